Source: an optimization exercise on an open RTL-to-GDS flow (aim: a short achievable clock period and few clock cycles). Production flows keep margins and buffers that such runs may drop. Where RTL was checked, it was by simulation tests only, not by an equivalence proof against the original. Order is by start time. A run may have started before the one above it ended, and the first run may already hold edits. Not every run is shown, and edits may drop behaviour that the tests do not exercise. Function not checked in runs 4 and 5: the RTL went through the layout flow alone. Power figures rest on the tool's default switching activity, not on a simulated workload.

==> design/flow/run.sh <==
#!/bin/bash
# synth_recipe.tcl (not shown) runs the flow's synth.tcl, then flattens the netlist and writes it again
# the make line also repeats each setting of config.mk as NAME=value (left out here)
make -C /OpenROAD-flow-scripts/flow DESIGN_CONFIG=/design/flow/config.mk WORK_HOME=/design/flow/orfs CLKGATE_MAP_FILE= SYNTH_SCRIPT=/design/flow/synth_recipe.tcl finish
==> design/flow/config.mk <==
export PLATFORM = sky130hd
export DESIGN_NAME = computer
export DESIGN_NICKNAME = computer
export VERILOG_FILES = /design/flow/design.v
export SDC_FILE = /design/flow/constraint.sdc
export NUM_CORES = 4
export LEC_CHECK = 0
export CAP_MARGIN = 20
export CORE_MARGIN = 2
export CORE_UTILIZATION = 40
export SLEW_MARGIN = 20
==> design/flow/constraint.sdc <==
create_clock -name core_clock -period 8.0 [get_ports {clk}]
set_input_delay 1.6000 -clock core_clock [delete_from_list [all_inputs] [get_ports {clk}]]
set_output_delay 1.6000 -clock core_clock [all_outputs]
set_load 0.01 [all_outputs]
==> design/flow/design.v <==
`timescale 1ns/1ps
module alu(
    output reg [7:0] Result,
	output reg [3:0] NZVC,
	input wire [7:0] A, B,
	input wire [2:0] ALU_Sel
    );
	always @ (A, B, ALU_Sel)
		begin
			case (ALU_Sel)
                3'b000: begin
							{NZVC[0], Result} = A + B;
							NZVC[3] = Result[7];
							if (Result==0)
								NZVC[2] = 1;
							else
								NZVC[2] = 0;
							if (A[7]==0 && B[7]==0 && Result[7]==1) 
								NZVC[1] = 1;
							else if (A[7]==1 && B[7]==1 && Result[7]==0)
								NZVC[1] = 1;
							else
								NZVC[1] = 0;
						end
                3'b001: begin
							{NZVC[0], Result} = A + 1;
							NZVC[3] = Result[7];
							if (Result==0)
								NZVC[2] = 1;
							else
								NZVC[2] = 0;
							if (A[7]==0 && Result[7]==1) 
								NZVC[1] = 1;
							else
								NZVC[1] = 0;
						end	
                3'b010: begin
							{NZVC[0], Result} = A - B;
							NZVC[3] = Result[7];
							if (Result==0)
								NZVC[2] = 1;
							else
								NZVC[2] = 0;
							if (A[7]==0 && B[7]==1 && Result[7]==1) 
								NZVC[1] = 1;
							else if (A[7]==1 && B[7]==0 && Result[7]==0)
								NZVC[1] = 1;
							else 
								NZVC[1] = 0;
						end
                3'b011: begin
							{NZVC[0], Result} = A - 1;
							NZVC[3] = Result[7];
							if (Result==0)
								NZVC[2] = 1;
							else
								NZVC[2] = 0;
							if (A[7]==1 && Result[7]==0) 
								NZVC[1] = 1;
							else 
								NZVC[1] = 0;          
						end	
                3'b100: begin
							Result = A & B;
							NZVC[3] = Result[7];
							if (Result==0)
								NZVC[2] = 1;
							else
								NZVC[2] = 0;
							NZVC[1] = 0;
							NZVC[0] = 0;
						end
                3'b101: begin
							Result = A | B;
							NZVC[3] = Result[7];
							if (Result==0)
								NZVC[2] = 1;
							else
								NZVC[2] = 0;
							NZVC[1] = 0;
							NZVC[0] = 0;
						end
                3'b110: begin
							Result = A ^ B;
							NZVC[3] = Result[7];
							if (Result==0)
								NZVC[2] = 1;
							else
								NZVC[2] = 0;
							NZVC[1] = 0;
							NZVC[0] = 0;
						end
                3'b111: begin
							Result = ~A;
							NZVC[3] = Result[7];
							if (Result==0)
								NZVC[2] = 1;
							else
								NZVC[2] = 0;
							NZVC[1] = 0;
							NZVC[0] = 0;
						end	
                default: begin
							Result = 8'hXX;
							NZVC = 4'hX; 
						end
				endcase	
		end	
endmodule
`timescale 1ns/1ps
module register(
    output reg [7:0] Reg_Out, 
    input wire clk, load, reset,
    input wire [7:0] Reg_In
    );
  always @ (posedge clk)
    begin: REGISTER	  	
        if (!reset)
            Reg_Out <= 8'b0;
        else
            if (load)
                Reg_Out <= Reg_In;
  	end
endmodule
`timescale 1ns/1ps
module counter(
    output reg [7:0] CNT, 
    input wire clk, load, inc, reset,
    input wire [7:0] CNT_In
    );
  always @ (posedge clk)
    begin: COUNTER	  	
        if (!reset)
            CNT <= 8'b0;
        else
            if (load)
                CNT <= CNT_In;	
            else if (inc)
                CNT <= CNT + 1; 		
    end
endmodule
module data_path(
	output reg [7:0] address,
	output reg [7:0] to_memory,
	output wire [7:0] IR_out,
	output wire [3:0] CCR_Result, 
	input wire [7:0] from_memory,
	input wire [2:0] ALU_Sel,
	input wire [1:0] Bus1_Sel, Bus2_Sel,
	input wire IR_Load, MAR_Load, PC_Load, PC_Inc, A_Load, B_Load, CCR_Load,  
	input wire clk, reset
	);
	reg [7:0] Bus1, Bus2;
	wire [7:0] PC, MAR, A, B, ALU_Result;
	wire [3:0] NZVC;
	always @ (Bus1_Sel, PC, A, B) 
	begin: MUX_BUS1
		case (Bus1_Sel)
			2'b00 : Bus1 = PC;
			2'b01 : Bus1 = A;
			2'b10 : Bus1 = B; 
			default : Bus1 = 8'hXX;
		endcase 
	end
	always @ (Bus2_Sel, ALU_Result, Bus1, from_memory) 
	begin: MUX_BUS2
		case (Bus2_Sel)
			2'b00 : Bus2 = ALU_Result;
			2'b01 : Bus2 = Bus1;
			2'b10 : Bus2 = from_memory; 
			default : Bus2 = 8'hXX;
		endcase 
	end	
	always @ (Bus1, MAR) 
	begin
		to_memory = Bus1;
		address = MAR; 
	end
	counter PC0(
		.CNT(PC),
		.clk(clk),
		.load(PC_Load),
		.inc(PC_Inc),
		.reset(reset),
		.CNT_In(Bus2)
	);
	register MAR0(
		.Reg_Out(MAR),
		.clk(clk),
		.load(MAR_Load),
		.reset(reset),
		.Reg_In(Bus2)
	);
	register IR0(
		.Reg_Out(IR_out),
		.clk(clk),
		.load(IR_Load),
		.reset(reset),
		.Reg_In(Bus2)
	);
	register A_Register(
		.Reg_Out(A),
		.clk(clk),
		.load(A_Load),
		.reset(reset),
		.Reg_In(Bus2)
	);
	register B_Register(
		.Reg_Out(B),
		.clk(clk),
		.load(B_Load),
		.reset(reset),
		.Reg_In(Bus2)
	);
	alu ALU0(
		.A(B),
		.B(Bus1),
		.ALU_Sel(ALU_Sel),
		.Result(ALU_Result),
		.NZVC(NZVC)
	);
	register CCR0(
		.Reg_Out(CCR_Result),
		.clk(clk),
		.load(CCR_Load),
		.reset(reset),
		.Reg_In(NZVC)
	);
endmodule
module control_unit(
	output reg IR_Load, 
	output reg MAR_Load, 
	output reg PC_Load, PC_Inc, 
	output reg A_Load, B_Load,
	output reg CCR_Load,
	output reg [2:0] ALU_Sel,
	output reg [1:0] Bus1_Sel, Bus2_Sel,
	output reg write, 
	input wire [7:0] IR, 
	input wire [3:0] CCR_Result,
	input wire clk, reset
	);
  	reg [7:0] current_state, next_state;
	parameter LDA_IMM = 8'h86;  
	parameter LDA_DIR = 8'h87;  
	parameter LDB_IMM = 8'h88;  
	parameter LDB_DIR = 8'h89;  
	parameter STA_DIR = 8'h96;  
	parameter STB_DIR = 8'h97;  
	parameter ADD_AB  = 8'h42;  
	parameter SUB_AB  = 8'h43;  
	parameter AND_AB  = 8'h44;  
	parameter OR_AB   = 8'h45;  
	parameter INCA    = 8'h46;  
	parameter INCB    = 8'h47;  
	parameter DECA	  = 8'h48;  
	parameter DECB    = 8'h49;  
	parameter XOR_AB  = 8'h4A;  
	parameter NOTA	  = 8'h4B;  
	parameter NOTB    = 8'h4C;  
	parameter BRA     = 8'h20;  
	parameter BMI     = 8'h21;  
	parameter BPL     = 8'h22;  
	parameter BEQ     = 8'h23;  
	parameter BNE	  = 8'h24;  
	parameter BVS	  = 8'h25;  
	parameter BVC     = 8'h26;  
	parameter BCS     = 8'h27;  
	parameter BCC     = 8'h28;  
	parameter S0_FETCH =    0,   
              S1_FETCH =    1,
              S2_FETCH =    2,
              S3_DECODE =   3,  
              S4_LDA_IMM =  4,  
              S5_LDA_IMM =  5,
              S6_LDA_IMM =  6,
              S4_LDA_DIR =  7,  
              S5_LDA_DIR =  8,
              S6_LDA_DIR =  9,
			  S7_LDA_DIR = 10,
			  S8_LDA_DIR = 11,
			  S4_LDB_IMM = 12,  
			  S5_LDB_IMM = 13,
			  S6_LDB_IMM = 14,
			  S4_LDB_DIR = 15,  
			  S5_LDB_DIR = 16,
			  S6_LDB_DIR = 17,
			  S7_LDB_DIR = 18,
			  S8_LDB_DIR = 19,
			  S4_STA_DIR = 20,  
			  S5_STA_DIR = 21,
			  S6_STA_DIR = 22,
			  S7_STA_DIR = 23,
			  S4_STB_DIR = 24,  
			  S5_STB_DIR = 25,
			  S6_STB_DIR = 26,
			  S7_STB_DIR = 27,
			  S4_ADD_AB = 28,  
			  S4_SUB_AB = 29,  
			  S5_SUB_AB = 30,
			  S6_SUB_AB = 31,
			  S4_AND_AB = 32,  
			  S4_OR_AB  = 33,  
			  S4_INCA   = 34,  
			  S5_INCA   = 35,
			  S4_INCB   = 36,  
			  S4_DECA   = 37,  
			  S5_DECA   = 38,
			  S4_DECB   = 39,  
			  S4_XOR_AB = 40,  
			  S4_NOTA   = 41,  
			  S5_NOTA   = 42,
			  S4_NOTB   = 43,  
			  S4_BRA    = 44,  
			  S5_BRA    = 45,
			  S6_BRA    = 46,
			  S4_BMI    = 47,  
			  S5_BMI    = 48,
			  S6_BMI    = 49,
			  S7_BMI    = 50,
			  S4_BPL    = 51,  
			  S5_BPL    = 52,
			  S6_BPL    = 53,
			  S7_BPL    = 54,
			  S4_BEQ    = 55,  
			  S5_BEQ    = 56,
			  S6_BEQ    = 57,
			  S7_BEQ    = 58,
			  S4_BNE    = 59,  
			  S5_BNE    = 60,
			  S6_BNE    = 61,
			  S7_BNE    = 62,
			  S4_BVS    = 63,  
			  S5_BVS    = 64,
			  S6_BVS    = 65,
			  S7_BVS    = 66,
			  S4_BVC    = 67,  
			  S5_BVC    = 68,
			  S6_BVC    = 69,
			  S7_BVC    = 70,
			  S4_BCS    = 71,  
			  S5_BCS    = 72,
			  S6_BCS    = 73,
			  S7_BCS    = 74,
			  S4_BCC    = 75,  
			  S5_BCC    = 76,
			  S6_BCC    = 77,
			  S7_BCC    = 78;
  	always @ (posedge clk or negedge reset)
  		begin: STATE_MEMORY
  			if (!reset)
  				current_state <= S0_FETCH;
  			else
  				current_state <= next_state;
  		end
  	always @ (*)
  		begin: NEXT_STATE_LOGIC
			case (current_state)
				S0_FETCH : next_state = S1_FETCH;
  				S1_FETCH : next_state = S2_FETCH;
  				S2_FETCH : next_state = S3_DECODE;
  				S3_DECODE :  if (IR == LDA_IMM) next_state = S4_LDA_IMM;
  						else if (IR == LDA_DIR) next_state = S4_LDA_DIR;
						else if (IR == LDB_IMM) next_state = S4_LDB_IMM;
  						else if (IR == LDB_DIR) next_state = S4_LDB_DIR;
  						else if (IR == STA_DIR) next_state = S4_STA_DIR;
  						else if (IR == STB_DIR) next_state = S4_STB_DIR;
  						else if (IR ==  ADD_AB) next_state = S4_ADD_AB;
  						else if (IR ==  SUB_AB) next_state = S4_SUB_AB;
  						else if (IR ==  AND_AB) next_state = S4_AND_AB;
  						else if (IR ==   OR_AB) next_state = S4_OR_AB;
  						else if (IR ==    INCA) next_state = S4_INCA;
  						else if (IR ==    INCB) next_state = S4_INCB;
  						else if (IR ==    DECA) next_state = S4_DECA;
  						else if (IR ==    DECB) next_state = S4_DECB;
  						else if (IR ==  XOR_AB) next_state = S4_XOR_AB;
  						else if (IR ==    NOTA) next_state = S4_NOTA;
  						else if (IR ==    NOTB) next_state = S4_NOTB;
  						else if (IR ==     BRA) next_state = S4_BRA;
						else if (IR == BMI) begin
							if (CCR_Result[3] == 1)
								next_state = S4_BMI;
							else
								next_state = S7_BMI;
						end
						else if (IR == BPL) begin
							if (CCR_Result[3] == 0)
								next_state = S4_BPL;
							else
								next_state = S7_BPL;
						end
						else if (IR == BEQ) begin
							if (CCR_Result[2] == 1)
								next_state = S4_BEQ;
							else
								next_state = S7_BEQ;
						end
						else if (IR == BNE) begin
							if (CCR_Result[2] == 0)
								next_state = S4_BNE;
							else
								next_state = S7_BNE;
						end
						else if (IR == BVS) begin
							if (CCR_Result[1] == 1)
								next_state = S4_BVS;
							else
								next_state = S7_BVS;
						end
						else if (IR == BVC) begin
							if (CCR_Result[1] == 0)
								next_state = S4_BVC;
							else
								next_state = S7_BVC;
						end
						else if (IR == BCS) begin
							if (CCR_Result[0] == 1)
								next_state = S4_BCS;
							else
								next_state = S7_BCS;
						end
						else if (IR == BCC) begin
							if (CCR_Result[0] == 0)
								next_state = S4_BCC;
							else
								next_state = S7_BCC;
						end
						else next_state = S0_FETCH;
  				S4_LDA_IMM : next_state = S5_LDA_IMM;  
  				S5_LDA_IMM : next_state = S6_LDA_IMM;
				S6_LDA_IMM : next_state = S0_FETCH;
				S4_LDA_DIR : next_state = S5_LDA_DIR;  
				S5_LDA_DIR : next_state = S6_LDA_DIR;
				S6_LDA_DIR : next_state = S7_LDA_DIR;
				S7_LDA_DIR : next_state = S8_LDA_DIR;
				S8_LDA_DIR : next_state = S0_FETCH;
				S4_LDB_IMM : next_state = S5_LDB_IMM;  
				S5_LDB_IMM : next_state = S6_LDB_IMM;
				S6_LDB_IMM : next_state = S0_FETCH;
				S4_LDB_DIR : next_state = S5_LDB_DIR;  
				S5_LDB_DIR : next_state = S6_LDB_DIR;
				S6_LDB_DIR : next_state = S7_LDB_DIR;
				S7_LDB_DIR : next_state = S8_LDB_DIR;
				S8_LDB_DIR : next_state = S0_FETCH;
				S4_STA_DIR : next_state = S5_STA_DIR;  
				S5_STA_DIR : next_state = S6_STA_DIR;
				S6_STA_DIR : next_state = S7_STA_DIR;
				S7_STA_DIR : next_state = S0_FETCH;
				S4_STB_DIR : next_state = S5_STB_DIR;  
				S5_STB_DIR : next_state = S6_STB_DIR;
				S6_STB_DIR : next_state = S7_STB_DIR;
				S7_STB_DIR : next_state = S0_FETCH;
				S4_ADD_AB : next_state = S0_FETCH;  
				S4_SUB_AB : next_state = S5_SUB_AB;  
				S5_SUB_AB : next_state = S6_SUB_AB;
				S6_SUB_AB : next_state = S0_FETCH;
				S4_AND_AB : next_state = S0_FETCH;  
				S4_OR_AB  : next_state = S0_FETCH;  
				S4_INCA   : next_state = S5_INCA;
				S5_INCA   : next_state = S0_FETCH;  
				S4_INCB   : next_state = S0_FETCH;  
				S4_DECA   : next_state = S5_DECA;
				S5_DECA   : next_state = S0_FETCH;  
				S4_DECB   : next_state = S0_FETCH;  
				S4_XOR_AB : next_state = S0_FETCH;  
				S4_NOTA   : next_state = S5_NOTA;
				S5_NOTA   : next_state = S0_FETCH;  
				S4_NOTB   : next_state = S0_FETCH;  
				S4_BRA : next_state = S5_BRA;  
				S5_BRA : next_state = S6_BRA;
				S6_BRA : next_state = S0_FETCH;
				S4_BMI : next_state = S5_BMI;  
				S5_BMI : next_state = S6_BMI;
				S6_BMI : next_state = S0_FETCH;
				S7_BMI : next_state = S0_FETCH;
				S4_BPL : next_state = S5_BPL;  
				S5_BPL : next_state = S6_BPL;
				S6_BPL : next_state = S0_FETCH;
				S7_BPL : next_state = S0_FETCH;
				S4_BEQ : next_state = S5_BEQ;  
				S5_BEQ : next_state = S6_BEQ;
				S6_BEQ : next_state = S0_FETCH;
				S7_BEQ : next_state = S0_FETCH;
				S4_BNE : next_state = S5_BNE;  
				S5_BNE : next_state = S6_BNE;
				S6_BNE : next_state = S0_FETCH;
				S7_BNE : next_state = S0_FETCH;
				S4_BVS : next_state = S5_BVS;  
				S5_BVS : next_state = S6_BVS;
				S6_BVS : next_state = S0_FETCH;
				S7_BVS : next_state = S0_FETCH;
				S4_BVC : next_state = S5_BVC;  
				S5_BVC : next_state = S6_BVC;
				S6_BVC : next_state = S0_FETCH;
				S7_BVC : next_state = S0_FETCH;
				S4_BCS : next_state = S5_BCS;  
				S5_BCS : next_state = S6_BCS;
				S6_BCS : next_state = S0_FETCH;
				S7_BCS : next_state = S0_FETCH;
				S4_BCC : next_state = S5_BCC;  
				S5_BCC : next_state = S6_BCC;
				S6_BCC : next_state = S0_FETCH;
				S7_BCC : next_state = S0_FETCH;
  				default  : next_state = S0_FETCH;
			endcase
  		end
  		always @ (*)
  			begin: OUTPUT_LOGIC
  				case (current_state)
  					S0_FETCH : 
  						begin  
  							IR_Load = 0;
							MAR_Load = 1;
							PC_Load = 0;
							PC_Inc = 0;
 							A_Load = 0;
							B_Load = 0;
 							ALU_Sel = 3'b000;
 							CCR_Load = 0;
 							Bus1_Sel = 2'b00;  
  							Bus2_Sel = 2'b01;  
 							write = 0;
						end
					S1_FETCH : 
  						begin  
  							IR_Load = 0;
							MAR_Load = 1;
							PC_Load = 0;
							PC_Inc = 1;
 							A_Load = 0;
							B_Load = 0;
 							ALU_Sel = 3'b000;
 							CCR_Load = 0;
 							Bus1_Sel = 2'b00;  
  							Bus2_Sel = 2'b01;  
 							write = 0;
						end
					S2_FETCH : 
  						begin  
  							IR_Load = 1;
							MAR_Load = 0;
							PC_Load = 0;
							PC_Inc = 0;
 							A_Load = 0;
							B_Load = 0;
 							ALU_Sel = 3'b000;
 							CCR_Load = 0;
 							Bus1_Sel = 2'b00;  
  							Bus2_Sel = 2'b10;  
 							write = 0;
						end
					S3_DECODE : 
  						begin  
  							IR_Load = 0;
							MAR_Load = 0;
							PC_Load = 0;
							PC_Inc = 0;
 							A_Load = 0;
							B_Load = 0;
 							ALU_Sel = 3'b000;
 							CCR_Load = 0;
 							Bus1_Sel = 2'b00;  
  							Bus2_Sel = 2'b01;  
 							write = 0;
						end
					S4_LDA_IMM : 
  						begin  
  							IR_Load = 0;
							MAR_Load = 1;
							PC_Load = 0;
							PC_Inc = 0;
 							A_Load = 0;
							B_Load = 0;
 							ALU_Sel = 3'b000;
 							CCR_Load = 0;
 							Bus1_Sel = 2'b00;  
  							Bus2_Sel = 2'b01;  
 							write = 0;
						end
					S5_LDA_IMM : 
  						begin  
  							IR_Load = 0;
							MAR_Load = 0;
							PC_Load = 0;
							PC_Inc = 1;
 							A_Load = 0;
							B_Load = 0;
 							ALU_Sel = 3'b000;
 							CCR_Load = 0;
 							Bus1_Sel = 2'b00;  
  							Bus2_Sel = 2'b10;  
 							write = 0;
						end
					S6_LDA_IMM : 
  						begin  
  							IR_Load = 0;
							MAR_Load = 0;
							PC_Load = 0;
							PC_Inc = 0;
 							A_Load = 1;
							B_Load = 0;
 							ALU_Sel = 3'b000;
 							CCR_Load = 0;
 							Bus1_Sel = 2'b00;  
  							Bus2_Sel = 2'b10;  
 							write = 0;
						end
					S4_LDA_DIR : 
  						begin  
  							IR_Load = 0;
							MAR_Load = 1;
							PC_Load = 0;
							PC_Inc = 0;
 							A_Load = 0;
							B_Load = 0;
 							ALU_Sel = 3'b000;
 							CCR_Load = 0;
 							Bus1_Sel = 2'b00;  
  							Bus2_Sel = 2'b01;  
 							write = 0;
						end
					S5_LDA_DIR : 
  						begin  
  							IR_Load = 0;
							MAR_Load = 0;
							PC_Load = 0;
							PC_Inc = 1;
 							A_Load = 0;
							B_Load = 0;
 							ALU_Sel = 3'b000;
 							CCR_Load = 0;
 							Bus1_Sel = 2'b00;  
  							Bus2_Sel = 2'b10;  
 							write = 0;
						end
					S6_LDA_DIR : 
  						begin  
  							IR_Load = 0;
							MAR_Load = 1;
							PC_Load = 0;
							PC_Inc = 0;
 							A_Load = 0;
							B_Load = 0;
 							ALU_Sel = 3'b000;
 							CCR_Load = 0;
 							Bus1_Sel = 2'b00;  
  							Bus2_Sel = 2'b10;  
 							write = 0;
						end
					S7_LDA_DIR :
						begin  
  							IR_Load = 0;
							MAR_Load = 0;
							PC_Load = 0;
							PC_Inc = 0;
 							A_Load = 0;
							B_Load = 0;
 							ALU_Sel = 3'b000;
 							CCR_Load = 0;
 							Bus1_Sel = 2'b00;  
  							Bus2_Sel = 2'b10;  
 							write = 0;
						end
					S8_LDA_DIR :
						begin  
  							IR_Load = 0;
							MAR_Load = 0;
							PC_Load = 0;
							PC_Inc = 0;
 							A_Load = 1;
							B_Load = 0;
 							ALU_Sel = 3'b000;
 							CCR_Load = 0;
 							Bus1_Sel = 2'b00;  
  							Bus2_Sel = 2'b10;  
 							write = 0;
						end
					S4_LDB_IMM : 
  						begin  
  							IR_Load = 0;
							MAR_Load = 1;
							PC_Load = 0;
							PC_Inc = 0;
 							A_Load = 0;
							B_Load = 0;
 							ALU_Sel = 3'b000;
 							CCR_Load = 0;
 							Bus1_Sel = 2'b00;  
  							Bus2_Sel = 2'b01;  
 							write = 0;
						end
					S5_LDB_IMM : 
  						begin  
  							IR_Load = 0;
							MAR_Load = 0;
							PC_Load = 0;
							PC_Inc = 1;
 							A_Load = 0;
							B_Load = 0;
 							ALU_Sel = 3'b000;
 							CCR_Load = 0;
 							Bus1_Sel = 2'b00;  
  							Bus2_Sel = 2'b10;  
 							write = 0;
						end
					S6_LDB_IMM : 
  						begin  
  							IR_Load = 0;
							MAR_Load = 0;
							PC_Load = 0;
							PC_Inc = 0;
 							A_Load = 0;
							B_Load = 1;
 							ALU_Sel = 3'b000;
 							CCR_Load = 0;
 							Bus1_Sel = 2'b00;  
  							Bus2_Sel = 2'b10;  
 							write = 0;
						end
					S4_LDB_DIR : 
  						begin  
  							IR_Load = 0;
							MAR_Load = 1;
							PC_Load = 0;
							PC_Inc = 0;
 							A_Load = 0;
							B_Load = 0;
 							ALU_Sel = 3'b000;
 							CCR_Load = 0;
 							Bus1_Sel = 2'b00;  
  							Bus2_Sel = 2'b01;  
 							write = 0;
						end
					S5_LDB_DIR : 
  						begin  
  							IR_Load = 0;
							MAR_Load = 0;
							PC_Load = 0;
							PC_Inc = 1;
 							A_Load = 0;
							B_Load = 0;
 							ALU_Sel = 3'b000;
 							CCR_Load = 0;
 							Bus1_Sel = 2'b00;  
  							Bus2_Sel = 2'b10;  
 							write = 0;
						end
					S6_LDB_DIR : 
  						begin  
  							IR_Load = 0;
							MAR_Load = 1;
							PC_Load = 0;
							PC_Inc = 0;
 							A_Load = 0;
							B_Load = 0;
 							ALU_Sel = 3'b000;
 							CCR_Load = 0;
 							Bus1_Sel = 2'b00;  
  							Bus2_Sel = 2'b10;  
 							write = 0;
						end
					S7_LDB_DIR : 
  						begin  
  							IR_Load = 0;
							MAR_Load = 0;
							PC_Load = 0;
							PC_Inc = 0;
 							A_Load = 0;
							B_Load = 0;
 							ALU_Sel = 3'b000;
 							CCR_Load = 0;
 							Bus1_Sel = 2'b00;  
  							Bus2_Sel = 2'b10;  
 							write = 0;
						end
					S8_LDB_DIR :
						begin  
  							IR_Load = 0;
							MAR_Load = 0;
							PC_Load = 0;
							PC_Inc = 0;
 							A_Load = 0;
							B_Load = 1;
 							ALU_Sel = 3'b000;
 							CCR_Load = 0;
 							Bus1_Sel = 2'b00;  
  							Bus2_Sel = 2'b10;  
 							write = 0;
						end
					S4_STA_DIR : 
  						begin  
  							IR_Load = 0;
							MAR_Load = 1;
							PC_Load = 0;
							PC_Inc = 0;
 							A_Load = 0;
							B_Load = 0;
 							ALU_Sel = 3'b000;
 							CCR_Load = 0;
 							Bus1_Sel = 2'b00;  
  							Bus2_Sel = 2'b01;  
 							write = 0;
						end
					S5_STA_DIR : 
  						begin  
  							IR_Load = 0;
							MAR_Load = 0;
							PC_Load = 0;
							PC_Inc = 1;
 							A_Load = 0;
							B_Load = 0;
 							ALU_Sel = 3'b000;
 							CCR_Load = 0;
 							Bus1_Sel = 2'b00;  
  							Bus2_Sel = 2'b10;  
 							write = 0;
						end
					S6_STA_DIR : 
  						begin  
  							IR_Load = 0;
							MAR_Load = 1;
							PC_Load = 0;
							PC_Inc = 0;
 							A_Load = 0;
							B_Load = 0;
 							ALU_Sel = 3'b000;
 							CCR_Load = 0;
 							Bus1_Sel = 2'b00;  
  							Bus2_Sel = 2'b10;  
 							write = 0;
						end
					S7_STA_DIR : 
  						begin  
  							IR_Load = 0;
							MAR_Load = 0;
							PC_Load = 0;
							PC_Inc = 0;
 							A_Load = 0;
							B_Load = 0;
 							ALU_Sel = 3'b000;
 							CCR_Load = 0;
 							Bus1_Sel = 2'b01;  
  							Bus2_Sel = 2'b00;  
 							write = 1;
						end
					S4_STB_DIR : 
  						begin  
  							IR_Load = 0;
							MAR_Load = 1;
							PC_Load = 0;
							PC_Inc = 0;
 							A_Load = 0;
							B_Load = 0;
 							ALU_Sel = 3'b000;
 							CCR_Load = 0;
 							Bus1_Sel = 2'b00;  
  							Bus2_Sel = 2'b01;  
 							write = 0;
						end
					S5_STB_DIR : 
  						begin  
  							IR_Load = 0;
							MAR_Load = 0;
							PC_Load = 0;
							PC_Inc = 1;
 							A_Load = 0;
							B_Load = 0;
 							ALU_Sel = 3'b000;
 							CCR_Load = 0;
 							Bus1_Sel = 2'b00;  
  							Bus2_Sel = 2'b10;  
 							write = 0;
						end
					S6_STB_DIR : 
  						begin  
  							IR_Load = 0;
							MAR_Load = 1;
							PC_Load = 0;
							PC_Inc = 0;
 							A_Load = 0;
							B_Load = 0;
 							ALU_Sel = 3'b000;
 							CCR_Load = 0;
 							Bus1_Sel = 2'b00;  
  							Bus2_Sel = 2'b10;  
 							write = 0;
						end
					S7_STB_DIR : 
  						begin  
  							IR_Load = 0;
							MAR_Load = 0;
							PC_Load = 0;
							PC_Inc = 0;
 							A_Load = 0;
							B_Load = 0;
 							ALU_Sel = 3'b000;
 							CCR_Load = 0;
 							Bus1_Sel = 2'b10;  
  							Bus2_Sel = 2'b00;  
 							write = 1;
						end
					S4_ADD_AB : 
  						begin  
  							IR_Load = 0;
							MAR_Load = 0;
							PC_Load = 0;
							PC_Inc = 0;
 							A_Load = 1;
							B_Load = 0;
 							ALU_Sel = 3'b000;
 							CCR_Load = 1;
 							Bus1_Sel = 2'b01;  
  							Bus2_Sel = 2'b00;  
 							write = 0;
						end
					S4_SUB_AB :
						begin  
							IR_Load = 0;
							MAR_Load = 0;
							PC_Load = 0;
							PC_Inc = 0;
							A_Load = 0;
							B_Load = 1;
							ALU_Sel = 3'b111;
							CCR_Load = 0;
							Bus1_Sel = 2'b10;  
							Bus2_Sel = 2'b00;  
							write = 0;
						end
					S5_SUB_AB :
						begin  
							IR_Load = 0;
							MAR_Load = 0;
							PC_Load = 0;
							PC_Inc = 0;
							A_Load = 0;
							B_Load = 1;
							ALU_Sel = 3'b001;
							CCR_Load = 0;
							Bus1_Sel = 2'b10;  
							Bus2_Sel = 2'b00;  
							write = 0;
						end
					S6_SUB_AB :
						begin  
							IR_Load = 0;
							MAR_Load = 0;
							PC_Load = 0;
							PC_Inc = 0;
							A_Load = 1;
							B_Load = 0;
							ALU_Sel = 3'b000;
							CCR_Load = 1;
							Bus1_Sel = 2'b01;  
							Bus2_Sel = 2'b00;  
							write = 0;
						end
					S4_AND_AB :
						begin  
							IR_Load = 0;
							MAR_Load = 0;
							PC_Load = 0;
							PC_Inc = 0;
							A_Load = 1;
							B_Load = 0;
							ALU_Sel = 3'b100;
							CCR_Load = 1;
							Bus1_Sel = 2'b01;  
							Bus2_Sel = 2'b00;  
							write = 0;
						end
					S4_OR_AB :
						begin  
							IR_Load = 0;
							MAR_Load = 0;
							PC_Load = 0;
							PC_Inc = 0;
							A_Load = 1;
							B_Load = 0;
							ALU_Sel = 3'b101;
							CCR_Load = 1;
							Bus1_Sel = 2'b01;  
							Bus2_Sel = 2'b00;  
							write = 0;
						end
					S4_INCA :
						begin  
							IR_Load = 0;
							MAR_Load = 0;
							PC_Load = 0;
							PC_Inc = 0;
							A_Load = 0;
							B_Load = 1;
							ALU_Sel = 3'b000;
							CCR_Load = 0;
							Bus1_Sel = 2'b01;  
							Bus2_Sel = 2'b01;  
							write = 0;
						end
					S5_INCA :
						begin  
							IR_Load = 0;
							MAR_Load = 0;
							PC_Load = 0;
							PC_Inc = 0;
							A_Load = 1;
							B_Load = 0;
							ALU_Sel = 3'b001;
							CCR_Load = 0;
							Bus1_Sel = 2'b01;  
							Bus2_Sel = 2'b00;  
							write = 0;
						end
					S4_INCB :
						begin  
							IR_Load = 0;
							MAR_Load = 0;
							PC_Load = 0;
							PC_Inc = 0;
							A_Load = 0;
							B_Load = 1;
							ALU_Sel = 3'b001;
							CCR_Load = 1;
							Bus1_Sel = 2'b10;  
							Bus2_Sel = 2'b00;  
							write = 0;
						end	
					S4_DECA :
						begin  
							IR_Load = 0;
							MAR_Load = 0;
							PC_Load = 0;
							PC_Inc = 0;
							A_Load = 0;
							B_Load = 1;
							ALU_Sel = 3'b000;
							CCR_Load = 0;
							Bus1_Sel = 2'b01;  
							Bus2_Sel = 2'b01;  
							write = 0;
						end
					S5_DECA :
						begin  
							IR_Load = 0;
							MAR_Load = 0;
							PC_Load = 0;
							PC_Inc = 0;
							A_Load = 1;
							B_Load = 0;
							ALU_Sel = 3'b011;
							CCR_Load = 0;
							Bus1_Sel = 2'b01;  
							Bus2_Sel = 2'b00;  
							write = 0;
						end
					S4_DECB :
						begin  
							IR_Load = 0;
							MAR_Load = 0;
							PC_Load = 0;
							PC_Inc = 0;
							A_Load = 0;
							B_Load = 1;
							ALU_Sel = 3'b011;
							CCR_Load = 1;
							Bus1_Sel = 2'b10;  
							Bus2_Sel = 2'b00;  
							write = 0;
						end
					S4_XOR_AB :
						begin  
							IR_Load = 0;
							MAR_Load = 0;
							PC_Load = 0;
							PC_Inc = 0;
							A_Load = 1;
							B_Load = 0;
							ALU_Sel = 3'b110;
							CCR_Load = 1;
							Bus1_Sel = 2'b01;  
							Bus2_Sel = 2'b00;  
							write = 0;
						end
					S4_NOTA :
						begin  
							IR_Load = 0;
							MAR_Load = 0;
							PC_Load = 0;
							PC_Inc = 0;
							A_Load = 0;
							B_Load = 1;
							ALU_Sel = 3'b000;
							CCR_Load = 0;
							Bus1_Sel = 2'b01;  
							Bus2_Sel = 2'b01;  
							write = 0;
						end
					S5_NOTA :
						begin  
							IR_Load = 0;
							MAR_Load = 0;
							PC_Load = 0;
							PC_Inc = 0;
							A_Load = 1;
							B_Load = 0;
							ALU_Sel = 3'b111;
							CCR_Load = 1;
							Bus1_Sel = 2'b01;  
							Bus2_Sel = 2'b00;  
							write = 0;
						end
					S4_NOTB :
						begin  
							IR_Load = 0;
							MAR_Load = 0;
							PC_Load = 0;
							PC_Inc = 0;
							A_Load = 0;
							B_Load = 1;
							ALU_Sel = 3'b111;
							CCR_Load = 1;
							Bus1_Sel = 2'b10;  
							Bus2_Sel = 2'b00;  
							write = 0;
						end
					S4_BRA :
						begin  
							IR_Load = 0;
							MAR_Load = 1;
							PC_Load = 0;
							PC_Inc = 0;
							A_Load = 0;
							B_Load = 0;
							ALU_Sel = 3'b000;
							CCR_Load = 0;
							Bus1_Sel = 2'b00;  
							Bus2_Sel = 2'b01;  
							write = 0;
						end
					S5_BRA :
						begin  
							IR_Load = 0;
							MAR_Load = 0;
							PC_Load = 0;
							PC_Inc = 0;
							A_Load = 0;
							B_Load = 0;
							ALU_Sel = 3'b000;
							CCR_Load = 0;
							Bus1_Sel = 2'b00;  
							Bus2_Sel = 2'b10;  
							write = 0;
						end
					S6_BRA :
						begin  
							IR_Load = 0;
							MAR_Load = 0;
							PC_Load = 1;
							PC_Inc = 0;
							A_Load = 0;
							B_Load = 0;
							ALU_Sel = 3'b000;
							CCR_Load = 0;
							Bus1_Sel = 2'b00;  
							Bus2_Sel = 2'b10;  
							write = 0;
						end
					S4_BMI :
						begin  
							IR_Load = 0;
							MAR_Load = 1;
							PC_Load = 0;
							PC_Inc = 0;
							A_Load = 0;
							B_Load = 0;
							ALU_Sel = 3'b000;
							CCR_Load = 0;
							Bus1_Sel = 2'b00;  
							Bus2_Sel = 2'b01;  
							write = 0;
						end
					S5_BMI :
						begin  
							IR_Load = 0;
							MAR_Load = 0;
							PC_Load = 0;
							PC_Inc = 0;
							A_Load = 0;
							B_Load = 0;
							ALU_Sel = 3'b000;
							CCR_Load = 0;
							Bus1_Sel = 2'b00;  
							Bus2_Sel = 2'b10;  
							write = 0;
						end
					S6_BMI :
						begin  
							IR_Load = 0;
							MAR_Load = 0;
							PC_Load = 1;
							PC_Inc = 0;
							A_Load = 0;
							B_Load = 0;
							ALU_Sel = 3'b000;
							CCR_Load = 0;
							Bus1_Sel = 2'b00;  
							Bus2_Sel = 2'b10;  
							write = 0;
						end
					S7_BMI :
						begin  
							IR_Load = 0;
							MAR_Load = 0;
							PC_Load = 0;
							PC_Inc = 1;
							A_Load = 0;
							B_Load = 0;
							ALU_Sel = 3'b000;
							CCR_Load = 0;
							Bus1_Sel = 2'b00;  
							Bus2_Sel = 2'b10;  
							write = 0;
						end
					S4_BPL :
						begin  
							IR_Load = 0;
							MAR_Load = 1;
							PC_Load = 0;
							PC_Inc = 0;
							A_Load = 0;
							B_Load = 0;
							ALU_Sel = 3'b000;
							CCR_Load = 0;
							Bus1_Sel = 2'b00;  
							Bus2_Sel = 2'b01;  
							write = 0;
						end
					S5_BPL :
						begin  
							IR_Load = 0;
							MAR_Load = 0;
							PC_Load = 0;
							PC_Inc = 0;
							A_Load = 0;
							B_Load = 0;
							ALU_Sel = 3'b000;
							CCR_Load = 0;
							Bus1_Sel = 2'b00;  
							Bus2_Sel = 2'b10;  
							write = 0;
						end
					S6_BPL :
						begin  
							IR_Load = 0;
							MAR_Load = 0;
							PC_Load = 1;
							PC_Inc = 0;
							A_Load = 0;
							B_Load = 0;
							ALU_Sel = 3'b000;
							CCR_Load = 0;
							Bus1_Sel = 2'b00;  
							Bus2_Sel = 2'b10;  
							write = 0;
						end
					S7_BPL :
						begin  
							IR_Load = 0;
							MAR_Load = 0;
							PC_Load = 0;
							PC_Inc = 1;
							A_Load = 0;
							B_Load = 0;
							ALU_Sel = 3'b000;
							CCR_Load = 0;
							Bus1_Sel = 2'b00;  
							Bus2_Sel = 2'b10;  
							write = 0;
						end
					S4_BEQ :
						begin  
							IR_Load = 0;
							MAR_Load = 1;
							PC_Load = 0;
							PC_Inc = 0;
							A_Load = 0;
							B_Load = 0;
							ALU_Sel = 3'b000;
							CCR_Load = 0;
							Bus1_Sel = 2'b00;  
							Bus2_Sel = 2'b01;  
							write = 0;
						end
					S5_BEQ :
						begin  
							IR_Load = 0;
							MAR_Load = 0;
							PC_Load = 0;
							PC_Inc = 0;
							A_Load = 0;
							B_Load = 0;
							ALU_Sel = 3'b000;
							CCR_Load = 0;
							Bus1_Sel = 2'b00;  
							Bus2_Sel = 2'b10;  
							write = 0;
						end
					S6_BEQ :
						begin  
							IR_Load = 0;
							MAR_Load = 0;
							PC_Load = 1;
							PC_Inc = 0;
							A_Load = 0;
							B_Load = 0;
							ALU_Sel = 3'b000;
							CCR_Load = 0;
							Bus1_Sel = 2'b00;  
							Bus2_Sel = 2'b10;  
							write = 0;
						end
					S7_BEQ :
						begin  
							IR_Load = 0;
							MAR_Load = 0;
							PC_Load = 0;
							PC_Inc = 1;
							A_Load = 0;
							B_Load = 0;
							ALU_Sel = 3'b000;
							CCR_Load = 0;
							Bus1_Sel = 2'b00;  
							Bus2_Sel = 2'b10;  
							write = 0;
						end
					S4_BNE :
						begin  
							IR_Load = 0;
							MAR_Load = 1;
							PC_Load = 0;
							PC_Inc = 0;
							A_Load = 0;
							B_Load = 0;
							ALU_Sel = 3'b000;
							CCR_Load = 0;
							Bus1_Sel = 2'b00;  
							Bus2_Sel = 2'b01;  
							write = 0;
						end
					S5_BNE :
						begin  
							IR_Load = 0;
							MAR_Load = 0;
							PC_Load = 0;
							PC_Inc = 0;
							A_Load = 0;
							B_Load = 0;
							ALU_Sel = 3'b000;
							CCR_Load = 0;
							Bus1_Sel = 2'b00;  
							Bus2_Sel = 2'b10;  
							write = 0;
						end
					S6_BNE :
						begin  
							IR_Load = 0;
							MAR_Load = 0;
							PC_Load = 1;
							PC_Inc = 0;
							A_Load = 0;
							B_Load = 0;
							ALU_Sel = 3'b000;
							CCR_Load = 0;
							Bus1_Sel = 2'b00;  
							Bus2_Sel = 2'b10;  
							write = 0;
						end
					S7_BNE :
						begin  
							IR_Load = 0;
							MAR_Load = 0;
							PC_Load = 0;
							PC_Inc = 1;
							A_Load = 0;
							B_Load = 0;
							ALU_Sel = 3'b000;
							CCR_Load = 0;
							Bus1_Sel = 2'b00;  
							Bus2_Sel = 2'b10;  
							write = 0;
						end
					S4_BVS :
						begin  
							IR_Load = 0;
							MAR_Load = 1;
							PC_Load = 0;
							PC_Inc = 0;
							A_Load = 0;
							B_Load = 0;
							ALU_Sel = 3'b000;
							CCR_Load = 0;
							Bus1_Sel = 2'b00;  
							Bus2_Sel = 2'b01;  
							write = 0;
						end
					S5_BVS :
						begin  
							IR_Load = 0;
							MAR_Load = 0;
							PC_Load = 0;
							PC_Inc = 0;
							A_Load = 0;
							B_Load = 0;
							ALU_Sel = 3'b000;
							CCR_Load = 0;
							Bus1_Sel = 2'b00;  
							Bus2_Sel = 2'b10;  
							write = 0;
						end
					S6_BVS :
						begin  
							IR_Load = 0;
							MAR_Load = 0;
							PC_Load = 1;
							PC_Inc = 0;
							A_Load = 0;
							B_Load = 0;
							ALU_Sel = 3'b000;
							CCR_Load = 0;
							Bus1_Sel = 2'b00;  
							Bus2_Sel = 2'b10;  
							write = 0;
						end
					S7_BVS :
						begin  
							IR_Load = 0;
							MAR_Load = 0;
							PC_Load = 0;
							PC_Inc = 1;
							A_Load = 0;
							B_Load = 0;
							ALU_Sel = 3'b000;
							CCR_Load = 0;
							Bus1_Sel = 2'b00;  
							Bus2_Sel = 2'b10;  
							write = 0;
						end
					S4_BVC :
						begin  
							IR_Load = 0;
							MAR_Load = 1;
							PC_Load = 0;
							PC_Inc = 0;
							A_Load = 0;
							B_Load = 0;
							ALU_Sel = 3'b000;
							CCR_Load = 0;
							Bus1_Sel = 2'b00;  
							Bus2_Sel = 2'b01;  
							write = 0;
						end
					S5_BVC :
						begin  
							IR_Load = 0;
							MAR_Load = 0;
							PC_Load = 0;
							PC_Inc = 0;
							A_Load = 0;
							B_Load = 0;
							ALU_Sel = 3'b000;
							CCR_Load = 0;
							Bus1_Sel = 2'b00;  
							Bus2_Sel = 2'b10;  
							write = 0;
						end
					S6_BVC :
						begin  
							IR_Load = 0;
							MAR_Load = 0;
							PC_Load = 1;
							PC_Inc = 0;
							A_Load = 0;
							B_Load = 0;
							ALU_Sel = 3'b000;
							CCR_Load = 0;
							Bus1_Sel = 2'b00;  
							Bus2_Sel = 2'b10;  
							write = 0;
						end
					S7_BVC :
						begin  
							IR_Load = 0;
							MAR_Load = 0;
							PC_Load = 0;
							PC_Inc = 1;
							A_Load = 0;
							B_Load = 0;
							ALU_Sel = 3'b000;
							CCR_Load = 0;
							Bus1_Sel = 2'b00;  
							Bus2_Sel = 2'b10;  
							write = 0;
						end
					S4_BCS :
						begin  
							IR_Load = 0;
							MAR_Load = 1;
							PC_Load = 0;
							PC_Inc = 0;
							A_Load = 0;
							B_Load = 0;
							ALU_Sel = 3'b000;
							CCR_Load = 0;
							Bus1_Sel = 2'b00;  
							Bus2_Sel = 2'b01;  
							write = 0;
						end
					S5_BCS :
						begin  
							IR_Load = 0;
							MAR_Load = 0;
							PC_Load = 0;
							PC_Inc = 0;
							A_Load = 0;
							B_Load = 0;
							ALU_Sel = 3'b000;
							CCR_Load = 0;
							Bus1_Sel = 2'b00;  
							Bus2_Sel = 2'b10;  
							write = 0;
						end
					S6_BCS :
						begin  
							IR_Load = 0;
							MAR_Load = 0;
							PC_Load = 1;
							PC_Inc = 0;
							A_Load = 0;
							B_Load = 0;
							ALU_Sel = 3'b000;
							CCR_Load = 0;
							Bus1_Sel = 2'b00;  
							Bus2_Sel = 2'b10;  
							write = 0;
						end
					S7_BCS :
						begin  
							IR_Load = 0;
							MAR_Load = 0;
							PC_Load = 0;
							PC_Inc = 1;
							A_Load = 0;
							B_Load = 0;
							ALU_Sel = 3'b000;
							CCR_Load = 0;
							Bus1_Sel = 2'b00;  
							Bus2_Sel = 2'b10;  
							write = 0;
						end
					S4_BCC :
						begin  
							IR_Load = 0;
							MAR_Load = 1;
							PC_Load = 0;
							PC_Inc = 0;
							A_Load = 0;
							B_Load = 0;
							ALU_Sel = 3'b000;
							CCR_Load = 0;
							Bus1_Sel = 2'b00;  
							Bus2_Sel = 2'b01;  
							write = 0;
						end
					S5_BCC :
						begin  
							IR_Load = 0;
							MAR_Load = 0;
							PC_Load = 0;
							PC_Inc = 0;
							A_Load = 0;
							B_Load = 0;
							ALU_Sel = 3'b000;
							CCR_Load = 0;
							Bus1_Sel = 2'b00;  
							Bus2_Sel = 2'b10;  
							write = 0;
						end
					S6_BCC :
						begin  
							IR_Load = 0;
							MAR_Load = 0;
							PC_Load = 1;
							PC_Inc = 0;
							A_Load = 0;
							B_Load = 0;
							ALU_Sel = 3'b000;
							CCR_Load = 0;
							Bus1_Sel = 2'b00;  
							Bus2_Sel = 2'b10;  
							write = 0;
						end
					S7_BCC :
						begin  
							IR_Load = 0;
							MAR_Load = 0;
							PC_Load = 0;
							PC_Inc = 1;
							A_Load = 0;
							B_Load = 0;
							ALU_Sel = 3'b000;
							CCR_Load = 0;
							Bus1_Sel = 2'b00;  
							Bus2_Sel = 2'b10;  
							write = 0;
						end
					default : 
						begin
							IR_Load = 0;
							MAR_Load = 0;
							PC_Load = 0;
							PC_Inc = 0;
							A_Load = 0;
							B_Load = 0;
							ALU_Sel = 3'b000;
							CCR_Load = 0;
							Bus1_Sel = 2'b00;  
							Bus2_Sel = 2'b00;  
							write = 0;
						end
				endcase
  			end
endmodule
module cpu(
    output wire [7:0] address,
    output wire [7:0] to_memory,
    output wire write,
    input wire [7:0] from_memory,
    input wire clk, reset
    );
    wire IR_Load;
    wire MAR_Load;
    wire PC_Load;
    wire PC_Inc;
    wire A_Load;
    wire B_Load;
    wire CCR_Load;
    wire [2:0] ALU_Sel;
    wire [1:0] Bus1_Sel;
    wire [1:0] Bus2_Sel;
    wire [7:0] IR;
    wire [3:0] CCR_Result;
    control_unit c_unit(
        .IR_Load(IR_Load),
        .MAR_Load(MAR_Load),
        .PC_Load(PC_Load),
        .PC_Inc(PC_Inc),
        .A_Load(A_Load),
        .B_Load(B_Load),
        .CCR_Load(CCR_Load),
        .ALU_Sel(ALU_Sel),
        .Bus1_Sel(Bus1_Sel),
        .Bus2_Sel(Bus2_Sel),
        .write(write),
        .IR(IR),
        .CCR_Result(CCR_Result),
        .clk(clk),
        .reset(reset)
    );
    data_path d_path(
        .address(address),
        .to_memory(to_memory),
        .IR_out(IR),
        .CCR_Result(CCR_Result),
        .from_memory(from_memory),
        .ALU_Sel(ALU_Sel),
        .Bus1_Sel(Bus1_Sel),
        .Bus2_Sel(Bus2_Sel),
        .IR_Load(IR_Load),
        .MAR_Load(MAR_Load),
        .PC_Load(PC_Load),
        .PC_Inc(PC_Inc),
        .A_Load(A_Load),
        .B_Load(B_Load),
        .CCR_Load(CCR_Load),
        .clk(clk),
        .reset(reset)
    );
endmodule
module port_out8_sync
	(output reg [7:0] port_out_00,
	 output reg [7:0] port_out_01,
	 output reg [7:0] port_out_02,
	 output reg [7:0] port_out_03,
	 output reg [7:0] port_out_04,
	 output reg [7:0] port_out_05,
	 output reg [7:0] port_out_06,
	 output reg [7:0] port_out_07,
	 output reg [7:0] port_out_08,
	 output reg [7:0] port_out_09,
	 output reg [7:0] port_out_10,
	 output reg [7:0] port_out_11,
	 output reg [7:0] port_out_12,
	 output reg [7:0] port_out_13,
	 output reg [7:0] port_out_14,
	 output reg [7:0] port_out_15,
	 input wire [7:0] address,
	 input wire [7:0] data_in,
	 input wire write, clk, reset);
	 always @ (posedge clk or negedge reset)
		begin
			if (!reset)
				port_out_00 <= 8'h00; 
			else if (address == 8'hE0 && write)
				port_out_00 <= data_in;
		end
	 always @ (posedge clk or negedge reset)
		begin
			if (!reset)
				port_out_01 <= 8'h00; 
			else if (address == 8'hE1 && write) 
				port_out_01 <= data_in;
		end
	 always @ (posedge clk or negedge reset)
		begin
			if (!reset)
				port_out_02 <= 8'h00; 
			else if (address == 8'hE2 && write)
				port_out_02 <= data_in;
		end	
	 always @ (posedge clk or negedge reset)
		begin
			if (!reset)
				port_out_03 <= 8'h00; 
			else if (address == 8'hE3 && write)
				port_out_03 <= data_in;
		end	
	 always @ (posedge clk or negedge reset)
		begin
			if (!reset)
				port_out_04 <= 8'h00; 
			else if (address == 8'hE4 && write) 
				port_out_04 <= data_in;
		end	
	 always @ (posedge clk or negedge reset)
		begin
			if (!reset)
				port_out_05 <= 8'h00; 
			else if (address == 8'hE5 && write) 
				port_out_05 <= data_in;
		end
	 always @ (posedge clk or negedge reset)
		begin
			if (!reset)
				port_out_06 <= 8'h00; 
			else if (address == 8'hE6 && write)
				port_out_06 <= data_in;
		end	
	 always @ (posedge clk or negedge reset)
		begin
			if (!reset)
				port_out_07 <= 8'h00; 
			else if (address == 8'hE7 && write) 
				port_out_07 <= data_in;
		end	
	 always @ (posedge clk or negedge reset)
		begin
			if (!reset)
				port_out_08 <= 8'h00; 
			else if (address == 8'hE8 && write) 
				port_out_08 <= data_in;
		end	
	 always @ (posedge clk or negedge reset)
		begin
			if (!reset)
				port_out_09 <= 8'h00; 
			else if (address == 8'hE9 && write) 
				port_out_09 <= data_in;
		end	
	 always @ (posedge clk or negedge reset)
		begin
			if (!reset)
				port_out_10 <= 8'h00; 
			else if (address == 8'hEA && write)
				port_out_10 <= data_in;
		end	
	 always @ (posedge clk or negedge reset)
		begin
			if (!reset)
				port_out_11 <= 8'h00; 
			else if (address == 8'hEB && write) 
				port_out_11 <= data_in;
		end	
	 always @ (posedge clk or negedge reset)
		begin
			if (!reset)
				port_out_12 <= 8'h00; 
			else if (address == 8'hEC && write) 
				port_out_12 <= data_in;
		end	
	 always @ (posedge clk or negedge reset)
		begin
			if (!reset)
				port_out_13 <= 8'h00; 
			else if (address == 8'hED && write) 
				port_out_13 <= data_in;
		end
	 always @ (posedge clk or negedge reset)
		begin
			if (!reset)
				port_out_14 <= 8'h00; 
			else if (address == 8'hEE && write) 
				port_out_14 <= data_in;
		end	
	 always @ (posedge clk or negedge reset)
		begin
			if (!reset)
				port_out_15 <= 8'h00; 
			else if (address == 8'hEF && write) 
				port_out_15 <= data_in;
		end					
endmodule
module rw_96x8_sync(
	output reg [7:0] data_out,
	input wire [7:0] address,
	input wire       WE,
	input wire [7:0] data_in,
	input wire       clk
	);
	reg[7:0] RW[0:95];
	reg EN;
	always @ (address) 
	begin
	if ( (address >= 128) && (address <= 223) ) 
		EN = 1'b1;
	else
		EN = 1'b0;
	end
	always @ (posedge clk)
	begin
		if (WE && EN)
			RW[address[6:0]] = data_in;
		else if (!WE && EN)
			data_out = RW[address[6:0]];
	end
endmodule
module memory(
	output wire [7:0] port_out_00,
	output wire [7:0] port_out_01,
	output wire [7:0] port_out_02,
	output wire [7:0] port_out_03,
	output wire [7:0] port_out_04,
	output wire [7:0] port_out_05,
	output wire [7:0] port_out_06,
	output wire [7:0] port_out_07,
	output wire [7:0] port_out_08,
	output wire [7:0] port_out_09,
	output wire [7:0] port_out_10,
	output wire [7:0] port_out_11,
	output wire [7:0] port_out_12,
	output wire [7:0] port_out_13,
	output wire [7:0] port_out_14,
	output wire [7:0] port_out_15,
	output reg [7:0] data_out,
	output wire [6:0] rom_addr,
	input wire [7:0] rom_data,
	input wire [7:0] address,
	input wire [7:0] data_in,
	input wire [7:0] port_in_00,
	input wire [7:0] port_in_01,
	input wire [7:0] port_in_02,
	input wire [7:0] port_in_03,
	input wire [7:0] port_in_04,
	input wire [7:0] port_in_05,
	input wire [7:0] port_in_06,
	input wire [7:0] port_in_07,
	input wire [7:0] port_in_08,
	input wire [7:0] port_in_09,
	input wire [7:0] port_in_10,
	input wire [7:0] port_in_11,
	input wire [7:0] port_in_12,
	input wire [7:0] port_in_13,
	input wire [7:0] port_in_14,
	input wire [7:0] port_in_15,
	input wire write, clk, reset
	);
	wire [7:0] rom_data_out, rw_data_out;
	assign rom_addr = address[6:0];
	assign rom_data_out = rom_data;
	always @ (	address, rom_data_out, rw_data_out, 
				port_in_00, port_in_01, port_in_02, port_in_03,
				port_in_04, port_in_05, port_in_06, port_in_07,
				port_in_08, port_in_09, port_in_10, port_in_11,
				port_in_12, port_in_13, port_in_14, port_in_15	)
	begin: Multiplexing_to_Memory_Data_Bus
		if ( (address >= 0) && (address <= 127) ) 
			data_out = rom_data_out;
		else if ( (address >= 128) && (address <= 223) ) 
			data_out = rw_data_out;
		else if (address == 8'hF0) 
			data_out = port_in_00; 
		else if (address == 8'hF1) 
			data_out = port_in_01; 
		else if (address == 8'hF2) 
			data_out = port_in_02; 
		else if (address == 8'hF3) 
			data_out = port_in_03; 
		else if (address == 8'hF4) 
			data_out = port_in_04; 
		else if (address == 8'hF5) 
			data_out = port_in_05; 
		else if (address == 8'hF6) 
			data_out = port_in_06; 
		else if (address == 8'hF7) 
			data_out = port_in_07; 
		else if (address == 8'hF8) 
			data_out = port_in_08; 
		else if (address == 8'hF9) 
			data_out = port_in_09; 
		else if (address == 8'hFA) 
			data_out = port_in_10; 
		else if (address == 8'hFB) 
			data_out = port_in_11; 
		else if (address == 8'hFC) 
			data_out = port_in_12; 
		else if (address == 8'hFD) 
			data_out = port_in_13; 
		else if (address == 8'hFE) 
			data_out = port_in_14; 
		else if (address == 8'hFF) 
			data_out = port_in_15;
		else
			data_out = 8'h00;
	end
	port_out8_sync port_out_sync(
		.port_out_00(port_out_00),
		.port_out_01(port_out_01),
		.port_out_02(port_out_02),
		.port_out_03(port_out_03),
		.port_out_04(port_out_04),
		.port_out_05(port_out_05),
		.port_out_06(port_out_06),
		.port_out_07(port_out_07),
		.port_out_08(port_out_08),
		.port_out_09(port_out_09),
		.port_out_10(port_out_10),
		.port_out_11(port_out_11),
		.port_out_12(port_out_12),
		.port_out_13(port_out_13),
		.port_out_14(port_out_14),
		.port_out_15(port_out_15),
		.address(address),
		.data_in(data_in),
		.write(write),
		.clk(clk),
		.reset(reset)
	);
	rw_96x8_sync rw_sync(
		.data_out(rw_data_out),
		.address(address),
		.data_in(data_in),
		.WE(write),
		.clk(clk)
	);
endmodule
module computer(
	output wire [7:0] port_out_00,
	output wire [7:0] port_out_01,
	output wire [7:0] port_out_02,
	output wire [7:0] port_out_03,
	output wire [7:0] port_out_04,
	output wire [7:0] port_out_05,
	output wire [7:0] port_out_06,
	output wire [7:0] port_out_07,
	output wire [7:0] port_out_08,
	output wire [7:0] port_out_09,
	output wire [7:0] port_out_10,
	output wire [7:0] port_out_11,
	output wire [7:0] port_out_12,
	output wire [7:0] port_out_13,
	output wire [7:0] port_out_14,
	output wire [7:0] port_out_15,
	input wire [7:0] port_in_00,
	input wire [7:0] port_in_01,
	input wire [7:0] port_in_02,
	input wire [7:0] port_in_03,
	input wire [7:0] port_in_04,
	input wire [7:0] port_in_05,
	input wire [7:0] port_in_06,
	input wire [7:0] port_in_07,
	input wire [7:0] port_in_08,
	input wire [7:0] port_in_09,
	input wire [7:0] port_in_10,
	input wire [7:0] port_in_11,
	input wire [7:0] port_in_12,
	input wire [7:0] port_in_13,
	input wire [7:0] port_in_14,
	input wire [7:0] port_in_15,
	output wire [6:0] rom_addr,
	input wire [7:0] rom_data,
	input wire clk, reset
	);
	wire [7:0] address; 
	wire [7:0] to_memory;
	wire [7:0] from_memory;
	wire write;
	cpu cpu_1(
		.address(address),
		.to_memory(to_memory),
		.from_memory(from_memory),
		.write(write),
		.clk(clk),
		.reset(reset)
	);
	memory memory_1(
		.rom_addr(rom_addr),
		.rom_data(rom_data),
		.port_out_00(port_out_00),
		.port_out_01(port_out_01),
		.port_out_02(port_out_02),
		.port_out_03(port_out_03),
		.port_out_04(port_out_04),
		.port_out_05(port_out_05),
		.port_out_06(port_out_06),
		.port_out_07(port_out_07),
		.port_out_08(port_out_08),
		.port_out_09(port_out_09),
		.port_out_10(port_out_10),
		.port_out_11(port_out_11),
		.port_out_12(port_out_12),
		.port_out_13(port_out_13),
		.port_out_14(port_out_14),
		.port_out_15(port_out_15),
		.data_out(from_memory),
		.port_in_00(port_in_00),
		.port_in_01(port_in_01),
		.port_in_02(port_in_02),
		.port_in_03(port_in_03),
		.port_in_04(port_in_04),
		.port_in_05(port_in_05),
		.port_in_06(port_in_06),
		.port_in_07(port_in_07),
		.port_in_08(port_in_08),
		.port_in_09(port_in_09),
		.port_in_10(port_in_10),
		.port_in_11(port_in_11),
		.port_in_12(port_in_12),
		.port_in_13(port_in_13),
		.port_in_14(port_in_14),
		.port_in_15(port_in_15),
		.data_in(to_memory),
		.write(write),
		.clk(clk),
		.reset(reset),
		.address(address)
	);
endmodule
==> run_results.csv, run 1 <==
group,metric,value,unit
power_and_ir_drop,p_leak,15.38,nW
detailed_routing,vias,33170,
critical_path,critPathMaxFanout,29,
place,dp_cells,4881,
sta,slew_headroom,0.1618,
clock_network,cts_setup_buffers,0,
power_and_ir_drop,ir_drop,0.0001969,V
clock_network,cts_resized,0,
yosys,ys_ff_latch,955,
final_layout,final_core_util,0.4800,
sta,finalSetupTns,0,ps
detailed_routing,drc_errors,0,
place,pre_cts_ws,1945,ps
clock_network,root_buffer,"clkbuf_16",
clock_network,htreeDepth,3,
global_route,track_usage,0.3107,
yosys,yosysUniqueCellTypes,104,
critical_path,cp.arrival,6700,ps
floorplan,die_h,328.2,um
detailed_routing,drtIter0Drc,5078,
floorplan,io_pins,273,
detailed_routing,ant_nets,0,
global_route,grt_pass1_vias,30800,
worst_hold_path,min_path_cells,2,
sta,period_share,0.7711,
place,post-dp-hpwl,111500,um
sta,drv_slew,0,
global_route,grt_first_pass_wirelength,238600,um
critical_path,reg2reg_depth,18,
run_status,status,"timing/DRC/antenna clean",
worst_hold_path,hp-start,"cpu_1.d_path.A_Register.Reg_Out[5]$_SDFFE_PN0P_",
place,portBuffers,272,
yosys,async_flop_share,0.1414,
clock_network,cts_tree,"yes",
yosys,yosys_warnings,11,
yosys,synth_area,42040,sq um
worst_hold_path,hold_path_class,"flop to flop",
critical_path,crit_type,"flop to flop",
yosys,yosys_most_used_dff,"edfxtp_1",
sta,fin_ws,1831,ps
sta,finClkSkew,59.62,ps
detailed_routing,finalWirelength,171300,um
final_layout,syn_to_final_growth,18.66,%
sta,fmax,162.1,MHz
detailed_routing,wl_per_cell,33.81,um
worst_hold_path,min_to,"cpu_1.d_path.A_Register.Reg_Out[5]$_SDFFE_PN0P_",
sta,hold_slack,473.4,ps
clock_network,clock_sinks,955,
critical_path,r2r_slack,1830,ps
yosys,syn_nets,3548,
detailed_routing,via_per_inst,6.549,
clock_network,clock_latency,710,ps
final_layout,largest_reg_flops,768,
global_route,grt-ovfl-total,0,
final_layout,fillers,9274,
yosys,seq_area_frac_synth,0.6555,
critical_path,crit_path_end_kind,"flop",
critical_path,start_kind,"flop",
sta,hold_viol_final,0,
clock_network,path_clk_slew,70,ps
global_route,antenna_found_initial,9,
final_layout,fin_cells,5065,
critical_path,reg2reg_from,"cpu_1.c_unit.current_state[1]$_DFF_PN0_",
yosys,syn_inst,3362,
critical_path,critPathRequiredTime,8530,ps
job,maxCapViolations,0,
floorplan,rows,118,
floorplan,start_util,0.4045,
sta,rsz0062_at_grt,"false",
yosys,avgSynthCellArea,12.51,sq um
clock_network,cts_buffers,97,
yosys,synth_edf_count,776,
final_layout,fin_nets,3789,
final_layout,regArea,27580,sq um
sta,period_needed,6169,ps
floorplan,core-area,103900,sq um
floorplan,die_w,328.2,um
global_route,grt_max_degree,121,
final_layout,multi_input_area,13240,sq um
floorplan,fp.dieArea,107700,sq um
place,finalWeightedCongestion,0.9655,
clock_network,cts_buffer_depth,3,
sta,worst_pin_slew,1256,ps
clock_network,ctsHoldBuffers,0,
detailed_routing,dr.pass1.iters,6,
sta,finalSetupViolCount,0,
critical_path,rr_endpoint,"cpu_1.d_path.IR0.Reg_Out[4]$_SDFFE_PN0P_",
power_and_ir_drop,p_per_area,283.0,nW/um^2
final_layout,drive_gt1_frac,0.1079,
## worst max path at each step
stage	startpoint	slack, ps	endpoint	cells after the start
floorplan	cpu_1.c_unit.current_state[1]$_DFF_PN0_	540	cpu_1.d_path.PC0.CNT[4]$_SDFFE_PN0P_	21
global placement	cpu_1.c_unit.current_state[1]$_DFF_PN0_	2080	cpu_1.d_path.PC0.CNT[4]$_SDFFE_PN0P_	18
detailed placement	cpu_1.c_unit.current_state[1]$_DFF_PN0_	1940	cpu_1.d_path.PC0.CNT[4]$_SDFFE_PN0P_	18
CTS	cpu_1.c_unit.current_state[1]$_DFF_PN0_	1930	cpu_1.d_path.PC0.CNT[4]$_SDFFE_PN0P_	18
global route	cpu_1.c_unit.current_state[1]$_DFF_PN0_	1440	cpu_1.d_path.PC0.CNT[4]$_SDFFE_PN0P_	18
finish	cpu_1.c_unit.current_state[1]$_DFF_PN0_	1830	cpu_1.d_path.IR0.Reg_Out[4]$_SDFFE_PN0P_	18
## logic make-up after synthesis
kind of cell,Yosys count,synth area share
DFF,955,0.6555
and+or+nand+nor,957,0.1175
AOI/OAI and AO/OA,975,0.1556
muxes,55,0.01440
xor gates and xnor gates,30,0.006249
adders and majority gates,48,0.01464
buffers and inverters,342,0.03607
## through the flow
stage | cell area (sq um) | power [W]
after floorplan | 42040 | 0.007884
after global routing | 49880 | 0.01447
after global placement | 46600 | 0.009421
after detailed placement | 46620 | 0.009407
after CTS | 49850 | 0.01400
final | 49890 | 0.01412
## layout by cell type, fill, tap and decap left out, types with 25 or more instances in the layout
| master | synthesis | routed |
|---|---|---|
| dfxtp_1 | 44 | 40 |
| o22ai_1 | 62 | 62 |
| a32oi_1 | 40 | 40 |
| o21ai_0 | 245 | 238 |
| nand3_1 | 197 | 197 |
| a31oi_1 | 40 | 40 |
| clkdlybuf4s50_1 | 0 | 271 |
| nand4_1 | 66 | 66 |
| ha_1 | 46 | 46 |
| a22oi_1 | 189 | 189 |
| inv_1 | 56 | 54 |
| edfxtp_1 | 776 | 776 |
| a222oi_1 | 39 | 39 |
| mux2i_1 | 29 | 29 |
| clkbuf_16 | 0 | 98 |
| nor4_1 | 26 | 26 |
| a21oi_1 | 148 | 146 |
| buf_4 | 14 | 152 |
| dfrtp_1 | 135 | 135 |
| nand2_1 | 266 | 266 |
| nor2_1 | 168 | 145 |
| clkbuf_1 | 164 | 27 |
| nand2b_1 | 25 | 25 |
| nor3_1 | 41 | 36 |
| and3_1 | 25 | 25 |
## where the power goes
part           leakage, nW  switching (W)  internal (W)  total [W]
Combinational         5.68        0.00265       0.00110    0.00375
Sequential            8.15       0.000183       0.00553    0.00571
Clock                 1.55        0.00198       0.00267    0.00465
Total                 15.4        0.00482       0.00930     0.0141
## layout make-up
class                           count  share of cell area
Antenna cell                        5           0.0002508
Clock buffer                      127             0.05174
Timing Repair Buffer              427             0.07807
Inverter                           57            0.004339
Sequential cell                   955              0.5527
Tap cell                         1380             0.03461
Multi-Input combinational cell   2065              0.2653
Clock inverter                     49             0.01297
## worst max-delay path: stages (launching register included)
cell and delay, ps:
dfrtp_1 570, inv_1 170, ha_1 480, nor2_1 120, o22a_1 210, nor2_1 100
a31oi_1 50, nor2_1 240, ha_1 600, o21ai_4 920, ha_1 350, fa_1 310
o21bai_1 90, a21oi_1 410, a31o_2 220, a211oi_1 80, or4b_1 550, a22oi_1 430
a21oi_1 130
## cell usage after synthesis, drive strengths merged (8+ instances only)
cell type | count | area share
nor3 | 43 | 0.0054
xor2 | 11 | 0.0023
nor4 | 28 | 0.0045
a22o | 23 | 0.0048
dfxtp | 44 | 0.021
nand3 | 197 | 0.023
nor4bb | 8 | 0.0023
a32oi | 40 | 0.0083
o211ai | 19 | 0.0034
a211oi | 17 | 0.0030
a31oi | 40 | 0.0060
inv | 56 | 0.0050
edfxtp | 776 | 0.55
nor3b | 19 | 0.0035
a222oi | 39 | 0.0093
clkbuf | 164 | 0.015
or4 | 16 | 0.0029
ha | 46 | 0.014
xnor2 | 19 | 0.0040
a221oi | 24 | 0.0051
dfrtp | 135 | 0.080
nor2 | 168 | 0.015
a21oi | 148 | 0.018
nor2b | 19 | 0.0028
buf | 121 | 0.016
mux2i | 29 | 0.0069
a21boi | 8 | 0.0014
nand3b | 16 | 0.0029
or3 | 11 | 0.0016
o22ai | 62 | 0.0092
nor4b | 11 | 0.0037
a2111oi | 10 | 0.0022
o21ai | 252 | 0.030
nand4 | 66 | 0.0098
a211o | 9 | 0.0019
nand2 | 266 | 0.024
o21a | 8 | 0.0014
a22oi | 189 | 0.034
and3 | 25 | 0.0037
nand2b | 25 | 0.0037
mux2 | 24 | 0.0064
o221ai | 11 | 0.0023
## per-layer routing
metal	track usage	wire (um)	vias to the layer above
li1	-	-	13650
met1	0.4172	64200	16390
met2	0.4610	73690	2571
met3	0.08333	22140	548
met4	0.1643	11170	8
met5	0	49	-
Testbench counts, summed over its fixed seeds: cycles 228,308.
==> inputs of run 2 (changes only) <==
==> design/flow/design.v (replaced) <==
module cpu(
	output wire [6:0] rom_addr,
	input  wire [7:0] rom_data,
	output wire [7:0] mem_addr,
	output wire [7:0] mem_wdata,
	output wire       mem_we,
	input  wire [7:0] mem_rdata,
	input  wire       clk, reset
	);
	localparam [7:0] LDA_IMM = 8'h86, LDA_DIR = 8'h87, LDB_IMM = 8'h88, LDB_DIR = 8'h89,
	                 STA_DIR = 8'h96, STB_DIR = 8'h97,
	                 ADD_AB = 8'h42, SUB_AB = 8'h43, AND_AB = 8'h44, OR_AB = 8'h45,
	                 INCA = 8'h46, INCB = 8'h47, DECA = 8'h48, DECB = 8'h49,
	                 XOR_AB = 8'h4A, NOTA = 8'h4B, NOTB = 8'h4C, BRA = 8'h20;
	localparam [2:0] K_LDI = 3'd0, K_LDD = 3'd1, K_ST = 3'd2, K_BR = 3'd3;
	reg [6:0] fa;         
	reg [6:0] fa_save;    
	reg       rv;         
	reg       lw;         
	reg       rl;         
	reg       rlb;        
	reg       opnd;       
	reg [2:0] pk;         
	reg       pb;         
	reg [3:0] pc;         
	reg [7:0] A, B;
	reg       N, Z, V, C;
	reg [7:0] ib;
	reg       ev;
	reg       e_add, e_sub, e_and, e_or, e_xor, e_inca, e_deca, e_nota,
	          e_incb, e_decb, e_notb;
	reg       e_ldi, e_ldm, e_st, e_b;
	assign rom_addr = fa;
	wire [7:0] b = rom_data;
	reg taken;
	always @(*) begin
		case (pc)
			4'h0: taken = 1'b1;
			4'h1: taken = N;
			4'h2: taken = !N;
			4'h3: taken = Z;
			4'h4: taken = !Z;
			4'h5: taken = V;
			4'h6: taken = !V;
			4'h7: taken = C;
			4'h8: taken = !C;
			default: taken = 1'b0;
		endcase
	end
	wire is_opc   = rv && !opnd;
	wire is_opd   = rv && opnd;
	wire br_take  = is_opd && pk == K_BR && taken;
	wire rom_load = is_opd && pk == K_LDD && !b[7];
	wire o_ldi = b == LDA_IMM || b == LDB_IMM;
	wire o_ldd = b == LDA_DIR || b == LDB_DIR;
	wire o_st  = b == STA_DIR || b == STB_DIR;
	wire o_br  = b[7:4] == 4'h2 && b[3:0] <= 4'h8;
	wire o_two = o_ldi || o_ldd || o_st || o_br;
	always @(posedge clk or negedge reset) begin
		if (!reset) begin
			fa <= 7'd0; fa_save <= 7'd0;
			rv <= 1'b0; lw <= 1'b0; rl <= 1'b0; rlb <= 1'b0;
			opnd <= 1'b0; pk <= 3'd0; pb <= 1'b0; pc <= 4'd0;
		end else begin
			if (br_take || rom_load)
				fa <= b[6:0];
			else if (lw)
				fa <= fa_save;
			else
				fa <= fa + 7'd1;
			if (rom_load)
				fa_save <= fa + 7'd1;
			rv <= !br_take && !lw;
			lw <= rom_load;
			rl <= lw;
			if (rom_load) rlb <= pb;
			if (is_opc) begin
				opnd <= o_two;
				pk   <= o_ldi ? K_LDI : o_ldd ? K_LDD : o_st ? K_ST : K_BR;
				pb   <= o_st ? b[0] : b[3];
				pc   <= b[3:0];
			end else if (is_opd) begin
				opnd <= 1'b0;
			end
		end
	end
	always @(posedge clk or negedge reset) begin
		if (!reset) begin
			ib <= 8'd0; ev <= 1'b0;
			{e_add, e_sub, e_and, e_or, e_xor, e_inca, e_deca, e_nota,
			 e_incb, e_decb, e_notb} <= 11'd0;
			{e_ldi, e_ldm, e_st, e_b} <= 4'd0;
		end else if (rv) begin
			ib <= b;
			ev <= 1'b1;
			e_add  <= is_opc && b == ADD_AB;
			e_sub  <= is_opc && b == SUB_AB;
			e_and  <= is_opc && b == AND_AB;
			e_or   <= is_opc && b == OR_AB;
			e_xor  <= is_opc && b == XOR_AB;
			e_inca <= is_opc && b == INCA;
			e_deca <= is_opc && b == DECA;
			e_nota <= is_opc && b == NOTA;
			e_incb <= is_opc && b == INCB;
			e_decb <= is_opc && b == DECB;
			e_notb <= is_opc && b == NOTB;
			e_ldi  <= is_opd && pk == K_LDI;
			e_ldm  <= is_opd && pk == K_LDD && b[7];
			e_st   <= is_opd && pk == K_ST;
			e_b    <= pb;
		end else if (!rl) begin
			ev <= 1'b0;
		end
	end
	wire x = ev && !rl;    
	assign mem_addr  = ib;
	assign mem_wdata = e_b ? B : A;
	assign mem_we    = x && e_st;
	wire [8:0] add_s  = {1'b0, B} + {1'b0, A};
	wire [7:0] sub_r  = A - B;
	wire       b_nz   = |B;
	wire [7:0] negb   = 8'd0 - B;
	wire       sub_c  = (A >= B) && b_nz;
	wire       sub_v  = (negb[7] == A[7]) && (sub_r[7] != A[7]);
	wire       add_v  = (B[7] == A[7]) && (add_s[7] != A[7]);
	wire [7:0] incb_r = B + 8'd1;
	wire [7:0] decb_r = B - 8'd1;
	reg [7:0] a_n, b_n;
	reg       a_w, b_w, f_w;
	reg [7:0] f_r;      
	reg       v_n, c_n;
	always @(*) begin
		a_n = A; b_n = B; a_w = 1'b0; b_w = 1'b0; f_w = 1'b0;
		f_r = 8'd0; v_n = 1'b0; c_n = 1'b0;
		if (rl) begin
			if (rlb) begin b_n = b; b_w = 1'b1; end
			else     begin a_n = b; a_w = 1'b1; end
		end else if (ev) begin
			if (e_add) begin
				a_n = add_s[7:0]; a_w = 1'b1; f_w = 1'b1; f_r = add_s[7:0];
				v_n = add_v; c_n = add_s[8];
			end
			if (e_sub) begin
				a_n = sub_r; a_w = 1'b1; b_n = negb; b_w = 1'b1; f_w = 1'b1; f_r = sub_r;
				v_n = sub_v; c_n = sub_c;
			end
			if (e_and) begin
				a_n = A & B; a_w = 1'b1; f_w = 1'b1; f_r = A & B;
			end
			if (e_or) begin
				a_n = A | B; a_w = 1'b1; f_w = 1'b1; f_r = A | B;
			end
			if (e_xor) begin
				a_n = A ^ B; a_w = 1'b1; f_w = 1'b1; f_r = A ^ B;
			end
			if (e_inca) begin
				a_n = A + 8'd1; a_w = 1'b1; b_n = A; b_w = 1'b1;
			end
			if (e_deca) begin
				a_n = A - 8'd1; a_w = 1'b1; b_n = A; b_w = 1'b1;
			end
			if (e_nota) begin
				a_n = ~A; a_w = 1'b1; b_n = A; b_w = 1'b1; f_w = 1'b1; f_r = ~A;
			end
			if (e_incb) begin
				b_n = incb_r; b_w = 1'b1; f_w = 1'b1; f_r = incb_r;
				v_n = !B[7] && incb_r[7]; c_n = B == 8'hFF;
			end
			if (e_decb) begin
				b_n = decb_r; b_w = 1'b1; f_w = 1'b1; f_r = decb_r;
				v_n = B[7] && !decb_r[7]; c_n = B == 8'h00;
			end
			if (e_notb) begin
				b_n = ~B; b_w = 1'b1; f_w = 1'b1; f_r = ~B;
			end
			if (e_ldi) begin
				if (e_b) begin b_n = ib; b_w = 1'b1; end
				else     begin a_n = ib; a_w = 1'b1; end
			end
			if (e_ldm) begin
				if (e_b) begin b_n = mem_rdata; b_w = 1'b1; end
				else     begin a_n = mem_rdata; a_w = 1'b1; end
			end
		end
	end
	always @(posedge clk or negedge reset) begin
		if (!reset) begin
			A <= 8'd0; B <= 8'd0;
			N <= 1'b0; Z <= 1'b0; V <= 1'b0; C <= 1'b0;
		end else begin
			if (a_w) A <= a_n;
			if (b_w) B <= b_n;
			if (f_w) begin
				N <= f_r[7]; Z <= f_r == 8'd0; V <= v_n; C <= c_n;
			end
		end
	end
endmodule
module port_out8_sync(
	output reg [127:0] port_out,
	input  wire [7:0]  address,
	input  wire [7:0]  data_in,
	input  wire        write, clk, reset
	);
	integer i;
	always @(posedge clk or negedge reset) begin
		if (!reset)
			port_out <= 128'd0;
		else if (write && address[7:4] == 4'hE)
			for (i = 0; i < 16; i = i + 1)
				if (address[3:0] == i)
					port_out[8*i +: 8] <= data_in;
	end
endmodule
module rw_96x8_sync(
	output wire [7:0] data_out,
	input  wire [7:0] address,
	input  wire       WE,
	input  wire [7:0] data_in,
	input  wire       clk
	);
	reg [7:0] RW [0:95];
	always @(posedge clk)
		if (WE && address[7] && address[6:0] < 7'd96)
			RW[address[6:0]] <= data_in;
	assign data_out = RW[address[6:0]];
endmodule
module memory(
	output wire [127:0] port_out,
	output reg  [7:0]   data_out,
	input  wire [127:0] port_in,
	input  wire [7:0]   address,
	input  wire [7:0]   data_in,
	input  wire         write, clk, reset
	);
	wire [7:0] rw_data_out;
	always @(*) begin
		if (address[7:4] == 4'hF)
			data_out = port_in[8*address[3:0] +: 8];
		else
			data_out = rw_data_out;
	end
	port_out8_sync port_out_sync(
		.port_out(port_out),
		.address(address),
		.data_in(data_in),
		.write(write),
		.clk(clk),
		.reset(reset)
	);
	rw_96x8_sync rw_sync(
		.data_out(rw_data_out),
		.address(address),
		.WE(write),
		.data_in(data_in),
		.clk(clk)
	);
endmodule
module computer(
	output wire [7:0] port_out_00,
	output wire [7:0] port_out_01,
	output wire [7:0] port_out_02,
	output wire [7:0] port_out_03,
	output wire [7:0] port_out_04,
	output wire [7:0] port_out_05,
	output wire [7:0] port_out_06,
	output wire [7:0] port_out_07,
	output wire [7:0] port_out_08,
	output wire [7:0] port_out_09,
	output wire [7:0] port_out_10,
	output wire [7:0] port_out_11,
	output wire [7:0] port_out_12,
	output wire [7:0] port_out_13,
	output wire [7:0] port_out_14,
	output wire [7:0] port_out_15,
	input wire [7:0] port_in_00,
	input wire [7:0] port_in_01,
	input wire [7:0] port_in_02,
	input wire [7:0] port_in_03,
	input wire [7:0] port_in_04,
	input wire [7:0] port_in_05,
	input wire [7:0] port_in_06,
	input wire [7:0] port_in_07,
	input wire [7:0] port_in_08,
	input wire [7:0] port_in_09,
	input wire [7:0] port_in_10,
	input wire [7:0] port_in_11,
	input wire [7:0] port_in_12,
	input wire [7:0] port_in_13,
	input wire [7:0] port_in_14,
	input wire [7:0] port_in_15,
	output wire [6:0] rom_addr,
	input wire [7:0] rom_data,
	input wire clk, reset
	);
	wire [7:0] address, to_memory, from_memory;
	wire write;
	wire [127:0] port_out, port_in;
	assign port_out_00 = port_out[7:0];
	assign port_out_01 = port_out[15:8];
	assign port_out_02 = port_out[23:16];
	assign port_out_03 = port_out[31:24];
	assign port_out_04 = port_out[39:32];
	assign port_out_05 = port_out[47:40];
	assign port_out_06 = port_out[55:48];
	assign port_out_07 = port_out[63:56];
	assign port_out_08 = port_out[71:64];
	assign port_out_09 = port_out[79:72];
	assign port_out_10 = port_out[87:80];
	assign port_out_11 = port_out[95:88];
	assign port_out_12 = port_out[103:96];
	assign port_out_13 = port_out[111:104];
	assign port_out_14 = port_out[119:112];
	assign port_out_15 = port_out[127:120];
	assign port_in = {port_in_15, port_in_14, port_in_13, port_in_12, port_in_11, port_in_10, port_in_09, port_in_08, port_in_07, port_in_06, port_in_05, port_in_04, port_in_03, port_in_02, port_in_01, port_in_00};
	cpu cpu_1(
		.rom_addr(rom_addr),
		.rom_data(rom_data),
		.mem_addr(address),
		.mem_wdata(to_memory),
		.mem_we(write),
		.mem_rdata(from_memory),
		.clk(clk),
		.reset(reset)
	);
	memory memory_1(
		.port_out(port_out),
		.data_out(from_memory),
		.port_in(port_in),
		.address(address),
		.data_in(to_memory),
		.write(write),
		.clk(clk),
		.reset(reset)
	);
endmodule
==> run 2 against run 1 <==
Register-to-register slack improved by 1900 ps. Largest power group unchanged. Highest routed layer is now met4. Count of clock-buffer cells in the layout fell by 1. Utilization fell by 0.72 points. Non-clock buffer count fell by 106. Worst setup slack improved by 1900 ps. Clock skew fell by 20 ps. Total power fell by 6.0%. Via count fell by 24%. Sequential share of layout area rose by 1.9 points. Largest cell class unchanged. Cell count fell by 14%. Cell area fell by 1.8%.
==> run_results.csv, run 2 <==
group,metric,value,unit
detailed_routing,finalWirelength,115000,um
clock_network,cts_buffer_depth,3,
final_layout,fin_nets,3080,
global_route,grt_first_pass_wirelength,170600,um
yosys,synth_edf_count,768,
global_route,track_usage,0.2131,
place,pre_cts_ws,3754,ps
place,finalWeightedCongestion,0.9372,
clock_network,cts_resized,0,
yosys,syn_nets,2835,
final_layout,final_core_util,0.4728,
global_route,globalRouteMet1Util,0.2871,
sta,fin_ws,3684,ps
global_route,grt_pass1_vias,25630,
sta,hold_viol_final,0,
critical_path,r2r_slack,3680,ps
final_layout,drive_gt1_frac,0.1688,
yosys,ys_ff_latch,966,
global_route,antenna_found_initial,1,
floorplan,die_w,327.3,um
detailed_routing,wl_per_cell,26.34,um
floorplan,rows,118,
critical_path,crit_type,"flop to flop",
worst_hold_path,hp-start,"cpu_1.ev$_DFFE_PN0P_",
clock_network,cts_tree,"yes",
worst_hold_path,hold_path_class,"flop to flop",
sta,period_needed,4316,ps
global_route,grt-ovfl-total,0,
clock_network,path_clk_slew,60,ps
worst_hold_path,min_path_cells,1,
place,portBuffers,272,
global_route,gr-max-usage-layer,"met2",
detailed_routing,via_per_inst,5.792,
sta,slew_headroom,0.2377,
detailed_routing,ant_nets,0,
place,post-dp-hpwl,74230,um
power_and_ir_drop,p_leak,16.40,nW
yosys,synth_area,41820,sq um
yosys,synth.area.top_cells,"edfxtp_1 (55%), mux4_2 (14%), dfrtp_1 (12%), nor2_1 (2.8%), a21oi_1 (2.5%)",
sta,drv_slew,0,
critical_path,cp.arrival,4880,ps
yosys,yosys_most_used_dff,"edfxtp_1",
clock_network,root_buffer,"clkbuf_16",
yosys,syn_inst,2664,
final_layout,mostFrequentLayoutCell,"edfxtp_1",
critical_path,critPathLaunch,"cpu_1.B[4]$_DFFE_PN0P_",
clock_network,clock_sinks,966,
yosys,yosys.cell_count.top_type,"edfxtp_1",
critical_path,critPathRequiredTime,8570,ps
yosys,yosys.area.top_type,"edfxtp_1",
floorplan,core-area,103600,sq um
global_route,use_met2,0.3540,
detailed_routing,dr.pass1.iters,5,
clock_network,clock_latency,690,ps
final_layout,fin_area,49000,sq um
final_layout,layout_common_cells,"edfxtp_1 (768), nor2_1 (310), clkdlybuf4s50_1 (271), mux4_2 (254), a21oi_1 (211)",
detailed_routing,vias,25290,
sta,period_share,0.5396,
sta,fmax,231.7,MHz
yosys,seq_area_frac_synth,0.6699,
floorplan,fp.dieArea,107200,sq um
final_layout,fillers,8834,
global_route,use_met3,0.03385,
clock_network,htreeDepth,3,
sta,finalSetupTns,0,ps
critical_path,reg2reg_depth,9,
clock_network,ctsHoldBuffers,0,
floorplan,io_pins,273,
yosys,async_flop_share,0.2050,
power_and_ir_drop,ir_drop,0.0001699,V
clock_network,cts_setup_buffers,0,
yosys,yosys_warnings,4,
sta,worst_pin_slew,1141,ps
final_layout,syn_to_final_growth,17.16,%
critical_path,rr_endpoint,"cpu_1.A[5]$_DFFE_PN0P_",
clock_network,cts_buffers,98,
power_and_ir_drop,p_per_area,270.8,nW/um^2
critical_path,critPathMaxFanout,13,
detailed_routing,drtIter0Drc,2825,
yosys,yosysUniqueCellTypes,77,
sta,finalSetupViolCount,0,
floorplan,start_util,0.4035,
critical_path,reg2reg_from,"cpu_1.B[4]$_DFFE_PN0P_",
yosys,synth_top_area_share,0.5514,
critical_path,crit_path_end_kind,"flop",
worst_hold_path,min_to,"cpu_1.ev$_DFFE_PN0P_",
critical_path,start_kind,"flop",
floorplan,die_h,327.3,um
sta,finClkSkew,40.08,ps
job,maxCapViolations,0,
sta,rsz0062_at_grt,"false",
run_status,status,"timing/DRC/antenna clean",
detailed_routing,drc_errors,0,
yosys,avgSynthCellArea,15.70,sq um
place,place_area,45820,sq um
yosys,yosys-top-cells-count,"edfxtp_1 (768), nor2_1 (313), mux4_2 (254)",
final_layout,largest_reg_flops,768,
global_route,grt_max_degree,144,
==> run 2: cell count changes after synthesis, moves of 63 or more <==
cell,change
a21oi_1,+63
a22oi_1,-155
clkbuf_1,-68
dfrtp_1,+63
mux4_2,+252
nand2_1,-148
nand3_1,-151
nor2_1,+145
o21ai_0,-184
==> run 2: layer usage <==
layer / wire length, um / share of wire
met3: 7929 / 0.069
met2: 56580 / 0.49
met1: 46940 / 0.41
met5: 0 / 0
met4: 3573 / 0.031
==> run 2: per-stage QoR <==
step / std cells / hold WS, ps / power, W
detailed placement: 4188 / 461.8 / 0.008844
global route: 4366 / 498.3 / 0.01376
finish: 4367 / 474.5 / 0.01327
floorplan: 2664 / 437.1 / 0.007769
CTS: 4365 / 476.3 / 0.01334
global placement: 4188 / 455.5 / 0.008770
==> run 2: layout make-up <==
| type | instances | area (sq um) | share of cell area |
|---|---|---|---|
| Sequential cell | 966 | 28030 | 0.5721 |
| Multi-Input combinational cell | 1463 | 12730 | 0.2598 |
| Timing Repair Buffer | 321 | 3119 | 0.06366 |
| Clock buffer | 126 | 2640 | 0.05388 |
| Tap cell | 1380 | 1727 | 0.03524 |
| Clock inverter | 51 | 528.0 | 0.01078 |
| Inverter | 59 | 221.5 | 0.004520 |
| Antenna cell | 1 | 2.502 | 0.00005107 |
==> run 2: cell families after synthesis <==
logic type | Yosys count | share of synthesized area
flops | 966 | 0.6699
fa+ha+maj | 33 | 0.01005
buf+inv | 235 | 0.02696
simple gates | 610 | 0.06375
compound gates | 487 | 0.07375
xor+xnor | 25 | 0.005236
mux | 308 | 0.1503
==> run 2: worst max-delay path, stage by stage, from the launching register on <==
cell,delay (ps)
dfrtp_1,650
inv_1,290
ha_1,630
inv_1,140
a221oi_1,770
a21oi_1,220
o41ai_1,690
a31oi_1,280
a31o_2,300
a31o_2,210
==> run 2: power by group <==
group	internal, W	leakage (nW)	switching (W)
logic	0.000797	5.41	0.00173
registers	0.00604	9.45	0.000184
clock network	0.00257	1.54	0.00195
total	0.00941	16.4	0.00386
==> run 2: how the worst max path moves through the flow <==
stage	end
3_5_place_dp	cpu_1.A[1]$_DFFE_PN0P_
6_report	cpu_1.A[5]$_DFFE_PN0P_
5_1_grt	cpu_1.A[3]$_DFFE_PN0P_
2_1_floorplan	cpu_1.A[2]$_DFFE_PN0P_
3_3_place_gp	cpu_1.A[3]$_DFFE_PN0P_
4_1_cts	cpu_1.A[1]$_DFFE_PN0P_
Testbench counts for the RTL of run 2, summed over its fixed seeds: cycles 60,028.
==> inputs of run 3 (changes only) <==
--- a/design/flow/config.mk
+++ b/design/flow/config.mk
@@ -7,2 +7,3 @@
 export LEC_CHECK = 0
+export ABC_CLOCK_PERIOD_IN_PS = 2500
 export CAP_MARGIN = 20
@@ -10,2 +11,3 @@
 export CORE_UTILIZATION = 40
+export SETUP_SLACK_MARGIN = 5
 export SLEW_MARGIN = 20
==> run 3 against run 2 <==
Worst setup slack better by 1100 ps. Still clean on timing, DRC and antenna. Critical path type unchanged. First-iteration DRC count increased by 0.28%. Maximum frequency increased by 35%. Combinational power grew 32%. Largest power group unchanged. Cell area up 7.3%. Clock skew decreased by 8.8 ps. Utilization is 3.5 points higher. Routed wire length is 11% higher. Cell count rose by 3.3%. Count of clock-buffer cells in the layout is 5 lower. Register-to-register slack better by 1100 ps. Die area unchanged.
==> run_results.csv, run 3 <==
group,metric,value,unit
run_status,status,"timing/DRC/antenna clean",
yosys,synth.area.top_cells,"edfxtp_1 (55%), mux4_2 (14%), dfrtp_1 (12%), nor2_1 (2.8%), a21oi_1 (2.5%)",
floorplan,die_w,327.3,um
yosys,yosys_most_used_dff,"edfxtp_1",
final_layout,syn_to_final_growth,25.76,%
worst_hold_path,hold_path_class,"flop to flop",
sta,fmax,312.1,MHz
detailed_routing,drtIter0Drc,2833,
clock_network,root_buffer,"clkbuf_16",
detailed_routing,highest_layer,"met4",
detailed_routing,wl_per_cell,28.19,um
yosys,syn_nets,2835,
detailed_routing,via_per_inst,5.960,
critical_path,critPathMaxFanout,6,
yosys,seq_area_frac_synth,0.6699,
critical_path,cp.arrival,3740,ps
global_route,grt_pass1_vias,26860,
clock_network,clock_sinks,966,
yosys,synth_area,41820,sq um
detailed_routing,wl_met3,9844,um
place,post-dp-hpwl,77040,um
floorplan,io_pins,273,
place,pre_cts_ws,3772,ps
job,maxCapViolations,0,
yosys,async_flop_share,0.2050,
final_layout,multi_input_area,14410,sq um
detailed_routing,drc_errors,0,
global_route,antenna_found_initial,0,
sta,worst_pin_slew,1133,ps
place,portBuffers,272,
yosys,synth_top_area_share,0.5514,
yosys,yosys_warnings,4,
sta,drv_slew,0,
critical_path,crit_type,"flop to flop",
global_route,grt_first_pass_wirelength,185500,um
critical_path,crit_path_end_kind,"flop",
yosys,yosys.area.top_type,"edfxtp_1",
final_layout,final_core_util,0.5074,
sta,finalSetupTns,0,ps
critical_path,critPathRequiredTime,8540,ps
final_layout,fillers,8462,
final_layout,mostFrequentLayoutCell,"edfxtp_1",
sta,period_share,0.4006,
detailed_routing,vias,26890,
power_and_ir_drop,ir_drop,0.0002800,V
clock_network,cts_buffers,99,
place,finalWeightedCongestion,0.9489,
detailed_routing,finalWirelength,127100,um
floorplan,core-area,103600,sq um
final_layout,diodes,0,
yosys,avgSynthCellArea,15.70,sq um
sta,period_needed,3205,ps
detailed_routing,dr.pass1.iters,8,
clock_network,cts_tree,"yes",
critical_path,start_kind,"flop",
final_layout,layout_common_cells,"edfxtp_1 (768), mux4_2 (254), nor2_1 (201), a21oi_1 (200), dfrtp_1 (177)",
sta,finClkSkew,31.24,ps
floorplan,fp.dieArea,107200,sq um
clock_network,htreeDepth,3,
final_layout,drive_gt1_frac,0.2890,
sta,rsz0062_at_grt,"true",
sta,slew_headroom,0.2422,
global_route,track_usage,0.2336,
detailed_routing,wl_met2,63930,um
global_route,grt_max_degree,128,
clock_network,clock_latency,690,ps
power_and_ir_drop,p_per_area,267.5,nW/um^2
yosys,syn_inst,2664,
final_layout,largest_reg_flops,768,
clock_network,path_clk_slew,60,ps
yosys,yosys.cell_count.top_type,"edfxtp_1",
power_and_ir_drop,finalPower,0.01407,W
global_route,grt-ovfl-total,0,
sta,hold_viol_final,0,
clock_network,ctsHoldBuffers,0,
detailed_routing,ant_nets,0,
sta,fin_ws,4795,ps
final_layout,fin_nets,3225,
floorplan,rows,118,
detailed_routing,wl_met1,49810,um
yosys,ys_ff_latch,966,
yosys,yosysUniqueCellTypes,77,
final_layout,regArea,28050,sq um
power_and_ir_drop,p_leak,18.37,nW
floorplan,die_h,327.3,um
yosys,yosys-top-cells-count,"edfxtp_1 (768), nor2_1 (313), mux4_2 (254)",
clock_network,cts_buffer_depth,3,
floorplan,start_util,0.4035,
sta,finalSetupViolCount,0,
yosys,synth_edf_count,768,
[run 3: cell types whose count changed in the layout (fill, tap and decap cells not counted), moves of 17 or more]
| cell | before | now |
|---|---|---|
| buf_12 | 2 | 29 |
| clkdlybuf4s50_1 | 271 | 80 |
| buf_4 | 47 | 121 |
| clkdlybuf4s15_1 | 0 | 39 |
| dfrtp_2 | 0 | 17 |
| dlygate4sd2_1 | 0 | 131 |
| buf_16 | 0 | 19 |
| dfrtp_1 | 194 | 177 |
| nor2_4 | 0 | 101 |
| nor2_1 | 310 | 201 |
| dlymetal6s2s_1 | 0 | 17 |
[run 3: worst paths after layout]
check / start / endpoint / slack [ps] / cells past startpoint
min in group asynchronous: reset / memory_1.port_out_sync.port_out[56]$_DFFE_PN0P_ / 1080 / 1
hold reg to reg: cpu_1.pc[3]$_DFFE_PN0P_ / cpu_1.pc[3]$_DFFE_PN0P_ / 490 / 2
hold / removal: cpu_1.pc[3]$_DFFE_PN0P_ / cpu_1.pc[3]$_DFFE_PN0P_ / 490 / 2
setup / recovery: cpu_1.ib[0]$_DFFE_PN0P_ / cpu_1.A[3]$_DFFE_PN0P_ / 4800 / 12
setup reg to reg: cpu_1.ib[0]$_DFFE_PN0P_ / cpu_1.A[3]$_DFFE_PN0P_ / 4800 / 12
max in group asynchronous: reset / cpu_1.ib[0]$_DFFE_PN0P_ / 5540 / 2
[run 3: repair_timing]
item	in CTS	in global routing
setup endpoints to repair	1240	721
pin swaps	38	41
resized for setup	562	154
cloned	14	2
setup buffers	65	63
[run 3: where the power goes]
part           total (W)  leakage (nW)  internal, W  switching, W
Combinational    0.00333          7.37      0.00121       0.00212
Sequential       0.00617          9.44      0.00605      0.000123
Clock            0.00457          1.56      0.00263       0.00194
[run 3: per-stage QoR]
stage	hold slack [ps]	cell area (sq um)	cells
floorplan	437.1	41840	2664
detailed placement	471.2	45860	4189
CTS	484.2	51280	4446
finish	485.4	52590	4511
global placement	466.2	45850	4189
global route	516.8	52590	4511
[run 3: cells by family (layout without fill, tap and decap cells)]
family / Yosys count / in the layout / synth area share
buffers and inverters: 235 / 702 / 0.02696
AOI/OAI and AO/OA: 487 / 487 / 0.07375
muxes: 308 / 308 / 0.1503
DFF: 966 / 966 / 0.6699
xor gates and xnor gates: 25 / 25 / 0.005236
adders and majority gates: 33 / 33 / 0.01005
and+or+nand+nor: 610 / 610 / 0.06375
[run 3: per-layer routing]
layer,track usage,up-vias
met5,0,-
met4,0.06512,0
met3,0.03815,241
met2,0.3954,1311
met1,0.3131,14070
li1,-,11260
[run 3: critical path, stage by stage, from the launching register on]
cell and delay (ps):
dfrtp_4 480, buf_12 170, buf_12 150, buf_16 140, buf_8 130, mux4_2 490
mux4_2 540, nor3_4 270, a2111oi_4 100, a211oi_2 170, buf_4 190, nand2b_1 120
a21oi_1 90
[run 3: cell type report]
class | instances | share of cell area
well taps | 1380 | 0.03283
repair buffers | 465 | 0.09452
clock buffers | 121 | 0.05003
inverters | 59 | 0.004853
clock inverters | 57 | 0.01032
multi-input cells | 1463 | 0.2740
flip-flops and latches | 966 | 0.5334
==> inputs of run 4 (changes only) <==
==> design/flow/design.v (replaced) <==
module cpu(
	output wire [6:0] rom_addr,
	input  wire [7:0] rom_data,
	output wire [7:0] mem_addr,
	output wire [127:0] mem_sel,
	output wire [7:0] mem_wdata,
	output wire       mem_we,
	input  wire [7:0] mem_rdata,
	input  wire       clk, reset
	);
	localparam [7:0] LDA_IMM = 8'h86, LDA_DIR = 8'h87, LDB_IMM = 8'h88, LDB_DIR = 8'h89,
	                 STA_DIR = 8'h96, STB_DIR = 8'h97,
	                 ADD_AB = 8'h42, SUB_AB = 8'h43, AND_AB = 8'h44, OR_AB = 8'h45,
	                 INCA = 8'h46, INCB = 8'h47, DECA = 8'h48, DECB = 8'h49,
	                 XOR_AB = 8'h4A, NOTA = 8'h4B, NOTB = 8'h4C;
	reg [7:0]   ic [0:127];
	reg [127:0] iv;
	reg [6:0] fp;        
	reg [6:0] fd;        
	reg       fdv;       
	reg [6:0] fret;      
	reg       fres;      
	assign rom_addr = fp;
	always @(posedge clk)
		if (fdv) ic[fd] <= rom_data;
	reg [6:0] PC;
	reg [7:0] A, B;
	reg       N, Z, V, C;
	reg         ev;
	reg [7:0]   eo;         
	reg [127:0] eoh;        
	reg       e_add, e_sub, e_and, e_or, e_xor, e_inca, e_deca, e_nota,
	          e_incb, e_decb, e_notb;
	reg       e_ldi, e_ld, e_st, e_b, e_fs;
	reg  [127:0] pco;    
	wire [127:0] oh0 = pco;
	wire [127:0] oh1 = {pco[126:0], pco[127]};
	wire [127:0] oh2 = {pco[125:0], pco[127:126]};
	reg [7:0] op, opr;
	reg       opv, oprv;
	integer i;
	always @(*) begin
		op = 8'd0; opr = 8'd0;
		for (i = 0; i < 128; i = i + 1) begin
			op  = op  | ({8{oh0[i]}} & ic[i]);
			opr = opr | ({8{oh1[i]}} & ic[i]);
		end
		opv  = |(oh0 & iv);
		oprv = |(oh1 & iv);
	end
	wire o_ldi = op == LDA_IMM || op == LDB_IMM;
	wire o_ld  = op == LDA_DIR || op == LDB_DIR;
	wire o_st  = op == STA_DIR || op == STB_DIR;
	wire o_br  = op[7:4] == 4'h2 && op[3:0] <= 4'h8;
	wire o_two = o_ldi || o_ld || o_st || o_br;
	wire o_fs  = op == ADD_AB || op == SUB_AB || op == AND_AB || op == OR_AB ||
	             op == XOR_AB || op == NOTA || op == INCB || op == DECB || op == NOTB;
	reg cond;
	always @(*) begin
		case (op[3:0])
			4'h0: cond = 1'b1;
			4'h1: cond = N;
			4'h2: cond = !N;
			4'h3: cond = Z;
			4'h4: cond = !Z;
			4'h5: cond = V;
			4'h6: cond = !V;
			4'h7: cond = C;
			default: cond = !C;
		endcase
	end
	wire       x_rom   = !eo[7];
	wire       x_hit   = |(eoh & iv);
	wire       x_byp   = fdv && fd == eo[6:0];
	wire       ex_ldr  = ev && e_ld && x_rom;
	wire       ex_stall = ex_ldr && !x_hit && !x_byp;
	wire flag_wait = o_br && op[3:0] != 4'h0 && ev && e_fs;
	wire go   = !ex_stall && opv && (!o_two || oprv) && !flag_wait;
	wire take = o_br && cond;
	wire [6:0] pc1 = PC + 7'd1;
	wire [6:0] pc2 = PC + 7'd2;
	wire [6:0] npc = take ? opr[6:0] : (o_two ? pc2 : pc1);
	wire [127:0] opr_oh = 128'd1 << opr[6:0];
	wire [127:0] npco = take ? opr_oh : (o_two ? oh2 : oh1);
	always @(posedge clk or negedge reset) begin
		if (!reset) begin
			PC <= 7'd0; pco <= 128'd1;
			ev <= 1'b0; eo <= 8'd0; eoh <= 128'd0;
			{e_add, e_sub, e_and, e_or, e_xor, e_inca, e_deca, e_nota,
			 e_incb, e_decb, e_notb} <= 11'd0;
			{e_ldi, e_ld, e_st, e_b, e_fs} <= 5'd0;
		end else if (!ex_stall) begin
			if (go) begin PC <= npc; pco <= npco; end
			ev     <= go;
			eo     <= opr;
			eoh    <= opr_oh;
			e_add  <= op == ADD_AB;
			e_sub  <= op == SUB_AB;
			e_and  <= op == AND_AB;
			e_or   <= op == OR_AB;
			e_xor  <= op == XOR_AB;
			e_inca <= op == INCA;
			e_deca <= op == DECA;
			e_nota <= op == NOTA;
			e_incb <= op == INCB;
			e_decb <= op == DECB;
			e_notb <= op == NOTB;
			e_ldi  <= o_ldi;
			e_ld   <= o_ld;
			e_st   <= o_st;
			e_b    <= o_st ? op[0] : op[3];
			e_fs   <= o_fs;
		end
	end
	wire [6:0] miss_a = !opv ? PC : pc1;
	wire       miss   = !opv || (o_two && !oprv);
	wire       soon   = (fdv && fd == miss_a) || fp == miss_a || fp + 7'd1 == miss_a;
	wire       x_soon = x_byp || fp == eo[6:0];
	wire       x_req  = ex_stall && !x_soon;
	wire       i_req  = !ex_stall && miss && !soon;
	always @(posedge clk or negedge reset) begin
		if (!reset) begin
			fp <= 7'd0; fd <= 7'd0; fdv <= 1'b1; fret <= 7'd0; fres <= 1'b0;
			iv <= 128'd0;
		end else begin
			if (fdv) iv[fd] <= 1'b1;
			fd  <= fp;
			fdv <= 1'b1;
			fres <= x_req;
			if (x_req) begin
				fp   <= eo[6:0];
				fret <= fp + 7'd1;
			end else if (fres)
				fp <= fret;
			else if (i_req)
				fp <= miss_a;
			else
				fp <= fp + 7'd1;
		end
	end
	reg [7:0] icx;
	always @(*) begin
		icx = 8'd0;
		for (i = 0; i < 128; i = i + 1)
			icx = icx | ({8{eoh[i]}} & ic[i]);
	end
	wire [7:0] ldv = x_rom ? (x_hit ? icx : rom_data) : mem_rdata;
	wire       x   = ev && !ex_stall;
	assign mem_addr  = eo;
	assign mem_sel   = eoh;
	assign mem_wdata = e_b ? B : A;
	assign mem_we    = x && e_st;
	wire [8:0] add_s  = {1'b0, B} + {1'b0, A};
	wire [7:0] sub_r  = A - B;
	wire [7:0] negb   = 8'd0 - B;
	wire       sub_c  = (A >= B) && (|B);
	wire       sub_v  = (negb[7] == A[7]) && (sub_r[7] != A[7]);
	wire       add_v  = (B[7] == A[7]) && (add_s[7] != A[7]);
	wire [7:0] incb_r = B + 8'd1;
	wire [7:0] decb_r = B - 8'd1;
	reg [7:0] a_n, b_n, f_r;
	reg       a_w, b_w, f_w, v_n, c_n;
	always @(*) begin
		a_n = A; b_n = B; a_w = 1'b0; b_w = 1'b0; f_w = 1'b0;
		f_r = 8'd0; v_n = 1'b0; c_n = 1'b0;
		if (x) begin
			if (e_add) begin
				a_n = add_s[7:0]; a_w = 1'b1; f_w = 1'b1; f_r = add_s[7:0];
				v_n = add_v; c_n = add_s[8];
			end
			if (e_sub) begin
				a_n = sub_r; a_w = 1'b1; b_n = negb; b_w = 1'b1; f_w = 1'b1; f_r = sub_r;
				v_n = sub_v; c_n = sub_c;
			end
			if (e_and) begin a_n = A & B; a_w = 1'b1; f_w = 1'b1; f_r = A & B; end
			if (e_or)  begin a_n = A | B; a_w = 1'b1; f_w = 1'b1; f_r = A | B; end
			if (e_xor) begin a_n = A ^ B; a_w = 1'b1; f_w = 1'b1; f_r = A ^ B; end
			if (e_inca) begin a_n = A + 8'd1; a_w = 1'b1; b_n = A; b_w = 1'b1; end
			if (e_deca) begin a_n = A - 8'd1; a_w = 1'b1; b_n = A; b_w = 1'b1; end
			if (e_nota) begin
				a_n = ~A; a_w = 1'b1; b_n = A; b_w = 1'b1; f_w = 1'b1; f_r = ~A;
			end
			if (e_incb) begin
				b_n = incb_r; b_w = 1'b1; f_w = 1'b1; f_r = incb_r;
				v_n = !B[7] && incb_r[7]; c_n = B == 8'hFF;
			end
			if (e_decb) begin
				b_n = decb_r; b_w = 1'b1; f_w = 1'b1; f_r = decb_r;
				v_n = B[7] && !decb_r[7]; c_n = B == 8'h00;
			end
			if (e_notb) begin b_n = ~B; b_w = 1'b1; f_w = 1'b1; f_r = ~B; end
			if (e_ldi) begin
				if (e_b) begin b_n = eo; b_w = 1'b1; end
				else     begin a_n = eo; a_w = 1'b1; end
			end
			if (e_ld) begin
				if (e_b) begin b_n = ldv; b_w = 1'b1; end
				else     begin a_n = ldv; a_w = 1'b1; end
			end
		end
	end
	always @(posedge clk or negedge reset) begin
		if (!reset) begin
			A <= 8'd0; B <= 8'd0;
			N <= 1'b0; Z <= 1'b0; V <= 1'b0; C <= 1'b0;
		end else begin
			if (a_w) A <= a_n;
			if (b_w) B <= b_n;
			if (f_w) begin
				N <= f_r[7]; Z <= f_r == 8'd0; V <= v_n; C <= c_n;
			end
		end
	end
endmodule
module port_out8_sync(
	output reg [127:0] port_out,
	input  wire [15:0] sel,
	input  wire [7:0]  data_in,
	input  wire        write, clk, reset
	);
	integer i;
	always @(posedge clk)
		for (i = 0; i < 16; i = i + 1)
			if (!reset)
				port_out[8*i +: 8] <= 8'h00;
			else if (write && sel[i])
				port_out[8*i +: 8] <= data_in;
endmodule
module rw_96x8_sync(
	output wire [767:0] words,
	input  wire [95:0]  sel,
	input  wire         WE,
	input  wire [7:0]   data_in,
	input  wire         clk
	);
	reg [7:0] RW [0:95];
	genvar g;
	generate
		for (g = 0; g < 96; g = g + 1) begin : w
			always @(posedge clk)
				if (WE && sel[g])
					RW[g] <= data_in;
			assign words[8*g +: 8] = RW[g];
		end
	endgenerate
endmodule
module memory(
	output wire [127:0] port_out,
	output reg  [7:0]   data_out,
	input  wire [127:0] port_in,
	input  wire [7:0]   address,
	input  wire [127:0] sel,
	input  wire [7:0]   data_in,
	input  wire         write, clk, reset
	);
	wire [767:0] ram_words;
	integer i;
	always @(*) begin
		data_out = 8'd0;
		for (i = 0; i < 96; i = i + 1)
			data_out = data_out | ({8{sel[i]}} & ram_words[8*i +: 8]);
		for (i = 0; i < 16; i = i + 1)
			data_out = data_out | ({8{sel[112 + i]}} & port_in[8*i +: 8]);
	end
	port_out8_sync port_out_sync(
		.port_out(port_out),
		.sel(sel[111:96]),
		.data_in(data_in),
		.write(write && address[7]),
		.clk(clk),
		.reset(reset)
	);
	rw_96x8_sync rw_sync(
		.words(ram_words),
		.sel(sel[95:0]),
		.WE(write && address[7]),
		.data_in(data_in),
		.clk(clk)
	);
endmodule
module computer(
	output wire [7:0] port_out_00,
	output wire [7:0] port_out_01,
	output wire [7:0] port_out_02,
	output wire [7:0] port_out_03,
	output wire [7:0] port_out_04,
	output wire [7:0] port_out_05,
	output wire [7:0] port_out_06,
	output wire [7:0] port_out_07,
	output wire [7:0] port_out_08,
	output wire [7:0] port_out_09,
	output wire [7:0] port_out_10,
	output wire [7:0] port_out_11,
	output wire [7:0] port_out_12,
	output wire [7:0] port_out_13,
	output wire [7:0] port_out_14,
	output wire [7:0] port_out_15,
	input wire [7:0] port_in_00,
	input wire [7:0] port_in_01,
	input wire [7:0] port_in_02,
	input wire [7:0] port_in_03,
	input wire [7:0] port_in_04,
	input wire [7:0] port_in_05,
	input wire [7:0] port_in_06,
	input wire [7:0] port_in_07,
	input wire [7:0] port_in_08,
	input wire [7:0] port_in_09,
	input wire [7:0] port_in_10,
	input wire [7:0] port_in_11,
	input wire [7:0] port_in_12,
	input wire [7:0] port_in_13,
	input wire [7:0] port_in_14,
	input wire [7:0] port_in_15,
	output wire [6:0] rom_addr,
	input wire [7:0] rom_data,
	input wire clk, reset
	);
	wire [7:0] address, to_memory, from_memory;
	wire write;
	wire [127:0] port_out, port_in, sel;
	assign port_out_00 = port_out[7:0];
	assign port_out_01 = port_out[15:8];
	assign port_out_02 = port_out[23:16];
	assign port_out_03 = port_out[31:24];
	assign port_out_04 = port_out[39:32];
	assign port_out_05 = port_out[47:40];
	assign port_out_06 = port_out[55:48];
	assign port_out_07 = port_out[63:56];
	assign port_out_08 = port_out[71:64];
	assign port_out_09 = port_out[79:72];
	assign port_out_10 = port_out[87:80];
	assign port_out_11 = port_out[95:88];
	assign port_out_12 = port_out[103:96];
	assign port_out_13 = port_out[111:104];
	assign port_out_14 = port_out[119:112];
	assign port_out_15 = port_out[127:120];
	assign port_in = {port_in_15, port_in_14, port_in_13, port_in_12, port_in_11, port_in_10, port_in_09, port_in_08, port_in_07, port_in_06, port_in_05, port_in_04, port_in_03, port_in_02, port_in_01, port_in_00};
	cpu cpu_1(
		.rom_addr(rom_addr),
		.rom_data(rom_data),
		.mem_addr(address),
		.mem_sel(sel),
		.mem_wdata(to_memory),
		.mem_we(write),
		.mem_rdata(from_memory),
		.clk(clk),
		.reset(reset)
	);
	memory memory_1(
		.port_out(port_out),
		.data_out(from_memory),
		.port_in(port_in),
		.address(address),
		.sel(sel),
		.data_in(to_memory),
		.write(write),
		.clk(clk),
		.reset(reset)
	);
endmodule
==> run 4 against run 3 <==
Area after synthesis increased to 2.6 times the previous value. Synthesized cell count increased to 3.1 times the previous value. The flow now stops in global routing.
==> run_results.csv, run 4 <==
group,metric,value,unit
run_status,status,"aborted with a tool error",
run_status,failed_stage,"global routing",
run_status,tool.error,"[ERROR GRT-0116] Global routing finished with congestion. Check the congestion regions in the DRC Viewer.",
floorplan,rows,190,
clock_network,root_buffer,"clkbuf_16",
yosys,yosys_most_used_dff,"edfxtp_1",
yosys,yosys.area.top_type,"edfxtp_1",
yosys,yosys-top-cells-count,"edfxtp_1 (1792), a22o_1 (742), a22oi_1 (734)",
yosys,synth_edf_count,1792,
place,place_area,119100,sq um
floorplan,io_pins,273,
place,post-dp-hpwl,707700,um
global_route,track_usage,0.8814,
yosys,synth.area.top_cells,"edfxtp_1 (50%), dfrtp_1 (11%), a22o_1 (6.0%), a221oi_1 (5.9%), a22oi_1 (5.1%)",
yosys,yosys_warnings,5,
yosys,synth_top_area_share,0.4982,
place,portBuffers,272,
yosys,avgSynthCellArea,12.94,sq um
yosys,synth_area,108000,sq um
floorplan,die_w,523.6,um
yosys,syn_nets,8523,
global_route,grt_max_degree,141,
global_route,grt-ovfl-total,1490,
clock_network,ctsHoldBuffers,0,
yosys,yosysUniqueCellTypes,94,
clock_network,htreeDepth,5,
place,finalWeightedCongestion,1.302,
floorplan,start_util,0.4028,
yosys,yosys.cell_count.top_type,"edfxtp_1",
clock_network,cts_buffers,272,
yosys,seq_area_frac_synth,0.6281,
yosys,async_flop_share,0.1926,
clock_network,cts_buffer_depth,4,
floorplan,die_h,523.6,um
clock_network,clock_sinks,2378,
global_route,grt_first_pass_wirelength,1614000,um
global_route,grt_pass1_vias,136800,
yosys,ys_ff_latch,2378,
yosys,syn_inst,8347,
==> run 4: changes by cell type after synthesis, sizes merged, moves of 333 or more <==
| cell | change |
|---|---|
| clkbuf | +543 |
| edfxtp | +1024 |
| a22oi | +700 |
| nand2 | +395 |
| a221oi | +719 |
| a22o | +740 |
| nand4 | +333 |
==> run 4: what timing repair did <==
| action | CTS |
|---|---|
| buffers inserted | 555 |
| gates cloned | 90 |
| setup endpoints to repair | 1912 |
| pin swaps | 255 |
| resized for setup | 2247 |
==> run 4: per-layer routing <==
metal	GRT overflow	GRT usage
met5	14	0.6743
met4	447	0.8430
met3	184	0.8285
met2	646	0.9511
met1	199	0.8895
==> run 4: per-stage QoR <==
stage / total power, W / cells / hold slack (ps) / worst slack, ps
after CTS: 0.02668 / 13210 / 481.5 / 3881
after global placement: 0.01373 / 12050 / 466.7 / 60.03
after detailed placement: 0.01373 / 12070 / 469.5 / 1847
after floorplan: 0.01348 / 8347 / 433.0 / 4600
==> run 4: worst min-delay path by stage <==
stage / from / endpoint / slack (ps) / cells after the start
floorplan: cpu_1.fp[2]$_DFF_PN0_ / cpu_1.fd[2]$_DFF_PN0_ / 430 / 0
global placement: cpu_1.fret[1]$_DFFE_PN0P_ / cpu_1.fret[1]$_DFFE_PN0P_ / 470 / 2
detailed placement: cpu_1.fret[1]$_DFFE_PN0P_ / cpu_1.fret[1]$_DFFE_PN0P_ / 470 / 2
CTS: cpu_1.fret[1]$_DFFE_PN0P_ / cpu_1.fret[1]$_DFFE_PN0P_ / 480 / 2
==> run 4: cell families after synthesis <==
family / after synthesis / synth area share
and+or+nand+nor: 1702 / 0.07721
adders and majority gates: 38 / 0.004541
muxes: 293 / 0.02889
xor gates and xnor gates: 73 / 0.006302
AOI/OAI and AO/OA: 3004 / 0.2237
buffers and inverters: 859 / 0.03126
DFF: 2378 / 0.6281
==> run 4: power groups by stage <==
stage,Combinational [W],Sequential [W],Clock (W)
floorplan,0.00000983,0.0135,0
global placement,0.000251,0.0135,0
detailed placement,0.000255,0.0135,0
CTS,0.000258,0.0132,0.0132
==> inputs of run 5 (changes only) <==
--- a/design/flow/design.v
+++ b/design/flow/design.v
@@ -14,138 +14,108 @@
 	                 INCA = 8'h46, INCB = 8'h47, DECA = 8'h48, DECB = 8'h49,
-	                 XOR_AB = 8'h4A, NOTA = 8'h4B, NOTB = 8'h4C;
-	reg [7:0]   ic [0:127];
-	reg [127:0] iv;
-	reg [6:0] fp;        
-	reg [6:0] fd;        
-	reg       fdv;       
-	reg [6:0] fret;      
-	reg       fres;      
-	assign rom_addr = fp;
-	always @(posedge clk)
-		if (fdv) ic[fd] <= rom_data;
-	reg [6:0] PC;
+	                 XOR_AB = 8'h4A, NOTA = 8'h4B, NOTB = 8'h4C, BRA = 8'h20;
+	localparam [2:0] K_LDI = 3'd0, K_LDD = 3'd1, K_ST = 3'd2, K_BR = 3'd3;
+	reg [6:0] fa;         
+	reg [6:0] fa_save;    
+	reg       rv;         
+	reg       lw;         
+	reg       rl;         
+	reg       rlb;        
+	reg       opnd;       
+	reg [2:0] pk;         
+	reg       pb;         
+	reg [3:0] pc;         
 	reg [7:0] A, B;
 	reg       N, Z, V, C;
+	reg [7:0]   ib;
+	reg [127:0] ibh;      
 	reg         ev;
-	reg [7:0]   eo;         
-	reg [127:0] eoh;        
 	reg       e_add, e_sub, e_and, e_or, e_xor, e_inca, e_deca, e_nota,
 	          e_incb, e_decb, e_notb;
-	reg       e_ldi, e_ld, e_st, e_b, e_fs;
-	reg  [127:0] pco;    
-	wire [127:0] oh0 = pco;
-	wire [127:0] oh1 = {pco[126:0], pco[127]};
-	wire [127:0] oh2 = {pco[125:0], pco[127:126]};
-	reg [7:0] op, opr;
-	reg       opv, oprv;
-	integer i;
+	reg       e_ldi, e_ldm, e_st, e_b;
+	assign rom_addr = fa;
+	wire [7:0] b = rom_data;
+	reg taken;
 	always @(*) begin
-		op = 8'd0; opr = 8'd0;
-		for (i = 0; i < 128; i = i + 1) begin
-			op  = op  | ({8{oh0[i]}} & ic[i]);
-			opr = opr | ({8{oh1[i]}} & ic[i]);
-		end
-		opv  = |(oh0 & iv);
-		oprv = |(oh1 & iv);
-	end
-	wire o_ldi = op == LDA_IMM || op == LDB_IMM;
-	wire o_ld  = op == LDA_DIR || op == LDB_DIR;
-	wire o_st  = op == STA_DIR || op == STB_DIR;
-	wire o_br  = op[7:4] == 4'h2 && op[3:0] <= 4'h8;
-	wire o_two = o_ldi || o_ld || o_st || o_br;
-	wire o_fs  = op == ADD_AB || op == SUB_AB || op == AND_AB || op == OR_AB ||
-	             op == XOR_AB || op == NOTA || op == INCB || op == DECB || op == NOTB;
-	reg cond;
-	always @(*) begin
-		case (op[3:0])
-			4'h0: cond = 1'b1;
-			4'h1: cond = N;
-			4'h2: cond = !N;
-			4'h3: cond = Z;
-			4'h4: cond = !Z;
-			4'h5: cond = V;
-			4'h6: cond = !V;
-			4'h7: cond = C;
-			default: cond = !C;
+		case (pc)
+			4'h0: taken = 1'b1;
+			4'h1: taken = N;
+			4'h2: taken = !N;
+			4'h3: taken = Z;
+			4'h4: taken = !Z;
+			4'h5: taken = V;
+			4'h6: taken = !V;
+			4'h7: taken = C;
+			4'h8: taken = !C;
+			default: taken = 1'b0;
 		endcase
 	end
-	wire       x_rom   = !eo[7];
-	wire       x_hit   = |(eoh & iv);
-	wire       x_byp   = fdv && fd == eo[6:0];
-	wire       ex_ldr  = ev && e_ld && x_rom;
-	wire       ex_stall = ex_ldr && !x_hit && !x_byp;
-	wire flag_wait = o_br && op[3:0] != 4'h0 && ev && e_fs;
-	wire go   = !ex_stall && opv && (!o_two || oprv) && !flag_wait;
-	wire take = o_br && cond;
-	wire [6:0] pc1 = PC + 7'd1;
-	wire [6:0] pc2 = PC + 7'd2;
-	wire [6:0] npc = take ? opr[6:0] : (o_two ? pc2 : pc1);
-	wire [127:0] opr_oh = 128'd1 << opr[6:0];
-	wire [127:0] npco = take ? opr_oh : (o_two ? oh2 : oh1);
+	wire is_opc   = rv && !opnd;
+	wire is_opd   = rv && opnd;
+	wire br_take  = is_opd && pk == K_BR && taken;
+	wire rom_load = is_opd && pk == K_LDD && !b[7];
+	wire o_ldi = b == LDA_IMM || b == LDB_IMM;
+	wire o_ldd = b == LDA_DIR || b == LDB_DIR;
+	wire o_st  = b == STA_DIR || b == STB_DIR;
+	wire o_br  = b[7:4] == 4'h2 && b[3:0] <= 4'h8;
+	wire o_two = o_ldi || o_ldd || o_st || o_br;
 	always @(posedge clk or negedge reset) begin
 		if (!reset) begin
-			PC <= 7'd0; pco <= 128'd1;
-			ev <= 1'b0; eo <= 8'd0; eoh <= 128'd0;
-			{e_add, e_sub, e_and, e_or, e_xor, e_inca, e_deca, e_nota,
-			 e_incb, e_decb, e_notb} <= 11'd0;
-			{e_ldi, e_ld, e_st, e_b, e_fs} <= 5'd0;
-		end else if (!ex_stall) begin
-			if (go) begin PC <= npc; pco <= npco; end
-			ev     <= go;
-			eo     <= opr;
-			eoh    <= opr_oh;
-			e_add  <= op == ADD_AB;
-			e_sub  <= op == SUB_AB;
-			e_and  <= op == AND_AB;
-			e_or   <= op == OR_AB;
-			e_xor  <= op == XOR_AB;
-			e_inca <= op == INCA;
-			e_deca <= op == DECA;
-			e_nota <= op == NOTA;
-			e_incb <= op == INCB;
-			e_decb <= op == DECB;
-			e_notb <= op == NOTB;
-			e_ldi  <= o_ldi;
-			e_ld   <= o_ld;
-			e_st   <= o_st;
-			e_b    <= o_st ? op[0] : op[3];
-			e_fs   <= o_fs;
+			fa <= 7'd0; fa_save <= 7'd0;
+			rv <= 1'b0; lw <= 1'b0; rl <= 1'b0; rlb <= 1'b0;
+			opnd <= 1'b0; pk <= 3'd0; pb <= 1'b0; pc <= 4'd0;
+		end else begin
+			if (br_take || rom_load)
+				fa <= b[6:0];
+			else if (lw)
+				fa <= fa_save;
+			else
+				fa <= fa + 7'd1;
+			if (rom_load)
+				fa_save <= fa + 7'd1;
+			rv <= !br_take && !lw;
+			lw <= rom_load;
+			rl <= lw;
+			if (rom_load) rlb <= pb;
+			if (is_opc) begin
+				opnd <= o_two;
+				pk   <= o_ldi ? K_LDI : o_ldd ? K_LDD : o_st ? K_ST : K_BR;
+				pb   <= o_st ? b[0] : b[3];
+				pc   <= b[3:0];
+			end else if (is_opd) begin
+				opnd <= 1'b0;
+			end
 		end
 	end
-	wire [6:0] miss_a = !opv ? PC : pc1;
-	wire       miss   = !opv || (o_two && !oprv);
-	wire       soon   = (fdv && fd == miss_a) || fp == miss_a || fp + 7'd1 == miss_a;
-	wire       x_soon = x_byp || fp == eo[6:0];
-	wire       x_req  = ex_stall && !x_soon;
-	wire       i_req  = !ex_stall && miss && !soon;
 	always @(posedge clk or negedge reset) begin
 		if (!reset) begin
-			fp <= 7'd0; fd <= 7'd0; fdv <= 1'b1; fret <= 7'd0; fres <= 1'b0;
-			iv <= 128'd0;
-		end else begin
-			if (fdv) iv[fd] <= 1'b1;
-			fd  <= fp;
-			fdv <= 1'b1;
-			fres <= x_req;
-			if (x_req) begin
-				fp   <= eo[6:0];
-				fret <= fp + 7'd1;
-			end else if (fres)
-				fp <= fret;
-			else if (i_req)
-				fp <= miss_a;
-			else
-				fp <= fp + 7'd1;
+			ib <= 8'd0; ibh <= 128'd0; ev <= 1'b0;
+			{e_add, e_sub, e_and, e_or, e_xor, e_inca, e_deca, e_nota,
+			 e_incb, e_decb, e_notb} <= 11'd0;
+			{e_ldi, e_ldm, e_st, e_b} <= 4'd0;
+		end else if (rv) begin
+			ib <= b;
+			ibh <= 128'd1 << b[6:0];
+			ev <= 1'b1;
+			e_add  <= is_opc && b == ADD_AB;
+			e_sub  <= is_opc && b == SUB_AB;
+			e_and  <= is_opc && b == AND_AB;
+			e_or   <= is_opc && b == OR_AB;
+			e_xor  <= is_opc && b == XOR_AB;
+			e_inca <= is_opc && b == INCA;
+			e_deca <= is_opc && b == DECA;
+			e_nota <= is_opc && b == NOTA;
+			e_incb <= is_opc && b == INCB;
+			e_decb <= is_opc && b == DECB;
+			e_notb <= is_opc && b == NOTB;
+			e_ldi  <= is_opd && pk == K_LDI;
+			e_ldm  <= is_opd && pk == K_LDD && b[7];
+			e_st   <= is_opd && pk == K_ST;
+			e_b    <= pb;
+		end else if (!rl) begin
+			ev <= 1'b0;
 		end
 	end
-	reg [7:0] icx;
-	always @(*) begin
-		icx = 8'd0;
-		for (i = 0; i < 128; i = i + 1)
-			icx = icx | ({8{eoh[i]}} & ic[i]);
-	end
-	wire [7:0] ldv = x_rom ? (x_hit ? icx : rom_data) : mem_rdata;
-	wire       x   = ev && !ex_stall;
-	assign mem_addr  = eo;
-	assign mem_sel   = eoh;
+	wire x = ev && !rl;    
+	assign mem_addr  = ib;
+	assign mem_sel   = ibh;
 	assign mem_wdata = e_b ? B : A;
@@ -154,4 +124,5 @@
 	wire [7:0] sub_r  = A - B;
+	wire       b_nz   = |B;
 	wire [7:0] negb   = 8'd0 - B;
-	wire       sub_c  = (A >= B) && (|B);
+	wire       sub_c  = (A >= B) && b_nz;
 	wire       sub_v  = (negb[7] == A[7]) && (sub_r[7] != A[7]);
@@ -160,4 +131,6 @@
 	wire [7:0] decb_r = B - 8'd1;
-	reg [7:0] a_n, b_n, f_r;
-	reg       a_w, b_w, f_w, v_n, c_n;
+	reg [7:0] a_n, b_n;
+	reg       a_w, b_w, f_w;
+	reg [7:0] f_r;      
+	reg       v_n, c_n;
 	always @(*) begin
@@ -165,3 +138,6 @@
 		f_r = 8'd0; v_n = 1'b0; c_n = 1'b0;
-		if (x) begin
+		if (rl) begin
+			if (rlb) begin b_n = b; b_w = 1'b1; end
+			else     begin a_n = b; a_w = 1'b1; end
+		end else if (ev) begin
 			if (e_add) begin
@@ -174,7 +150,17 @@
 			end
-			if (e_and) begin a_n = A & B; a_w = 1'b1; f_w = 1'b1; f_r = A & B; end
-			if (e_or)  begin a_n = A | B; a_w = 1'b1; f_w = 1'b1; f_r = A | B; end
-			if (e_xor) begin a_n = A ^ B; a_w = 1'b1; f_w = 1'b1; f_r = A ^ B; end
-			if (e_inca) begin a_n = A + 8'd1; a_w = 1'b1; b_n = A; b_w = 1'b1; end
-			if (e_deca) begin a_n = A - 8'd1; a_w = 1'b1; b_n = A; b_w = 1'b1; end
+			if (e_and) begin
+				a_n = A & B; a_w = 1'b1; f_w = 1'b1; f_r = A & B;
+			end
+			if (e_or) begin
+				a_n = A | B; a_w = 1'b1; f_w = 1'b1; f_r = A | B;
+			end
+			if (e_xor) begin
+				a_n = A ^ B; a_w = 1'b1; f_w = 1'b1; f_r = A ^ B;
+			end
+			if (e_inca) begin
+				a_n = A + 8'd1; a_w = 1'b1; b_n = A; b_w = 1'b1;
+			end
+			if (e_deca) begin
+				a_n = A - 8'd1; a_w = 1'b1; b_n = A; b_w = 1'b1;
+			end
 			if (e_nota) begin
@@ -190,10 +176,12 @@
 			end
-			if (e_notb) begin b_n = ~B; b_w = 1'b1; f_w = 1'b1; f_r = ~B; end
+			if (e_notb) begin
+				b_n = ~B; b_w = 1'b1; f_w = 1'b1; f_r = ~B;
+			end
 			if (e_ldi) begin
-				if (e_b) begin b_n = eo; b_w = 1'b1; end
-				else     begin a_n = eo; a_w = 1'b1; end
+				if (e_b) begin b_n = ib; b_w = 1'b1; end
+				else     begin a_n = ib; a_w = 1'b1; end
 			end
-			if (e_ld) begin
-				if (e_b) begin b_n = ldv; b_w = 1'b1; end
-				else     begin a_n = ldv; a_w = 1'b1; end
+			if (e_ldm) begin
+				if (e_b) begin b_n = mem_rdata; b_w = 1'b1; end
+				else     begin a_n = mem_rdata; a_w = 1'b1; end
 			end
==> run 5 against run 4 <==
The run now finishes clean. Area after synthesis is 59% lower. Synthesized cell count is 61% lower.
==> run_results.csv, run 5 <==
group,metric,value,unit
clock_network,clock_sinks,1094,
floorplan,io_pins,273,
detailed_routing,finalWirelength,190400,um
clock_network,cts_tree,"yes",
sta,drv_slew,0,
detailed_routing,ant_nets,0,
sta,period_needed,3258,ps
yosys,syn_nets,3420,
yosys,yosys_warnings,5,
run_status,status,"timing/DRC/antenna clean",
clock_network,cts_buffer_depth,3,
yosys,muxShareOfSynthArea,0.009858,
yosys,synth_top_area_share,0.5206,
clock_network,clock_latency,760,ps
worst_hold_path,hold_path_class,"flop to flop",
sta,hold_viol_final,0,
final_layout,largest_reg_flops,768,
yosys,yosys.cell_count.top_type,"edfxtp_1",
yosys,synth_top_family_by_area,"compound AO/OA/AOI/OAI gates",
sta,finalSetupViolCount,0,
global_route,antenna_found_initial,6,
power_and_ir_drop,p_leak,20.42,nW
detailed_routing,drc_errors,0,
final_layout,fin_cells,5070,
place,place_area,48510,sq um
yosys,syn_inst,3249,
yosys,yosysUniqueCellTypes,83,
yosys,synth.area.top_cells,"edfxtp_1 (52%), dfrtp_1 (11%), dfxtp_1 (5.8%), a22oi_1 (3.4%), o211a_1 (3.0%)",
detailed_routing,drtIter0Drc,5644,
detailed_routing,dr.pass1.iters,6,
final_layout,fin_area,53410,sq um
global_route,grt_max_degree,113,
yosys,ys_ff_latch,1094,
power_and_ir_drop,clockPowerShare,0.364,
place,portBuffers,272,
yosys,synthSimpleGateAreaFrac,0.07559,
clock_network,path_clk_slew,60,ps
yosys,avgSynthCellArea,13.63,sq um
final_layout,fillers,9787,
global_route,grt-ovfl-total,0,
floorplan,rows,122,
job,maxCapViolations,0,
sta,worst_pin_slew,1216,ps
place,finalWeightedCongestion,0.9885,
power_and_ir_drop,switching_share,0.2871,
power_and_ir_drop,ir_drop,0.0002474,V
yosys,yosys-top-cells-count,"edfxtp_1 (768), clkbuf_1 (233), a22oi_1 (203)",
sta,fin_ws,4742,ps
yosys,synth_xor_area_frac,0.003954,
clock_network,cts_buffers,112,
sta,slew_headroom,0.1892,
critical_path,critPathMaxFanout,10,
clock_network,root_buffer,"clkbuf_16",
sta,rsz0062_at_grt,"true",
critical_path,crit_type,"flop to flop",
global_route,track_usage,0.3304,
power_and_ir_drop,p_sw,0.004125,W
critical_path,critPathRequiredTime,8520,ps
power_and_ir_drop,finalPower,0.01437,W
final_layout,syn_to_final_growth,20.58,%
floorplan,core-area,110200,sq um
power_and_ir_drop,p_per_area,269.0,nW/um^2
yosys,yosys_most_used_dff,"edfxtp_1",
sta,fmax,307.0,MHz
floorplan,die_h,336.8,um
clock_network,htreeDepth,3,
detailed_routing,via_per_inst,6.544,
final_layout,drive_gt1_frac,0.1558,
yosys,synth_edf_count,768,
critical_path,crit_path_end_kind,"flop",
sta,finalSetupTns,0,ps
floorplan,fp.dieArea,113400,sq um
power_and_ir_drop,combPwrFrac,0.165,
global_route,grt_pass1_vias,30300,
detailed_routing,vias,33180,
place,pre_cts_ws,3249,ps
yosys,seq_area_frac_synth,0.6903,
critical_path,cp.arrival,3780,ps
floorplan,start_util,0.4019,
final_layout,mostFrequentLayoutCell,"edfxtp_1",
critical_path,start_kind,"flop",
final_layout,layout_common_cells,"edfxtp_1 (768), nand2_1 (195), a22oi_1 (190), dfrtp_1 (172), inv_1 (163)",
sta,period_share,0.4072,
place,post-dp-hpwl,122500,um
detailed_routing,wl_per_cell,37.55,um
yosys,synth_area,44300,sq um
clock_network,ctsHoldBuffers,0,
yosys,synthAdderAreaFrac,0.009660,
final_layout,fin_nets,3647,
yosys,async_flop_share,0.1810,
power_and_ir_drop,p_seq_frac,0.471,
yosys,yosys.area.top_type,"edfxtp_1",
sta,finClkSkew,100.5,ps
place,dp_cells,4817,
yosys,synth_compound_area_frac,0.1712,
global_route,grt_first_pass_wirelength,255000,um
power_and_ir_drop,internal_power,0.01024,W
floorplan,die_w,336.8,um
==> run 5: cell types whose count changed after synthesis, sizes merged, moves of 292 or more <==
cell    delta
nor2     -292
clkbuf   -407
edfxtp  -1024
a22o     -617
a22oi    -531
a221oi   -608
nand2    -313
==> run 5: power groups by stage <==
| stage | Combinational (W) | Sequential [W] | Clock [W] |
|---|---|---|---|
| after detailed placement | 0.00202 | 0.00695 | 0 |
| final | 0.00236 | 0.00677 | 0.00523 |
| after global routing | 0.00247 | 0.00677 | 0.00543 |
| after CTS | 0.00221 | 0.00678 | 0.00523 |
| after floorplan | 0.00114 | 0.00686 | 0 |
| after global placement | 0.00199 | 0.00695 | 0 |
==> run 5: layout make-up <==
cell class	instances	area [sq um]	area share
timing repair buffer	384	3437	0.06435
tap	1488	1862	0.03486
sequential	1094	30610	0.5732
multi-input combinational	1706	13170	0.2465
antenna	8	20.02	0.0003748
clock buffer	142	2987	0.05592
clock inverter	70	648.1	0.01213
inverter	178	678.2	0.01270
==> run 5: kinds of logic after synthesis <==
| family | Yosys count |
|---|---|
| buf+inv | 451 |
| compound gates | 963 |
| xor+xnor | 20 |
| flops | 1094 |
| fa+ha+maj | 33 |
| mux | 41 |
| simple gates | 647 |
==> run 5: routing by layer <==
layer | wire, um | track usage
met1 | 67030 | 0.4165
met2 | 81770 | 0.4833
met3 | 25580 | 0.1046
met4 | 15950 | 0.2305
met5 | 26 | 0
==> run 5: what timing repair did <==
item	CTS	global route
cloned	2	0
pin swaps	85	54
endpoints found under the setup margin	971	146
gates resized for setup	432	92
setup buffers	24	5
==> run 5: final timing paths <==
| path | startpoint | endpoint | slack (ps) | depth (start not counted) |
|---|---|---|---|---|
| max | cpu_1.ibh[43]$_DFFE_PN0P_ | cpu_1.B[6]$_DFFE_PN0P_ | 4740 | 8 |
| max in group asynchronous | reset | cpu_1.A[4]$_DFFE_PN0P_ | 5550 | 2 |
| min | cpu_1.N$_DFFE_PN0P_ | cpu_1.N$_DFFE_PN0P_ | 480 | 1 |
| min in group asynchronous | reset | cpu_1.ibh[20]$_DFFE_PN0P_ | 950 | 1 |
| max reg2reg | cpu_1.ibh[43]$_DFFE_PN0P_ | cpu_1.B[6]$_DFFE_PN0P_ | 4740 | 8 |
| min reg2reg | cpu_1.N$_DFFE_PN0P_ | cpu_1.N$_DFFE_PN0P_ | 480 | 1 |
==> run 5: worst max-delay path: stages (launching register included) <==
cell and delay [ps]:
dfrtp_1 670, a22o_1 360, a221oi_2 370, nand4_1 410, or4_4 610, nor4_4 260, buf_6 190, a221o_1 150
a31oi_1 40
==> run 5: through the flow <==
| stage | hold WS, ps | util |
|---|---|---|
| after global routing | 493.8 | 0.4844 |
| final | 482.2 | 0.4846 |
| after detailed placement | 470.3 | 0.4401 |
| after floorplan | 436.7 | - |
| after global placement | 465.3 | 0.4401 |
| after CTS | 482.8 | 0.4810 |
==> inputs of run 6 (changes only) <==
--- a/design/flow/design.v
+++ b/design/flow/design.v
@@ -3,8 +3,8 @@
 	input  wire [7:0] rom_data,
-	output wire [7:0] mem_addr,
+	output wire [7:0]   mem_addr,
 	output wire [127:0] mem_sel,
-	output wire [7:0] mem_wdata,
-	output wire       mem_we,
-	input  wire [7:0] mem_rdata,
-	input  wire       clk, reset
+	output wire [7:0]   mem_wdata,
+	output wire         mem_we,
+	input  wire [7:0]   mem_rdata,
+	input  wire         clk, reset
 	);
@@ -14,108 +14,241 @@
 	                 INCA = 8'h46, INCB = 8'h47, DECA = 8'h48, DECB = 8'h49,
-	                 XOR_AB = 8'h4A, NOTA = 8'h4B, NOTB = 8'h4C, BRA = 8'h20;
-	localparam [2:0] K_LDI = 3'd0, K_LDD = 3'd1, K_ST = 3'd2, K_BR = 3'd3;
-	reg [6:0] fa;         
-	reg [6:0] fa_save;    
-	reg       rv;         
-	reg       lw;         
-	reg       rl;         
-	reg       rlb;        
-	reg       opnd;       
-	reg [2:0] pk;         
-	reg       pb;         
-	reg [3:0] pc;         
-	reg [7:0] A, B;
-	reg       N, Z, V, C;
-	reg [7:0]   ib;
-	reg [127:0] ibh;      
+	                 XOR_AB = 8'h4A, NOTA = 8'h4B, NOTB = 8'h4C;
+	function is_two(input [7:0] o);
+		is_two = o == LDA_IMM || o == LDB_IMM || o == LDA_DIR || o == LDB_DIR ||
+		         o == STA_DIR || o == STB_DIR || (o[7:4] == 4'h2 && o[3:0] <= 4'h8);
+	endfunction
+	function cond_of(input [3:0] c, input n, input z, input v, input cy);
+		case (c)
+			4'h0: cond_of = 1'b1;
+			4'h1: cond_of = n;
+			4'h2: cond_of = !n;
+			4'h3: cond_of = z;
+			4'h4: cond_of = !z;
+			4'h5: cond_of = v;
+			4'h6: cond_of = !v;
+			4'h7: cond_of = cy;
+			default: cond_of = !cy;
+		endcase
+	endfunction
+	reg [7:0]  ic [0:63];
+	reg [63:0] ic2;       
+	reg [63:0] it;        
+	reg [63:0] iv;
+	reg [6:0] fp;        
+	reg [6:0] fd;        
+	reg       fdv;       
+	reg       fdat;      
+	reg [6:0] fret;      
+	reg       fres;      
+	reg [6:0] fpo;
+	assign rom_addr = fpo;
+	wire rd_two = is_two(rom_data);
+	wire wr_ic  = fdv && !fdat;
+	always @(posedge clk)
+		if (wr_ic) begin
+			ic[fd[5:0]]  <= rom_data;
+			ic2[fd[5:0]] <= rd_two;
+			it[fd[5:0]]  <= fd[6];
+		end
+	reg [6:0]   PC;
+	reg [63:0]  pco;      
+	reg [7:0]   A, B;
+	reg         N, Z, V, C;
+	reg         bt_v;
+	reg [6:0]   bt_src, bt_src1, bt_tgt;
+	reg [3:0]   bt_cc;
 	reg         ev;
-	reg       e_add, e_sub, e_and, e_or, e_xor, e_inca, e_deca, e_nota,
-	          e_incb, e_decb, e_notb;
-	reg       e_ldi, e_ldm, e_st, e_b;
-	assign rom_addr = fa;
-	wire [7:0] b = rom_data;
-	reg taken;
+	reg [7:0]   eo;         
+	reg [127:0] eoh;        
+	reg [6:0]   e_pc, e_pc1, e_pc2;
+	reg [3:0]   e_cc;
+	reg [8:0]   e_cs;       
+	reg         e_add, e_sub, e_and, e_or, e_xor, e_inca, e_deca, e_nota,
+	            e_incb, e_decb, e_notb;
+	reg         e_ldi, e_ld, e_st, e_br, e_b, e_fs, e_pred;
+	reg         e_ldr;      
+	reg         lok;        
+	reg [7:0]   ldat;
+	wire [63:0] oh1 = {pco[62:0], pco[63]};
+	reg [7:0] op, opr;
+	integer i;
 	always @(*) begin
-		case (pc)
-			4'h0: taken = 1'b1;
-			4'h1: taken = N;
-			4'h2: taken = !N;
-			4'h3: taken = Z;
-			4'h4: taken = !Z;
-			4'h5: taken = V;
-			4'h6: taken = !V;
-			4'h7: taken = C;
-			4'h8: taken = !C;
-			default: taken = 1'b0;
-		endcase
+		op = 8'd0; opr = 8'd0;
+		for (i = 0; i < 64; i = i + 1) begin
+			op  = op  | ({8{pco[i]}} & ic[i]);
+			opr = opr | ({8{oh1[i]}} & ic[i]);
+		end
 	end
-	wire is_opc   = rv && !opnd;
-	wire is_opd   = rv && opnd;
-	wire br_take  = is_opd && pk == K_BR && taken;
-	wire rom_load = is_opd && pk == K_LDD && !b[7];
-	wire o_ldi = b == LDA_IMM || b == LDB_IMM;
-	wire o_ldd = b == LDA_DIR || b == LDB_DIR;
-	wire o_st  = b == STA_DIR || b == STB_DIR;
-	wire o_br  = b[7:4] == 4'h2 && b[3:0] <= 4'h8;
-	wire o_two = o_ldi || o_ldd || o_st || o_br;
-	always @(posedge clk or negedge reset) begin
+	wire [63:0] vt  = iv & ~(it ^ {64{PC[6]}});
+	wire [63:0] vtw = iv & ~(it ^ {64{!PC[6]}});
+	wire [63:0] vt1 = {vtw[0], vt[63:1]};                   
+	wire [63:0] rdy  = vt & (~ic2 | vt1);
+	wire [63:0] adv1 = pco & rdy & ~ic2;
+	wire [63:0] adv2 = pco & rdy & ic2;
+	wire [63:0] seq  = {adv1[62:0], adv1[63]} | {adv2[61:0], adv2[63:62]} | (pco & ~rdy);
+	wire        go_i = |(pco & rdy);
+	wire        opv  = |(pco & vt);
+	wire        two  = |(pco & ic2);
+	wire o_ldi = op == LDA_IMM || op == LDB_IMM;
+	wire o_ld  = op == LDA_DIR || op == LDB_DIR;
+	wire o_st  = op == STA_DIR || op == STB_DIR;
+	wire o_br  = op[7:4] == 4'h2 && op[3:0] <= 4'h8;
+	wire o_fs  = op == ADD_AB || op == SUB_AB || op == AND_AB || op == OR_AB ||
+	             op == XOR_AB || op == NOTA || op == INCB || op == DECB || op == NOTB;
+	wire pred = bt_v && PC == bt_src && ((ev && e_fs) || cond_of(bt_cc, N, Z, V, C));
+	wire [6:0]  pc1   = PC + 7'd1;
+	wire [6:0]  pc2   = PC + 7'd2;
+	wire [63:0] bt_oh = 64'd1 << bt_tgt[5:0];
+	wire       x_rom    = !eo[7];
+	wire       x_byp    = fdv && fd == eo[6:0];
+	wire [63:0] xoh     = eoh[63:0] | eoh[127:64];
+	wire       x_hit    = |(xoh & iv & ~(it ^ {64{eo[6]}}));
+	wire       ex_stall = ev && e_ldr && !lok;
+	wire       e_take   = |(e_cs & {!C, C, !V, V, !Z, Z, !N, N, 1'b1});
+	wire       redir    = ev && e_br && (e_take != e_pred);
+	wire [6:0] rd_pc    = e_take ? eo[6:0] : e_pc2;
+	wire go = !ex_stall && !redir && go_i;
+	wire       bt_set = ev && e_br && e_take && !ex_stall;
+	wire       ev_cur = wr_ic && ((fd[5:0] == bt_src[5:0] && fd[6] != bt_src[6]) ||
+	                              (fd[5:0] == bt_src1[5:0] && fd[6] != bt_src1[6]));
+	wire       ev_new = wr_ic && ((fd[5:0] == e_pc[5:0] && fd[6] != e_pc[6]) ||
+	                              (fd[5:0] == e_pc1[5:0] && fd[6] != e_pc1[6]));
+	always @(posedge clk) begin
 		if (!reset) begin
-			fa <= 7'd0; fa_save <= 7'd0;
-			rv <= 1'b0; lw <= 1'b0; rl <= 1'b0; rlb <= 1'b0;
-			opnd <= 1'b0; pk <= 3'd0; pb <= 1'b0; pc <= 4'd0;
+			bt_v <= 1'b0; bt_src <= 7'd0; bt_src1 <= 7'd0; bt_tgt <= 7'd0; bt_cc <= 4'd0;
 		end else begin
-			if (br_take || rom_load)
-				fa <= b[6:0];
-			else if (lw)
-				fa <= fa_save;
-			else
-				fa <= fa + 7'd1;
-			if (rom_load)
-				fa_save <= fa + 7'd1;
-			rv <= !br_take && !lw;
-			lw <= rom_load;
-			rl <= lw;
-			if (rom_load) rlb <= pb;
-			if (is_opc) begin
-				opnd <= o_two;
-				pk   <= o_ldi ? K_LDI : o_ldd ? K_LDD : o_st ? K_ST : K_BR;
-				pb   <= o_st ? b[0] : b[3];
-				pc   <= b[3:0];
-			end else if (is_opd) begin
-				opnd <= 1'b0;
+			if (bt_set) begin
+				bt_src <= e_pc; bt_src1 <= e_pc1; bt_tgt <= eo[6:0]; bt_cc <= e_cc;
 			end
+			bt_v <= bt_set ? !ev_new : bt_v && !ev_cur;
 		end
 	end
-	always @(posedge clk or negedge reset) begin
+	always @(posedge clk) begin
 		if (!reset) begin
-			ib <= 8'd0; ibh <= 128'd0; ev <= 1'b0;
+			PC <= 7'd0; pco <= 64'd1;
+			ev <= 1'b0; eo <= 8'd0; eoh <= 128'd0;
+			e_pc <= 7'd0; e_pc1 <= 7'd0; e_pc2 <= 7'd0; e_cc <= 4'd0; e_cs <= 9'd0;
 			{e_add, e_sub, e_and, e_or, e_xor, e_inca, e_deca, e_nota,
 			 e_incb, e_decb, e_notb} <= 11'd0;
-			{e_ldi, e_ldm, e_st, e_b} <= 4'd0;
-		end else if (rv) begin
-			ib <= b;
-			ibh <= 128'd1 << b[6:0];
-			ev <= 1'b1;
-			e_add  <= is_opc && b == ADD_AB;
-			e_sub  <= is_opc && b == SUB_AB;
-			e_and  <= is_opc && b == AND_AB;
-			e_or   <= is_opc && b == OR_AB;
-			e_xor  <= is_opc && b == XOR_AB;
-			e_inca <= is_opc && b == INCA;
-			e_deca <= is_opc && b == DECA;
-			e_nota <= is_opc && b == NOTA;
-			e_incb <= is_opc && b == INCB;
-			e_decb <= is_opc && b == DECB;
-			e_notb <= is_opc && b == NOTB;
-			e_ldi  <= is_opd && pk == K_LDI;
-			e_ldm  <= is_opd && pk == K_LDD && b[7];
-			e_st   <= is_opd && pk == K_ST;
-			e_b    <= pb;
-		end else if (!rl) begin
-			ev <= 1'b0;
-		end
-	end
-	wire x = ev && !rl;    
-	assign mem_addr  = ib;
-	assign mem_sel   = ibh;
+			{e_ldi, e_ld, e_st, e_br, e_b, e_fs, e_pred, e_ldr} <= 8'd0;
+		end else if (!ex_stall) begin
+			if (redir) begin
+				PC  <= rd_pc;
+				pco <= 64'd1 << rd_pc[5:0];
+			end else if (pred) begin
+				PC  <= bt_tgt;
+				pco <= bt_oh;
+			end else begin
+				if (go) PC <= two ? pc2 : pc1;
+				pco <= seq;
+			end
+			ev     <= go;
+			eo     <= opr;
+			eoh    <= 128'd1 << opr[6:0];
+			e_pc   <= PC;
+			e_pc1  <= pc1;
+			e_pc2  <= pc2;
+			e_cc   <= op[3:0];
+			e_cs   <= 9'd1 << op[3:0];
+			e_pred <= pred;
+			e_add  <= op == ADD_AB;
+			e_sub  <= op == SUB_AB;
+			e_and  <= op == AND_AB;
+			e_or   <= op == OR_AB;
+			e_xor  <= op == XOR_AB;
+			e_inca <= op == INCA;
+			e_deca <= op == DECA;
+			e_nota <= op == NOTA;
+			e_incb <= op == INCB;
+			e_decb <= op == DECB;
+			e_notb <= op == NOTB;
+			e_ldi  <= o_ldi;
+			e_ld   <= o_ld;
+			e_ldr  <= o_ld && !opr[7];
+			e_st   <= o_st;
+			e_br   <= o_br;
+			e_b    <= o_st ? op[0] : op[3];
+			e_fs   <= o_fs;
+		end
+	end
+	wire [6:0] miss_a = !opv ? PC : pc1;
+	wire       soon0  = (fdv && fd == PC)  || fp == PC  || fp + 7'd1 == PC;
+	wire       soon1  = (fdv && fd == pc1) || fp == pc1 || fp + 7'd1 == pc1;
+	reg        mreq;
+	reg  [6:0] ma;
+	wire       ma_soon = (fdv && fd == ma) || fp == ma || fp + 7'd1 == ma;
+	wire       i_req  = mreq && !ma_soon;
+	wire       t_soon = x_byp || fp == eo[6:0];
+	wire       t_req  = redir && e_take && !x_hit && !t_soon;
+	always @(posedge clk) begin
+		if (!reset) begin
+			mreq <= 1'b0; ma <= 7'd0;
+		end else begin
+			mreq <= !ex_stall && !redir && !go_i && (opv ? !soon1 : !soon0);
+			ma   <= miss_a;
+		end
+	end
+	wire       x_req  = ex_stall && !x_hit && !x_byp && fp != eo[6:0];
+	localparam [6:0] WIN = 7'd44;
+	wire [6:0] ahead  = fp - PC;
+	wire       hold   = ahead >= WIN && ahead < 7'd100;
+	reg [6:0] fp_n;
+	always @(*) begin
+		if (x_req)
+			fp_n = eo[6:0];
+		else if (fres)
+			fp_n = fret;
+		else if (t_req)
+			fp_n = eo[6:0];
+		else if (i_req)
+			fp_n = ma;
+		else if (!hold)
+			fp_n = fp + 7'd1;
+		else
+			fp_n = fp;
+	end
+	always @(posedge clk or negedge reset) begin
+		if (!reset) begin
+			fpo <= 7'd0; fd <= 7'd0; fdv <= 1'b1;
+		end else begin
+			fpo <= fp_n;
+			fd  <= fp;
+			fdv <= 1'b1;
+		end
+	end
+	always @(posedge clk)
+		if (!reset) fp <= 7'd0;
+		else        fp <= fp_n;
+	always @(posedge clk) begin
+		if (!reset) begin
+			iv <= 64'd0; fret <= 7'd0; fres <= 1'b0; fdat <= 1'b0;
+		end else begin
+			if (wr_ic) iv[fd[5:0]] <= 1'b1;
+			fdat <= x_req;
+			if (x_req) begin
+				fres <= 1'b1;
+				if (!fres) fret <= fp + 7'd1;
+			end else
+				fres <= 1'b0;
+		end
+	end
+	reg [7:0] icx;
+	always @(*) begin
+		icx = 8'd0;
+		for (i = 0; i < 64; i = i + 1)
+			icx = icx | ({8{xoh[i]}} & ic[i]);
+	end
+	wire [7:0] ldv = e_ldr ? ldat : mem_rdata;
+	always @(posedge clk) begin
+		if (!reset) begin
+			lok <= 1'b0; ldat <= 8'd0;
+		end else if (ex_stall) begin
+			if (x_hit || x_byp) lok <= 1'b1;
+			ldat <= x_hit ? icx : rom_data;
+		end else
+			lok <= 1'b0;
+	end
+	wire       x   = ev && !ex_stall;
+	assign mem_addr  = eo;
+	assign mem_sel   = eoh;
 	assign mem_wdata = e_b ? B : A;
@@ -124,5 +257,4 @@
 	wire [7:0] sub_r  = A - B;
-	wire       b_nz   = |B;
 	wire [7:0] negb   = 8'd0 - B;
-	wire       sub_c  = (A >= B) && b_nz;
+	wire       sub_c  = (A >= B) && (|B);
 	wire       sub_v  = (negb[7] == A[7]) && (sub_r[7] != A[7]);
@@ -131,6 +263,4 @@
 	wire [7:0] decb_r = B - 8'd1;
-	reg [7:0] a_n, b_n;
-	reg       a_w, b_w, f_w;
-	reg [7:0] f_r;      
-	reg       v_n, c_n;
+	reg [7:0] a_n, b_n, f_r;
+	reg       a_w, b_w, f_w, v_n, c_n;
 	always @(*) begin
@@ -138,6 +268,3 @@
 		f_r = 8'd0; v_n = 1'b0; c_n = 1'b0;
-		if (rl) begin
-			if (rlb) begin b_n = b; b_w = 1'b1; end
-			else     begin a_n = b; a_w = 1'b1; end
-		end else if (ev) begin
+		if (x) begin
 			if (e_add) begin
@@ -150,17 +277,7 @@
 			end
-			if (e_and) begin
-				a_n = A & B; a_w = 1'b1; f_w = 1'b1; f_r = A & B;
-			end
-			if (e_or) begin
-				a_n = A | B; a_w = 1'b1; f_w = 1'b1; f_r = A | B;
-			end
-			if (e_xor) begin
-				a_n = A ^ B; a_w = 1'b1; f_w = 1'b1; f_r = A ^ B;
-			end
-			if (e_inca) begin
-				a_n = A + 8'd1; a_w = 1'b1; b_n = A; b_w = 1'b1;
-			end
-			if (e_deca) begin
-				a_n = A - 8'd1; a_w = 1'b1; b_n = A; b_w = 1'b1;
-			end
+			if (e_and) begin a_n = A & B; a_w = 1'b1; f_w = 1'b1; f_r = A & B; end
+			if (e_or)  begin a_n = A | B; a_w = 1'b1; f_w = 1'b1; f_r = A | B; end
+			if (e_xor) begin a_n = A ^ B; a_w = 1'b1; f_w = 1'b1; f_r = A ^ B; end
+			if (e_inca) begin a_n = A + 8'd1; a_w = 1'b1; b_n = A; b_w = 1'b1; end
+			if (e_deca) begin a_n = A - 8'd1; a_w = 1'b1; b_n = A; b_w = 1'b1; end
 			if (e_nota) begin
@@ -176,12 +293,10 @@
 			end
-			if (e_notb) begin
-				b_n = ~B; b_w = 1'b1; f_w = 1'b1; f_r = ~B;
-			end
+			if (e_notb) begin b_n = ~B; b_w = 1'b1; f_w = 1'b1; f_r = ~B; end
 			if (e_ldi) begin
-				if (e_b) begin b_n = ib; b_w = 1'b1; end
-				else     begin a_n = ib; a_w = 1'b1; end
+				if (e_b) begin b_n = eo; b_w = 1'b1; end
+				else     begin a_n = eo; a_w = 1'b1; end
 			end
-			if (e_ldm) begin
-				if (e_b) begin b_n = mem_rdata; b_w = 1'b1; end
-				else     begin a_n = mem_rdata; a_w = 1'b1; end
+			if (e_ld) begin
+				if (e_b) begin b_n = ldv; b_w = 1'b1; end
+				else     begin a_n = ldv; a_w = 1'b1; end
 			end
@@ -189,3 +304,3 @@
 	end
-	always @(posedge clk or negedge reset) begin
+	always @(posedge clk) begin
 		if (!reset) begin
--- a/design/flow/config.mk
+++ b/design/flow/config.mk
@@ -10,3 +10,4 @@
 export CORE_MARGIN = 2
-export CORE_UTILIZATION = 40
+export CORE_UTILIZATION = 35
+export PLACE_DENSITY = 0.45
 export SETUP_SLACK_MARGIN = 5
==> run 6 against run 5 <==
Worst hold slack worse by 38 ps. Sequential power up 79%. Clock power rose by 100%. Total power rose by 110%. Critical path type unchanged. Area after synthesis up 100%. Global-route usage grew 14 points. The layout now fails its checks (max-slew violations).
==> run_results.csv, run 6 <==
group,metric,value,unit
yosys,synth_top_family_by_area,"compound AO/OA/AOI/OAI gates",
sta,period_share,0.4152,
yosys,synth_compound_area_frac,0.2237,
yosys,yosys-top-cells-count,"edfxtp_1 (1408), nand2_1 (574), nor2_1 (543)",
floorplan,die_w,512.1,um
critical_path,crit_type,"flop to flop",
job,maxCapViolations,0,
floorplan,start_util,0.3520,
sta,slew_headroom,-0.007752,
final_layout,largest_reg_flops,768,
worst_hold_path,hp-start,"cpu_1.e_cc[3]$_SDFFE_PN0N_",
global_route,grt_pass1_vias,78870,
clock_network,cts_tree,"yes",
clock_network,ctsHoldBuffers,0,
place,finalWeightedCongestion,1.081,
yosys,yosys.cell_count.top_type,"edfxtp_1",
clock_network,clock_latency,980,ps
run_status,violations,"max-slew violations",
detailed_routing,finalWirelength,638500,um
detailed_routing,ant_nets,0,
critical_path,start_kind,"flop",
power_and_ir_drop,p_per_area,258.1,nW/um^2
yosys,seq_area_frac_synth,0.5893,
critical_path,reg2reg_depth,8,
run_status,status,"complete, but fails checks",
detailed_routing,wl_per_cell,51.90,um
detailed_routing,via_per_inst,7.289,
worst_hold_path,hold_path_class,"flop to flop",
detailed_routing,drc_errors,0,
sta,finalSetupTns,0,ps
critical_path,rr_endpoint,"cpu_1.e_incb$_SDFFE_PN0N_",
yosys,synthSimpleGateAreaFrac,0.1114,
yosys,synth.area.top_cells,"edfxtp_1 (47%), dfxtp_1 (12%), a22o_1 (5.2%), a221oi_1 (4.2%), a22oi_1 (3.4%)",
clock_network,clock_sinks,1952,
yosys,synthAdderAreaFrac,0.006730,
place,dp_cells,11370,
global_route,grt-ovfl-total,0,
final_layout,drive_gt1_frac,0.2615,
final_layout,layout_common_cells,"edfxtp_1 (1408), buf_4 (572), a22o_1 (536), nand2_1 (530), nor2_1 (439)",
yosys,syn_nets,8157,
global_route,grt_first_pass_wirelength,809100,um
sta,period_needed,3321,ps
yosys,ys_ff_latch,1952,
global_route,track_usage,0.4668,
floorplan,die_h,512.1,um
yosys,yosys_most_used_dff,"edfxtp_1",
sta,drv_slew,13,
global_route,antenna_found_initial,68,
critical_path,reg2reg_from,"cpu_1.pco[18]$_SDFFE_PN0N_",
floorplan,core-area,256700,sq um
sta,hold_slack,443.9,ps
final_layout,syn_to_final_growth,28.57,%
final_layout,fin_nets,8827,
yosys,synth_area,90350,sq um
final_layout,mostFrequentLayoutCell,"edfxtp_1",
critical_path,critPathRequiredTime,8790,ps
final_layout,fin_cells,12300,
clock_network,root_buffer,"clkbuf_16",
sta,hold_viol_final,0,
clock_network,cts_buffers,227,
worst_hold_path,min_path_cells,2,
yosys,yosysUniqueCellTypes,97,
place,post-dp-hpwl,430300,um
place,portBuffers,272,
yosys,avgSynthCellArea,11.33,sq um
yosys,yosys.area.top_type,"edfxtp_1",
critical_path,cp.arrival,4110,ps
sta,finalSetupViolCount,0,
yosys,synth_xor_area_frac,0.02501,
detailed_routing,vias,89670,
yosys,yosys_warnings,5,
critical_path,critPathMaxFanout,12,
worst_hold_path,min_to,"cpu_1.e_cc[3]$_SDFFE_PN0N_",
sta,fmax,301.1,MHz
critical_path,crit_path_end_kind,"flop",
sta,rsz0062_at_grt,"true",
floorplan,io_pins,273,
yosys,muxShareOfSynthArea,0.007340,
yosys,syn_inst,7973,
global_route,grt_max_degree,149,
sta,worst_pin_slew,1512,ps
power_and_ir_drop,ir_drop,0.0001846,V
yosys,async_flop_share,0.007172,
clock_network,htreeDepth,4,
clock_network,cts_buffer_depth,4,
power_and_ir_drop,p_leak,40.87,nW
final_layout,fillers,23800,
detailed_routing,dr.pass1.iters,12,
yosys,synth_edf_count,1408,
clock_network,path_clk_slew,60,ps
floorplan,rows,186,
critical_path,r2r_slack,4680,ps
floorplan,fp.dieArea,262200,sq um
detailed_routing,drtIter0Drc,16750,
yosys,synth_top_area_share,0.4680,
sta,finClkSkew,119.7,ps
==> run 6: what timing repair did <==
action,in CTS,in global routing
setup buffers,243,165
gates resized for setup,1698,491
pin swaps,194,238
gates cloned,11,5
setup endpoints to repair,1727,523
==> run 6: cell type report <==
class | instances | area, sq um | area share
diodes | 91 | 227.7 | 0.001960
repair buffers | 1112 | 11450 | 0.09855
flip-flops and latches | 1952 | 53510 | 0.4607
well taps | 3384 | 4234 | 0.03645
clock inverters | 110 | 1075 | 0.009253
inverters | 135 | 588.1 | 0.005063
multi-input cells | 5215 | 38770 | 0.3338
clock buffers | 303 | 6306 | 0.05429
==> run 6: how the worst max path moves through the flow <==
stage	start	to	slack, ps	cells after the start
floorplan	rom_data[4]	cpu_1.ic2[19]$_DFFE_PN_	4660	8
global placement	cpu_1.pco[51]$_SDFFE_PN0N_	cpu_1.eoh[102]$_SDFFE_PN0N_	2260	10
detailed placement	cpu_1.eo[6]$_SDFFE_PN0N_	cpu_1.ldat[5]$_SDFFE_PN0P_	2570	11
CTS	cpu_1.pco[34]$_SDFFE_PN0N_	cpu_1.e_xor$_SDFFE_PN0N_	4860	10
global route	cpu_1.pco[33]$_SDFFE_PN0N_	cpu_1.e_sub$_SDFFE_PN0N_	4750	8
finish	cpu_1.pco[18]$_SDFFE_PN0N_	cpu_1.e_incb$_SDFFE_PN0N_	4680	8
==> run 6: kinds of logic after synthesis <==
logic type,count (synthesis)
compound gates,2765
xor+xnor,258
fa+ha+maj,47
buf+inv,806
flops,1952
mux,62
simple gates,2083
==> run 6: through the flow <==
step	utilization	total power [W]	setup WS, ps	cell area (sq um)
after floorplan	-	0.01435	4661	90430
after global placement	0.3817	0.01740	2258	97990
after global routing	0.4517	0.03029	4752	115900
final	0.4525	0.02998	4679	116200
after CTS	0.4370	0.02897	4856	112200
after detailed placement	0.3822	0.01740	2566	98110
==> run 6: where the power goes <==
part	switching, W	internal [W]
registers	0.000931	0.0112
logic	0.00479	0.00238
clock network	0.00457	0.00609
total	0.0103	0.0197
==> run 6: layer usage <==
metal | global-route usage | share of wire | vias to the layer above
li1 | - | - | 32920
met1 | 0.5759 | 0.36 | 45320
met2 | 0.6294 | 0.39 | 8767
met3 | 0.2346 | 0.16 | 2628
met4 | 0.3171 | 0.089 | 43
met5 | 0.008767 | 0.0014 | -
==> run 6: critical path, cell delays in order (launching register included) <==
cell	delay, ps
dfxtp_1	310
buf_4	260
a22o_1	270
a221oi_1	360
nand4_1	170
or4_4	720
or4b_4	670
buf_4	180
o32ai_2	220
Testbench counts for the RTL of run 6, summed over its fixed seeds: cycles 44,847.
==> inputs of run 7 (changes only) <==
--- a/design/flow/config.mk
+++ b/design/flow/config.mk
@@ -7,4 +7,3 @@
 export LEC_CHECK = 0
-export ABC_CLOCK_PERIOD_IN_PS = 2500
-export CAP_MARGIN = 20
+export CAP_MARGIN = 40
 export CORE_MARGIN = 2
@@ -13,2 +12,2 @@
 export SETUP_SLACK_MARGIN = 5
-export SLEW_MARGIN = 20
+export SLEW_MARGIN = 40
==> run 7 against run 6 <==
Now clean on timing, DRC and antenna. Register-to-register slack improved by 50 ps. Count of clock-buffer cells in the layout decreased by 6. Non-clock buffer count up 56. Total power decreased by 0.53%. Worst setup slack better by 54 ps. Cell count increased by 0.36%. Synthesized cell count unchanged. Highest routed layer unchanged.
==> run_results.csv, run 7 <==
group,metric,value,unit
yosys,yosysUniqueCellTypes,97,
yosys,syn_inst,7973,
global_route,track_usage,0.4672,
floorplan,die_w,512.1,um
clock_network,cts_tree,"yes",
floorplan,start_util,0.3520,
yosys,avgSynthCellArea,11.33,sq um
yosys,synth.area.top_cells,"edfxtp_1 (47%), dfxtp_1 (12%), a22o_1 (5.2%), a221oi_1 (4.2%), a22oi_1 (3.4%)",
yosys,syn_nets,8157,
power_and_ir_drop,ir_drop,0.0001831,V
final_layout,fin_nets,8881,
final_layout,final_core_util,0.4551,
global_route,grt_max_degree,149,
critical_path,crit_path_end_kind,"flop",
sta,finClkSkew,105.9,ps
floorplan,die_h,512.1,um
yosys,async_flop_share,0.007172,
final_layout,drive_gt1_frac,0.2710,
yosys,muxShareOfSynthArea,0.007340,
yosys,synth_top_family_by_area,"compound AO/OA/AOI/OAI gates",
detailed_routing,ant_nets,0,
power_and_ir_drop,p_leak,41.07,nW
floorplan,core-area,256700,sq um
place,portBuffers,272,
floorplan,fp.dieArea,262200,sq um
run_status,status,"timing/DRC/antenna clean",
critical_path,cpMaxStageDelayCell,"or4_4",
yosys,synth_edf_count,1408,
yosys,yosys_warnings,5,
place,post-dp-hpwl,433100,um
clock_network,path_clk_slew,60,ps
final_layout,largest_reg_flops,768,
sta,rsz0062_at_grt,"true",
worst_hold_path,hold_path_class,"flop to flop",
clock_network,root_buffer,"clkbuf_16",
critical_path,critPathMaxFanout,20,
critical_path,worstPathCellList,"buf_8 -> a22o_1 -> a221oi_2 -> nand4_1 -> or4_4 -> or4b_4 -> nor4b_4 -> a21oi_1 -> nor2_1",
critical_path,crit_type,"flop to flop",
job,maxCapViolations,0,
final_layout,layout_common_cells,"edfxtp_1 (1408), buf_4 (608), a22o_1 (535), nand2_1 (526), nor2_1 (442)",
sta,finalSetupViolCount,0,
yosys,seq_area_frac_synth,0.5893,
detailed_routing,drtIter0Drc,17450,
clock_network,htreeDepth,4,
yosys,yosys.cell_count.top_type,"edfxtp_1",
yosys,synth_area,90350,sq um
sta,fin_ws,4732,ps
clock_network,cts_buffers,224,
global_route,antenna_found_initial,83,
critical_path,path_delay_family,"simple AND/OR/NAND/NOR gates",
detailed_routing,vias,90030,
yosys,synth_xor_area_frac,0.02501,
final_layout,mostFrequentLayoutCell,"edfxtp_1",
detailed_routing,wl_per_cell,51.92,um
detailed_routing,drc_errors,0,
sta,slew_headroom,0.3411,
sta,finalSetupTns,0,ps
place,pre_cts_ws,3220,ps
sta,hold_slack,446.5,ps
global_route,grt_pass1_vias,78700,
yosys,synthSimpleGateAreaFrac,0.1114,
power_and_ir_drop,p_per_area,255.3,nW/um^2
yosys,ys_ff_latch,1952,
critical_path,cp.arrival,4090,ps
clock_network,clock_sinks,1952,
sta,period_share,0.4085,
place,finalWeightedCongestion,1.081,
detailed_routing,dr.pass1.iters,14,
final_layout,syn_to_final_growth,29.31,%
critical_path,cpPeakStageDelay,750,ps
floorplan,io_pins,273,
detailed_routing,via_per_inst,7.292,
detailed_routing,finalWirelength,641000,um
floorplan,rows,186,
sta,fmax,306.0,MHz
critical_path,start_kind,"flop",
critical_path,critPathRequiredTime,8820,ps
yosys,yosys_most_used_dff,"edfxtp_1",
sta,worst_pin_slew,988.4,ps
clock_network,clock_latency,990,ps
clock_network,cts_buffer_depth,4,
yosys,yosys-top-cells-count,"edfxtp_1 (1408), nand2_1 (574), nor2_1 (543)",
yosys,synthAdderAreaFrac,0.006730,
yosys,synth_compound_area_frac,0.2237,
global_route,grt_first_pass_wirelength,809800,um
sta,hold_viol_final,0,
yosys,synth_top_area_share,0.4680,
yosys,yosys.area.top_type,"edfxtp_1",
clock_network,ctsHoldBuffers,0,
critical_path,path_buf_inv,1,
sta,period_needed,3268,ps
global_route,grt-ovfl-total,0,
sta,drv_slew,0,
## run 7: final timing paths
check | startpoint | end | slack (ps) | cells past startpoint
max | cpu_1.pco[44]$_SDFFE_PN0N_ | cpu_1.e_xor$_SDFFE_PN0N_ | 4730 | 9
min | cpu_1.e_cc[3]$_SDFFE_PN0N_ | cpu_1.e_cc[3]$_SDFFE_PN0N_ | 450 | 2
min reg2reg | cpu_1.e_cc[3]$_SDFFE_PN0N_ | cpu_1.e_cc[3]$_SDFFE_PN0N_ | 450 | 2
min in group asynchronous | reset | cpu_1.fpo[1]$_DFF_PN0_ | 1100 | 2
max in group asynchronous | reset | cpu_1.fd[6]$_DFF_PN0_ | 6450 | 2
max reg2reg | cpu_1.pco[44]$_SDFFE_PN0N_ | cpu_1.e_xor$_SDFFE_PN0N_ | 4730 | 9
## run 7: per-layer routing
metal  vias up  GRT usage  share of wire
met2      8945     0.6340           0.39
met3      2510     0.2300           0.15
li1      33010          -              -
met4        32     0.3036          0.087
met1     45540     0.5803           0.37
met5         -    0.02100         0.0013
## run 7: worst reg2reg max path, stage by stage, from the launching register on
cell	delay (ps)
dfxtp_1	310
buf_8	210
a22o_1	430
a221oi_2	190
nand4_1	200
or4_4	750
or4b_4	680
nor4b_4	230
a21oi_1	60
nor2_1	110
## run 7: kinds of logic after synthesis
logic type,Yosys count
multiplexers,62
adder cells (fa/ha/maj),47
AO/OA/AOI/OAI,2765
flip-flops,1952
AND/OR/NAND/NOR,2083
buffers and inverters,806
XOR/XNOR,258
## run 7: per-stage QoR
step / cell area (sq um) / instances / power (W)
after global placement: 97990 / 11370 / 0.01740
after detailed placement: 98780 / 11400 / 0.01743
after global routing: 116600 / 12260 / 0.03014
after floorplan: 90430 / 7973 / 0.01435
final: 116800 / 12350 / 0.02982
after CTS: 111500 / 12000 / 0.02861
## run 7: area by class of cell
type	count	area [sq um]
fillers	23580	139900
well taps	3384	4234
multi-input cells	5216	38960
repair buffers	1168	12260
diodes	95	237.7
clock inverters	99	952.2
inverters	135	596.8
flip-flops and latches	1952	53520
clock buffers	297	6070
## run 7: what timing repair did
item | in CTS | in global routing
pin swaps | 158 | 276
cloned | 13 | 13
setup buffers | 191 | 235
resized for setup | 1615 | 594
setup endpoints to repair | 1492 | 534
## run 7: where the power goes
| group | switching, W | leakage (nW) | internal [W] |
|---|---|---|---|
| combinational | 0.00484 | 19.0 | 0.00255 |
| sequential | 0.000925 | 18.6 | 0.0112 |
| clock | 0.00455 | 3.44 | 0.00576 |
| total | 0.0103 | 41.1 | 0.0195 |
==> inputs of run 8 (changes only) <==
--- a/design/flow/config.mk
+++ b/design/flow/config.mk
@@ -9,4 +9,4 @@
 export CORE_MARGIN = 2
-export CORE_UTILIZATION = 35
-export PLACE_DENSITY = 0.45
+export CORE_UTILIZATION = 40
+export PLACE_DENSITY = 0.5
 export SETUP_SLACK_MARGIN = 5
==> run 8 against run 7 <==
Still clean. Worst hold slack improved by 2.8 ps. Critical path depth did not move. Register-to-register slack got worse by 50 ps. Critical endpoint unchanged. Via count is 1.8% higher. Largest cell class unchanged. Die area is 12% lower.
==> run_results.csv, run 8 <==
group,metric,value,unit
run_status,status,"timing/DRC/antenna clean",
place,portBuffers,272,
final_layout,fin_nets,8919,
detailed_routing,via_per_inst,7.636,
sta,finalSetupTns,0,ps
power_and_ir_drop,internal_power,0.01921,W
sta,slew_headroom,0.3564,
critical_path,start_kind,"flop",
sta,rsz0062_at_grt,"true",
critical_path,worstPathCellList,"buf_12 -> a22o_1 -> a221oi_2 -> nand4_1 -> or4_4 -> or4b_4 -> nor4b_4 -> a21oi_1 -> nor2_1",
critical_path,path_delay_family,"simple AND/OR/NAND/NOR gates",
job,maxCapViolations,0,
critical_path,crit_type,"flop to flop",
place,finalWeightedCongestion,1.085,
sta,fmax,301.5,MHz
power_and_ir_drop,ir_drop,0.0002246,V
yosys,synth.area.top_cells,"edfxtp_1 (47%), dfxtp_1 (12%), a22o_1 (5.2%), a221oi_1 (4.2%), a22oi_1 (3.4%)",
clock_network,ctsHoldBuffers,0,
worst_hold_path,hold_path_class,"flop to flop",
yosys,synth_compound_area_frac,0.2237,
detailed_routing,ant_nets,0,
final_layout,drive_gt1_frac,0.2708,
detailed_routing,dr.pass1.iters,13,
sta,finalSetupViolCount,0,
sta,worst_pin_slew,964.4,ps
power_and_ir_drop,p_per_area,254.4,nW/um^2
global_route,antenna_found_initial,80,
global_route,grt_max_degree,100,
detailed_routing,drc_errors,0,
floorplan,die_w,479.3,um
critical_path,critPathRequiredTime,8830,ps
yosys,yosysUniqueCellTypes,97,
critical_path,critPathMaxFanout,24,
yosys,yosys-top-cells-count,"edfxtp_1 (1408), nand2_1 (574), nor2_1 (543)",
yosys,synthAdderAreaFrac,0.006730,
yosys,yosys_most_used_dff,"edfxtp_1",
floorplan,die_h,479.3,um
place,post-dp-hpwl,418100,um
yosys,ys_ff_latch,1952,
sta,hold_viol_final,0,
sta,period_share,0.4145,
global_route,track_usage,0.5221,
yosys,syn_inst,7973,
sta,hold_slack,449.2,ps
floorplan,core-area,224700,sq um
yosys,synth_top_family_by_area,"compound AO/OA/AOI/OAI gates",
critical_path,r2r_slack,4680,ps
power_and_ir_drop,combPwrFrac,0.251,
clock_network,clock_latency,960,ps
yosys,yosys.cell_count.top_type,"edfxtp_1",
final_layout,mostFrequentLayoutCell,"edfxtp_1",
yosys,yosys.area.top_type,"edfxtp_1",
critical_path,cp.arrival,4150,ps
power_and_ir_drop,clockPowerShare,0.342,
clock_network,htreeDepth,4,
yosys,muxShareOfSynthArea,0.007340,
power_and_ir_drop,p_seq_frac,0.408,
detailed_routing,vias,91620,
final_layout,syn_to_final_growth,28.66,%
clock_network,cts_buffer_depth,3,
global_route,grt_pass1_vias,80060,
final_layout,fin_area,116200,sq um
yosys,seq_area_frac_synth,0.5893,
power_and_ir_drop,p_sw,0.01036,W
critical_path,path_buf_inv,1,
final_layout,final_core_util,0.5174,
power_and_ir_drop,switching_share,0.3504,
floorplan,rows,174,
yosys,synth_xor_area_frac,0.02501,
clock_network,path_clk_slew,60,ps
yosys,synthSimpleGateAreaFrac,0.1114,
final_layout,largest_reg_flops,768,
detailed_routing,drtIter0Drc,18890,
yosys,syn_nets,8157,
yosys,synth_edf_count,1408,
yosys,async_flop_share,0.007172,
detailed_routing,wl_per_cell,52.09,um
clock_network,clock_sinks,1952,
detailed_routing,finalWirelength,625000,um
yosys,yosys_warnings,5,
sta,finClkSkew,108.7,ps
power_and_ir_drop,p_leak,41.14,nW
clock_network,cts_tree,"yes",
yosys,synth_area,90350,sq um
clock_network,root_buffer,"clkbuf_16",
yosys,synth_top_area_share,0.4680,
floorplan,start_util,0.4021,
global_route,grt_first_pass_wirelength,793700,um
critical_path,cpPeakStageDelay,760,ps
critical_path,crit_path_end_kind,"flop",
floorplan,io_pins,273,
critical_path,cpMaxStageDelayCell,"or4_4",
sta,drv_slew,0,
place,place_area,98460,sq um
sta,period_needed,3316,ps
clock_network,cts_buffers,210,
final_layout,layout_common_cells,"edfxtp_1 (1408), buf_4 (593), a22o_1 (537), nand2_1 (532), nor2_1 (452)",
yosys,avgSynthCellArea,11.33,sq um
floorplan,fp.dieArea,229700,sq um
global_route,grt-ovfl-total,0,
[run 8: cell counts after synthesis]
Identical to the previous run, type by type.
[run 8: logic make-up (layout without fill, tap and decap cells)]
logic type | Yosys count | after routing
AND/OR/NAND/NOR | 2083 | 2086
AO/OA/AOI/OAI | 2765 | 2765
XOR/XNOR | 258 | 258
multiplexers | 62 | 62
buffers and inverters | 806 | 1752
adder cells (fa/ha/maj) | 47 | 47
other | 0 | 85
flip-flops | 1952 | 1952
[run 8: repair_timing]
| item | in CTS | in global routing |
|---|---|---|
| resized for setup | 1545 | 566 |
| pin swaps | 162 | 244 |
| hold endpoints to repair | 0 | 0 |
| cloned | 16 | 8 |
| endpoints found under the setup margin | 1611 | 454 |
| buffers inserted | 261 | 190 |
[run 8: worst paths after layout]
path | start | to | depth (start not counted)
worst max-delay path | cpu_1.pco[13]$_SDFFE_PN0N_ | cpu_1.e_xor$_SDFFE_PN0N_ | 9
worst min-delay path | cpu_1.e_cc[3]$_SDFFE_PN0N_ | cpu_1.e_cc[3]$_SDFFE_PN0N_ | 2
worst max register to register | cpu_1.pco[13]$_SDFFE_PN0N_ | cpu_1.e_xor$_SDFFE_PN0N_ | 9
worst min register to register | cpu_1.e_cc[3]$_SDFFE_PN0N_ | cpu_1.e_cc[3]$_SDFFE_PN0N_ | 2
max in group asynchronous | reset | cpu_1.fd[6]$_DFF_PN0_ | 2
min in group asynchronous | reset | cpu_1.fpo[3]$_DFF_PN0_ | 2
[run 8: tightest hold or removal path, stage by stage, from the launching register on]
cell and delay, ps:
dfxtp_1 310, nand2_1 50, nand2_1 40
[run 8: area by class of cell]
cell class | count | area, sq um
fill | 19860 | 108400
sequential | 1952 | 53520
multi-input combinational | 5218 | 38660
timing repair buffer | 1218 | 12500
clock buffer | 275 | 5660
tap | 2992 | 3744
clock inverter | 124 | 1353
inverter | 135 | 599.3
antenna | 85 | 212.7
[run 8: stage by stage]
step                setup WS [ps]  total power, W  instances
floorplan                    4661         0.01435       7973
global placement             2737         0.01733      10990
detailed placement           3081         0.01741      11040
CTS                          4850         0.02837      11710
global route                 4769         0.02977      11920
finish                       4684         0.02957      12000
[run 8: power groups by stage]
stage	sequential (W)	clock [W]	combinational [W]
6_report	0.0121	0.0101	0.00741
5_1_grt	0.0120	0.0104	0.00734
4_1_cts	0.0120	0.0100	0.00635
3_5_place_dp	0.0122	0	0.00520
3_3_place_gp	0.0122	0	0.00510
2_1_floorplan	0.0117	0	0.00266
[run 8: per-layer routing]
metal | GRT usage | vias up | routed length [um]
met3 | 0.2976 | 3015 | 107000
li1 | - | 33110 | -
met1 | 0.6279 | 45380 | 216400
met2 | 0.6849 | 10060 | 238300
met4 | 0.3827 | 64 | 61360
met5 | 0.01719 | - | 1960

[re-timing with driven ports]
The flow's constraints put no driver on any port. The routed layouts listed below were extracted and timed again, unchanged, in two steps.
Step 1 (the two cells are an assumption about what drives the block):
set clk [get_ports {clk}]
set_driving_cell -lib_cell sky130_fd_sc_hd__clkbuf_16 $clk
set_driving_cell -lib_cell sky130_fd_sc_hd__buf_2 [delete_from_list [all_inputs] $clk]
Step 2 adds t to the input delays and takes it off the output delays; t is the mean of the earliest and latest rising clock arrival at the registers after step 1. Input paths then give back, and output paths get back, about the clock's delay inside the block.
Three values: no drivers, after step 1, after step 2; two values: the first two.
run | t (ns) | setup slack, ns | worst setup path at the end | clock arrival spread, ns
run 1 | 0.754 | 1.831 / 1.831 / 1.831 | register to register | 0.063 / 0.064
run 2 | 0.740 | 3.684 / 3.684 / 3.684 | register to register | 0.041 / 0.041
run 3 | 0.737 | 4.795 / 4.795 / 4.177 | input to register | 0.031 / 0.032
run 5 | 0.779 | 4.742 / 4.742 / 4.077 | input to register | 0.106 / 0.107
run 6 | 1.006 | 4.679 / 4.679 / 3.995 | input to register | 0.129 / 0.129
run 7 | 1.020 | 4.732 / 4.732 / 3.909 | input to register | 0.131 / 0.131
run 8 | 0.988 | 4.684 / 4.684 / 3.942 | input to register | 0.137 / 0.137
For run 7, which loses most, drivers alone change the setup slack by 0.000 ns; drivers and shift together by -0.823 ns.
